This design comes from an exercise in tuning for small area on the open sky130 flow, not from production work. Function was checked by simulation only, so behaviour that the tests miss may differ from the original. Order is by start time. A run may have started before the one above it ended, and the first run may already hold edits. Some runs may be left out. An edit can pass the tests and still lose a function that they never use. In runs 6 to 17 and 19 the design's own scripts or RTL, not TritonCTS, make the clock network. No driver is modelled on the clock port, so clock power and skew are understated where the tree is cut down; a real chip needs a root buffer or a tree. Power is estimated from default activity; no workload was simulated.

### flow/run.sh
#!/bin/bash
# synth_recipe.tcl (not shown) runs the flow's synth.tcl, then flattens the netlist and writes it again
# the make line also repeats each setting of config.mk as NAME=value (left out here)
make -C /OpenROAD-flow-scripts/flow DESIGN_CONFIG=/design/flow/config.mk WORK_HOME=/design/flow/orfs CLKGATE_MAP_FILE= SYNTH_SCRIPT=/design/flow/synth_recipe.tcl finish
### flow/config.mk
export PLATFORM = sky130hd
export DESIGN_NAME = stopwatch
export DESIGN_NICKNAME = stopwatch
export VERILOG_FILES = /design/flow/design.v
export SDC_FILE = /design/flow/constraint.sdc
export NUM_CORES = 4
export LEC_CHECK = 0
export CAP_MARGIN = 20
export CORE_MARGIN = 2
export CORE_UTILIZATION = 40
export SLEW_MARGIN = 20
### flow/constraint.sdc
create_clock -name core_clock -period 10.0 [get_ports {clk}]
set_input_delay 2.0000 -clock core_clock [delete_from_list [all_inputs] [get_ports {clk}]]
set_output_delay 2.0000 -clock core_clock [all_outputs]
set_load 0.01 [all_outputs]
### flow/design.v
module clk_div #(
    parameter DIVISOR = 100000000
) (
    input clk,
    input rst,
    output reg clk_out
);
  localparam W = $clog2(DIVISOR);
  reg [W-1:0] counter;
  always @(posedge clk) begin
    counter <= counter + 1'b1;
    if (rst) begin
      clk_out <= 0;
      counter <= {W{1'b0}};
    end else begin
      if (counter >= (DIVISOR - 1)) counter <= {W{1'b0}};
      clk_out <= (counter < DIVISOR / 2) ? 1'b1 : 1'b0;
    end
  end
endmodule
module input_filtering(
	input pb_1,
	input clk,
	input rst,
	output pb_out
    );
reg button_state_reg;
reg [15:0] counter;
always @ (posedge clk)
begin
  if(rst || pb_1 == 0)  
	begin
		counter <= 0;
		button_state_reg <= 0;
	end
	else
	begin
		counter <= counter + 1'b1;
		if(counter == 16'hffff)  
		begin
			button_state_reg <= 1;
			counter <= 0;
		end
	end
end
assign pb_out = button_state_reg;
endmodule
module tff (
    input clk,
    input rst,
    input t,
    output reg q
);
  reg t_q;
  always @(posedge clk) begin
    if (rst) begin
      q   <= 1'b0;
      t_q <= 1'b0;
    end else begin
      t_q <= t;
      if (t & ~t_q) q <= ~q;
    end
  end
endmodule
module next_number (
    input  [5:0] currentSeconds,
    input  [5:0] currentMinutes,
    input  [1:0] switches,
    output [5:0] nextSeconds,
    output [5:0] nextMinutes
);
  wire select;
  assign select = switches[1] & switches[0];
  wire [5:0] secondsMax;
  wire [5:0] minutesMax;
  assign secondsMax = (currentSeconds == 59);
  assign minutesMax = (currentMinutes == 59);
  wire [5:0] nextSecondsNormal;
  wire [5:0] nextMinutesNormal;
  wire [5:0] nextSecondsAlt;
  wire [5:0] nextMinutesAlt;
  assign nextSecondsNormal = secondsMax ? 0 : currentSeconds + 1;
  assign nextMinutesNormal = (minutesMax & secondsMax) ? 0 : secondsMax ? currentMinutes + 1 : currentMinutes;
  assign nextSecondsAlt = currentSeconds;
  assign nextMinutesAlt = (minutesMax & secondsMax) ? 0 : currentMinutes + 1;
  assign nextSeconds = select ? nextSecondsAlt : nextSecondsNormal;
  assign nextMinutes = select ? nextMinutesAlt : nextMinutesNormal;
endmodule   
module calculation (
    input clk,
    input rst,
    input pause,
    input sel_switch,
    input adj_switch,
    input clk1,   
    input clk2,   
    output [5:0] outputSeconds,
    output [5:0] outputMinutes
);
  reg  [5:0] currentSeconds;
  reg  [5:0] currentMinutes;
  reg        clk2_q;
  wire [5:0] nextSeconds;
  wire [5:0] nextMinutes;
  next_number nn (
      .currentSeconds(currentSeconds),
      .currentMinutes(currentMinutes),
      .switches({adj_switch, sel_switch}),
      .nextSeconds(nextSeconds),
      .nextMinutes(nextMinutes)
  );
  assign outputSeconds = currentSeconds;
  assign outputMinutes = currentMinutes;
  wire clk2_rise = clk2 & ~clk2_q;
  always @(posedge clk) begin
    clk2_q <= clk2;
    if (rst == 1) begin
      currentSeconds <= 6'b000000;
      currentMinutes <= 6'b000000;
    end
    else if (clk2_rise && (adj_switch || clk1)) begin
      if (pause == 0) begin
        currentSeconds <= nextSeconds;
        currentMinutes <= nextMinutes;
      end
    end
    if (rst == 1) begin
      currentSeconds <= 6'b000000;
      currentMinutes <= 6'b000000;
      clk2_q <= 1'b0;
    end
  end
endmodule
module get_digits (
    input  [5:0] inputNum,
    output [3:0] outputNum1sPlace,
    output [3:0] outputNum10sPlace
);
  assign outputNum1sPlace  = inputNum % 10;
  assign outputNum10sPlace = inputNum / 10;
endmodule
module ssd_mux (
    input  [3:0] inputNum,
    output [6:0] outputSegments
);
  reg [6:0] outputSegmentsTemp;
  assign outputSegments = outputSegmentsTemp;
  always @(inputNum) begin
    case (inputNum)
      0: outputSegmentsTemp = 7'b0000001;
      1: outputSegmentsTemp = 7'b1001111;
      2: outputSegmentsTemp = 7'b0010010;
      3: outputSegmentsTemp = 7'b0000110;
      4: outputSegmentsTemp = 7'b1001100;
      5: outputSegmentsTemp = 7'b0100100;
      6: outputSegmentsTemp = 7'b0100000;
      7: outputSegmentsTemp = 7'b0001111;
      8: outputSegmentsTemp = 7'b0000000;
      9: outputSegmentsTemp = 7'b0000100;
      default: outputSegmentsTemp = 7'b1111111;
    endcase
  end
endmodule
module blink (
    in,
    blink_clk,
    blink_sel,
    out
);
  input [6:0] in;
  input blink_clk;
  input blink_sel;
  output [6:0] out;
  wire is_on;   
  assign is_on = blink_sel == 0 || blink_clk == 0;
  assign out   = is_on ? in : 7'b1111111;
endmodule
module ssd_display_mux (
    input [6:0] segments1,
    input [6:0] segments2,
    input [6:0] segments3,
    input [6:0] segments4,
    input clk,
    input refresh_clk,
    input rst,
    output reg [3:0] Anode_Activate,   
    output reg [6:0] output_segments
);
  reg [1:0] LED_activating_counter;
  reg       refresh_clk_q;
  always @(posedge clk) begin
    if (rst) begin
      LED_activating_counter <= 2'b00;
      refresh_clk_q <= 1'b0;
    end else begin
      refresh_clk_q <= refresh_clk;
      if (refresh_clk & ~refresh_clk_q)
        LED_activating_counter <= LED_activating_counter + 1;
    end
  end
  always @(*) begin
    case (LED_activating_counter)
      2'b00: begin
        Anode_Activate  = 4'b0111;
        output_segments = segments1;
      end
      2'b01: begin
        Anode_Activate  = 4'b1011;
        output_segments = segments2;
      end
      2'b10: begin
        Anode_Activate  = 4'b1101;
        output_segments = segments3;
      end
      2'b11: begin
        Anode_Activate  = 4'b1110;
        output_segments = segments4;
      end
      default: begin
        Anode_Activate  = 4'b0111;
        output_segments = segments1;
      end
    endcase
  end
endmodule   
module stopwatch (
    input clk,
    input pb_rst,
    input pb_pause,
    input sw_select,
    input sw_mode,
    output [6:0] seven_seg,
    output [3:0] anode_count,
    output [1:0] Led
);
  wire clk1Hz;
  wire clk2Hz;
  wire clk10Hz;
  wire clk100Hz;
  wire slow_clk_en;
  wire [5:0] currentSeconds;
  wire [5:0] currentMinutes;
  wire [3:0] currentSeconds1sPlace;
  wire [3:0] currentSeconds10sPlace;
  wire [3:0] currentMinutes1sPlace;
  wire [3:0] currentMinutes10sPlace;
  wire [6:0] currentSeconds1sPlaceSegments;
  wire [6:0] currentSeconds10sPlaceSegments;
  wire [6:0] currentMinutes1sPlaceSegments;
  wire [6:0] currentMinutes10sPlaceSegments;
  wire [6:0] currentSeconds1sPlaceSegmentsBlinked;
  wire [6:0] currentSeconds10sPlaceSegmentsBlinked;
  wire [6:0] currentMinutes1sPlaceSegmentsBlinked;
  wire [6:0] currentMinutes10sPlaceSegmentsBlinked;
  wire pb_pause_filtered;
  wire sw_select_filtered;
  wire sw_mode_filtered;
  wire blink_sel_seconds;
  wire blink_sel_minutes;
  wire pause;
  wire rst;
assign Led[0] = rst;
assign Led[1] = pause;
  ssd_display_mux u_ssd_display_mux (
      .segments1      (currentMinutes10sPlaceSegmentsBlinked),
      .segments2      (currentMinutes1sPlaceSegmentsBlinked),
      .segments3      (currentSeconds10sPlaceSegmentsBlinked),
      .segments4      (currentSeconds1sPlaceSegmentsBlinked),
      .clk            (clk),
      .refresh_clk    (clk100Hz),
      .rst            (rst),
      .Anode_Activate (anode_count),
      .output_segments(seven_seg)
  );
  clk_div #(
      .DIVISOR(100000)
  ) u_clk_div_0 (
      .clk(clk),
      .rst(rst),
      .clk_out(clk1Hz)
  );
  clk_div #(
      .DIVISOR(50000)
  ) u_clk_div_1 (
      .clk(clk),
      .rst(rst),
      .clk_out(clk2Hz)
  );
  clk_div #(
      .DIVISOR(20000)
  ) u_clk_div_2 (
      .clk(clk),
      .rst(rst),
      .clk_out(clk10Hz)
  );
  clk_div #(
      .DIVISOR(10)
  ) u_clk_div_3 (
      .clk(clk),
      .rst(rst),
      .clk_out(clk100Hz)
  );
  assign rst = pb_rst;
  input_filtering u_input_filtering_button_2 (
      .pb_1       (pb_pause),
      .clk        (clk),
      .rst        (rst),
      .pb_out     (pb_pause_filtered)
  );
  input_filtering u_input_filtering_switch_1 (
      .pb_1       (sw_select),
      .clk        (clk),
      .rst        (rst),
      .pb_out     (sw_select_filtered)
  );
  input_filtering u_input_filtering_switch_2 (
      .pb_1       (sw_mode),
      .clk        (clk),
      .rst        (rst),
      .pb_out     (sw_mode_filtered)
  );
  get_digits u_get_digits_seconds (
      .inputNum         (currentSeconds),
      .outputNum1sPlace (currentSeconds1sPlace),
      .outputNum10sPlace(currentSeconds10sPlace)
  );
  get_digits u_get_digits_minutes (
      .inputNum         (currentMinutes),
      .outputNum1sPlace (currentMinutes1sPlace),
      .outputNum10sPlace(currentMinutes10sPlace)
  );
  ssd_mux u_ssd_mux_0 (
      .inputNum(currentSeconds1sPlace),
      .outputSegments(currentSeconds1sPlaceSegments)
  );
  ssd_mux u_ssd_mux_1 (
      .inputNum(currentSeconds10sPlace),
      .outputSegments(currentSeconds10sPlaceSegments)
  );
  ssd_mux u_ssd_mux_2 (
      .inputNum(currentMinutes1sPlace),
      .outputSegments(currentMinutes1sPlaceSegments)
  );
  ssd_mux u_ssd_mux_3 (
      .inputNum(currentMinutes10sPlace),
      .outputSegments(currentMinutes10sPlaceSegments)
  );
  blink u_blink_0 (
      .in       (currentSeconds1sPlaceSegments),
      .blink_clk(clk10Hz),
      .blink_sel(blink_sel_seconds),
      .out      (currentSeconds1sPlaceSegmentsBlinked)
  );
  blink u_blink_1 (
      .in       (currentSeconds10sPlaceSegments),
      .blink_clk(clk10Hz),
      .blink_sel(blink_sel_seconds),
      .out      (currentSeconds10sPlaceSegmentsBlinked)
  );
  blink u_blink_2 (
      .in       (currentMinutes1sPlaceSegments),
      .blink_clk(clk10Hz),
      .blink_sel(blink_sel_minutes),
      .out      (currentMinutes1sPlaceSegmentsBlinked)
  );
  blink u_blink_3 (
      .in       (currentMinutes10sPlaceSegments),
      .blink_clk(clk10Hz),
      .blink_sel(blink_sel_minutes),
      .out      (currentMinutes10sPlaceSegmentsBlinked)
  );
  tff u_tff (
      .clk(clk),
      .rst(rst),
      .t  (pb_pause_filtered),
      .q  (pause)
  );
  assign blink_sel_seconds = ~pause & ~sw_select & sw_mode;
  assign blink_sel_minutes = ~pause & sw_select & sw_mode;
  calculation u_calculation (
      .clk          (clk),
      .outputSeconds(currentSeconds),
      .outputMinutes(currentMinutes),
      .rst          (rst),
      .pause        (pause),
      .sel_switch   (sw_select),
      .adj_switch   (sw_mode),
      .clk1         (clk1Hz),
      .clk2         (clk2Hz)
  );
endmodule
==> results of run 1 <==
==> worst max-delay path, stage by stage (launching register included) <==
cell	delay (ns)
dfxtp_1	0.57
inv_1	0.16
ha_1	0.23
or2_2	0.32
ha_1	0.34
o21bai_1	0.18
o2bb2ai_1	0.15
a222oi_1	0.57
o211ai_1	0.41
xnor2_2	0.36
ha_1	0.27
nand2b_1	0.07
and3_1	0.18
o31ai_1	0.25
o32a_1	0.18
clkdlybuf4s50_1	0.53
==> through the flow <==
step | instance area (um2) | hold slack, ns | worst slack, ns | total power [mW]
4_1_cts | 6330 | 0.447 | 2.95 | 0.858
3_5_place_dp | 5980 | 0.438 | 3.26 | 0.467
5_1_grt | 6330 | 0.478 | 2.54 | 0.883
3_3_place_gp | 5980 | 0.427 | 3.36 | 0.465
2_1_floorplan | 5690 | 0.413 | 4.47 | 0.437
6_report | 6330 | 0.441 | 2.91 | 0.845
==> cell type report <==
cell class                 count  area (um2)  share of cell area
multi-input combinational    537        3600               0.568
sequential                    91        1820               0.288
clock buffer                  10         239              0.0377
tap                          180         225              0.0356
timing repair buffer          17         170              0.0269
inverter                      45         169              0.0267
clock inverter                 6         111              0.0176
==> layer usage <==
layer  vias up  global-route usage
met2        77               0.270
li1       2419                   -
met5         -                   0
met4         0              0.0625
met1      2179               0.196
met3        17              0.0171
==> power by group through the flow <==
stage	Combinational [mW]	Clock [mW]	Sequential [mW]
2_1_floorplan	0.0530	0	0.384
3_3_place_gp	0.0795	0	0.386
3_5_place_dp	0.0806	0	0.386
4_1_cts	0.0809	0.399	0.378
5_1_grt	0.0919	0.412	0.379
6_report	0.0799	0.387	0.378
==> synth_stat cells, drive strengths merged, types with 9 or more instances <==
| master | n | area share |
|---|---|---|
| a21oi | 27 | 0.024 |
| and3 | 14 | 0.015 |
| buf | 9 | 0.0086 |
| clkbuf | 13 | 0.0086 |
| dfxtp | 91 | 0.32 |
| ha | 53 | 0.12 |
| inv | 45 | 0.030 |
| nand2 | 46 | 0.030 |
| nand3 | 30 | 0.026 |
| nand4 | 16 | 0.018 |
| nor2 | 119 | 0.079 |
| o21ai | 18 | 0.016 |
| xnor2 | 39 | 0.061 |
| xor2 | 29 | 0.045 |
==> logic make-up after synthesis <==
kind of cell             count (synthesis)  share of synthesized area
adder cells (fa/ha/maj)                 53                      0.117
flip-flops                              91                      0.320
multiplexers                             8                     0.0143
AO/OA/AOI/OAI                          124                      0.154
AND/OR/NAND/NOR                        283                      0.237
buffers and inverters                   67                     0.0469
XOR/XNOR                                69                      0.110
==> how the worst min path moves through the flow <==
| stage | depth (start not counted) | to | start | slack (ns) |
|---|---|---|---|---|
| finish | 1 | u_clk_div_1.counter[0]$_SDFF_PP0_ | u_clk_div_1.counter[0]$_SDFF_PP0_ | 0.44 |
| global route | 1 | u_clk_div_1.counter[0]$_SDFF_PP0_ | u_clk_div_1.counter[0]$_SDFF_PP0_ | 0.48 |
| CTS | 1 | u_clk_div_1.counter[0]$_SDFF_PP0_ | u_clk_div_1.counter[0]$_SDFF_PP0_ | 0.45 |
| detailed placement | 1 | u_clk_div_1.counter[0]$_SDFF_PP0_ | u_clk_div_1.counter[0]$_SDFF_PP0_ | 0.44 |
| global placement | 1 | u_clk_div_1.counter[0]$_SDFF_PP0_ | u_clk_div_1.counter[0]$_SDFF_PP0_ | 0.43 |
| floorplan | 1 | u_clk_div_1.counter[0]$_SDFF_PP0_ | u_clk_div_1.counter[0]$_SDFF_PP0_ | 0.41 |
==> out/metrics.yaml, run 1 <==
pwr:
  combPwrFrac: 0.095
  sequentialPowerShare: 0.447
  intPower_mw: 0.660
  netSwitchingPower_mw: 0.185
  power_density_nw_per_um2: 133
  p_leak_nw: 2.47
  peakVddDrop_mv: 0.0877
  sw_frac_of_total: 0.219
  p_clk_frac: 0.458
synthesis:
  syn_area_um2: 5690
  synth-edff-count: 0
  yosysWarnings: 9
  ys_seq_area_frac: 0.320
  synth_seq_cells: 91
  syn_nets: 753
  async_flop_share: 0
  synth_cell_types: 70
  syn_area_per_cell_um2: 8.18
  syn_inst: 695
  yosys_most_used_dff: "dfxtp_1"
sta:
  hold_violations: 0
  max-slew-margin-rel: 0.313
  finalSetupViolCount: 0
  period_share: 0.709
  rsz0062_at_grt: "no"
  tightest_slew_ns: 1.02
  fmax_mhz: 141
  slew_viol_final: 0
  period_needed_ns: 7.09
  finClkSkew_ns: 0.00549
  setup_tns_ns: 0
setup_path:
  worstReg2RegEnd: "u_calculation.currentMinutes[5]$_SDFFE_PP0P_"
  rr_worst_depth: 7
  r2r_start: "u_calculation.currentSeconds[1]$_SDFFE_PP0P_"
  worstSetupEndpoint: "seven_seg[0]"
  critical_path_required_ns: 8.00
  end_kind: "output port"
  startpoint_type: "register"
  arrival_ns: 5.09
  crit_path_start: "u_calculation.currentMinutes[4]$_SDFFE_PP0P_"
  worstPathMaxFanout: 14
  r2r_setup_slack_ns: 7.56
  worstSetupPathType: "register to output port"
clock_tree:
  postCtsSetupBuffers: 0
  path_clk_slew_ns: 0.06
  cts_resized: 0
  clock_latency_ns: 0.34
  cts-hold-fix-buffers: 0
  clock-sinks: 91
  cts.path.max_buffers: 2
  cts_max_level: 3
  cts_tree: "yes"
  cts_buffers: 9
  clock-root-buffer: "clkbuf_16"
placed_design:
  port_buffers: 17
  dp_cells: 870
  gp_congestion: 0.850
  dp.final_hpwl_um: 8360
route:
  dr.pass1.iters: 7
  wirelength_um: 11000
  drt-initial-drc-count: 298
  drtAntennaViolNets: 0
  routed.top_layer: "met4"
  wl_met2_um: 5340
  wl_per_cell_um: 12.5
  drc: 0
  vias: 4692
  met1Wirelength_um: 5230
  avgViaCountPerCell: 5.30
  wl_met3_um: 273
flow_run:
  max_cap_viol_count: 0
hold_path:
  hp-class: "register to register"
final_layout:
  layout.nets: 759
  final_cell_mix: "nor2_1 (118), dfxtp_1 (91), ha_1 (53), nand2_1 (46), inv_1 (45)"
  area_growth_syn_to_layout_pct: 11.4
  top_regs: "u_clk_div_0.counter (17), u_clk_div_1.counter (16), u_input_filtering_button_2.counter (16)"
  fillers: 1359
  largest_register_ffs: 17
  drive_above_1_share: 0.0425
  top_register: "u_clk_div_0.counter"
  final_common_cell: "nor2_1"
  final_util: 0.456
  insertedDiodeCount: 0
  final_cells: 886
floorplanning:
  rows: 43
  die_h_um: 123
  initial_core_util: 0.410
  die_x_um: 123
  ioPinCount: 18
  die_area_um2: 15200
  core_area_um2: 13900
global_routing:
  grt.total_usage: 0.155
  grt_max_degree: 22
  grt_pass1_wl_um: 19400
  antenna_found_initial: 0
  overflow: 0
  grt_pass1_vias: 4380
status:
  status: "finished clean"
==> run 2, diff against run 1 <==
==> flow/design.v (replaced) <==
module stopwatch (
    input clk,
    input pb_rst,
    input pb_pause,
    input sw_select,
    input sw_mode,
    output [6:0] seven_seg,
    output [3:0] anode_count,
    output [1:0] Led
);
  wire rst = pb_rst;
  reg [4:0] q;
  reg [9:0] b;
  reg [3:0] d;
  wire slot_end = q[4] & q[3];
  wire [10:0] b_inc = {1'b0, b} + {10'd0, slot_end};
  wire tick = b_inc[10];
  wire [4:0] d_inc = {1'b0, d} + {4'd0, tick};
  wire d_wrap = d_inc[4];
  always @(posedge clk) begin
    if (rst) begin
      q <= 5'b10010;
      b <= 10'd1023;
      d <= 4'd6;
    end else begin
      q <= ~{q[3:0], q[4]};
      b <= b_inc[9:0] | {5'd0, tick, tick, 3'd0};
      d <= d_inc[3:0] | {1'b0, d_wrap, d_wrap, 1'b0};
    end
  end
  wire clk10 = d[0] ^ tick;
  wire d_first  = ~d[3] & ~d[0];
  wire d_second = ~d[2] & d[1] & d[0];
  reg [16:0] p;
  reg pause;
  wire p_x = (p == 17'h05555);
  always @(posedge clk) begin
    if (rst | ~pb_pause) p <= 17'h155d4;
    else p <= {~p[15:0], (p[16] ^ p[13]) | p_x};
    if (rst) pause <= 1'b0;
    else if (p_x) pause <= ~pause;
  end
  reg [3:0] s1;
  reg [2:0] s10;
  reg [3:0] m1;
  reg [2:0] m10;
  wire upd = tick & ~pause & (d_first | (sw_mode & d_second));
  wire selmin = sw_mode & sw_select;
  wire s1_9 = s1[3] & s1[0];
  wire s_max = s1_9 & s10[2] & s10[0];
  wire m1_9 = m1[3] & m1[0];
  wire m_max = m1_9 & m10[2] & m10[0];
  wire m_63 = m10[2] & m10[1] & m1[1] & m1[0];
  wire s_inc = upd & ~selmin;
  wire m_inc = upd & (selmin | s_max);
  always @(posedge clk) begin
    if (rst) begin
      s1 <= 4'd0;
      s10 <= 3'd0;
      m1 <= 4'd0;
      m10 <= 3'd0;
    end else begin
      if (s_inc) begin
        if (s1_9) begin
          s1 <= 4'd0;
          s10 <= (s10[2] & s10[0]) ? 3'd0 : s10 + 3'd1;
        end else s1 <= s1 + 4'd1;
      end
      if (m_inc) begin
        if ((m_max & s_max) | m_63) begin
          m1 <= 4'd0;
          m10 <= 3'd0;
        end else if (m1_9) begin
          m1 <= 4'd0;
          m10 <= m10 + 3'd1;
        end else m1 <= m1 + 4'd1;
      end
    end
  end
  reg [3:0] dig;
  always @(*) begin
    case (b[1:0])
      2'd3: dig = {1'b0, m10};
      2'd0: dig = m1;
      2'd1: dig = {1'b0, s10};
      default: dig = s1;
    endcase
  end
  reg [6:0] seg;
  always @(*) begin
    case (dig)
      4'd0: seg = 7'b0000001;
      4'd1: seg = 7'b1001111;
      4'd2: seg = 7'b0010010;
      4'd3: seg = 7'b0000110;
      4'd4: seg = 7'b1001100;
      4'd5: seg = 7'b0100100;
      4'd6: seg = 7'b0100000;
      4'd7: seg = 7'b0001111;
      4'd8: seg = 7'b0000000;
      4'd9: seg = 7'b0000100;
      default: seg = 7'b1111111;
    endcase
  end
  wire show_min = b[1] ~^ b[0];
  wire blank = clk10 & sw_mode & ~pause & ~(sw_select ^ show_min);
  assign seven_seg = seg | {7{blank}};
  assign anode_count = {b[1:0] != 2'd3, b[1:0] != 2'd0, b[1:0] != 2'd1, b[1:0] != 2'd2};
  assign Led = {pause, rst};
endmodule
==> flow/flow/run.sh (new file) <==
#!/bin/bash
# Own layout flow: the standard ORFS flow, with
#  - synthesis mapped by an area-oriented abc script (flow/abc.script) and no
#    half/full-adder extraction; everything else in synth_recipe.tcl unchanged
#  - small buffers on the ports
#  - a clock tree with no dummy loads
set -euo pipefail
W=$PWD
cat > $W/my_synth.tcl <<EOS
proc abc {args} {
  set i [lsearch -exact \$args -script]
  if {\$i >= 0} { set args [lreplace \$args [expr {\$i + 1}] [expr {\$i + 1}] $W/flow/abc.script] }
  yosys abc {*}\$args
}
source $W/synth_recipe.tcl
EOS
bash standard.sh SYNTH_SCRIPT=$W/my_synth.tcl ADDER_MAP_FILE= \
  "BUFFER_PORTS_ARGS=-buffer_cell sky130_fd_sc_hd__buf_1" \
  "CTS_ARGS=-sink_clustering_enable -repair_clock_nets -dont_use_dummy_load" \
  finish > $W/standard.log 2>&1
==> flow/flow/abc.script (new file) <==
strash
dc2
&get -n
&dch -f
&nf -R 1000 -a
&put
==> flow/standard.sh (new file) <==
#!/bin/bash
# synth_recipe.tcl (not shown) runs the flow's synth.tcl, then flattens the netlist and writes it again
# the make line also repeats each setting of config.mk as NAME=value (left out here)
make -C /OpenROAD-flow-scripts/flow DESIGN_CONFIG=/design/flow/config.mk WORK_HOME=/design/flow/orfs CLKGATE_MAP_FILE= SYNTH_SCRIPT=/design/flow/synth_recipe.tcl "${@:-finish}"
removed: flow/run.sh
==> out/metrics.yaml, run 2 <==
status:
  status: "finished clean"
sta:
  max-slew-margin-rel: 0.580
  fmax_mhz: 194
  postLayoutSetupSlackWorst_ns: 4.85
  setup_tns_ns: 0
  slew_viol_final: 0
  rsz0062_at_grt: "no"
  tightest_slew_ns: 0.628
  finalSetupViolCount: 0
  finClkSkew_ns: 0.0213
  hold_violations: 0
  period_needed_ns: 5.15
  period_share: 0.515
synthesis:
  synthTopCellsByCount: "dfxtp_1 (51), nor2_1 (35), nand2_1 (30), a21oi_1 (19), o21ai_0 (8)"
  synth_area_leaders: "dfxtp_1 (52%), nor2_1 (6.7%), nand2_1 (5.7%)"
  async_flop_share: 0
  synth-compound-area-share: 0.158
  syn_nets: 232
  ys_seq_area_frac: 0.521
  synthMuxAreaShare: 0
  yosys_most_used_dff: "dfxtp_1"
  synth-xor-area-share: 0.0358
  synthSimpleGateAreaFrac: 0.266
  syn_area_per_cell_um2: 8.63
  synth_top_area_frac: 0.521
  synthAdderAreaFrac: 0
  syn_area_um2: 1960
  syn_inst: 227
  synth-edff-count: 0
  yosysWarnings: 1
  synth_top_family_by_area: "simple AND/OR/NAND/NOR gates"
  synth_seq_cells: 51
  yosysTopAreaCell: "dfxtp_1"
  synth_most_common_cell: "dfxtp_1"
  synth_cell_types: 35
setup_path:
  arrival_ns: 3.15
  worstPathMaxFanout: 9
  worstReg2RegEnd: "m10[2]$_SDFFE_PP0P_"
  startpoint_type: "register"
  r2r_setup_slack_ns: 6.50
  worstSetupPathType: "register to output port"
  critical_path_required_ns: 8.00
  end_kind: "output port"
  rr_worst_depth: 13
  r2r_start: "b[0]$_SDFF_PP1_"
pwr:
  power_density_nw_per_um2: 171
  p_leak_nw: 0.829
  peakVddDrop_mv: 0.0797
clock_tree:
  clock-sinks: 51
  cts_resized: 0
  cts-hold-fix-buffers: 0
  clock-root-buffer: "clkbuf_8"
  postCtsSetupBuffers: 0
  clock_latency_ns: 0.30
  cts.path.max_buffers: 2
  cts_max_level: 2
  cts_buffers: 5
  path_clk_slew_ns: 0.08
  cts_tree: "yes"
placed_design:
  dp_cells: 310
  port_buffers: 17
  pre_cts_ws_ns: 4.93
  dp.final_hpwl_um: 2490
  place_area_um2: 2100
  gp_congestion: 0.745
hold_path:
  holdPathStages: 1
  holdPathEnd: "q[1]$_SDFF_PP1_"
  hp-class: "register to register"
  hp-start: "q[0]$_SDFF_PP0_"
route:
  drc: 0
  wirelength_um: 3500
  vias: 1551
  drtAntennaViolNets: 0
  drt-initial-drc-count: 99
  wl_per_cell_um: 11.1
  dr.pass1.iters: 4
  avgViaCountPerCell: 4.92
final_layout:
  final_common_cell: "dfxtp_1"
  fillers: 481
  drive_above_1_share: 0.0242
  fin_area_um2: 2170
  final_cells: 315
  insertedDiodeCount: 0
  final_cell_mix: "dfxtp_1 (51), nor2_1 (35), nand2_1 (30), a21oi_1 (19), buf_1 (17)"
  top_regs: "p (17), b (10), q (5)"
  top_register: "p"
  largest_register_ffs: 17
  area_growth_syn_to_layout_pct: 10.7
  layout.nets: 255
  final_util: 0.459
flow_run:
  max_cap_viol_count: 0
floorplanning:
  die_h_um: 74.0
  ioPinCount: 18
  core_area_um2: 4720
  initial_core_util: 0.415
  die_x_um: 74.0
  die_area_um2: 5470
  rows: 25
global_routing:
  grt.total_usage: 0.137
  grt_max_degree: 30
  grt_pass1_vias: 1307
  antenna_found_initial: 0
  grt_pass1_wl_um: 5860
  overflow: 0
run 2: cell type report:
cell class	count	area, um2	area share
clock buffer	5	68.8	0.0317
tap	67	83.8	0.0387
multi-input combinational	168	901	0.415
inverter	6	22.5	0.0104
timing repair buffer	18	71.3	0.0329
sequential	51	1020	0.471
run 2: how the worst max path moves through the flow:
| stage | to | slack [ns] | startpoint | cells past startpoint |
|---|---|---|---|---|
| 4_1_cts | seven_seg[3] | 4.80 | b[0]$_SDFF_PP1_ | 10 |
| 3_3_place_gp | seven_seg[3] | 4.96 | sw_select | 6 |
| 2_1_floorplan | seven_seg[1] | 5.17 | sw_select | 4 |
| 3_5_place_dp | seven_seg[3] | 4.93 | sw_select | 6 |
| 5_1_grt | seven_seg[1] | 4.49 | b[0]$_SDFF_PP1_ | 10 |
| 6_report | seven_seg[3] | 4.85 | b[0]$_SDFF_PP1_ | 10 |
run 2: kinds of logic after synthesis:
kind of cell,Yosys count
simple gates,110
flops,51
compound gates,50
xor+xnor,8
buf+inv,8
run 2: routing by layer:
metal,GRT usage,up-vias,wire [um],share of wire
met5,0,-,0,0
met4,0.0667,0,29,0.0083
met3,0.0298,4,178,0.051
met2,0.198,34,1460,0.42
met1,0.194,687,1830,0.52
li1,-,826,-,-
run 2: metrics by stage:
step / hold slack (ns) / total power [mW]
final: 0.379 / 0.370
after global routing: 0.390 / 0.389
after CTS: 0.383 / 0.375
after detailed placement: 0.365 / 0.270
after global placement: 0.360 / 0.269
after floorplan: 0.353 / 0.256
run 2: power breakdown:
part	internal (mW)	switching [mW]
Sequential	0.212	0.00817
Combinational	0.0180	0.0263
Clock	0.0453	0.0604
run 2: critical path, cell delays in order (launching register included):
cell,delay (ns)
dfxtp_1,0.46
and3_1,0.27
and3_1,0.29
nand3_1,0.12
nor2_1,0.24
and4_1,0.27
and2_0,0.35
xnor2_1,0.15
o32a_1,0.42
o211ai_1,0.12
buf_1,0.17
==> run 3, diff against run 2 <==
--- a/flow/flow/run.sh
+++ b/flow/flow/run.sh
@@ -16,5 +16,5 @@
 EOS
 bash standard.sh SYNTH_SCRIPT=$W/my_synth.tcl ADDER_MAP_FILE= \
   "BUFFER_PORTS_ARGS=-buffer_cell sky130_fd_sc_hd__buf_1" \
-  "CTS_ARGS=-sink_clustering_enable -repair_clock_nets -dont_use_dummy_load" \
+  "CTS_ARGS=-repair_clock_nets -dont_use_dummy_load -buf_list sky130_fd_sc_hd__clkbuf_8 -root_buf sky130_fd_sc_hd__clkbuf_8" \
   finish > $W/standard.log 2>&1
==> out/metrics.yaml, run 3 <==
status:
  status: "finished clean"
sta:
  finalSetupViolCount: 0
  fmax_mhz: 194
  rsz0062_at_grt: "no"
  max-slew-margin-rel: 0.580
  period_needed_ns: 5.15
  setup_tns_ns: 0
  slew_viol_final: 0
  period_share: 0.515
  hold_violations: 0
  hold_slack_ns: 0.379
  finClkSkew_ns: 0.0213
  tightest_slew_ns: 0.628
synthesis:
  synthMuxAreaShare: 0
  yosysTopAreaCell: "dfxtp_1"
  synth_seq_cells: 51
  syn_area_per_cell_um2: 8.63
  synth-edff-count: 0
  synth-xor-area-share: 0.0358
  synth-compound-area-share: 0.158
  synth_top_area_frac: 0.521
  synthTopCellsByCount: "dfxtp_1 (51), nor2_1 (35), nand2_1 (30), a21oi_1 (19), o21ai_0 (8)"
  syn_inst: 227
  ys_seq_area_frac: 0.521
  synthSimpleGateAreaFrac: 0.266
  synthAdderAreaFrac: 0
  syn_nets: 232
  synth_top_family_by_area: "simple AND/OR/NAND/NOR gates"
  yosysWarnings: 1
  async_flop_share: 0
  syn_area_um2: 1960
  synth_most_common_cell: "dfxtp_1"
  synth_area_leaders: "dfxtp_1 (52%), nor2_1 (6.7%), nand2_1 (5.7%)"
  synth_cell_types: 35
  yosys_most_used_dff: "dfxtp_1"
pwr:
  peakVddDrop_mv: 0.0797
  p_leak_nw: 0.829
  power_density_nw_per_um2: 171
setup_path:
  slowest_stage: "dfxtp_1"
  worstPathCellList: "and3_1, and3_1, nand3_1, nor2_1, and4_1, and2_0, xnor2_1, o32a_1, o211ai_1, buf_1"
  critical-path-max-stage-delay_ns: 0.46
  r2r_start: "b[0]$_SDFF_PP1_"
  end_kind: "output port"
  worstPathMaxFanout: 9
  path_buf_inv: 1
  arrival_ns: 3.15
  cpMostUsedCell: "and3_1"
  critPathTopFamily: "simple AND/OR/NAND/NOR gates"
  worstReg2RegEnd: "m10[2]$_SDFFE_PP0P_"
  r2r_setup_slack_ns: 6.50
  worstSetupPathType: "register to output port"
  critical_path_required_ns: 8.00
  startpoint_type: "register"
  rr_worst_depth: 13
clock_tree:
  cts-hold-fix-buffers: 0
  cts_tree: "yes"
  cts.path.max_buffers: 2
  postCtsSetupBuffers: 0
  clock-root-buffer: "clkbuf_8"
  clock-sinks: 51
  cts_buffers: 5
  cts_resized: 0
  path_clk_slew_ns: 0.08
  cts_max_level: 2
  clock_latency_ns: 0.30
final_layout:
  top_register: "p"
  drive_above_1_share: 0.0242
  final_cell_mix: "dfxtp_1 (51), nor2_1 (35), nand2_1 (30), a21oi_1 (19), buf_1 (17)"
  final_common_cell: "dfxtp_1"
  fillers: 481
  layout.nets: 255
  insertedDiodeCount: 0
  seq_area_um2: 1020
  multi_input_area_um2: 901
  top_regs: "p (17), b (10), q (5)"
  area_growth_syn_to_layout_pct: 10.7
  largest_register_ffs: 17
hold_path:
  holdPathStages: 1
  holdPathEnd: "q[1]$_SDFF_PP1_"
  hp-class: "register to register"
  hp-start: "q[0]$_SDFF_PP0_"
floorplanning:
  ioPinCount: 18
  die_h_um: 74.0
  die_x_um: 74.0
  die_area_um2: 5470
  rows: 25
  initial_core_util: 0.415
  core_area_um2: 4720
placed_design:
  gp_congestion: 0.745
  port_buffers: 17
  dp.final_hpwl_um: 2490
route:
  wirelength_um: 3500
  vias: 1551
  drtAntennaViolNets: 0
  drt-initial-drc-count: 99
  drc: 0
  dr.pass1.iters: 4
  avgViaCountPerCell: 4.92
  wl_per_cell_um: 11.1
flow_run:
  max_cap_viol_count: 0
global_routing:
  antenna_found_initial: 0
  grt_max_degree: 30
  grt.total_usage: 0.137
  grt_pass1_wl_um: 5860
  grt_pass1_vias: 1307
  overflow: 0
-- run 3: cell counts in the layout (fill, tap and decap cells not counted) --
No cell type changed its count.
-- run 3: where the power goes --
group	internal [mW]	switching [mW]	leakage (nW)
Combinational	0.0180	0.0263	0.378
Clock	0.0453	0.0604	0.0359
Sequential	0.212	0.00817	0.415
-- run 3: worst register-to-register path, cell delays in order, from the launching register on --
cell and delay [ns]:
dfxtp_1 0.46, and3_1 0.27, and3_1 0.29, nand3_1 0.12, nor2_1 0.24, and4_1 0.27
and2_0 0.35, nand3b_1 0.16, a21oi_1 0.39, nand3_1 0.18, a21boi_0 0.35, nand2_1 0.13
xor2_1 0.14, nor2_1 0.05
-- run 3: cell type report --
type,instances,share of cell area
clock buffer,5,0.0317
inverter,6,0.0104
multi-input combinational,168,0.415
sequential,51,0.471
tap,67,0.0387
timing repair buffer,18,0.0329
-- run 3: worst max path at each step --
stage	from	end	slack, ns	cells past startpoint
detailed placement	sw_select	seven_seg[3]	4.93	6
floorplan	sw_select	seven_seg[1]	5.17	4
finish	b[0]$_SDFF_PP1_	seven_seg[3]	4.85	10
global route	b[0]$_SDFF_PP1_	seven_seg[1]	4.49	10
CTS	b[0]$_SDFF_PP1_	seven_seg[3]	4.80	10
global placement	sw_select	seven_seg[3]	4.96	6
-- run 3: metrics by stage --
step                      power (mW)  cells  setup WS [ns]  cell area [um2]  utilization
after floorplan                0.256    227           5.17             1960            -
after global placement         0.269    310           4.96             2100        0.445
after detailed placement       0.270    310           4.93             2100        0.445
after CTS                      0.375    315           4.80             2170        0.459
after global routing           0.389    315           4.49             2170        0.459
final                          0.370    315           4.85             2170        0.459
-- run 3: kinds of logic after synthesis --
logic type             count (synthesis)
AO/OA/AOI/OAI                         50
XOR/XNOR                               8
buffers and inverters                  8
flip-flops                            51
AND/OR/NAND/NOR                      110
-- run 3: layer usage --
layer	global-route usage	vias up	routed length (um)	part of all wire
met5	0	-	0	0
met4	0.0667	0	29	0.0083
met3	0.0298	4	178	0.051
met2	0.198	34	1460	0.42
met1	0.194	687	1830	0.52
li1	-	826	-	-
==> run 4, diff against run 3 <==
--- a/flow/flow/run.sh
+++ b/flow/flow/run.sh
@@ -16,5 +16,5 @@
 EOS
 bash standard.sh SYNTH_SCRIPT=$W/my_synth.tcl ADDER_MAP_FILE= \
   "BUFFER_PORTS_ARGS=-buffer_cell sky130_fd_sc_hd__buf_1" \
-  "CTS_ARGS=-repair_clock_nets -dont_use_dummy_load -buf_list sky130_fd_sc_hd__clkbuf_8 -root_buf sky130_fd_sc_hd__clkbuf_8" \
+  "CTS_ARGS=-repair_clock_nets -dont_use_dummy_load -buf_list sky130_fd_sc_hd__clkbuf_16 -root_buf sky130_fd_sc_hd__clkbuf_16" \
   finish > $W/standard.log 2>&1
==> out/metrics.yaml, run 4 <==
status:
  status: "finished clean"
global_routing:
  grt_max_degree: 30
  use_met1: 0.191
  overflow: 0
  grtUsageMet3: 0.0379
  grt.total_usage: 0.138
  grt_pass1_vias: 1297
  top_usage_layer: "met2"
  use_met2: 0.201
  antenna_found_initial: 0
  grt_pass1_wl_um: 5850
clock_tree:
  cts_resized: 0
  clock-root-buffer: "clkbuf_16"
  path_clk_slew_ns: 0.06
  cts_max_level: 2
  cts_buffers: 5
  postCtsSetupBuffers: 0
  clock_latency_ns: 0.28
  cts_tree: "yes"
  cts-hold-fix-buffers: 0
  clock-sinks: 51
  cts.path.max_buffers: 2
final_layout:
  final_cell_mix: "dfxtp_1 (51), nor2_1 (35), nand2_1 (30), a21oi_1 (19), buf_1 (17)"
  insertedDiodeCount: 0
  largest_register_ffs: 17
  seq_area_um2: 1020
  final_common_cell: "dfxtp_1"
  multi_input_area_um2: 901
  layout.nets: 255
  top_register: "p"
  area_growth_syn_to_layout_pct: 13.5
  top_regs: "p (17), b (10), q (5)"
  drive_above_1_share: 0.0242
  fillers: 474
synthesis:
  yosysWarnings: 1
  syn_area_um2: 1960
  syn_nets: 232
  yosysTopAreaCell: "dfxtp_1"
  synthTopCellsByCount: "dfxtp_1 (51), nor2_1 (35), nand2_1 (30), a21oi_1 (19), o21ai_0 (8)"
  yosys_most_used_dff: "dfxtp_1"
  synth_most_common_cell: "dfxtp_1"
  syn_inst: 227
  synth_top_area_frac: 0.521
  synth-edff-count: 0
  synth_area_leaders: "dfxtp_1 (52%), nor2_1 (6.7%), nand2_1 (5.7%)"
  async_flop_share: 0
  synth_seq_cells: 51
  ys_seq_area_frac: 0.521
  syn_area_per_cell_um2: 8.63
  synth_cell_types: 35
placed_design:
  pre_cts_ws_ns: 4.93
  gp_congestion: 0.745
  dp.final_hpwl_um: 2490
  port_buffers: 17
sta:
  finClkSkew_ns: 0.0135
  slew_viol_final: 0
  postLayoutSetupSlackWorst_ns: 4.84
  max-slew-margin-rel: 0.593
  finalSetupViolCount: 0
  tightest_slew_ns: 0.610
  hold_violations: 0
  rsz0062_at_grt: "no"
  period_needed_ns: 5.16
  fmax_mhz: 194
  setup_tns_ns: 0
  period_share: 0.516
floorplanning:
  die_h_um: 74.0
  initial_core_util: 0.415
  core_area_um2: 4720
  die_area_um2: 5470
  ioPinCount: 18
  die_x_um: 74.0
  rows: 25
route:
  drtAntennaViolNets: 0
  drt-initial-drc-count: 86
  wl_per_cell_um: 11.2
  avgViaCountPerCell: 4.91
  wirelength_um: 3530
  dr.pass1.iters: 4
  vias: 1548
  drc: 0
pwr:
  peakVddDrop_mv: 0.0969
  power_density_nw_per_um2: 188
  p_leak_nw: 0.855
setup_path:
  worstSetupPathType: "register to output port"
  worstPathMaxFanout: 9
  end_kind: "output port"
  arrival_ns: 3.16
  critical_path_required_ns: 8.00
  startpoint_type: "register"
flow_run:
  max_cap_viol_count: 0
hold_path:
  hp-class: "register to register"
-- run 4: cell count changes in the layout (fill, tap and decap cells not counted) --
cell	change
clkbuf_16	+5
clkbuf_8	-5
-- run 4: final cells by class --
cell class	count	area share
clock buffer	5	0.0562
inverter	6	0.0101
multi-input combinational	168	0.405
sequential	51	0.459
tap	67	0.0377
timing repair buffer	18	0.0321
-- run 4: worst max-delay path: stages, from the launching register on --
cell and delay [ns]:
dfxtp_1 0.45, and3_1 0.27, and3_1 0.30, nand3_1 0.14, nor2_1 0.24, and4_1 0.27
and2_0 0.36, xnor2_1 0.15, o32a_1 0.42, o211ai_1 0.12, buf_1 0.17
-- run 4: cells by family after synthesis --
| kind of cell | synth area share |
|---|---|
| and+or+nand+nor | 0.266 |
| DFF | 0.521 |
| AOI/OAI and AO/OA | 0.158 |
| xor gates and xnor gates | 0.0358 |
| buffers and inverters | 0.0192 |
-- run 4: worst paths after layout --
| check | depth (start not counted) | slack, ns | endpoint | startpoint |
|---|---|---|---|---|
| setup reg to reg | 13 | 6.47 | m10[2]$_SDFFE_PP0P_ | b[0]$_SDFF_PP1_ |
| hold / removal | 1 | 0.37 | q[1]$_SDFF_PP1_ | q[0]$_SDFF_PP0_ |
| hold reg to reg | 1 | 0.37 | q[1]$_SDFF_PP1_ | q[0]$_SDFF_PP0_ |
| setup / recovery | 10 | 4.84 | seven_seg[3] | b[0]$_SDFF_PP1_ |
-- run 4: per-stage QoR --
step	cell area, um2	cells	util	power (mW)	hold WS (ns)
2_1_floorplan	1960	227	-	0.256	0.353
3_3_place_gp	2100	310	0.445	0.269	0.360
3_5_place_dp	2100	310	0.445	0.270	0.365
4_1_cts	2220	315	0.471	0.424	0.378
5_1_grt	2220	315	0.471	0.438	0.386
6_report	2220	315	0.471	0.418	0.375
-- run 4: power breakdown --
| part | total (mW) | switching, mW | internal, mW |
|---|---|---|---|
| Clock | 0.152 | 0.0640 | 0.0884 |
| Sequential | 0.221 | 0.00827 | 0.212 |
| Combinational | 0.0445 | 0.0265 | 0.0180 |
| Total | 0.418 | 0.0988 | 0.319 |
-- run 4: layer usage --
metal  wire [um]  share of wire
met1        1840           0.52
met2        1480           0.42
met3         151          0.043
met4          63          0.018
met5           0              0
==> run 5, diff against run 4 <==
--- a/flow/flow/run.sh
+++ b/flow/flow/run.sh
@@ -16,5 +16,5 @@
 EOS
 bash standard.sh SYNTH_SCRIPT=$W/my_synth.tcl ADDER_MAP_FILE= \
   "BUFFER_PORTS_ARGS=-buffer_cell sky130_fd_sc_hd__buf_1" \
-  "CTS_ARGS=-repair_clock_nets -dont_use_dummy_load -buf_list sky130_fd_sc_hd__clkbuf_16 -root_buf sky130_fd_sc_hd__clkbuf_16" \
+  "CTS_ARGS=-repair_clock_nets -dont_use_dummy_load -sink_clustering_enable -sink_clustering_size 60 -sink_clustering_max_diameter 400 -buf_list sky130_fd_sc_hd__clkbuf_8 -root_buf sky130_fd_sc_hd__clkbuf_8" \
   finish > $W/standard.log 2>&1
==> out/metrics.yaml, run 5 <==
status:
  status: "finished clean"
setup_path:
  slowest_stage: "dfxtp_1"
  critPathTopFamily: "simple AND/OR/NAND/NOR gates"
  arrival_ns: 3.15
  end_kind: "output port"
  critical-path-max-stage-delay_ns: 0.46
  critical_path_required_ns: 8.00
  startpoint_type: "register"
  cpMostUsedCell: "and3_1"
  r2r_setup_slack_ns: 6.50
  worstSetupPathType: "register to output port"
  path_buf_inv: 1
  worstPathMaxFanout: 9
  worstPathCellList: "and3_1, and3_1, nand3_1, nor2_1, and4_1, and2_0, xnor2_1, o32a_1, o211ai_1, buf_1"
route:
  drtAntennaViolNets: 0
  wirelength_um: 3500
  vias: 1551
  dr.pass1.iters: 4
  avgViaCountPerCell: 4.92
  wl_per_cell_um: 11.1
  drt-initial-drc-count: 99
  drc: 0
synthesis:
  yosys_most_used_dff: "dfxtp_1"
  synthTopCellsByCount: "dfxtp_1 (51), nor2_1 (35), nand2_1 (30), a21oi_1 (19), o21ai_0 (8)"
  syn_area_um2: 1960
  ys_seq_area_frac: 0.521
  synthSimpleGateAreaFrac: 0.266
  yosysTopAreaCell: "dfxtp_1"
  async_flop_share: 0
  synthAdderAreaFrac: 0
  synth_top_family_by_area: "simple AND/OR/NAND/NOR gates"
  synth_most_common_cell: "dfxtp_1"
  synthMuxAreaShare: 0
  syn_inst: 227
  synth-compound-area-share: 0.158
  synth_seq_cells: 51
  synth_cell_types: 35
  syn_nets: 232
  yosysWarnings: 1
  synth-xor-area-share: 0.0358
  synth-edff-count: 0
  synth_area_leaders: "dfxtp_1 (52%), nor2_1 (6.7%), nand2_1 (5.7%)"
  synth_top_area_frac: 0.521
  syn_area_per_cell_um2: 8.63
pwr:
  sequentialPowerShare: 0.595
  peakVddDrop_mv: 0.0797
  intPower_mw: 0.276
  power_density_nw_per_um2: 171
  combPwrFrac: 0.120
  netSwitchingPower_mw: 0.0949
  sw_frac_of_total: 0.256
  p_leak_nw: 0.829
  totalPowerFinal_mw: 0.370
  p_clk_frac: 0.285
global_routing:
  overflow: 0
  antenna_found_initial: 0
  grt_max_degree: 30
  grt_pass1_vias: 1307
  grt.total_usage: 0.137
  grt_pass1_wl_um: 5860
floorplanning:
  initial_core_util: 0.415
  ioPinCount: 18
  core_area_um2: 4720
  rows: 25
  die_area_um2: 5470
  die_x_um: 74.0
  die_h_um: 74.0
clock_tree:
  cts_max_level: 2
  postCtsSetupBuffers: 0
  cts_buffers: 5
  path_clk_slew_ns: 0.08
  cts_tree: "yes"
  cts_resized: 0
  cts-hold-fix-buffers: 0
  clock-root-buffer: "clkbuf_8"
  clock-sinks: 51
  clock_latency_ns: 0.30
  cts.path.max_buffers: 2
sta:
  rsz0062_at_grt: "no"
  slew_viol_final: 0
  tightest_slew_ns: 0.628
  period_needed_ns: 5.15
  finalSetupViolCount: 0
  fmax_mhz: 194
  setup_tns_ns: 0
  period_share: 0.515
  hold_violations: 0
  max-slew-margin-rel: 0.580
  finClkSkew_ns: 0.0213
final_layout:
  fillers: 481
  largest_register_ffs: 17
  insertedDiodeCount: 0
  final_util: 0.459
  drive_above_1_share: 0.0242
  multi_input_area_um2: 901
  layout.nets: 255
  area_growth_syn_to_layout_pct: 10.7
  final_cell_mix: "dfxtp_1 (51), nor2_1 (35), nand2_1 (30), a21oi_1 (19), buf_1 (17)"
  seq_area_um2: 1020
  top_register: "p"
  final_common_cell: "dfxtp_1"
  top_regs: "p (17), b (10), q (5)"
flow_run:
  max_cap_viol_count: 0
hold_path:
  hp-class: "register to register"
placed_design:
  port_buffers: 17
  dp.final_hpwl_um: 2490
  gp_congestion: 0.745
[run 5: logic make-up after synthesis]
family / after synthesis
AND/OR/NAND/NOR: 110
flip-flops: 51
AO/OA/AOI/OAI: 50
XOR/XNOR: 8
buffers and inverters: 8
[run 5: stage by stage]
| stage | hold slack, ns | instances | area (um2) | setup slack (ns) |
|---|---|---|---|---|
| after floorplan | 0.353 | 227 | 1960 | 5.17 |
| after CTS | 0.383 | 315 | 2170 | 4.80 |
| after detailed placement | 0.365 | 310 | 2100 | 4.93 |
| after global routing | 0.390 | 315 | 2170 | 4.49 |
| after global placement | 0.360 | 310 | 2100 | 4.96 |
| final | 0.379 | 315 | 2170 | 4.85 |
[run 5: power groups by stage]
| stage | combinational [mW] | clock (mW) | sequential, mW |
|---|---|---|---|
| after floorplan | 0.0332 | 0 | 0.223 |
| after global placement | 0.0442 | 0 | 0.225 |
| after detailed placement | 0.0448 | 0 | 0.225 |
| after CTS | 0.0449 | 0.109 | 0.220 |
| after global routing | 0.0507 | 0.116 | 0.222 |
| final | 0.0443 | 0.106 | 0.220 |
[run 5: layout make-up]
type | count | share of cell area
Timing Repair Buffer | 18 | 0.0329
Sequential cell | 51 | 0.471
Multi-Input combinational cell | 168 | 0.415
Tap cell | 67 | 0.0387
Inverter | 6 | 0.0104
Clock buffer | 5 | 0.0317
[run 5: routing by layer]
layer / vias up / wire length, um / part of all wire / track usage
met5: - / 0 / 0 / 0
met4: 0 / 29 / 0.0083 / 0.0667
met3: 4 / 178 / 0.051 / 0.0298
met2: 34 / 1460 / 0.42 / 0.198
met1: 687 / 1830 / 0.52 / 0.194
li1: 826 / - / - / -
[run 5: worst paths after layout]
| check | startpoint | to | cells after the start |
|---|---|---|---|
| max reg2reg | b[0]$_SDFF_PP1_ | m10[2]$_SDFFE_PP0P_ | 13 |
| min | q[0]$_SDFF_PP0_ | q[1]$_SDFF_PP1_ | 1 |
| max | b[0]$_SDFF_PP1_ | seven_seg[3] | 10 |
| min reg2reg | q[0]$_SDFF_PP0_ | q[1]$_SDFF_PP1_ | 1 |
[run 5: worst reg2reg max path, delay by kind of cell, from the launching register on]
kind	cells	cell delay (ns)
DFF	1	0.46
xor gates and xnor gates	1	0.14
AOI/OAI and AO/OA	2	0.74
and+or+nand+nor	10	2.06
==> run 6, diff against run 5 <==
==> flow/flow/run.sh (replaced) <==
#!/bin/bash
# Own layout flow: the standard ORFS flow, with
#  - synthesis mapped by an area-oriented abc script (flow/abc.script) and no
#    half/full-adder extraction; everything else in synth_recipe.tcl unchanged
#  - small buffers on the ports
#  - a clock tree of one buffer (flow/pre_cts.tcl)
set -euo pipefail
W=$PWD
cat > $W/my_synth.tcl <<EOS
proc abc {args} {
  set i [lsearch -exact \$args -script]
  if {\$i >= 0} { set args [lreplace \$args [expr {\$i + 1}] [expr {\$i + 1}] $W/flow/abc.script] }
  yosys abc {*}\$args
}
source $W/synth_recipe.tcl
EOS
export FLOW_CLK_BUF=sky130_fd_sc_hd__clkbuf_8
export FLOW_CLK_K=3
bash standard.sh SYNTH_SCRIPT=$W/my_synth.tcl ADDER_MAP_FILE= \
  "BUFFER_PORTS_ARGS=-buffer_cell sky130_fd_sc_hd__buf_1" \
  PRE_CTS_TCL=$W/flow/pre_cts.tcl \
  finish > $W/standard.log 2>&1
==> flow/flow/pre_cts.tcl (new file) <==
# Clock tree: the flip-flops are split into CLK_K groups by position (k-means);
# each group gets one clock buffer at its centroid, and the clock port drives
# only those buffers.
set block [ord::get_db_block]
set dbu [$block getDbUnitsPerMicron]
set k $::env(FLOW_CLK_K)
set pins {}
foreach it [[$block findNet clk] getITerms] {
  set loc [[$it getInst] getLocation]
  lappend pins [list [$it getName] [expr {double([lindex $loc 0]) / $dbu}] [expr {double([lindex $loc 1]) / $dbu}]]
}
set pins [lsort -real -index 1 $pins]
set n [llength $pins]
# initial centres: spread along x
set cents {}
for {set c 0} {$c < $k} {incr c} {
  set p [lindex $pins [expr {int(($c + 0.5) * $n / $k)}]]
  lappend cents [list [lindex $p 1] [lindex $p 2]]
}
for {set iter 0} {$iter < 20} {incr iter} {
  set groups {}
  for {set c 0} {$c < $k} {incr c} { lappend groups {} }
  foreach p $pins {
    set best 0
    set bd 1e30
    for {set c 0} {$c < $k} {incr c} {
      set cc [lindex $cents $c]
      set d [expr {abs([lindex $p 1] - [lindex $cc 0]) + abs([lindex $p 2] - [lindex $cc 1])}]
      if {$d < $bd} { set bd $d; set best $c }
    }
    lset groups $best [concat [lindex $groups $best] [list $p]]
  }
  set cents {}
  foreach g $groups {
    set sx 0.0
    set sy 0.0
    foreach p $g { set sx [expr {$sx + [lindex $p 1]}]; set sy [expr {$sy + [lindex $p 2]}] }
    set m [llength $g]
    if {$m == 0} { set m 1 }
    lappend cents [list [expr {$sx / $m}] [expr {$sy / $m}]]
  }
}
set c 0
foreach g $groups cc $cents {
  if {[llength $g] == 0} { continue }
  set loads {}
  foreach p $g { lappend loads [get_pins [lindex $p 0]] }
  puts "clock buffer $c: [llength $g] sinks at $cc"
  insert_buffer -buffer_cell $::env(FLOW_CLK_BUF) -net clk -load_pins $loads -location $cc -buffer_name clkbuf_$c -net_name clk_leaf_$c
  incr c
}
rename clock_tree_synthesis orig_clock_tree_synthesis
proc clock_tree_synthesis {args} {
  puts "clock_tree_synthesis skipped: the clock buffers were inserted by pre_cts.tcl"
}
==> out/metrics.yaml, run 6 <==
status:
  status: "finished clean"
final_layout:
  area_growth_syn_to_layout_pct: 9.26
  largest_register_ffs: 17
  fin_area_um2: 2140
  insertedDiodeCount: 0
  layout.nets: 253
  final_util: 0.453
  final_common_cell: "dfxtp_1"
  top_regs: "p (17), b (10), q (5)"
  top_register: "p"
  final_cells: 313
  final_cell_mix: "dfxtp_1 (51), nor2_1 (35), nand2_1 (30), a21oi_1 (19), buf_1 (17)"
  drive_above_1_share: 0.0163
sta:
  hold_violations: 0
  setup_tns_ns: 0
  fmax_mhz: 197
  period_share: 0.507
  slew_viol_final: 0
  max-slew-margin-rel: 0.595
  rsz0062_at_grt: "no"
  tightest_slew_ns: 0.607
  finClkSkew_ns: 0.0190
  finalSetupViolCount: 0
  period_needed_ns: 5.07
clock_tree:
  path_clk_slew_ns: 0.11
  postCtsSetupBuffers: 0
  clock_latency_ns: 0.17
  cts-hold-fix-buffers: 0
  cts_resized: 0
pwr:
  totalPowerFinal_mw: 0.342
  power_density_nw_per_um2: 160
  p_leak_nw: 0.815
  peakVddDrop_mv: 0.121
placed_design:
  place_area_um2: 2100
  dp.final_hpwl_um: 2490
  port_buffers: 17
  dp_cells: 310
  gp_congestion: 0.745
route:
  wl_met3_um: 133
  met1Wirelength_um: 1790
  wl_met2_um: 1470
  wirelength_um: 3410
  drc: 0
  drt-initial-drc-count: 90
  vias: 1532
  avgViaCountPerCell: 4.89
  wl_per_cell_um: 10.9
  routed.top_layer: "met4"
  dr.pass1.iters: 4
  drtAntennaViolNets: 0
hold_path:
  holdPathStages: 1
  hp-class: "register to register"
setup_path:
  worstSetupPathType: "input port to output port"
  rr_worst_depth: 13
  worstPathMaxFanout: 7
  arrival_ns: 3.07
  critical_path_required_ns: 8.00
  startpoint_type: "input port"
  end_kind: "output port"
global_routing:
  grt_pass1_wl_um: 5750
  grt.total_usage: 0.125
  antenna_found_initial: 0
  overflow: 0
  grt_pass1_vias: 1279
  grt_max_degree: 30
synthesis:
  synth_cell_types: 35
  syn_nets: 232
  async_flop_share: 0
  synth_most_common_cell: "dfxtp_1"
  synth-edff-count: 0
  synth_top_area_frac: 0.521
  syn_inst: 227
  syn_area_per_cell_um2: 8.63
  ys_seq_area_frac: 0.521
  synth_area_leaders: "dfxtp_1 (52%), nor2_1 (6.7%), nand2_1 (5.7%)"
  synthTopCellsByCount: "dfxtp_1 (51), nor2_1 (35), nand2_1 (30), a21oi_1 (19), o21ai_0 (8)"
  yosysWarnings: 1
  yosys_most_used_dff: "dfxtp_1"
  syn_area_um2: 1960
  yosysTopAreaCell: "dfxtp_1"
  synth_seq_cells: 51
floorplanning:
  die_x_um: 74.0
  ioPinCount: 18
  rows: 25
  die_area_um2: 5470
  initial_core_util: 0.415
  die_h_um: 74.0
  core_area_um2: 4720
flow_run:
  max_cap_viol_count: 0
==> run 6: path summary, 6_finish.rpt <==
kind                            slack (ns)                  end            start
worst max register to register        6.48  m10[2]$_SDFFE_PP0P_  b[0]$_SDFF_PP1_
worst max-delay path                  4.93         seven_seg[3]        sw_select
worst min register to register        0.38      q[3]$_SDFF_PP0_  q[2]$_SDFF_PP0_
worst min-delay path                  0.38      q[3]$_SDFF_PP0_  q[2]$_SDFF_PP0_
==> run 6: routing by layer <==
metal / track usage / vias to the layer above
met4: 0.00808 / 0
met5: 0 / -
met3: 0.0122 / 2
li1: - / 822
met2: 0.207 / 23
met1: 0.185 / 685
==> run 6: critical path, stage by stage <==
cell and delay (ns):
buf_1 0.11, or3_1 0.37, nand3_1 0.08, o32a_1 0.25
o211ai_1 0.12, buf_1 0.14
==> run 6: cells by family after synthesis <==
kind of cell / share of synthesized area
simple gates: 0.266
compound gates: 0.158
buf+inv: 0.0192
xor+xnor: 0.0358
flops: 0.521
==> run 6: area by class of cell, without the clock buffers <==
cell class              instances  area (um2)
flip-flops and latches         51        1020
fillers                       482        2580
well taps                      67        83.8
multi-input cells             168         901
repair buffers                 18        71.3
inverters                       6        22.5
==> run 6: power by group <==
part	total, mW	switching, mW	leakage, nW	internal, mW
clock network	0.0773	0.0494	0.0216	0.0279
logic	0.0442	0.0262	0.378	0.0180
registers	0.220	0.00810	0.415	0.212
total	0.342	0.0838	0.815	0.258
==> run 6: per-stage QoR <==
stage	hold slack [ns]	setup WS, ns
2_1_floorplan	0.353	5.17
3_3_place_gp	0.360	4.96
3_5_place_dp	0.365	4.93
4_1_cts	0.365	4.93
5_1_grt	0.394	4.60
6_report	0.381	4.93
==> run 7, diff against run 6 <==
--- a/flow/config.mk
+++ b/flow/config.mk
@@ -7,5 +7,5 @@
 export LEC_CHECK = 0
 export CAP_MARGIN = 20
 export CORE_MARGIN = 2
-export CORE_UTILIZATION = 40
+export CORE_UTILIZATION = 70
 export SLEW_MARGIN = 20
==> out/metrics.yaml, run 7 <==
route:
  drc: 0
  drt-initial-drc-count: 119
  wirelength_um: 3410
  dr.pass1.iters: 4
  avgViaCountPerCell: 5.77
  wl_per_cell_um: 12.3
  vias: 1599
  drtAntennaViolNets: 0
synthesis:
  synthTopCellsByCount: "dfxtp_1 (51), nor2_1 (35), nand2_1 (30), a21oi_1 (19), o21ai_0 (8)"
  async_flop_share: 0
  yosys_most_used_dff: "dfxtp_1"
  synth_cell_types: 35
  syn_area_per_cell_um2: 8.63
  yosysWarnings: 1
  synth_most_common_cell: "dfxtp_1"
  yosysTopAreaCell: "dfxtp_1"
  syn_nets: 232
  synth_seq_cells: 51
  synth-edff-count: 0
  syn_area_um2: 1960
  synth_area_leaders: "dfxtp_1 (52%), nor2_1 (6.7%), nand2_1 (5.7%)"
  synth_top_area_frac: 0.521
  ys_seq_area_frac: 0.521
  syn_inst: 227
flow_run:
  max_cap_viol_count: 0
hold_path:
  hp-class: "register to register"
floorplanning:
  initial_core_util: 0.723
  die_h_um: 56.9
  die_x_um: 56.9
  core_area_um2: 2710
  rows: 19
  die_area_um2: 3240
  ioPinCount: 18
setup_path:
  worstSetupPathType: "register to output port"
  path_buf_inv: 1
  arrival_ns: 3.14
  end_kind: "output port"
  critical_path_required_ns: 8.00
  cpMostUsedCell: "and3_1"
  worstPathCellList: "and3_1, and3_1, nand3_1, nor2_1, and4_1, and2_0, xnor2_1, o32a_1, o21ai_0, buf_1"
  slowest_stage: "dfxtp_1"
  critical-path-max-stage-delay_ns: 0.47
  critPathTopFamily: "simple AND/OR/NAND/NOR gates"
  startpoint_type: "register"
  r2r_setup_slack_ns: 6.40
  worstPathMaxFanout: 9
sta:
  max-slew-margin-rel: 0.630
  tightest_slew_ns: 0.555
  finalSetupViolCount: 0
  fmax_mhz: 194
  hold_violations: 0
  slew_viol_final: 0
  period_share: 0.514
  finClkSkew_ns: 0.0297
  rsz0062_at_grt: "no"
  setup_tns_ns: 0
  period_needed_ns: 5.14
  postLayoutSetupSlackWorst_ns: 4.86
global_routing:
  overflow: 0
  antenna_found_initial: 0
  grt_pass1_vias: 1465
  grt_max_degree: 30
  grt_pass1_wl_um: 5980
  grt.total_usage: 0.220
final_layout:
  insertedDiodeCount: 0
  largest_register_ffs: 17
  final_util: 0.773
  final_cell_mix: "dfxtp_1 (51), nor2_1 (35), nand2_1 (30), a21oi_1 (19), buf_1 (17)"
  top_regs: "p (17), b (10), q (5)"
  seq_area_um2: 1020
  layout.nets: 253
  multi_input_area_um2: 901
  fillers: 203
  drive_above_1_share: 0.0163
  area_growth_syn_to_layout_pct: 6.96
  final_common_cell: "dfxtp_1"
  top_register: "p"
clock_tree:
  cts_resized: 0
  clock_latency_ns: 0.16
  postCtsSetupBuffers: 0
  cts-hold-fix-buffers: 0
  path_clk_slew_ns: 0.11
placed_design:
  gp_congestion: 0.993
  pre_cts_ws_ns: 4.91
  port_buffers: 17
  dp.final_hpwl_um: 2600
status:
  status: "finished clean"
pwr:
  power_density_nw_per_um2: 162
  p_leak_nw: 0.815
  peakVddDrop_mv: 0.177
## run 7: power by group
| group | switching [mW] | internal [mW] |
|---|---|---|
| combinational | 0.0274 | 0.0180 |
| sequential | 0.00834 | 0.212 |
| clock | 0.0460 | 0.0278 |
## run 7: per-stage QoR
| step | cells | hold WS, ns | power [mW] | area (um2) |
|---|---|---|---|---|
| after floorplan | 227 | 0.353 | 0.256 | 1960 |
| after global placement | 274 | 0.364 | 0.267 | 2050 |
| after detailed placement | 274 | 0.372 | 0.270 | 2050 |
| after CTS | 277 | 0.374 | 0.329 | 2100 |
| after global routing | 277 | 0.410 | 0.356 | 2100 |
| final | 277 | 0.386 | 0.340 | 2100 |
## run 7: area by class of cell, without the clock buffers
type / count / share of cell area
Inverter: 6 / 0.0107
Tap cell: 31 / 0.0185
Multi-Input combinational cell: 168 / 0.430
Sequential cell: 51 / 0.487
Timing Repair Buffer: 18 / 0.0340
## run 7: kinds of logic (layout without fill, tap and decap cells)
family                    Yosys count  in the layout  synth area share
buffers and inverters               8             27            0.0192
DFF                                51             51             0.521
AOI/OAI and AO/OA                  50             50             0.158
and+or+nand+nor                   110            110             0.266
xor gates and xnor gates            8              8            0.0358
## run 7: layer usage
metal  vias up  part of all wire  GRT usage
li1        823                 -          -
met1       736              0.45      0.300
met2        35              0.50      0.392
met5         -                 0          0
met3         5             0.040    0.00922
met4         0             0.012     0.0399
## run 7: worst reg2reg max path, delay by kind of cell, from the launching register on
family	cells	cell delay [ns]
DFF	1	0.47
AOI/OAI and AO/OA	2	0.73
xor gates and xnor gates	1	0.15
and+or+nand+nor	10	2.19
## run 7: path summary, 6_finish.rpt
path,start,to,depth (start not counted)
min,p[1]$_SDFF_PP0_,p[2]$_SDFF_PP1_,1
max reg2reg,b[0]$_SDFF_PP1_,m10[2]$_SDFFE_PP0P_,13
min reg2reg,p[1]$_SDFF_PP0_,p[2]$_SDFF_PP1_,1
max,b[0]$_SDFF_PP1_,seven_seg[5],10
==> run 8, diff against run 7 <==
==> flow/flow/abc.script (replaced) <==
strash
&get -n
&deepsyn -T 30 -S 2
&dch -f
&nf -R 1000 -a
&put
--- a/flow/config.mk
+++ b/flow/config.mk
@@ -7,5 +7,5 @@
 export LEC_CHECK = 0
 export CAP_MARGIN = 20
 export CORE_MARGIN = 2
-export CORE_UTILIZATION = 70
+export CORE_UTILIZATION = 40
 export SLEW_MARGIN = 20
==> out/metrics.yaml, run 8 <==
sta:
  max-slew-margin-rel: 0.588
  finalSetupViolCount: 0
  slew_viol_final: 0
  finClkSkew_ns: 0.00608
  tightest_slew_ns: 0.617
  fmax_mhz: 176
  period_needed_ns: 5.69
  period_share: 0.569
  setup_tns_ns: 0
  rsz0062_at_grt: "no"
  hold_violations: 0
  postLayoutSetupSlackWorst_ns: 4.31
synthesis:
  async_flop_share: 0
  synthMuxAreaShare: 0.00580
  synthSimpleGateAreaFrac: 0.250
  syn_nets: 227
  synth-xor-area-share: 0.0406
  synth_area_leaders: "dfxtp_1 (53%), nor2_1 (6.4%), nand2_1 (6.0%)"
  yosysWarnings: 1
  synth_cell_types: 35
  synth-edff-count: 0
  synth_seq_cells: 51
  syn_inst: 222
  ys_seq_area_frac: 0.526
  synthAdderAreaFrac: 0
  yosysTopAreaCell: "dfxtp_1"
  synthTopCellsByCount: "dfxtp_1 (51), nor2_1 (33), nand2_1 (31), a21oi_1 (10)"
  syn_area_um2: 1940
  yosys_most_used_dff: "dfxtp_1"
  synth_most_common_cell: "dfxtp_1"
  synth-compound-area-share: 0.153
  synth_top_area_frac: 0.526
  syn_area_per_cell_um2: 8.75
  synth_top_family_by_area: "simple AND/OR/NAND/NOR gates"
final_layout:
  fin_area_um2: 2110
  final_cell_mix: "dfxtp_1 (51), nor2_1 (33), nand2_1 (31), buf_1 (17), a21oi_1 (10)"
  drive_above_1_share: 0.0166
  final_util: 0.449
  top_regs: "p (17), b (10), q (5)"
  final_common_cell: "dfxtp_1"
  layout.nets: 248
  top_register: "p"
  area_growth_syn_to_layout_pct: 8.51
  largest_register_ffs: 17
  insertedDiodeCount: 0
route:
  drt-initial-drc-count: 79
  wirelength_um: 3370
  dr.pass1.iters: 4
  drc: 0
  avgViaCountPerCell: 5.18
  wl_per_cell_um: 11.4
  vias: 1529
  drtAntennaViolNets: 0
flow_run:
  max_cap_viol_count: 0
floorplanning:
  die_h_um: 73.7
  ioPinCount: 18
  initial_core_util: 0.414
  die_area_um2: 5430
  rows: 25
  core_area_um2: 4690
  die_x_um: 73.7
clock_tree:
  postCtsSetupBuffers: 0
  path_clk_slew_ns: 0.10
  clock_latency_ns: 0.16
  cts_resized: 0
  cts-hold-fix-buffers: 0
setup_path:
  worstSetupPathType: "input port to output port"
  critical_path_required_ns: 8.00
  end_kind: "output port"
  arrival_ns: 3.69
  startpoint_type: "input port"
  worstPathMaxFanout: 5
placed_design:
  gp_congestion: 0.842
  place_area_um2: 2070
  pre_cts_ws_ns: 4.31
  port_buffers: 17
  dp.final_hpwl_um: 2560
global_routing:
  grt_pass1_vias: 1454
  grt_pass1_wl_um: 6150
  grt_max_degree: 32
  grt.total_usage: 0.134
  overflow: 0
  antenna_found_initial: 0
pwr:
  peakVddDrop_mv: 0.0944
  p_leak_nw: 0.805
  power_density_nw_per_um2: 162
status:
  status: "finished clean"
hold_path:
  hp-class: "register to register"
[run 8: area by class of cell, without the clock buffers]
cell class                      count  area, um2
Fill cell                         486       2580
Sequential cell                    51       1020
Tap cell                           54       67.6
Multi-Input combinational cell    160        872
Timing Repair Buffer               18       71.3
Inverter                            9       33.8
[run 8: kinds of logic after synthesis]
kind of cell	after synthesis
AO/OA/AOI/OAI	46
XOR/XNOR	9
buffers and inverters	11
flip-flops	51
multiplexers	1
AND/OR/NAND/NOR	104
[run 8: worst paths after layout]
check	startpoint	to	slack, ns	cells past startpoint
max	sw_select	seven_seg[5]	4.31	9
min	p[6]$_SDFF_PP1_	p[7]$_SDFF_PP1_	0.38	1
min reg2reg	p[6]$_SDFF_PP1_	p[7]$_SDFF_PP1_	0.38	1
max reg2reg	b[0]$_SDFF_PP1_	m10[2]$_SDFFE_PP0P_	6.21	16
[run 8: critical path, stage by stage]
cell      delay [ns]
buf_1           0.10
or3_1           0.36
nand3_1         0.08
o32a_1          0.22
a21boi_0        0.26
a21boi_0        0.16
o21bai_1        0.19
o21ai_0         0.15
buf_1           0.16
[run 8: per-layer routing]
layer | global-route usage | up-vias | wire [um]
li1 | - | 804 | -
met1 | 0.184 | 700 | 1680
met2 | 0.234 | 19 | 1540
met3 | 0.0137 | 6 | 110
met4 | 0.0182 | 0 | 39
met5 | 0 | - | 0
[run 8: power breakdown]
group	switching [mW]	leakage, nW	internal, mW
combinational	0.0258	0.368	0.0178
clock	0.0490	0.0216	0.0279
sequential	0.00752	0.415	0.212
[run 8: through the flow]
stage | total power [mW] | hold slack, ns | std cells
global placement | 0.268 | 0.363 | 292
detailed placement | 0.269 | 0.363 | 292
CTS | 0.327 | 0.363 | 295
finish | 0.340 | 0.382 | 295
floorplan | 0.255 | 0.353 | 222
global route | 0.361 | 0.397 | 295
==> run 9, diff against run 8 <==
--- a/flow/design.v
+++ b/flow/design.v
@@ -9,21 +9,21 @@
     output [1:0] Led
 );
   wire rst = pb_rst;
-  reg [4:0] q;
+  reg [3:0] q;
   reg [9:0] b;
   reg [3:0] d;
-  wire slot_end = q[4] & q[3];
+  wire slot_end = ~q[2] & ~q[1] & ~q[0];
   wire [10:0] b_inc = {1'b0, b} + {10'd0, slot_end};
   wire tick = b_inc[10];
   wire [4:0] d_inc = {1'b0, d} + {4'd0, tick};
   wire d_wrap = d_inc[4];
   always @(posedge clk) begin
     if (rst) begin
-      q <= 5'b10010;
+      q <= 4'b0111;
       b <= 10'd1023;
       d <= 4'd6;
     end else begin
-      q <= ~{q[3:0], q[4]};
+      q <= {~q[2:0], q[3] ^ (q[2] & ~q[0])};
       b <= b_inc[9:0] | {5'd0, tick, tick, 3'd0};
       d <= d_inc[3:0] | {1'b0, d_wrap, d_wrap, 1'b0};
     end
==> out/metrics.yaml, run 9 <==
status:
  status: "finished clean"
synthesis:
  synth_cell_types: 35
  yosys_most_used_dff: "dfxtp_1"
  async_flop_share: 0
  synth_top_area_frac: 0.517
  yosysWarnings: 1
  syn_area_per_cell_um2: 8.87
  yosysTopAreaCell: "dfxtp_1"
  syn_nets: 223
  synth_seq_cells: 50
  synth_area_leaders: "dfxtp_1 (52%), nor2_1 (6.4%), a21oi_1 (4.7%)"
  synth-edff-count: 0
  synthTopCellsByCount: "dfxtp_1 (50), nor2_1 (33), nand2_1 (23), a21oi_1 (18)"
  syn_inst: 218
  synth_most_common_cell: "dfxtp_1"
  syn_area_um2: 1930
  ys_seq_area_frac: 0.517
floorplanning:
  rows: 25
  die_h_um: 73.5
  die_area_um2: 5410
  ioPinCount: 18
  die_x_um: 73.5
  initial_core_util: 0.412
  core_area_um2: 4690
pwr:
  sw_frac_of_total: 0.219
  power_density_nw_per_um2: 147
  sequentialPowerShare: 0.666
  combPwrFrac: 0.087
  p_clk_frac: 0.247
  p_leak_nw: 0.822
  intPower_mw: 0.242
  netSwitchingPower_mw: 0.0678
  peakVddDrop_mv: 0.143
sta:
  fmax_mhz: 181
  hold_violations: 0
  rsz0062_at_grt: "no"
  finClkSkew_ns: 0.0232
  slew_viol_final: 0
  setup_tns_ns: 0
  period_share: 0.553
  postLayoutSetupSlackWorst_ns: 4.47
  max-slew-margin-rel: 0.588
  finalSetupViolCount: 0
  period_needed_ns: 5.53
  tightest_slew_ns: 0.616
setup_path:
  cpMostUsedCell: "and3_1"
  worstPathMaxFanout: 6
  critical_path_required_ns: 8.00
  startpoint_type: "register"
  worstPathCellList: "nor3_1, nor2b_1, and4_1, and3_1, and2_0, and3_1, xnor2_1, o32a_1, o211ai_1, o21a_1, nand2b_1, o21ai_0, buf_1"
  slowest_stage: "nor3_1"
  end_kind: "output port"
  critical-path-max-stage-delay_ns: 0.36
  worstSetupPathType: "register to output port"
  arrival_ns: 3.53
final_layout:
  insertedDiodeCount: 0
  largest_register_ffs: 17
  final_cells: 291
  final_cell_mix: "dfxtp_1 (50), nor2_1 (33), nand2_1 (23), a21oi_1 (18), buf_1 (17)"
  final_util: 0.447
  top_register: "p"
  final_common_cell: "dfxtp_1"
  drive_above_1_share: 0.0169
  fillers: 476
  multi_input_area_um2: 907
  area_growth_syn_to_layout_pct: 8.54
  seq_area_um2: 1000
  layout.nets: 244
  top_regs: "p (17), b (10)"
route:
  drtAntennaViolNets: 0
  avgViaCountPerCell: 5.12
  wirelength_um: 3470
  vias: 1490
  drt-initial-drc-count: 70
  dr.pass1.iters: 4
  drc: 0
  wl_per_cell_um: 11.9
clock_tree:
  path_clk_slew_ns: 0.12
  clock_latency_ns: 0.17
  cts_resized: 0
  cts-hold-fix-buffers: 0
  postCtsSetupBuffers: 0
global_routing:
  grt_max_degree: 28
  grt_pass1_vias: 1283
  overflow: 0
  grt_pass1_wl_um: 5750
  grt.total_usage: 0.126
  antenna_found_initial: 0
placed_design:
  gp_congestion: 0.730
  dp_cells: 288
  dp.final_hpwl_um: 2540
  port_buffers: 17
  pre_cts_ws_ns: 4.69
flow_run:
  max_cap_viol_count: 0
hold_path:
  hp-class: "register to register"
[run 9: cell count changes in the layout (fill, tap and decap cells not counted), moves of 3 or more]
cell and delta:
nand2_1 -8, a31oi_1 -4, o21ai_0 -3, clkinv_1 -6, a21oi_1 +8, nor3_1 +4, nand2b_1 +5
[run 9: path summary, 6_finish.rpt]
check | from | endpoint | slack (ns) | cells past startpoint
max | q[2]$_SDFF_PP1_ | seven_seg[5] | 4.47 | 13
min | p[1]$_SDFF_PP0_ | p[2]$_SDFF_PP1_ | 0.37 | 1
max reg2reg | q[2]$_SDFF_PP1_ | s10[1]$_SDFFE_PP0P_ | 6.06 | 14
min reg2reg | p[1]$_SDFF_PP0_ | p[2]$_SDFF_PP1_ | 0.37 | 1
[run 9: logic make-up (layout without fill, tap and decap cells)]
logic type | Yosys count | after routing | share of synthesized area
AO/OA/AOI/OAI | 47 | 47 | 0.153
XOR/XNOR | 10 | 10 | 0.0453
buffers and inverters | 5 | 24 | 0.0136
flip-flops | 50 | 50 | 0.517
AND/OR/NAND/NOR | 106 | 106 | 0.270
[run 9: worst max-delay path: cells and delay by family (launching register included)]
family / cells / cell delay, ns
AND/OR/NAND/NOR: 7 / 1.93
AO/OA/AOI/OAI: 4 / 0.75
flip-flops: 1 / 0.34
XOR/XNOR: 1 / 0.17
buffers and inverters: 1 / 0.17
[run 9: metrics by stage]
step | power (mW) | hold WS [ns] | area (um2)
6_report | 0.309 | 0.375 | 2100
2_1_floorplan | 0.229 | 0.353 | 1930
4_1_cts | 0.295 | 0.363 | 2100
3_5_place_dp | 0.238 | 0.363 | 2060
3_3_place_gp | 0.237 | 0.360 | 2060
5_1_grt | 0.323 | 0.382 | 2100
[run 9: final cells by class, without the clock buffers]
cell class,instances,share of cell area
Sequential cell,50,0.477
Tap cell,54,0.0322
Inverter,3,0.00536
Timing Repair Buffer,18,0.0340
Multi-Input combinational cell,163,0.432
[run 9: layer usage]
metal,wire length [um],part of all wire,global-route usage
met1,1920,0.55,0.196
met2,1390,0.40,0.191
met3,117,0.034,0.0151
met4,48,0.014,0.0141
met5,0,0,0
[run 9: power by group through the flow]
stage	sequential, mW	clock (mW)	combinational, mW
3_5_place_dp	0.211	0	0.0270
6_report	0.206	0.0765	0.0268
3_3_place_gp	0.211	0	0.0266
2_1_floorplan	0.210	0	0.0188
5_1_grt	0.207	0.0858	0.0302
4_1_cts	0.211	0.0577	0.0270
==> run 10, diff against run 9 <==
--- a/flow/design.v
+++ b/flow/design.v
@@ -11,26 +11,27 @@
   wire rst = pb_rst;
   reg [3:0] q;
   reg [9:0] b;
-  reg [3:0] d;
+  reg par;
+  reg [2:0] k;
   wire slot_end = ~q[2] & ~q[1] & ~q[0];
   wire [10:0] b_inc = {1'b0, b} + {10'd0, slot_end};
   wire tick = b_inc[10];
-  wire [4:0] d_inc = {1'b0, d} + {4'd0, tick};
-  wire d_wrap = d_inc[4];
+  wire [3:0] k_inc = {1'b0, k} + {3'd0, tick};
+  wire k_wrap = k_inc[3];
   always @(posedge clk) begin
     if (rst) begin
       q <= 4'b0111;
       b <= 10'd1023;
-      d <= 4'd6;
+      par <= 1'b0;
+      k <= 3'd3;
     end else begin
       q <= {~q[2:0], q[3] ^ (q[2] & ~q[0])};
       b <= b_inc[9:0] | {5'd0, tick, tick, 3'd0};
-      d <= d_inc[3:0] | {1'b0, d_wrap, d_wrap, 1'b0};
+      par <= par ^ tick;
+      k <= k_inc[2:0] | {1'b0, k_wrap, k_wrap};
     end
   end
-  wire clk10 = d[0] ^ tick;
-  wire d_first  = ~d[3] & ~d[0];
-  wire d_second = ~d[2] & d[1] & d[0];
+  wire clk10 = par ^ tick;
   reg [16:0] p;
   reg pause;
   wire p_x = (p == 17'h05555);
@@ -44,7 +45,7 @@
   reg [2:0] s10;
   reg [3:0] m1;
   reg [2:0] m10;
-  wire upd = tick & ~pause & (d_first | (sw_mode & d_second));
+  wire upd = tick & ~pause & ~k[2] & (~par | sw_mode);
   wire selmin = sw_mode & sw_select;
   wire s1_9 = s1[3] & s1[0];
   wire s_max = s1_9 & s10[2] & s10[0];
==> out/metrics.yaml, run 10 <==
status:
  status: "finished clean"
flow_run:
  max_cap_viol_count: 0
route:
  wl_per_cell_um: 11.2
  vias: 1444
  avgViaCountPerCell: 5.01
  drc: 0
  drtAntennaViolNets: 0
  wirelength_um: 3240
  dr.pass1.iters: 5
  drt-initial-drc-count: 77
clock_tree:
  postCtsSetupBuffers: 0
  cts_resized: 0
  path_clk_slew_ns: 0.11
  cts-hold-fix-buffers: 0
  clock_latency_ns: 0.16
global_routing:
  grt_max_degree: 32
  grt.total_usage: 0.130
  grt_pass1_wl_um: 5870
  overflow: 0
  grt_pass1_vias: 1345
  antenna_found_initial: 0
floorplanning:
  die_area_um2: 5330
  initial_core_util: 0.409
  rows: 25
  core_area_um2: 4660
  die_x_um: 73.0
  ioPinCount: 18
  die_h_um: 73.0
placed_design:
  dp_cells: 285
  dp.final_hpwl_um: 2420
  port_buffers: 17
  gp_congestion: 0.727
synthesis:
  synth_area_leaders: "dfxtp_1 (53%), nand2_1 (5.5%), nor2_1 (5.3%)"
  synth-edff-count: 0
  synth_top_area_frac: 0.525
  yosysTopAreaCell: "dfxtp_1"
  synthTopCellsByCount: "dfxtp_1 (50), nand2_1 (28), nor2_1 (27), a21oi_1 (14)"
  synth_most_common_cell: "dfxtp_1"
  syn_inst: 215
  synth_seq_cells: 50
  yosys_most_used_dff: "dfxtp_1"
  ys_seq_area_frac: 0.525
  synth_cell_types: 33
  async_flop_share: 0
  syn_area_per_cell_um2: 8.86
  syn_nets: 220
  yosysWarnings: 1
  syn_area_um2: 1910
setup_path:
  worstSetupPathType: "register to output port"
  arrival_ns: 3.42
  startpoint_type: "register"
  end_kind: "output port"
  worstPathMaxFanout: 6
  critical_path_required_ns: 8.00
final_layout:
  top_register: "p"
  seq_area_um2: 1000
  largest_register_ffs: 17
  fillers: 458
  final_common_cell: "dfxtp_1"
  top_regs: "p (17), b (10)"
  final_cell_mix: "dfxtp_1 (50), nand2_1 (28), nor2_1 (27), buf_1 (17), a21oi_1 (14)"
  drive_above_1_share: 0.0171
  multi_input_area_um2: 878
  insertedDiodeCount: 0
  area_growth_syn_to_layout_pct: 8.67
  final_cells: 288
  layout.nets: 241
sta:
  period_needed_ns: 5.42
  period_share: 0.542
  max-slew-margin-rel: 0.630
  slew_viol_final: 0
  fmax_mhz: 185
  tightest_slew_ns: 0.554
  finClkSkew_ns: 0.0293
  finalSetupViolCount: 0
  rsz0062_at_grt: "no"
  hold_violations: 0
  setup_tns_ns: 0
pwr:
  p_clk_frac: 0.247
  sequentialPowerShare: 0.677
  peakVddDrop_mv: 0.0759
  netSwitchingPower_mw: 0.0644
  power_density_nw_per_um2: 147
  p_leak_nw: 0.778
  combPwrFrac: 0.076
  intPower_mw: 0.241
  sw_frac_of_total: 0.211
hold_path:
  hp-class: "register to register"
==> run 10: kinds of logic (layout without fill, tap and decap cells) <==
family | after synthesis | after routing | share of synthesized area
DFF | 50 | 50 | 0.525
buffers and inverters | 5 | 24 | 0.0138
AOI/OAI and AO/OA | 43 | 43 | 0.139
xor gates and xnor gates | 9 | 9 | 0.0414
and+or+nand+nor | 108 | 108 | 0.280
==> run 10: cell type report, without the clock buffers <==
| cell class | instances | area share |
|---|---|---|
| flip-flops and latches | 50 | 0.483 |
| repair buffers | 18 | 0.0344 |
| well taps | 54 | 0.0326 |
| inverters | 3 | 0.00544 |
| multi-input cells | 160 | 0.424 |
==> run 10: final timing paths <==
kind | startpoint | endpoint | slack [ns] | cells past startpoint
worst max register to register | q[2]$_SDFF_PP1_ | m1[2]$_SDFFE_PP0P_ | 6.52 | 14
worst min register to register | p[3]$_SDFF_PP0_ | p[4]$_SDFF_PP1_ | 0.37 | 1
worst min-delay path | p[3]$_SDFF_PP0_ | p[4]$_SDFF_PP1_ | 0.37 | 1
worst max-delay path | q[2]$_SDFF_PP1_ | seven_seg[3] | 4.58 | 12
==> run 10: per-layer routing <==
metal / share of wire / vias up / global-route usage
li1: - / 776 / -
met1: 0.52 / 653 / 0.190
met2: 0.44 / 12 / 0.216
met3: 0.026 / 3 / 0.0124
met4: 0.012 / 0 / 0.0103
met5: 0 / - / 0
==> run 10: per-stage QoR <==
stage          hold WS, ns  power, mW  utilization  cell area (um2)  setup slack (ns)
3_3_place_gp         0.361      0.235        0.435             2030              4.63
5_1_grt              0.370      0.321        0.444             2070              4.18
4_1_cts              0.366      0.293        0.444             2070              4.58
3_5_place_dp         0.366      0.235        0.435             2030              4.58
2_1_floorplan        0.353      0.227            -             1910              4.77
6_report             0.371      0.305        0.444             2070              4.58
==> run 10: critical path, cell delays in order, from the launching register on <==
cell and delay, ns:
dfxtp_1 0.34, nor3_1 0.32, nor2b_1 0.33, and4_1 0.31
and3_1 0.21, and2_0 0.24, and3_1 0.32, xnor2_1 0.13
o32a_1 0.38, a21boi_0 0.15, a21boi_0 0.25, nand2b_1 0.14
buf_1 0.14
==> run 10: power groups by stage <==
stage | Sequential, mW | Combinational (mW) | Clock (mW)
4_1_cts | 0.211 | 0.0236 | 0.0577
3_5_place_dp | 0.211 | 0.0235 | 0
5_1_grt | 0.207 | 0.0269 | 0.0864
3_3_place_gp | 0.211 | 0.0233 | 0
6_report | 0.207 | 0.0232 | 0.0754
2_1_floorplan | 0.211 | 0.0162 | 0
==> run 11, diff against run 10 <==
--- a/flow/flow/run.sh
+++ b/flow/flow/run.sh
@@ -14,7 +14,7 @@
 }
 source $W/synth_recipe.tcl
 EOS
-export FLOW_CLK_BUF=sky130_fd_sc_hd__clkbuf_8
+export FLOW_CLK_BUF=sky130_fd_sc_hd__buf_6
 export FLOW_CLK_K=3
 bash standard.sh SYNTH_SCRIPT=$W/my_synth.tcl ADDER_MAP_FILE= \
   "BUFFER_PORTS_ARGS=-buffer_cell sky130_fd_sc_hd__buf_1" \
==> flow/flow/abc.script (replaced) <==
strash
&get -n
&deepsyn -J 300 -S 2
&dch -f
&nf -R 1000 -a
&put
mfs3 -ae
topo
==> out/metrics.yaml, run 11 <==
synthesis:
  async_flop_share: 0
  synth_cell_types: 31
  yosysTopAreaCell: "dfxtp_1"
  yosys_most_used_dff: "dfxtp_1"
  syn_nets: 222
  synthTopCellsByCount: "dfxtp_1 (50), nand2_1 (30), nor2_1 (28), a21oi_1 (14)"
  yosysWarnings: 1
  syn_area_um2: 1900
  syn_area_per_cell_um2: 8.74
  synth_top_area_frac: 0.528
  synth_seq_cells: 50
  ys_seq_area_frac: 0.528
  synth_area_leaders: "dfxtp_1 (53%), nand2_1 (5.9%), nor2_1 (5.5%)"
  syn_inst: 217
  synth_most_common_cell: "dfxtp_1"
  synth-edff-count: 0
floorplanning:
  core_area_um2: 4660
  die_x_um: 72.9
  die_area_um2: 5310
  initial_core_util: 0.407
  rows: 25
  ioPinCount: 18
  die_h_um: 72.9
hold_path:
  hp-start: "p[5]$_SDFF_PP0_"
  hp-class: "register to register"
  holdPathStages: 1
  holdPathEnd: "p[6]$_SDFF_PP1_"
final_layout:
  area_growth_syn_to_layout_pct: 8.31
  insertedDiodeCount: 0
  largest_register_ffs: 17
  fin_area_um2: 2050
  final_cell_mix: "dfxtp_1 (50), nand2_1 (30), nor2_1 (28), buf_1 (17), a21oi_1 (14)"
  drive_above_1_share: 0.0169
  top_regs: "p (17), b (10)"
  final_common_cell: "dfxtp_1"
  final_cells: 290
  layout.nets: 243
  top_register: "p"
  final_util: 0.441
sta:
  period_share: 0.551
  slew_viol_final: 0
  period_needed_ns: 5.51
  postLayoutSetupSlackWorst_ns: 4.49
  hold_slack_ns: 0.394
  tightest_slew_ns: 0.592
  fmax_mhz: 182
  hold_violations: 0
  finClkSkew_ns: 0.0168
  rsz0062_at_grt: "no"
  finalSetupViolCount: 0
  max-slew-margin-rel: 0.605
  setup_tns_ns: 0
route:
  drc: 0
  wirelength_um: 3240
  drtAntennaViolNets: 0
  drt-initial-drc-count: 75
  dr.pass1.iters: 4
  vias: 1427
  avgViaCountPerCell: 4.92
  wl_per_cell_um: 11.2
clock_tree:
  cts_resized: 0
  postCtsSetupBuffers: 0
  path_clk_slew_ns: 0.12
  clock_latency_ns: 0.14
  cts-hold-fix-buffers: 0
placed_design:
  gp_congestion: 0.841
  pre_cts_ws_ns: 4.54
  dp_cells: 287
  place_area_um2: 2020
  port_buffers: 17
  dp.final_hpwl_um: 2430
setup_path:
  r2r_setup_slack_ns: 6.41
  critical-path-max-stage-delay_ns: 0.38
  crit_path_start: "q[2]$_SDFF_PP1_"
  worstSetupPathType: "register to output port"
  startpoint_type: "register"
  worstPathCellList: "nor3_1, nor2b_1, nand2_1, nor2_1, and3_1, and2_0, and3_1, xnor2_1, o32a_1, a21boi_0, a21boi_0, nand2b_1, buf_1"
  r2r_start: "q[2]$_SDFF_PP1_"
  worstPathMaxFanout: 6
  rr_worst_depth: 15
  worstReg2RegEnd: "m1[2]$_SDFFE_PP0P_"
  critical_path_required_ns: 8.00
  slowest_stage: "o32a_1"
  arrival_ns: 3.51
  end_kind: "output port"
global_routing:
  grt_max_degree: 32
  overflow: 0
  grt.total_usage: 0.126
  grt_pass1_vias: 1262
  antenna_found_initial: 0
  grt_pass1_wl_um: 5600
pwr:
  power_density_nw_per_um2: 146
  p_leak_nw: 0.781
  peakVddDrop_mv: 0.119
  totalPowerFinal_mw: 0.300
status:
  status: "finished clean"
flow_run:
  max_cap_viol_count: 0
run 11: cells by family after synthesis:
group	synth area share
buf+inv	0.0178
compound gates	0.139
flops	0.528
xor+xnor	0.0416
simple gates	0.274
run 11: final cells by class, without the clock buffers:
| cell class | instances | area (um2) |
|---|---|---|
| Fill cell | 474 | 2610 |
| Sequential cell | 50 | 1000 |
| Multi-Input combinational cell | 160 | 862 |
| Timing Repair Buffer | 18 | 71.3 |
| Tap cell | 54 | 67.6 |
| Inverter | 5 | 18.8 |
run 11: layer usage:
layer,vias up,GRT usage,share of wire
met5,-,0,0
met4,0,0.0123,0.012
met3,2,0.0124,0.027
met2,15,0.193,0.40
met1,627,0.197,0.56
li1,783,-,-
run 11: worst max-delay path by stage:
stage                     cells past startpoint           end
after CTS                                     8  seven_seg[3]
after detailed placement                      8  seven_seg[3]
final                                        13  seven_seg[3]
after global routing                         13  seven_seg[3]
after floorplan                               6  seven_seg[3]
after global placement                        8  seven_seg[3]
run 11: power breakdown:
group	total, mW	leakage, nW	switching, mW	internal, mW
Sequential	0.207	0.407	0.00309	0.204
Clock	0.0703	0.0182	0.0460	0.0242
Combinational	0.0232	0.356	0.0140	0.00917
Total	0.300	0.781	0.0631	0.237
run 11: worst max-delay path, delay by kind of cell (launching register included):
kind	cells	cell delay, ns
AOI/OAI and AO/OA	3	0.80
buffers and inverters	1	0.14
DFF	1	0.34
and+or+nand+nor	8	1.97
xor gates and xnor gates	1	0.12
==> run 12, diff against run 11 <==
--- a/flow/flow/run.sh
+++ b/flow/flow/run.sh
@@ -14,7 +14,7 @@
 }
 source $W/synth_recipe.tcl
 EOS
-export FLOW_CLK_BUF=sky130_fd_sc_hd__buf_6
+export FLOW_CLK_BUF=sky130_fd_sc_hd__clkbuf_8
 export FLOW_CLK_K=3
 bash standard.sh SYNTH_SCRIPT=$W/my_synth.tcl ADDER_MAP_FILE= \
   "BUFFER_PORTS_ARGS=-buffer_cell sky130_fd_sc_hd__buf_1" \
==> out/metrics.yaml, run 12 <==
synthesis:
  synth_cell_types: 31
  async_flop_share: 0
  syn_area_um2: 1900
  synth_most_common_cell: "dfxtp_1"
  yosys_most_used_dff: "dfxtp_1"
  syn_nets: 222
  yosysWarnings: 1
  synth_seq_cells: 50
  syn_area_per_cell_um2: 8.74
  synthTopCellsByCount: "dfxtp_1 (50), nand2_1 (30), nor2_1 (28), a21oi_1 (14)"
  synth_top_area_frac: 0.528
  synth-edff-count: 0
  yosysTopAreaCell: "dfxtp_1"
  synth_area_leaders: "dfxtp_1 (53%), nand2_1 (5.9%), nor2_1 (5.5%)"
  ys_seq_area_frac: 0.528
  syn_inst: 217
hold_path:
  holdPathStages: 1
  hp-class: "register to register"
  holdPathEnd: "p[6]$_SDFF_PP1_"
  hp-start: "p[5]$_SDFF_PP0_"
pwr:
  intPower_mw: 0.241
  power_density_nw_per_um2: 147
  sequentialPowerShare: 0.681
  p_leak_nw: 0.785
  peakVddDrop_mv: 0.122
  p_clk_frac: 0.243
  combPwrFrac: 0.076
  netSwitchingPower_mw: 0.0629
  totalPowerFinal_mw: 0.304
  sw_frac_of_total: 0.207
global_routing:
  antenna_found_initial: 0
  grt_pass1_wl_um: 5600
  grt_max_degree: 32
  grt.total_usage: 0.126
  overflow: 0
  grt_pass1_vias: 1262
setup_path:
  worstSetupPathType: "register to output port"
  r2r_start: "q[2]$_SDFF_PP1_"
  rr_worst_depth: 15
  r2r_setup_slack_ns: 6.41
  arrival_ns: 3.53
  end_kind: "output port"
  worstReg2RegEnd: "m1[2]$_SDFFE_PP0P_"
  critical_path_required_ns: 8.00
  startpoint_type: "register"
  worstPathMaxFanout: 6
status:
  status: "finished clean"
route:
  drtAntennaViolNets: 0
  drc: 0
  wirelength_um: 3240
  avgViaCountPerCell: 4.93
  dr.pass1.iters: 4
  wl_per_cell_um: 11.2
  vias: 1429
  drt-initial-drc-count: 75
final_layout:
  insertedDiodeCount: 0
  final_common_cell: "dfxtp_1"
  area_growth_syn_to_layout_pct: 8.71
  fin_area_um2: 2060
  largest_register_ffs: 17
  drive_above_1_share: 0.0169
  top_register: "p"
  top_regs: "p (17), b (10)"
  final_cells: 290
  final_cell_mix: "dfxtp_1 (50), nand2_1 (30), nor2_1 (28), buf_1 (17), a21oi_1 (14)"
  layout.nets: 243
  final_util: 0.442
sta:
  rsz0062_at_grt: "no"
  finalSetupViolCount: 0
  hold_violations: 0
  period_share: 0.553
  hold_slack_ns: 0.392
  finClkSkew_ns: 0.0143
  max-slew-margin-rel: 0.605
  fmax_mhz: 181
  period_needed_ns: 5.53
  setup_tns_ns: 0
  slew_viol_final: 0
  postLayoutSetupSlackWorst_ns: 4.47
  tightest_slew_ns: 0.592
floorplanning:
  die_area_um2: 5310
  rows: 25
  initial_core_util: 0.407
  ioPinCount: 18
  core_area_um2: 4660
  die_h_um: 72.9
  die_x_um: 72.9
clock_tree:
  path_clk_slew_ns: 0.10
  clock_latency_ns: 0.16
  cts_resized: 0
  postCtsSetupBuffers: 0
  cts-hold-fix-buffers: 0
placed_design:
  dp_cells: 287
  pre_cts_ws_ns: 4.54
  place_area_um2: 2020
  port_buffers: 17
  gp_congestion: 0.841
  dp.final_hpwl_um: 2430
flow_run:
  max_cap_viol_count: 0
[run 12: cell counts after synthesis]
No cell type changed its count.
[run 12: cell families (layout without fill, tap and decap cells)]
logic type,Yosys count,count (layout),synth area share
xor gates and xnor gates,9,9,0.0416
DFF,50,50,0.528
and+or+nand+nor,108,108,0.274
AOI/OAI and AO/OA,43,43,0.139
buffers and inverters,7,26,0.0178
[run 12: worst max-delay path, cell delays in order (launching register included)]
cell,delay [ns]
dfxtp_1,0.34
nor3_1,0.34
nor2b_1,0.31
nand2_1,0.14
nor2_1,0.23
and3_1,0.24
and2_0,0.25
and3_1,0.33
xnor2_1,0.12
o32a_1,0.38
a21boi_0,0.16
a21boi_0,0.26
nand2b_1,0.13
buf_1,0.14
[run 12: worst max path at each step]
| stage | startpoint | end | slack (ns) | depth (start not counted) |
|---|---|---|---|---|
| floorplan | sw_select | seven_seg[3] | 4.77 | 6 |
| detailed placement | sw_select | seven_seg[3] | 4.54 | 8 |
| CTS | sw_select | seven_seg[3] | 4.54 | 8 |
| global route | q[2]$_SDFF_PP1_ | seven_seg[3] | 4.04 | 13 |
| finish | q[2]$_SDFF_PP1_ | seven_seg[3] | 4.47 | 13 |
| global placement | sw_select | seven_seg[3] | 4.63 | 8 |
[run 12: power by group through the flow]
stage	combinational, mW	sequential, mW	clock (mW)
finish	0.0232	0.207	0.0736
global route	0.0267	0.208	0.0856
floorplan	0.0163	0.211	0
global placement	0.0232	0.211	0
detailed placement	0.0234	0.211	0
CTS	0.0235	0.211	0.0577
[run 12: layout make-up, without the clock buffers]
type                    count  area, um2
inverters                   5       18.8
well taps                  54       67.6
flip-flops and latches     50       1000
fillers                   472       2600
multi-input cells         160        862
repair buffers             18       71.3
[run 12: layer usage]
| metal | global-route usage | share of wire |
|---|---|---|
| met1 | 0.197 | 0.56 |
| met2 | 0.193 | 0.40 |
| met3 | 0.0138 | 0.027 |
| met4 | 0.0123 | 0.012 |
| met5 | 0 | 0 |
==> run 13, diff against run 12 <==
--- a/flow/design.v
+++ b/flow/design.v
@@ -100,7 +100,12 @@
       4'd7: seg = 7'b0001111;
       4'd8: seg = 7'b0000000;
       4'd9: seg = 7'b0000100;
-      default: seg = 7'b1111111;
+      4'd10: seg = 7'b0010010;
+      4'd11: seg = 7'b0000110;
+      4'd12: seg = 7'b1001100;
+      4'd13: seg = 7'b0100100;
+      4'd14: seg = 7'b0100000;
+      default: seg = 7'b0001111;
     endcase
   end
   wire show_min = b[1] ~^ b[0];
--- a/flow/flow/run.sh
+++ b/flow/flow/run.sh
@@ -3,7 +3,8 @@
 #  - synthesis mapped by an area-oriented abc script (flow/abc.script) and no
 #    half/full-adder extraction; everything else in synth_recipe.tcl unchanged
 #  - small buffers on the ports
-#  - a clock tree of one buffer (flow/pre_cts.tcl)
+#  - a clock tree of FLOW_CLK_K buffers driven by the clock port (flow/pre_cts.tcl),
+#    made stronger if its slew comes near the limit (flow/post_cts.tcl)
 set -euo pipefail
 W=$PWD
 cat > $W/my_synth.tcl <<EOS
@@ -15,8 +16,10 @@
 source $W/synth_recipe.tcl
 EOS
 export FLOW_CLK_BUF=sky130_fd_sc_hd__clkbuf_8
+export FLOW_CLK_BUF_BIG=sky130_fd_sc_hd__clkbuf_16
+export FLOW_CLK_SLEW_PS=105
 export FLOW_CLK_K=3
 bash standard.sh SYNTH_SCRIPT=$W/my_synth.tcl ADDER_MAP_FILE= \
   "BUFFER_PORTS_ARGS=-buffer_cell sky130_fd_sc_hd__buf_1" \
-  PRE_CTS_TCL=$W/flow/pre_cts.tcl \
+  PRE_CTS_TCL=$W/flow/pre_cts.tcl POST_CTS_TCL=$W/flow/post_cts.tcl \
   finish > $W/standard.log 2>&1
==> flow/flow/post_cts.tcl (new file) <==
proc clk_pin_slew_max {} {
  set_propagated_clock [all_clocks]
  estimate_parasitics -placement
  set worst 0.0
  foreach pin [all_registers -clock_pins] {
    foreach prop {slew_max_rise slew_max_fall} {
      set s [get_property $pin $prop]
      if {$s > $worst} { set worst $s }
    }
  }
  unset_propagated_clock [all_clocks]
  return [expr {$worst * 1000.0}]
}
set w [clk_pin_slew_max]
puts "clock pin slew (placement estimate): $w ps"
if {$w > $::env(FLOW_CLK_SLEW_PS)} {
  foreach inst [get_cells clkbuf_*] {
    replace_cell $inst $::env(FLOW_CLK_BUF_BIG)
  }
  detailed_placement
  set w [clk_pin_slew_max]
  puts "clock buffers swapped for $::env(FLOW_CLK_BUF_BIG); clock pin slew (placement estimate): $w ps"
}
--- a/flow/flow/pre_cts.tcl
+++ b/flow/flow/pre_cts.tcl
@@ -1,6 +1,6 @@
-# Clock tree: the flip-flops are split into CLK_K groups by position (k-means);
-# each group gets one clock buffer at its centroid, and the clock port drives
-# only those buffers.
+# Clock tree: the flip-flops are split into FLOW_CLK_K groups of nearly equal
+# size by position (k-means with a capacity per group); each group gets one
+# clock buffer at its centroid, and the clock port drives only those buffers.
 set block [ord::get_db_block]
 set dbu [$block getDbUnitsPerMicron]
 set k $::env(FLOW_CLK_K)
@@ -11,24 +11,35 @@
 }
 set pins [lsort -real -index 1 $pins]
 set n [llength $pins]
-# initial centres: spread along x
+set cap [expr {($n + $k - 1) / $k}]
 set cents {}
 for {set c 0} {$c < $k} {incr c} {
   set p [lindex $pins [expr {int(($c + 0.5) * $n / $k)}]]
   lappend cents [list [lindex $p 1] [lindex $p 2]]
 }
-for {set iter 0} {$iter < 20} {incr iter} {
-  set groups {}
-  for {set c 0} {$c < $k} {incr c} { lappend groups {} }
-  foreach p $pins {
-    set best 0
-    set bd 1e30
+for {set iter 0} {$iter < 30} {incr iter} {
+  # all sink-centre pairs, nearest first; assign while the centre has room
+  set pairs {}
+  for {set i 0} {$i < $n} {incr i} {
+    set p [lindex $pins $i]
     for {set c 0} {$c < $k} {incr c} {
       set cc [lindex $cents $c]
-      set d [expr {abs([lindex $p 1] - [lindex $cc 0]) + abs([lindex $p 2] - [lindex $cc 1])}]
-      if {$d < $bd} { set bd $d; set best $c }
+      lappend pairs [list [expr {abs([lindex $p 1] - [lindex $cc 0]) + abs([lindex $p 2] - [lindex $cc 1])}] $i $c]
     }
-    lset groups $best [concat [lindex $groups $best] [list $p]]
+  }
+  set pairs [lsort -real -index 0 $pairs]
+  set owner [lrepeat $n -1]
+  set count [lrepeat $k 0]
+  foreach pr $pairs {
+    lassign $pr d i c
+    if {[lindex $owner $i] >= 0 || [lindex $count $c] >= $cap} { continue }
+    lset owner $i $c
+    lset count $c [expr {[lindex $count $c] + 1}]
+  }
+  set groups [lrepeat $k {}]
+  for {set i 0} {$i < $n} {incr i} {
+    set c [lindex $owner $i]
+    lset groups $c [concat [lindex $groups $c] [list [lindex $pins $i]]]
   }
   set cents {}
   foreach g $groups {
==> out/metrics.yaml, run 13 <==
final_layout:
  top_register: "p"
  area_growth_syn_to_layout_pct: 10.5
  top_regs: "p (17), b (10)"
  largest_register_ffs: 17
  drive_above_1_share: 0.0169
  final_cell_mix: "dfxtp_1 (50), nand2_1 (29), nor2_1 (26), a21oi_1 (19), buf_1 (17)"
  final_common_cell: "dfxtp_1"
  fillers: 478
  layout.nets: 244
  insertedDiodeCount: 0
sta:
  fmax_mhz: 195
  period_needed_ns: 5.13
  max-slew-margin-rel: 0.598
  finClkSkew_ns: 0.00471
  postLayoutSetupSlackWorst_ns: 4.87
  hold_violations: 0
  setup_tns_ns: 0
  rsz0062_at_grt: "no"
  slew_viol_final: 0
  finalSetupViolCount: 0
  period_share: 0.513
  tightest_slew_ns: 0.602
setup_path:
  rr_worst_depth: 16
  critical_path_required_ns: 8.00
  r2r_start: "q[2]$_SDFF_PP1_"
  arrival_ns: 3.13
  end_kind: "output port"
  worstReg2RegEnd: "m10[2]$_SDFFE_PP0P_"
  r2r_setup_slack_ns: 6.13
  worstPathMaxFanout: 7
  startpoint_type: "register"
  worstSetupPathType: "register to output port"
floorplanning:
  core_area_um2: 4660
  die_x_um: 72.9
  die_area_um2: 5320
  die_h_um: 72.9
  initial_core_util: 0.408
  rows: 25
  ioPinCount: 18
synthesis:
  synth_most_common_cell: "dfxtp_1"
  syn_area_per_cell_um2: 8.72
  synthMuxAreaShare: 0
  synth-compound-area-share: 0.135
  syn_inst: 218
  synth-edff-count: 0
  synth_top_area_frac: 0.527
  yosysWarnings: 1
  synth_seq_cells: 50
  synth-xor-area-share: 0.0415
  synth_cell_types: 29
  synth_area_leaders: "dfxtp_1 (53%), nand2_1 (5.7%), nor2_1 (5.1%)"
  synth_top_family_by_area: "simple AND/OR/NAND/NOR gates"
  yosysTopAreaCell: "dfxtp_1"
  async_flop_share: 0
  syn_area_um2: 1900
  synthAdderAreaFrac: 0
  ys_seq_area_frac: 0.527
  synthSimpleGateAreaFrac: 0.277
  yosys_most_used_dff: "dfxtp_1"
  syn_nets: 223
  synthTopCellsByCount: "dfxtp_1 (50), nand2_1 (29), nor2_1 (26), a21oi_1 (19), nand2b_1 (10)"
clock_tree:
  clock_latency_ns: 0.14
  path_clk_slew_ns: 0.07
route:
  avgViaCountPerCell: 5.07
  drc: 0
  drtAntennaViolNets: 0
  dr.pass1.iters: 6
  wl_per_cell_um: 11.8
  wirelength_um: 3420
  vias: 1476
  drt-initial-drc-count: 55
hold_path:
  hp-start: "p[11]$_SDFF_PP0_"
  hp-class: "register to register"
  holdPathStages: 1
  holdPathEnd: "p[12]$_SDFF_PP1_"
global_routing:
  grt_pass1_vias: 1357
  grt.total_usage: 0.135
  overflow: 0
  grt_pass1_wl_um: 6010
  antenna_found_initial: 0
  grt_max_degree: 34
flow_run:
  max_cap_viol_count: 0
pwr:
  peakVddDrop_mv: 0.145
  power_density_nw_per_um2: 183
  p_leak_nw: 0.800
placed_design:
  dp.final_hpwl_um: 2520
  port_buffers: 17
  gp_congestion: 0.798
  pre_cts_ws_ns: 4.97
status:
  status: "finished clean"
## run 13: cell types whose count changed after synthesis, moves of 3 or more
cell     before  now
nand3_1       3    9
and3_1        7    4
o22ai_1       4    0
a21oi_1      14   19
## run 13: worst max path at each step
stage | start | to | cells past startpoint
after floorplan | sw_select | seven_seg[4] | 4
after global placement | sw_select | seven_seg[4] | 6
after detailed placement | sw_select | seven_seg[4] | 6
after global routing | q[2]$_SDFF_PP1_ | seven_seg[2] | 11
final | q[2]$_SDFF_PP1_ | seven_seg[4] | 11
## run 13: critical path, stage by stage, from the launching register on
cell and delay, ns:
dfxtp_1 0.33, nor3_1 0.34, nor2b_1 0.30, nand2_1 0.14, nor2_1 0.24, and3_1 0.24
and2_0 0.24, and3_1 0.32, xnor2_1 0.11, or3_1 0.45, o21ai_0 0.11, buf_1 0.17
## run 13: cell type report, without the clock buffers
class / instances / area (um2) / area share
sequential: 50 / 1000 / 0.477
inverter: 6 / 22.5 / 0.0107
multi-input combinational: 160 / 862 / 0.411
tap: 54 / 67.6 / 0.0322
timing repair buffer: 18 / 71.3 / 0.0340
## run 13: cell families after synthesis
| group | count (synthesis) |
|---|---|
| xor+xnor | 9 |
| buf+inv | 8 |
| simple gates | 108 |
| compound gates | 43 |
| flops | 50 |
## run 13: per-layer routing
layer	share of wire	GRT usage	vias up	wire length, um
met5	0	0	-	0
met2	0.41	0.218	16	1390
met4	0.018	0.0185	0	60
met1	0.55	0.201	669	1870
li1	-	-	786	-
met3	0.031	0.0138	5	105
## run 13: stage by stage
stage / hold WS, ns / power [mW] / std cells / util / instance area (um2)
2_1_floorplan: 0.358 / 0.264 / 218 / - / 1900
3_3_place_gp: 0.365 / 0.284 / 288 / 0.434 / 2020
3_5_place_dp: 0.368 / 0.285 / 288 / 0.434 / 2020
5_1_grt: 0.394 / 0.405 / 291 / 0.450 / 2100
6_report: 0.381 / 0.384 / 291 / 0.450 / 2100
## run 13: where the power goes
group | leakage (nW) | switching (mW) | internal, mW
sequential | 0.408 | 0.00610 | 0.208
clock | 0.0370 | 0.0497 | 0.0541
combinational | 0.356 | 0.0404 | 0.0256
total | 0.800 | 0.0962 | 0.287
==> run 14, diff against run 13 <==
--- a/flow/flow/run.sh
+++ b/flow/flow/run.sh
@@ -17,7 +17,7 @@
 EOS
 export FLOW_CLK_BUF=sky130_fd_sc_hd__clkbuf_8
 export FLOW_CLK_BUF_BIG=sky130_fd_sc_hd__clkbuf_16
-export FLOW_CLK_SLEW_PS=105
+export FLOW_CLK_SLEW_PS=118
 export FLOW_CLK_K=3
 bash standard.sh SYNTH_SCRIPT=$W/my_synth.tcl ADDER_MAP_FILE= \
   "BUFFER_PORTS_ARGS=-buffer_cell sky130_fd_sc_hd__buf_1" \
==> out/metrics.yaml, run 14 <==
status:
  status: "finished clean"
synthesis:
  syn_area_um2: 1900
  ys_seq_area_frac: 0.527
  synth-edff-count: 0
  synth_top_area_frac: 0.527
  synth_seq_cells: 50
  async_flop_share: 0
  yosys_most_used_dff: "dfxtp_1"
  yosysWarnings: 1
  syn_area_per_cell_um2: 8.72
  synthTopCellsByCount: "dfxtp_1 (50), nand2_1 (29), nor2_1 (26), a21oi_1 (19), nand2b_1 (10)"
  synth_most_common_cell: "dfxtp_1"
  syn_inst: 218
  yosysTopAreaCell: "dfxtp_1"
  syn_nets: 223
  synth_cell_types: 29
  synth_area_leaders: "dfxtp_1 (53%), nand2_1 (5.7%), nor2_1 (5.1%)"
sta:
  finClkSkew_ns: 0.00526
  rsz0062_at_grt: "no"
  hold_violations: 0
  tightest_slew_ns: 0.606
  fmax_mhz: 194
  setup_tns_ns: 0
  finalSetupViolCount: 0
  period_share: 0.516
  slew_viol_final: 0
  period_needed_ns: 5.16
  max-slew-margin-rel: 0.595
global_routing:
  antenna_found_initial: 0
  grt.total_usage: 0.135
  grt_max_degree: 34
  grt_pass1_vias: 1352
  overflow: 0
  grt_pass1_wl_um: 6010
setup_path:
  critical_path_required_ns: 8.00
  startpoint_type: "register"
  cpMostUsedCell: "and3_1"
  worstPathCellList: "nor3_1, nor2b_1, nand2_1, nor2_1, and3_1, and2_0, and3_1, xnor2_1, or3_1, o21ai_0, buf_1"
  critical-path-max-stage-delay_ns: 0.45
  slowest_stage: "or3_1"
  critPathTopFamily: "simple AND/OR/NAND/NOR gates"
  worstPathMaxFanout: 7
  worstSetupPathType: "register to output port"
  arrival_ns: 3.16
  path_buf_inv: 1
  end_kind: "output port"
route:
  wirelength_um: 3410
  drt-initial-drc-count: 66
  wl_per_cell_um: 11.7
  vias: 1482
  drtAntennaViolNets: 0
  dr.pass1.iters: 4
  drc: 0
  avgViaCountPerCell: 5.09
final_layout:
  insertedDiodeCount: 0
  fillers: 482
  top_register: "p"
  seq_area_um2: 1000
  drive_above_1_share: 0.0169
  multi_input_area_um2: 862
  final_cell_mix: "dfxtp_1 (50), nand2_1 (29), nor2_1 (26), a21oi_1 (19), buf_1 (17)"
  final_common_cell: "dfxtp_1"
  area_growth_syn_to_layout_pct: 8.69
  layout.nets: 244
  top_regs: "p (17), b (10)"
  largest_register_ffs: 17
floorplanning:
  die_area_um2: 5320
  rows: 25
  die_h_um: 72.9
  ioPinCount: 18
  die_x_um: 72.9
  initial_core_util: 0.408
  core_area_um2: 4660
flow_run:
  max_cap_viol_count: 0
hold_path:
  hp-class: "register to register"
pwr:
  p_leak_nw: 0.785
  power_density_nw_per_um2: 173
  totalPowerFinal_mw: 0.357
  peakVddDrop_mv: 0.121
placed_design:
  gp_congestion: 0.798
  port_buffers: 17
  dp.final_hpwl_um: 2520
clock_tree:
  clock_latency_ns: 0.16
  path_clk_slew_ns: 0.10
[run 14: area by class of cell, without the clock buffers]
class                   count  area share
repair buffers             18      0.0345
inverters                   6      0.0109
multi-input cells         160       0.417
well taps                  54      0.0327
flip-flops and latches     50       0.485
[run 14: path summary, 6_finish.rpt]
path	start	to	slack, ns	cells after the start
worst max-delay path	q[2]$_SDFF_PP1_	seven_seg[4]	4.84	11
worst min-delay path	p[11]$_SDFF_PP0_	p[12]$_SDFF_PP1_	0.39	1
worst min register to register	p[11]$_SDFF_PP0_	p[12]$_SDFF_PP1_	0.39	1
worst max register to register	q[2]$_SDFF_PP1_	m10[2]$_SDFFE_PP0P_	6.11	16
[run 14: stage by stage]
stage	hold slack, ns	setup slack [ns]	util	cell area, um2	instances
2_1_floorplan	0.358	5.27	-	1900	218
3_3_place_gp	0.365	5.00	0.434	2020	288
3_5_place_dp	0.368	4.97	0.434	2020	288
5_1_grt	0.402	4.43	0.443	2070	291
6_report	0.389	4.84	0.443	2070	291
[run 14: cells by family after synthesis]
group,after synthesis,synth area share
buffers and inverters,8,0.0197
AND/OR/NAND/NOR,108,0.277
flip-flops,50,0.527
AO/OA/AOI/OAI,43,0.135
XOR/XNOR,9,0.0415
[run 14: per-layer routing]
| metal | vias to the layer above | global-route usage | part of all wire |
|---|---|---|---|
| met5 | - | 0 | 0 |
| met1 | 676 | 0.202 | 0.54 |
| li1 | 786 | - | - |
| met3 | 4 | 0.0138 | 0.030 |
| met4 | 0 | 0.0185 | 0.018 |
| met2 | 16 | 0.217 | 0.42 |
[run 14: power breakdown]
group | leakage (nW) | internal, mW | switching [mW]
Sequential | 0.408 | 0.208 | 0.00608
Combinational | 0.356 | 0.0256 | 0.0403
Clock | 0.0216 | 0.0279 | 0.0494
Total | 0.785 | 0.261 | 0.0958
==> run 15, diff against run 14 <==
--- a/flow/flow/run.sh
+++ b/flow/flow/run.sh
@@ -15,8 +15,8 @@
 }
 source $W/synth_recipe.tcl
 EOS
-export FLOW_CLK_BUF=sky130_fd_sc_hd__clkbuf_8
-export FLOW_CLK_BUF_BIG=sky130_fd_sc_hd__clkbuf_16
+export FLOW_CLK_BUF=sky130_fd_sc_hd__buf_6
+export FLOW_CLK_BUF_UP="sky130_fd_sc_hd__clkbuf_8 sky130_fd_sc_hd__clkbuf_16"
 export FLOW_CLK_SLEW_PS=118
 export FLOW_CLK_K=3
 bash standard.sh SYNTH_SCRIPT=$W/my_synth.tcl ADDER_MAP_FILE= \
--- a/flow/flow/post_cts.tcl
+++ b/flow/flow/post_cts.tcl
@@ -13,11 +13,12 @@
 }
 set w [clk_pin_slew_max]
 puts "clock pin slew (placement estimate): $w ps"
-if {$w > $::env(FLOW_CLK_SLEW_PS)} {
+foreach cell $::env(FLOW_CLK_BUF_UP) {
+  if {$w <= $::env(FLOW_CLK_SLEW_PS)} { break }
   foreach inst [get_cells clkbuf_*] {
-    replace_cell $inst $::env(FLOW_CLK_BUF_BIG)
+    replace_cell $inst $cell
   }
   detailed_placement
   set w [clk_pin_slew_max]
-  puts "clock buffers swapped for $::env(FLOW_CLK_BUF_BIG); clock pin slew (placement estimate): $w ps"
+  puts "clock buffers swapped for $cell; clock pin slew (placement estimate): $w ps"
 }
==> out/metrics.yaml, run 15 <==
status:
  status: "finished clean"
sta:
  slew_viol_final: 0
  setup_tns_ns: 0
  finalSetupViolCount: 0
  fmax_mhz: 194
  period_needed_ns: 5.15
  max-slew-margin-rel: 0.595
  period_share: 0.515
  tightest_slew_ns: 0.606
  hold_violations: 0
  finClkSkew_ns: 0.00541
  postLayoutSetupSlackWorst_ns: 4.85
  rsz0062_at_grt: "no"
final_layout:
  largest_register_ffs: 17
  area_growth_syn_to_layout_pct: 8.29
  fillers: 486
  top_regs: "p (17), b (10)"
  multi_input_area_um2: 862
  drive_above_1_share: 0.0169
  fin_area_um2: 2060
  insertedDiodeCount: 0
  final_common_cell: "dfxtp_1"
  layout.nets: 244
  final_cell_mix: "dfxtp_1 (50), nand2_1 (29), nor2_1 (26), a21oi_1 (19), buf_1 (17)"
  seq_area_um2: 1000
  top_register: "p"
floorplanning:
  die_h_um: 72.9
  rows: 25
  core_area_um2: 4660
  die_area_um2: 5320
  initial_core_util: 0.408
  die_x_um: 72.9
  ioPinCount: 18
setup_path:
  critical_path_required_ns: 8.00
  end_kind: "output port"
  worstSetupPathType: "register to output port"
  path_buf_inv: 1
  arrival_ns: 3.15
  worstPathMaxFanout: 7
  slowest_stage: "or3_1"
  startpoint_type: "register"
  critical-path-max-stage-delay_ns: 0.45
  critPathTopFamily: "simple AND/OR/NAND/NOR gates"
  cpMostUsedCell: "and3_1"
  worstPathCellList: "nor3_1, nor2b_1, nand2_1, nor2_1, and3_1, and2_0, and3_1, xnor2_1, or3_1, o21ai_0, buf_1"
clock_tree:
  clock_latency_ns: 0.13
  path_clk_slew_ns: 0.11
route:
  drtAntennaViolNets: 0
  wirelength_um: 3420
  wl_met2_um: 1420
  drt-initial-drc-count: 57
  routed.top_layer: "met4"
  drc: 0
  met1Wirelength_um: 1840
  vias: 1470
  wl_met3_um: 103
  avgViaCountPerCell: 5.05
  wl_per_cell_um: 11.7
  dr.pass1.iters: 4
synthesis:
  synth_area_leaders: "dfxtp_1 (53%), nand2_1 (5.7%), nor2_1 (5.1%)"
  syn_area_per_cell_um2: 8.72
  synth_most_common_cell: "dfxtp_1"
  ys_seq_area_frac: 0.527
  synth_top_area_frac: 0.527
  async_flop_share: 0
  yosysWarnings: 1
  synth_cell_types: 29
  synth-edff-count: 0
  synth_seq_cells: 50
  yosys_most_used_dff: "dfxtp_1"
  syn_nets: 223
  syn_area_um2: 1900
  syn_inst: 218
  synthTopCellsByCount: "dfxtp_1 (50), nand2_1 (29), nor2_1 (26), a21oi_1 (19), nand2b_1 (10)"
  yosysTopAreaCell: "dfxtp_1"
global_routing:
  overflow: 0
  antenna_found_initial: 0
  grt_pass1_vias: 1352
  grt.total_usage: 0.135
  grt_max_degree: 34
  grt_pass1_wl_um: 6010
flow_run:
  max_cap_viol_count: 0
placed_design:
  dp.final_hpwl_um: 2520
  gp_congestion: 0.798
  port_buffers: 17
  pre_cts_ws_ns: 4.97
  place_area_um2: 2020
pwr:
  p_leak_nw: 0.781
  peakVddDrop_mv: 0.116
  power_density_nw_per_um2: 172
hold_path:
  hp-class: "register to register"
[run 15: area by class of cell, without the clock buffers]
cell class,count,share of cell area
sequential,50,0.486
tap,54,0.0328
timing repair buffer,18,0.0347
multi-input combinational,160,0.419
inverter,6,0.0109
[run 15: logic make-up (layout without fill, tap and decap cells)]
kind of cell    count (synthesis)  count (layout)  share of synthesized area
simple gates                  108             108                      0.277
flops                          50              50                      0.527
compound gates                 43              43                      0.135
xor+xnor                        9               9                     0.0415
buf+inv                         8              27                     0.0197
[run 15: metrics by stage]
step / power [mW] / cells / utilization / hold slack (ns)
5_1_grt: 0.375 / 291 / 0.442 / 0.404
6_report: 0.353 / 291 / 0.442 / 0.390
3_5_place_dp: 0.285 / 288 / 0.434 / 0.368
3_3_place_gp: 0.284 / 288 / 0.434 / 0.365
2_1_floorplan: 0.264 / 218 / - / 0.358
[run 15: path summary, 6_finish.rpt]
| check | from | end | slack [ns] | depth (start not counted) |
|---|---|---|---|---|
| worst max register to register | q[2]$_SDFF_PP1_ | m10[2]$_SDFFE_PP0P_ | 6.11 | 16 |
| worst min-delay path | p[11]$_SDFF_PP0_ | p[12]$_SDFF_PP1_ | 0.39 | 1 |
| worst min register to register | p[11]$_SDFF_PP0_ | p[12]$_SDFF_PP1_ | 0.39 | 1 |
| worst max-delay path | q[2]$_SDFF_PP1_ | seven_seg[4] | 4.85 | 11 |
[run 15: power by group]
| group | switching, mW | total (mW) | internal (mW) | leakage (nW) |
|---|---|---|---|---|
| clock network | 0.0493 | 0.0736 | 0.0243 | 0.0182 |
| logic | 0.0403 | 0.0659 | 0.0256 | 0.356 |
| registers | 0.00609 | 0.214 | 0.208 | 0.408 |
[run 15: metal layers]
layer  up-vias  GRT usage
met5         -          0
met4         0     0.0185
met3         4     0.0138
met2        16      0.217
met1       665      0.202
li1        785          -
==> run 16, diff against run 15 <==
--- a/flow/flow/run.sh
+++ b/flow/flow/run.sh
@@ -15,10 +15,10 @@
 }
 source $W/synth_recipe.tcl
 EOS
-export FLOW_CLK_BUF=sky130_fd_sc_hd__buf_6
-export FLOW_CLK_BUF_UP="sky130_fd_sc_hd__clkbuf_8 sky130_fd_sc_hd__clkbuf_16"
+export FLOW_CLK_BUF=sky130_fd_sc_hd__buf_4
+export FLOW_CLK_BUF_UP="sky130_fd_sc_hd__buf_6 sky130_fd_sc_hd__clkbuf_8 sky130_fd_sc_hd__clkbuf_16"
 export FLOW_CLK_SLEW_PS=118
-export FLOW_CLK_K=3
+export FLOW_CLK_K=4
 bash standard.sh SYNTH_SCRIPT=$W/my_synth.tcl ADDER_MAP_FILE= \
   "BUFFER_PORTS_ARGS=-buffer_cell sky130_fd_sc_hd__buf_1" \
   PRE_CTS_TCL=$W/flow/pre_cts.tcl POST_CTS_TCL=$W/flow/post_cts.tcl \
==> out/metrics.yaml, run 16 <==
status:
  status: "finished clean"
route:
  wirelength_um: 3420
  vias: 1483
  drt-initial-drc-count: 61
  dr.pass1.iters: 4
  wl_per_cell_um: 11.7
  avgViaCountPerCell: 5.08
  drc: 0
  drtAntennaViolNets: 0
sta:
  finClkSkew_ns: 0.00822
  finalSetupViolCount: 0
  setup_tns_ns: 0
  tightest_slew_ns: 0.604
  postLayoutSetupSlackWorst_ns: 4.88
  rsz0062_at_grt: "no"
  max-slew-margin-rel: 0.596
  period_share: 0.512
  period_needed_ns: 5.12
  hold_violations: 0
  fmax_mhz: 195
  slew_viol_final: 0
synthesis:
  syn_inst: 218
  yosysWarnings: 1
  synth_most_common_cell: "dfxtp_1"
  ys_seq_area_frac: 0.527
  yosys_most_used_dff: "dfxtp_1"
  synth_area_leaders: "dfxtp_1 (53%), nand2_1 (5.7%), nor2_1 (5.1%)"
  async_flop_share: 0
  syn_nets: 223
  synthAdderAreaFrac: 0
  synth_seq_cells: 50
  synth-compound-area-share: 0.135
  synthSimpleGateAreaFrac: 0.277
  synthTopCellsByCount: "dfxtp_1 (50), nand2_1 (29), nor2_1 (26), a21oi_1 (19), nand2b_1 (10)"
  syn_area_per_cell_um2: 8.72
  synth-xor-area-share: 0.0415
  syn_area_um2: 1900
  synth_top_family_by_area: "simple AND/OR/NAND/NOR gates"
  synthMuxAreaShare: 0
  synth-edff-count: 0
  synth_cell_types: 29
  yosysTopAreaCell: "dfxtp_1"
  synth_top_area_frac: 0.527
final_layout:
  layout.nets: 245
  area_growth_syn_to_layout_pct: 8.89
  top_register: "p"
  fin_area_um2: 2070
  largest_register_ffs: 17
  final_common_cell: "dfxtp_1"
  top_regs: "p (17), b (10)"
  drive_above_1_share: 0.0210
  fillers: 480
  insertedDiodeCount: 0
  final_cell_mix: "dfxtp_1 (50), nand2_1 (29), nor2_1 (26), a21oi_1 (19), buf_1 (17)"
flow_run:
  max_cap_viol_count: 0
global_routing:
  overflow: 0
  grt.total_usage: 0.134
  grt_max_degree: 34
  antenna_found_initial: 0
  grt_pass1_vias: 1358
  grt_pass1_wl_um: 5980
pwr:
  power_density_nw_per_um2: 174
  p_leak_nw: 0.787
  peakVddDrop_mv: 0.0868
placed_design:
  pre_cts_ws_ns: 4.97
  place_area_um2: 2020
  dp.final_hpwl_um: 2520
  gp_congestion: 0.798
  port_buffers: 17
floorplanning:
  ioPinCount: 18
  die_area_um2: 5320
  rows: 25
  die_h_um: 72.9
  die_x_um: 72.9
  core_area_um2: 4660
  initial_core_util: 0.408
setup_path:
  critical_path_required_ns: 8.00
  worstSetupPathType: "register to output port"
  end_kind: "output port"
  path_buf_inv: 1
  worstPathCellList: "nor3_1, nor2b_1, nand2_1, nor2_1, and3_1, and2_0, and3_1, xnor2_1, or3_1, o21ai_0, buf_1"
  cpMostUsedCell: "and3_1"
  worstPathMaxFanout: 7
  arrival_ns: 3.12
  slowest_stage: "or3_1"
  critical-path-max-stage-delay_ns: 0.45
  startpoint_type: "register"
  critPathTopFamily: "simple AND/OR/NAND/NOR gates"
hold_path:
  hp-class: "register to register"
clock_tree:
  clock_latency_ns: 0.12
  path_clk_slew_ns: 0.09
run 16: layout make-up, without the clock buffers:
| class | instances | area [um2] | share of cell area |
|---|---|---|---|
| Inverter | 6 | 22.5 | 0.0109 |
| Multi-Input combinational cell | 160 | 862 | 0.417 |
| Sequential cell | 50 | 1000 | 0.484 |
| Tap cell | 54 | 67.6 | 0.0326 |
| Timing Repair Buffer | 18 | 71.3 | 0.0345 |
run 16: worst paths after layout:
path	depth (start not counted)	startpoint	end	slack, ns
max	11	q[2]$_SDFF_PP1_	seven_seg[4]	4.88
min	1	p[7]$_SDFF_PP1_	p[8]$_SDFF_PP1_	0.38
max reg2reg	16	q[2]$_SDFF_PP1_	m10[2]$_SDFFE_PP0P_	6.13
min reg2reg	1	p[7]$_SDFF_PP1_	p[8]$_SDFF_PP1_	0.38
run 16: per-layer routing:
metal  part of all wire  vias up  GRT usage  wire length (um)
met5                  0        -          0                 0
met4              0.016        0     0.0165                53
met3              0.035        7     0.0180               118
met2               0.41       15      0.212              1390
met1               0.54      673      0.201              1860
li1                   -      788          -                 -
run 16: logic make-up after synthesis:
kind of cell | count (synthesis)
simple gates | 108
flops | 50
compound gates | 43
xor+xnor | 9
buf+inv | 8
run 16: stage by stage:
stage | power [mW] | hold WS (ns) | utilization | instances
after floorplan | 0.264 | 0.358 | - | 218
after global placement | 0.284 | 0.365 | 0.434 | 288
after detailed placement | 0.285 | 0.368 | 0.434 | 288
after global routing | 0.382 | 0.398 | 0.444 | 292
final | 0.361 | 0.375 | 0.444 | 292
run 16: report_power, final:
part	internal, mW	switching, mW	leakage [nW]
clock	0.0320	0.0485	0.0242
sequential	0.208	0.00607	0.408
combinational	0.0256	0.0403	0.356
total	0.266	0.0949	0.787
run 16: worst reg2reg max path, delay by kind of cell (launching register included):
| family | cells | cell delay (ns) |
|---|---|---|
| xor+xnor | 1 | 0.14 |
| flops | 1 | 0.33 |
| simple gates | 14 | 3.14 |
| compound gates | 1 | 0.20 |
==> run 17, diff against run 16 <==
==> flow/flow/run.sh (replaced) <==
#!/bin/bash
# Own layout flow: the standard ORFS flow (standard.sh), with
#  - synthesis as in synth_recipe.tcl, except that its abc call is run with each
#    area-oriented abc script flow/abc_*.script and the smallest result is kept
#    (flow/synth_abc.tcl), and no half/full-adder extraction
#  - small buffers on the ports
#  - a clock tree of FLOW_CLK_K buffers driven by the clock port (flow/pre_cts.tcl),
#    where a buffer's sinks see a slew near the limit, that buffer is made
#    stronger (flow/post_cts.tcl)
# The make output goes to standard.log; each step's log is under orfs/logs/.
set -euo pipefail
W=$PWD
printf 'source %s\nsource %s\n' "$W/flow/synth_abc.tcl" "$W/synth_recipe.tcl" > "$W/my_synth.tcl"
export FLOW_FLOW_DIR=$W/flow
export FLOW_CLK_BUF=sky130_fd_sc_hd__buf_4
export FLOW_CLK_BUF_UP="sky130_fd_sc_hd__buf_6 sky130_fd_sc_hd__clkbuf_8 sky130_fd_sc_hd__clkbuf_16"
export FLOW_CLK_SLEW_PS=116
export FLOW_CLK_K=4
bash standard.sh SYNTH_SCRIPT=$W/my_synth.tcl ADDER_MAP_FILE= \
  "BUFFER_PORTS_ARGS=-buffer_cell sky130_fd_sc_hd__buf_1" \
  PRE_CTS_TCL=$W/flow/pre_cts.tcl POST_CTS_TCL=$W/flow/post_cts.tcl \
  finish > $W/standard.log 2>&1
==> flow/flow/abc_1r.script (new file) <==
strash
&get -n
&deepsyn -J 300 -S 1
&dch -f
&nf -R 1000 -a
&put
mfs3 -ae
topo
strash
&get -n
&dch -f
&nf -R 1000 -a
&put
mfs3 -ae
topo
==> flow/flow/abc_2r.script (new file) <==
strash
&get -n
&deepsyn -J 300 -S 2
&dch -f
&nf -R 1000 -a
&put
mfs3 -ae
topo
strash
&get -n
&dch -f
&nf -R 1000 -a
&put
mfs3 -ae
topo
==> flow/flow/abc_3r.script (new file) <==
strash
&get -n
&deepsyn -J 300 -S 3
&dch -f
&nf -R 1000 -a
&put
mfs3 -ae
topo
strash
&get -n
&dch -f
&nf -R 1000 -a
&put
mfs3 -ae
topo
==> flow/flow/abc_4r.script (new file) <==
strash
&get -n
&deepsyn -J 300 -S 4
&dch -f
&nf -R 1000 -a
&put
mfs3 -ae
topo
strash
&get -n
&dch -f
&nf -R 1000 -a
&put
mfs3 -ae
topo
==> flow/flow/post_cts.tcl (replaced) <==
proc clk_buf_slews {} {
  set_propagated_clock [all_clocks]
  estimate_parasitics -placement
  set res {}
  foreach inst [get_cells clkbuf_*] {
    set worst 0.0
    set net [get_nets -of_objects [get_pins [get_full_name $inst]/X]]
    foreach pin [get_pins -of_objects $net -filter "direction == input"] {
      foreach prop {slew_max_rise slew_max_fall} {
        set s [get_property $pin $prop]
        if {$s > $worst} { set worst $s }
      }
    }
    lappend res [list [get_full_name $inst] [expr {$worst * 1000.0}]]
  }
  unset_propagated_clock [all_clocks]
  return $res
}
set up $::env(FLOW_CLK_BUF_UP)
for {set round 0} {$round < 4} {incr round} {
  set changed 0
  foreach r [clk_buf_slews] {
    lassign $r name w
    set cell [get_property [get_cells $name] ref_name]
    puts "clock buffer $name ($cell): sink slew (placement estimate) $w ps"
    if {$w > $::env(FLOW_CLK_SLEW_PS)} {
      set chain [concat [list $::env(FLOW_CLK_BUF)] $up]
      set i [lsearch -exact $chain $cell]
      if {$i >= 0 && $i + 1 < [llength $chain]} {
        replace_cell [get_cells $name] [lindex $chain [expr {$i + 1}]]
        puts "clock buffer $name swapped for [lindex $chain [expr {$i + 1}]]"
        set changed 1
      }
    }
  }
  if {!$changed} { break }
  detailed_placement
}
==> flow/flow/synth_abc.tcl (new file) <==
# Sourced before synth_recipe.tcl: its abc call is run once per script
# flow/abc_*.script (an area-oriented abc script with different random seeds),
# and the smallest mapped design is kept.
proc abc {args} {
  set i [lsearch -exact $args -script]
  design -save my_pre_abc
  set best_area 1e30
  set best_script ""
  foreach script [lsort [glob $::env(FLOW_FLOW_DIR)/abc_*.script]] {
    design -load my_pre_abc
    set a $args
    if {$i >= 0} { set a [lreplace $a [expr {$i + 1}] [expr {$i + 1}] $script] }
    yosys abc {*}$a
    set st [tee -q -s result.string stat {*}$::lib_args]
    if {![regexp {Chip area for module '[^']*': ([0-9.]+)} $st -> area]} { set area 1e29 }
    puts "FLOW_ABC [file tail $script]: area $area"
    if {$area < $best_area} {
      set best_area $area
      set best_script $script
      design -save my_best_abc
    }
  }
  design -load my_best_abc
  puts "FLOW_ABC kept [file tail $best_script]: area $best_area"
}
--- a/flow/config.mk
+++ b/flow/config.mk
@@ -7,5 +7,5 @@
 export LEC_CHECK = 0
 export CAP_MARGIN = 20
 export CORE_MARGIN = 2
-export CORE_UTILIZATION = 40
+export CORE_UTILIZATION = 60
 export SLEW_MARGIN = 20
removed: flow/flow/abc.script
==> out/metrics.yaml, run 17 <==
synthesis:
  syn_nets: 222
  yosysWarnings: 1
  yosysTopAreaCell: "dfxtp_1"
  synth-edff-count: 0
  syn_area_per_cell_um2: 8.60
  synth_top_family_by_area: "simple AND/OR/NAND/NOR gates"
  synth_area_leaders: "dfxtp_1 (54%), nand2_1 (6.6%), a21oi_1 (5.9%)"
  synth_top_area_frac: 0.536
  ys_seq_area_frac: 0.536
  synthMuxAreaShare: 0
  synth-xor-area-share: 0.0469
  synthTopCellsByCount: "dfxtp_1 (50), nand2_1 (33), nor2_1 (25), a21oi_1 (22)"
  syn_inst: 217
  synth_most_common_cell: "dfxtp_1"
  synthAdderAreaFrac: 0
  yosys_most_used_dff: "dfxtp_1"
  synthSimpleGateAreaFrac: 0.258
  synth_seq_cells: 50
  synth-compound-area-share: 0.137
  syn_area_um2: 1870
  synth_cell_types: 26
  async_flop_share: 0
route:
  wirelength_um: 3370
  wl_per_cell_um: 12.5
  routed.top_layer: "met4"
  dr.pass1.iters: 4
  avgViaCountPerCell: 5.70
  wl_met3_um: 130
  met1Wirelength_um: 1550
  drt-initial-drc-count: 60
  wl_met2_um: 1620
  vias: 1532
  drc: 0
  drtAntennaViolNets: 0
sta:
  tightest_slew_ns: 0.820
  period_share: 0.522
  hold_violations: 0
  setup_tns_ns: 0
  max-slew-margin-rel: 0.453
  finClkSkew_ns: 0.0316
  fmax_mhz: 192
  period_needed_ns: 5.22
  slew_viol_final: 0
  finalSetupViolCount: 0
  rsz0062_at_grt: "no"
final_layout:
  largest_register_ffs: 17
  top_regs: "p (17), b (10)"
  final_common_cell: "dfxtp_1"
  final_cell_mix: "dfxtp_1 (50), nand2_1 (33), nor2_1 (25), a21oi_1 (22), buf_1 (17)"
  insertedDiodeCount: 0
  area_growth_syn_to_layout_pct: 6.84
  seq_area_um2: 1000
  multi_input_area_um2: 825
  final_util: 0.664
  layout.nets: 243
  fillers: 278
  drive_above_1_share: 0.0169
  top_register: "p"
floorplanning:
  die_x_um: 59.8
  die_area_um2: 3570
  rows: 20
  die_h_um: 59.8
  initial_core_util: 0.622
  core_area_um2: 3000
  ioPinCount: 18
setup_path:
  arrival_ns: 3.22
  startpoint_type: "register"
  worstPathMaxFanout: 9
  critical_path_required_ns: 8.00
  rr_worst_depth: 13
  end_kind: "output port"
  worstSetupPathType: "register to output port"
pwr:
  peakVddDrop_mv: 0.112
  intPower_mw: 0.242
  netSwitchingPower_mw: 0.0676
  p_leak_nw: 0.773
  combPwrFrac: 0.088
  p_clk_frac: 0.237
  power_density_nw_per_um2: 155
  sequentialPowerShare: 0.675
  sw_frac_of_total: 0.219
hold_path:
  holdPathStages: 1
  hp-class: "register to register"
global_routing:
  grt.total_usage: 0.199
  overflow: 0
  grt_max_degree: 19
  grt_pass1_wl_um: 5730
  antenna_found_initial: 0
  grt_pass1_vias: 1424
clock_tree:
  clock_latency_ns: 0.15
  path_clk_slew_ns: 0.11
placed_design:
  gp_congestion: 0.843
  dp.final_hpwl_um: 2530
  port_buffers: 17
flow_run:
  max_cap_viol_count: 0
status:
  status: "finished clean"
run 17: changes by cell type after synthesis, sizes merged, moves of 2 or more:
| cell | previous run | this run |
|---|---|---|
| a211oi | 2 | 0 |
| a21oi | 19 | 22 |
| and3 | 4 | 7 |
| nand2 | 29 | 33 |
| nand2b | 10 | 3 |
| nand3 | 9 | 11 |
| o21ai | 7 | 11 |
| o21bai | 4 | 0 |
| or3 | 2 | 0 |
run 17: cell type report, without the clock buffers:
cell class	instances	area share
inverters	7	0.0132
flip-flops and latches	50	0.502
well taps	33	0.0207
multi-input cells	158	0.413
repair buffers	17	0.0320
run 17: power by group through the flow:
stage / clock network (mW) / registers (mW) / logic (mW)
3_5_place_dp: 0 / 0.213 / 0.0272
2_1_floorplan: 0 / 0.212 / 0.0198
3_3_place_gp: 0 / 0.213 / 0.0266
6_report: 0.0731 / 0.209 / 0.0273
5_1_grt: 0.0860 / 0.209 / 0.0310
run 17: metal layers:
layer | up-vias | GRT usage
li1 | 784 | -
met1 | 704 | 0.260
met2 | 36 | 0.356
met3 | 8 | 0.0173
met4 | 0 | 0.0444
met5 | - | 0
run 17: worst max-delay path: stages, from the launching register on:
cell	delay [ns]
dfxtp_1	0.34
nor3_1	0.33
nor2b_1	0.25
and2_0	0.25
and3_1	0.26
and3_1	0.22
and2_0	0.23
and3_1	0.36
xnor2_1	0.12
nor2_1	0.11
nand3_1	0.17
o21a_1	0.18
nand3_1	0.08
buf_1	0.15
run 17: cells by family (layout without fill, tap and decap cells):
logic type	after synthesis	count (layout)
and+or+nand+nor	103	103
DFF	50	50
AOI/OAI and AO/OA	45	45
xor gates and xnor gates	10	10
buffers and inverters	9	28
run 17: final timing paths:
check                  startpoint             endpoint  slack [ns]
setup / recovery  q[2]$_SDFF_PP1_         seven_seg[3]        4.78
hold / removal    q[1]$_SDFF_PP1_      q[2]$_SDFF_PP1_        0.36
setup reg to reg  q[2]$_SDFF_PP1_  m10[2]$_SDFFE_PP0P_        6.48
hold reg to reg   q[1]$_SDFF_PP1_      q[2]$_SDFF_PP1_        0.36
run 17: per-stage QoR:
step	cell area, um2	hold slack [ns]	setup WS [ns]	power (mW)	instances
floorplan	1870	0.353	5.41	0.232	217
global placement	1960	0.359	5.17	0.239	265
detailed placement	1960	0.366	4.99	0.240	265
global route	1990	0.377	4.49	0.326	269
finish	1990	0.363	4.78	0.309	269
==> run 18, diff against run 17 <==
--- a/flow/config.mk
+++ b/flow/config.mk
@@ -7,5 +7,5 @@
 export LEC_CHECK = 0
 export CAP_MARGIN = 20
 export CORE_MARGIN = 2
-export CORE_UTILIZATION = 60
+export CORE_UTILIZATION = 85
 export SLEW_MARGIN = 20
==> out/metrics.yaml, run 18 <==
status:
  haltStage: "global placement without I/O"
  firstError: "[ERROR GPL-0301] Utilization 103.859 % exceeds 100%."
  status: "did not finish"
floorplanning:
  initial_core_util: 0.923
  die_x_um: 50.9
  die_h_um: 50.9
  rows: 16
synthesis:
  synth_cell_types: 26
  syn_inst: 217
  syn_nets: 222
  synth_seq_cells: 50
  synth-edff-count: 0
  yosysWarnings: 1
  synth_top_area_frac: 0.536
  synthTopCellsByCount: "dfxtp_1 (50), nand2_1 (33), nor2_1 (25), a21oi_1 (22)"
  yosys_most_used_dff: "dfxtp_1"
  syn_area_per_cell_um2: 8.60
  synth_area_leaders: "dfxtp_1 (54%), nand2_1 (6.6%), a21oi_1 (5.9%)"
  synth_most_common_cell: "dfxtp_1"
  ys_seq_area_frac: 0.536
  syn_area_um2: 1870
  async_flop_share: 0
  yosysTopAreaCell: "dfxtp_1"
run 18: cell counts after synthesis:
No cell type changed its count.
run 18: cells by family after synthesis:
| logic type | after synthesis | synth area share |
|---|---|---|
| AND/OR/NAND/NOR | 103 | 0.258 |
| flip-flops | 50 | 0.536 |
| AO/OA/AOI/OAI | 45 | 0.137 |
| XOR/XNOR | 10 | 0.0469 |
| buffers and inverters | 9 | 0.0221 |
==> run 19, diff against run 18 <==
--- a/flow/config.mk
+++ b/flow/config.mk
@@ -7,5 +7,5 @@
 export LEC_CHECK = 0
 export CAP_MARGIN = 20
 export CORE_MARGIN = 2
-export CORE_UTILIZATION = 85
+export CORE_UTILIZATION = 75
 export SLEW_MARGIN = 20
==> out/metrics.yaml, run 19 <==
route:
  drc: 0
  wirelength_um: 3600
  drtAntennaViolNets: 0
  dr.pass1.iters: 4
  avgViaCountPerCell: 5.92
  wl_per_cell_um: 13.5
  vias: 1574
  drt-initial-drc-count: 48
floorplanning:
  initial_core_util: 0.775
  rows: 18
  ioPinCount: 18
  die_h_um: 53.9
  core_area_um2: 2410
  die_area_um2: 2900
  die_x_um: 53.9
synthesis:
  synth-xor-area-share: 0.0469
  syn_area_per_cell_um2: 8.60
  yosys_most_used_dff: "dfxtp_1"
  synth_top_family_by_area: "simple AND/OR/NAND/NOR gates"
  synth_area_leaders: "dfxtp_1 (54%), nand2_1 (6.6%), a21oi_1 (5.9%)"
  yosysTopAreaCell: "dfxtp_1"
  synthSimpleGateAreaFrac: 0.258
  synth_seq_cells: 50
  syn_inst: 217
  syn_nets: 222
  async_flop_share: 0
  synth-compound-area-share: 0.137
  synth-edff-count: 0
  synthTopCellsByCount: "dfxtp_1 (50), nand2_1 (33), nor2_1 (25), a21oi_1 (22)"
  synth_most_common_cell: "dfxtp_1"
  ys_seq_area_frac: 0.536
  synth_top_area_frac: 0.536
  syn_area_um2: 1870
  synthAdderAreaFrac: 0
  synth_cell_types: 26
  synthMuxAreaShare: 0
  yosysWarnings: 1
setup_path:
  critical_path_required_ns: 8.00
  r2r_setup_slack_ns: 6.38
  r2r_start: "q[2]$_SDFF_PP1_"
  rr_worst_depth: 13
  startpoint_type: "register"
  worstReg2RegEnd: "m10[2]$_SDFFE_PP0P_"
  worstSetupPathType: "register to output port"
  worstPathMaxFanout: 9
  end_kind: "output port"
  arrival_ns: 3.28
  crit_path_start: "q[2]$_SDFF_PP1_"
global_routing:
  antenna_found_initial: 0
  grt_pass1_wl_um: 5800
  overflow: 0
  grt.total_usage: 0.266
  grt_max_degree: 19
  grt_pass1_vias: 1439
placed_design:
  dp.final_hpwl_um: 2630
  port_buffers: 17
  place_area_um2: 1950
  gp_congestion: 0.751
hold_path:
  holdPathStages: 1
  hp-class: "register to register"
  holdPathEnd: "p[7]$_SDFF_PP1_"
  hp-start: "p[6]$_SDFF_PP1_"
final_layout:
  fin_area_um2: 1990
  insertedDiodeCount: 0
  drive_above_1_share: 0.0169
  largest_register_ffs: 17
  final_common_cell: "dfxtp_1"
  multi_input_area_um2: 825
  layout.nets: 243
  top_register: "p"
  area_growth_syn_to_layout_pct: 6.64
  fillers: 151
  seq_area_um2: 1000
  top_regs: "p (17), b (10)"
  final_cell_mix: "dfxtp_1 (50), nand2_1 (33), nor2_1 (25), a21oi_1 (22), buf_1 (17)"
sta:
  fmax_mhz: 189
  period_share: 0.528
  slew_viol_final: 0
  tightest_slew_ns: 0.812
  max-slew-margin-rel: 0.458
  setup_tns_ns: 0
  rsz0062_at_grt: "no"
  period_needed_ns: 5.28
  finalSetupViolCount: 0
  finClkSkew_ns: 0.0273
  hold_violations: 0
pwr:
  totalPowerFinal_mw: 0.310
  power_density_nw_per_um2: 156
  p_leak_nw: 0.773
  peakVddDrop_mv: 0.142
flow_run:
  max_cap_viol_count: 0
clock_tree:
  path_clk_slew_ns: 0.10
  clock_latency_ns: 0.14
status:
  status: "finished clean"
==> run 19: cell counts after synthesis <==
No cell type changed its count.
==> run 19: worst max path at each step <==
stage | endpoint | slack, ns
floorplan | seven_seg[3] | 5.41
global placement | seven_seg[3] | 5.19
detailed placement | seven_seg[3] | 4.93
global route | seven_seg[3] | 4.33
finish | seven_seg[3] | 4.72
==> run 19: layout make-up, without the clock buffers <==
class                   count  share of cell area
well taps                  30              0.0189
inverters                   7              0.0132
flip-flops and latches     50               0.503
repair buffers             17              0.0321
multi-input cells         158               0.414
==> run 19: logic make-up (layout without fill, tap and decap cells) <==
logic type      Yosys count  after routing
simple gates            103            103
flops                    50             50
compound gates           45             45
xor+xnor                 10             10
buf+inv                   9             28
==> run 19: power by group <==
part / internal (mW) / switching (mW)
clock: 0.0266 / 0.0471
combinational: 0.0103 / 0.0175
sequential: 0.205 / 0.00415
==> run 19: critical path, stage by stage, from the launching register on <==
cell and delay, ns:
dfxtp_1 0.33, nor3_1 0.36, nor2b_1 0.26, and2_0 0.26, and3_1 0.27, and3_1 0.22, and2_0 0.24, and3_1 0.38
xnor2_1 0.13, nor2_1 0.11, nand3_1 0.18, o21a_1 0.19, nand3_1 0.09, buf_1 0.15
==> run 19: stage by stage <==
| step | setup slack (ns) | hold slack (ns) | std cells | utilization |
|---|---|---|---|---|
| after floorplan | 5.41 | 0.353 | 217 | - |
| after global placement | 5.19 | 0.357 | 262 | 0.810 |
| after detailed placement | 4.93 | 0.368 | 262 | 0.810 |
| after global routing | 4.33 | 0.377 | 266 | 0.826 |
| final | 4.72 | 0.372 | 266 | 0.826 |
==> run 19: per-layer routing <==
layer  wire length, um  vias up  GRT usage  share of wire
met3               200       12     0.0306          0.056
met2              1790       57      0.496           0.50
met1              1510      721      0.304           0.42
met4                96        0      0.107          0.027
li1                  -      784          -              -
met5                 0        -          0              0

## what the ideal ports hide
How much do the figures lean on ideal ports? The routed layouts below were timed once more, with nothing changed but the port constraints. Step 1: set_driving_cell puts a clkbuf_16 on clk and a buf_2 on each other input, an assumption about the parent block. Step 2, shift: input delay + t, output delay - t, t = (earliest + latest rising clock arrival at the registers) / 2. This alone moves slack from input paths to output paths. Three values: ideal, step 1, step 2; two values: the first two.
run | t, ns | slack for setup (ns) | hold slack, ns | clock arrival spread, ns | worst register clock-pin slew, ns
run 1 | 0.372 | 2.910 / 2.873 / 3.245 | 0.441 / 0.441 / 0.441 | 0.005 / 0.006 | 0.06 / 0.06
run 2 | 0.315 | 4.854 / 4.829 / 4.910 | 0.379 / 0.379 / 0.379 | 0.021 / 0.022 | 0.09 / 0.09
run 3 | 0.315 | 4.854 / 4.829 / 4.910 | 0.379 / 0.379 / 0.379 | 0.021 / 0.022 | 0.09 / 0.09
run 4 | 0.309 | 4.837 / 4.805 / 4.910 | 0.375 / 0.375 / 0.375 | 0.014 / 0.013 | 0.07 / 0.07
run 5 | 0.315 | 4.854 / 4.829 / 4.910 | 0.379 / 0.379 / 0.379 | 0.021 / 0.022 | 0.09 / 0.09
run 6 | 0.197 | 4.932 / 4.909 / 4.909 | 0.381 / 0.381 / 0.381 | 0.019 / 0.019 | 0.11 / 0.11
run 7 | 0.190 | 4.856 / 4.816 / 4.875 | 0.386 / 0.386 / 0.386 | 0.030 / 0.030 | 0.11 / 0.11
run 8 | 0.198 | 4.306 / 4.269 / 4.269 | 0.382 / 0.382 / 0.382 | 0.007 / 0.007 | 0.10 / 0.10
run 9 | 0.205 | 4.468 / 4.420 / 4.625 | 0.375 / 0.375 / 0.375 | 0.023 / 0.023 | 0.12 / 0.12
run 10 | 0.192 | 4.580 / 4.538 / 4.552 | 0.371 / 0.371 / 0.371 | 0.030 / 0.029 | 0.11 / 0.11
run 11 | 0.178 | 4.493 / 4.445 / 4.512 | 0.394 / 0.394 / 0.394 | 0.018 / 0.019 | 0.12 / 0.11
run 12 | 0.197 | 4.473 / 4.428 / 4.512 | 0.392 / 0.392 / 0.392 | 0.016 / 0.016 | 0.10 / 0.10
run 13 | 0.194 | 4.872 / 4.814 / 4.933 | 0.381 / 0.381 / 0.381 | 0.006 / 0.005 | 0.07 / 0.07
run 14 | 0.201 | 4.837 / 4.790 / 4.935 | 0.389 / 0.389 / 0.389 | 0.006 / 0.006 | 0.10 / 0.10
run 15 | 0.180 | 4.854 / 4.805 / 4.934 | 0.390 / 0.390 / 0.390 | 0.006 / 0.006 | 0.11 / 0.11
run 16 | 0.172 | 4.878 / 4.820 / 4.936 | 0.375 / 0.375 / 0.375 | 0.009 / 0.008 | 0.09 / 0.09
run 17 | 0.179 | 4.780 / 4.731 / 4.910 | 0.363 / 0.363 / 0.363 | 0.032 / 0.032 | 0.11 / 0.11
run 19 | 0.177 | 4.716 / 4.668 / 4.845 | 0.372 / 0.371 / 0.371 | 0.027 / 0.028 | 0.10 / 0.10
After both steps setup and hold are still met in every run listed. For run 8, which loses most, drivers alone change the setup slack by -0.037 ns; drivers and shift together by -0.037 ns.
